Context: an optimization exercise on an open-source flow, tuned for small area and a short achievable clock period. The choices shown serve that exercise and are no tape-out recipe.
Where RTL was checked, it was by simulation tests only, not by an equivalence proof against the original.
Order is by start time. A run may have started before the one above it ended, and the first run may already hold edits.
Some runs may be left out. An edit can pass the tests and still lose a function that they never use.
Function not checked in runs 4, 5 and 7: the RTL went through the layout flow alone.
Power is estimated from default activity; no workload was simulated.

--- flow/run.sh ---
#!/bin/bash
# synth_recipe.tcl (not shown) runs the flow's synth.tcl, then flattens the netlist and writes it again
# the make line also repeats each setting of config.mk as NAME=value (left out here)
make -C /OpenROAD-flow-scripts/flow DESIGN_CONFIG=/design/flow/config.mk WORK_HOME=/design/flow/orfs CLKGATE_MAP_FILE= SYNTH_SCRIPT=/design/flow/synth_recipe.tcl finish
--- flow/config.mk ---
export PLATFORM = sky130hd
export DESIGN_NAME = hw_cn119652311a_alu
export DESIGN_NICKNAME = hw_cn119652311a_alu
export VERILOG_FILES = /design/flow/design.v
export SDC_FILE = /design/flow/constraint.sdc
export NUM_CORES = 4
export LEC_CHECK = 0
export CAP_MARGIN = 20
export CORE_MARGIN = 2
export CORE_UTILIZATION = 40
export SLEW_MARGIN = 20
--- flow/constraint.sdc ---
create_clock -name core_clock -period 10.0 [get_ports {clk}]
set_input_delay 2.0000 -clock core_clock [delete_from_list [all_inputs] [get_ports {clk}]]
set_output_delay 2.0000 -clock core_clock [all_outputs]
set_load 0.01 [all_outputs]
--- flow/design.v ---
module hw_nti (
    input  [1:0] x,
    output reg [1:0] y
);
    always @(*) begin
        case (x)
            2'b00:   y = 2'b10;
            2'b01:   y = 2'b00;
            2'b10:   y = 2'b00;
            default: y = 2'b00;
        endcase
    end
endmodule
module hw_pti (
    input  [1:0] x,
    output reg [1:0] y
);
    always @(*) begin
        case (x)
            2'b00:   y = 2'b10;
            2'b01:   y = 2'b10;
            2'b10:   y = 2'b00;
            default: y = 2'b00;
        endcase
    end
endmodule
module hw_pb (
    input  [1:0] x,
    output reg [1:0] y
);
    always @(*) begin
        case (x)
            2'b00:   y = 2'b00;
            2'b01:   y = 2'b10;
            2'b10:   y = 2'b10;
            default: y = 2'b00;
        endcase
    end
endmodule
module hw_nb (
    input  [1:0] x,
    output reg [1:0] y
);
    always @(*) begin
        case (x)
            2'b00:   y = 2'b00;
            2'b01:   y = 2'b00;
            2'b10:   y = 2'b10;
            default: y = 2'b00;
        endcase
    end
endmodule
module hw_inc (
    input  [1:0] x,
    output reg [1:0] y
);
    always @(*) begin
        case (x)
            2'b00:   y = 2'b01;    
            2'b01:   y = 2'b10;    
            2'b10:   y = 2'b00;    
            default: y = 2'b00;
        endcase
    end
endmodule
module hw_dec (
    input  [1:0] x,
    output reg [1:0] y
);
    always @(*) begin
        case (x)
            2'b00:   y = 2'b10;    
            2'b01:   y = 2'b00;    
            2'b10:   y = 2'b01;    
            default: y = 2'b00;
        endcase
    end
endmodule
module hw_tsum (
    input  [1:0] a,
    input  [1:0] b,
    output reg [1:0] s
);
    wire [1:0] nti_a;      
    wire [1:0] pti_a;      
    wire [1:0] nti2_pti;   
    wire [1:0] inc_b;      
    wire [1:0] dec_b;      
    hw_nti u_nti1   (.x(a),     .y(nti_a));
    hw_pti u_pti    (.x(a),     .y(pti_a));
    hw_nti u_nti2   (.x(pti_a), .y(nti2_pti));
    hw_inc u_inc_b  (.x(b),     .y(inc_b));
    hw_dec u_dec_b  (.x(b),     .y(dec_b));
    wire a_is_0 = (nti_a == 2'b10);
    wire a_is_2 = (nti2_pti == 2'b10);
    wire a_is_1 = ~a_is_0 & ~a_is_2;
    always @(*) begin
        if (a_is_0)
            s = b;           
        else if (a_is_1)
            s = inc_b;       
        else
            s = dec_b;       
    end
endmodule
module hw_carry (
    input  [1:0] a,
    input  [1:0] b,
    output reg [1:0] c
);
    wire [1:0] pb_a, nb_a, pb_b, nb_b;
    hw_pb u_pb_a (.x(a), .y(pb_a));
    hw_nb u_nb_a (.x(a), .y(nb_a));
    hw_pb u_pb_b (.x(b), .y(pb_b));
    hw_nb u_nb_b (.x(b), .y(nb_b));
    always @(*) begin
        if ((nb_a == 2'b10 && pb_b == 2'b10) ||
            (pb_a == 2'b10 && nb_b == 2'b10))
            c = 2'b01;   
        else
            c = 2'b00;   
    end
endmodule
module hw_tha (
    input  [1:0] a,
    input  [1:0] b,
    output [1:0] sum,
    output [1:0] carry
);
    hw_tsum u_tsum  (.a(a), .b(b), .s(sum));
    hw_carry u_carry (.a(a), .b(b), .c(carry));
endmodule
module hw_tfa (
    input  [1:0] a,
    input  [1:0] b,
    input  [1:0] cin,
    output [1:0] sum,
    output reg [1:0] carry
);
    wire [1:0] sum_ab, carry_ab;
    wire [1:0] sum_abc, carry_sum;
    hw_tha u_tha1 (.a(a), .b(b), .sum(sum_ab), .carry(carry_ab));
    hw_tha u_tha2 (.a(sum_ab), .b(cin), .sum(sum_abc), .carry(carry_sum));
    assign sum = sum_abc;
    always @(*) begin
        if (carry_ab != 2'b00 || carry_sum != 2'b00)
            carry = 2'b01;
        else
            carry = 2'b00;
    end
endmodule
module hw_tmul (
    input  [1:0] a,
    input  [1:0] b,
    output reg [1:0] product,
    output reg [1:0] carry
);
    always @(*) begin
        case ({a, b})
            {2'b00, 2'b00}: begin product = 2'b00; carry = 2'b00; end
            {2'b00, 2'b01}: begin product = 2'b00; carry = 2'b00; end
            {2'b00, 2'b10}: begin product = 2'b00; carry = 2'b00; end
            {2'b01, 2'b00}: begin product = 2'b00; carry = 2'b00; end
            {2'b01, 2'b01}: begin product = 2'b01; carry = 2'b00; end
            {2'b01, 2'b10}: begin product = 2'b10; carry = 2'b00; end
            {2'b10, 2'b00}: begin product = 2'b00; carry = 2'b00; end
            {2'b10, 2'b01}: begin product = 2'b10; carry = 2'b00; end
            {2'b10, 2'b10}: begin product = 2'b01; carry = 2'b01; end  
            default:         begin product = 2'b00; carry = 2'b00; end
        endcase
    end
endmodule
module hw_atmul (
    input  [1:0] a,
    input  [1:0] b,
    output reg [1:0] product,
    output reg [1:0] carry
);
    always @(*) begin
        case ({a, b})
            {2'b00, 2'b00}: begin product = 2'b00; carry = 2'b00; end
            {2'b00, 2'b01}: begin product = 2'b00; carry = 2'b00; end
            {2'b00, 2'b10}: begin product = 2'b00; carry = 2'b00; end
            {2'b01, 2'b00}: begin product = 2'b00; carry = 2'b00; end
            {2'b01, 2'b01}: begin product = 2'b01; carry = 2'b00; end
            {2'b01, 2'b10}: begin product = 2'b10; carry = 2'b00; end
            {2'b10, 2'b00}: begin product = 2'b00; carry = 2'b00; end
            {2'b10, 2'b01}: begin product = 2'b10; carry = 2'b00; end
            {2'b10, 2'b10}: begin product = 2'b01; carry = 2'b00; end  
            default:         begin product = 2'b00; carry = 2'b00; end
        endcase
    end
endmodule
module hw_comp6 (
    input  [1:0] p1_in,    
    output [1:0] p1_out    
);
    hw_tsum u_add (.a(p1_in), .b(2'b10), .s(p1_out));
endmodule
module hw_comp9 (
    input  [1:0] p2_in,    
    output [1:0] p2_out    
);
    hw_tsum u_add (.a(p2_in), .b(2'b01), .s(p2_out));
endmodule
module hw_mul2x2 (
    input  [3:0] a,        
    input  [3:0] b,        
    input  [1:0] comp,     
    output [7:0] p         
);
    wire [1:0] a0 = a[1:0];
    wire [1:0] a1 = a[3:2];
    wire [1:0] b0 = b[1:0];
    wire [1:0] b1 = b[3:2];
    wire [1:0] pp_a0b0_prod, pp_a0b0_carry;   
    wire [1:0] pp_a0b1_prod, pp_a0b1_carry;   
    wire [1:0] pp_a1b0_prod, pp_a1b0_carry;   
    wire [1:0] pp_a1b1_prod, pp_a1b1_carry;   
    hw_tmul  u_pp00 (.a(a0), .b(b0), .product(pp_a0b0_prod), .carry(pp_a0b0_carry));
    hw_atmul u_pp01 (.a(a0), .b(b1), .product(pp_a0b1_prod), .carry(pp_a0b1_carry));
    hw_atmul u_pp10 (.a(a1), .b(b0), .product(pp_a1b0_prod), .carry(pp_a1b0_carry));
    hw_atmul u_pp11 (.a(a1), .b(b1), .product(pp_a1b1_prod), .carry(pp_a1b1_carry));
    wire [1:0] p0 = pp_a0b0_prod;
    wire [1:0] t1;    
    hw_tsum u_t1 (.a(pp_a0b1_prod), .b(pp_a1b0_prod), .s(t1));
    wire [1:0] p1_raw, c1;
    hw_tha u_tha1 (.a(t1), .b(pp_a0b0_carry), .sum(p1_raw), .carry(c1));
    wire [1:0] p1_comp6;
    hw_comp6 u_comp6 (.p1_in(p1_raw), .p1_out(p1_comp6));
    wire [1:0] p1 = (comp == 2'b01) ? p1_comp6 : p1_raw;
    wire [1:0] p2_raw, c2;
    hw_tha u_tha2 (.a(pp_a1b1_prod), .b(c1), .sum(p2_raw), .carry(c2));
    wire [1:0] p2_comp9;
    hw_comp9 u_comp9 (.p2_in(p2_raw), .p2_out(p2_comp9));
    wire [1:0] p2 = (comp == 2'b10) ? p2_comp9 : p2_raw;
    wire [1:0] p3_sum;
    hw_tsum u_p3 (.a(pp_a1b1_carry), .b(c2), .s(p3_sum));
    wire [1:0] p3 = p3_sum;
    assign p = {p3, p2, p1, p0};
endmodule
module hw_word_adder #(
    parameter WIDTH = 6
)(
    input  [2*WIDTH-1:0] a,
    input  [2*WIDTH-1:0] b,
    input  [1:0]         cin,
    output [2*WIDTH-1:0] sum,
    output [1:0]         cout
);
    wire [1:0] carry [0:WIDTH];
    assign carry[0] = cin;
    genvar i;
    generate
        for (i = 0; i < WIDTH; i = i + 1) begin : adder_chain
            hw_tfa u_tfa (
                .a(a[2*i+1 : 2*i]),
                .b(b[2*i+1 : 2*i]),
                .cin(carry[i]),
                .sum(sum[2*i+1 : 2*i]),
                .carry(carry[i+1])
            );
        end
    endgenerate
    assign cout = carry[WIDTH];
endmodule
module hw_mul6x6 (
    input  [11:0] a,        
    input  [11:0] b,        
    input  [1:0]  comp,     
    output [23:0] p         
);
    wire [3:0] a_l = a[3:0];     
    wire [3:0] a_m = a[7:4];     
    wire [3:0] a_h = a[11:8];    
    wire [3:0] b_l = b[3:0];
    wire [3:0] b_m = b[7:4];
    wire [3:0] b_h = b[11:8];
    wire [7:0] pp_ll, pp_lm, pp_lh;
    wire [7:0] pp_ml, pp_mm, pp_mh;
    wire [7:0] pp_hl, pp_hm, pp_hh;
    hw_mul2x2 u_ll (.a(a_l), .b(b_l), .comp(comp), .p(pp_ll));
    hw_mul2x2 u_lm (.a(a_l), .b(b_m), .comp(comp), .p(pp_lm));
    hw_mul2x2 u_lh (.a(a_l), .b(b_h), .comp(comp), .p(pp_lh));
    hw_mul2x2 u_ml (.a(a_m), .b(b_l), .comp(comp), .p(pp_ml));
    hw_mul2x2 u_mm (.a(a_m), .b(b_m), .comp(comp), .p(pp_mm));
    hw_mul2x2 u_mh (.a(a_m), .b(b_h), .comp(comp), .p(pp_mh));
    hw_mul2x2 u_hl (.a(a_h), .b(b_l), .comp(comp), .p(pp_hl));
    hw_mul2x2 u_hm (.a(a_h), .b(b_m), .comp(comp), .p(pp_hm));
    hw_mul2x2 u_hh (.a(a_h), .b(b_h), .comp(comp), .p(pp_hh));
    wire [23:0] aligned_ll = {16'b0, pp_ll};                                
    wire [23:0] aligned_lm = {12'b0, pp_lm, 4'b0};                          
    wire [23:0] aligned_lh = {8'b0,  pp_lh, 8'b0};                          
    wire [23:0] aligned_ml = {12'b0, pp_ml, 4'b0};                          
    wire [23:0] aligned_mm = {8'b0,  pp_mm, 8'b0};                          
    wire [23:0] aligned_mh = {4'b0,  pp_mh, 12'b0};                         
    wire [23:0] aligned_hl = {8'b0,  pp_hl, 8'b0};                          
    wire [23:0] aligned_hm = {4'b0,  pp_hm, 12'b0};                         
    wire [23:0] aligned_hh = {pp_hh, 16'b0};                                
    wire [23:0] sum_01, sum_23, sum_45, sum_67;
    wire [1:0]  co_01, co_23, co_45, co_67;
    hw_word_adder #(.WIDTH(12)) u_s1a (.a(aligned_ll), .b(aligned_lm),
                                        .cin(2'b00), .sum(sum_01), .cout(co_01));
    hw_word_adder #(.WIDTH(12)) u_s1b (.a(aligned_lh), .b(aligned_ml),
                                        .cin(2'b00), .sum(sum_23), .cout(co_23));
    hw_word_adder #(.WIDTH(12)) u_s1c (.a(aligned_mm), .b(aligned_mh),
                                        .cin(2'b00), .sum(sum_45), .cout(co_45));
    hw_word_adder #(.WIDTH(12)) u_s1d (.a(aligned_hl), .b(aligned_hm),
                                        .cin(2'b00), .sum(sum_67), .cout(co_67));
    wire [23:0] sum_0123, sum_4567;
    wire [1:0]  co_0123, co_4567;
    hw_word_adder #(.WIDTH(12)) u_s2a (.a(sum_01), .b(sum_23),
                                        .cin(2'b00), .sum(sum_0123), .cout(co_0123));
    hw_word_adder #(.WIDTH(12)) u_s2b (.a(sum_45), .b(sum_67),
                                        .cin(2'b00), .sum(sum_4567), .cout(co_4567));
    wire [23:0] sum_45678;
    wire [1:0]  co_45678;
    hw_word_adder #(.WIDTH(12)) u_s3 (.a(sum_4567), .b(aligned_hh),
                                       .cin(2'b00), .sum(sum_45678), .cout(co_45678));
    wire [1:0] co_final;
    hw_word_adder #(.WIDTH(12)) u_s4 (.a(sum_0123), .b(sum_45678),
                                       .cin(2'b00), .sum(p), .cout(co_final));
endmodule
module hw_cn119652311a_alu (
    input         clk,
    input         rst_n,
    input         wr_en,
    input         rd_en,
    input  [11:0] addr,     
    input  [31:0] wr_data,
    output reg [31:0] rd_data,
    output reg    irq
);
    reg [31:0] chip_id;
    reg [31:0] features;
    reg [31:0] vdd_ctrl;
    reg [31:0] vth_cfg;
    reg [31:0] operand_a;
    reg [31:0] operand_b;
    reg [31:0] operand_c;
    reg [31:0] operand_d;
    reg [31:0] alu_cmd;
    reg [31:0] alu_status;
    reg [31:0] alu_result;
    reg [31:0] gate_op;
    reg [31:0] gate_result;
    reg [31:0] approx_cfg;
    reg [31:0] comp_mode;
    reg [31:0] irq_status;
    reg [31:0] irq_enable;
    reg [31:0] wide_result [0:11];
    wire [1:0] inc_out, dec_out, nti_out, pti_out;
    wire [1:0] tsum_out;
    wire [1:0] tha_sum, tha_carry;
    wire [1:0] tfa_sum, tfa_carry;
    wire [1:0] tmul_prod, tmul_carry;
    wire [1:0] atmul_prod, atmul_carry;
    wire [7:0] mul2x2_out;
    wire [23:0] mul6x6_out;
    hw_inc  u_inc  (.x(operand_a[1:0]), .y(inc_out));
    hw_dec  u_dec  (.x(operand_a[1:0]), .y(dec_out));
    hw_nti  u_nti  (.x(operand_a[1:0]), .y(nti_out));
    hw_pti  u_pti  (.x(operand_a[1:0]), .y(pti_out));
    hw_tsum  u_tsum  (.a(operand_a[1:0]), .b(operand_b[1:0]), .s(tsum_out));
    hw_tha   u_tha   (.a(operand_a[1:0]), .b(operand_b[1:0]),
                      .sum(tha_sum), .carry(tha_carry));
    hw_tfa   u_tfa   (.a(operand_a[1:0]), .b(operand_b[1:0]),
                      .cin(operand_c[1:0]), .sum(tfa_sum), .carry(tfa_carry));
    hw_tmul  u_tmul  (.a(operand_a[1:0]), .b(operand_b[1:0]),
                      .product(tmul_prod), .carry(tmul_carry));
    hw_atmul u_atmul (.a(operand_a[1:0]), .b(operand_b[1:0]),
                      .product(atmul_prod), .carry(atmul_carry));
    hw_mul2x2 u_mul2x2 (.a(operand_a[3:0]), .b(operand_b[3:0]),
                         .comp(comp_mode[1:0]), .p(mul2x2_out));
    hw_mul6x6 u_mul6x6 (.a(operand_a[11:0]), .b(operand_b[11:0]),
                         .comp(comp_mode[1:0]), .p(mul6x6_out));
    localparam A_CHIP_ID    = 12'h000;
    localparam A_FEATURES   = 12'h004;
    localparam A_VDD_CTRL   = 12'h010;
    localparam A_VTH_CFG    = 12'h014;
    localparam A_GATE_OP    = 12'h020;
    localparam A_GATE_RESULT= 12'h024;
    localparam A_GATE_STATUS= 12'h028;
    localparam A_OP_A       = 12'h040;
    localparam A_OP_B       = 12'h044;
    localparam A_OP_C       = 12'h048;
    localparam A_OP_D       = 12'h04C;
    localparam A_ALU_CMD    = 12'h080;
    localparam A_ALU_STATUS = 12'h084;
    localparam A_ALU_RESULT = 12'h088;
    localparam A_APPROX_CFG = 12'h0C0;
    localparam A_COMP_MODE  = 12'h0C4;
    localparam A_IRQ_STATUS = 12'h200;
    localparam A_IRQ_ENABLE = 12'h204;
    localparam A_IRQ_CLEAR  = 12'h208;
    localparam OP_TSUM  = 4'd1;
    localparam OP_THA   = 4'd2;
    localparam OP_TFA   = 4'd3;
    localparam OP_TMUL  = 4'd4;
    localparam OP_ATMUL = 4'd5;
    localparam OP_WMUL2 = 4'd6;
    localparam OP_WMUL6 = 4'd7;
    localparam OP_COMP6 = 4'd8;
    localparam OP_COMP9 = 4'd9;
    integer j;
    always @(posedge clk or negedge rst_n) begin
        if (!rst_n) begin
            chip_id    <= 32'h48570001;   
            features   <= 32'h000001FF;   
            vdd_ctrl   <= 32'd1000;       
            vth_cfg    <= {8'd65, 8'd40, 8'd25, 8'd0};
            alu_status <= 32'h00000001;   
            alu_result <= 32'h0;
            gate_result<= 32'h0;
            irq_status <= 32'h0;
            irq_enable <= 32'h0;
            irq        <= 1'b0;
            approx_cfg <= 32'h0;
            comp_mode  <= 32'h0;
            operand_a  <= 32'h0;
            operand_b  <= 32'h0;
            operand_c  <= 32'h0;
            operand_d  <= 32'h0;
            alu_cmd    <= 32'h0;
            gate_op    <= 32'h0;
            for (j = 0; j < 12; j = j + 1)
                wide_result[j] <= 32'h0;
        end else begin
            if (wr_en) begin
                case (addr)
                    A_VDD_CTRL:  vdd_ctrl  <= wr_data;
                    A_VTH_CFG:   vth_cfg   <= wr_data;
                    A_OP_A:      operand_a <= wr_data;
                    A_OP_B:      operand_b <= wr_data;
                    A_OP_C:      operand_c <= wr_data;
                    A_OP_D:      operand_d <= wr_data;
                    A_APPROX_CFG:approx_cfg<= wr_data;
                    A_COMP_MODE: comp_mode <= wr_data;
                    A_IRQ_ENABLE:irq_enable<= wr_data;
                    A_IRQ_CLEAR: irq_status<= irq_status & ~wr_data;
                    A_GATE_OP: begin
                        gate_op <= wr_data;
                        case (wr_data[7:4])
                            4'h1: gate_result <= {30'b0, inc_out};
                            4'h2: gate_result <= {30'b0, dec_out};
                            4'h3: gate_result <= {30'b0, nti_out};
                            4'h4: gate_result <= {30'b0, pti_out};
                            default: gate_result <= 32'h0;
                        endcase
                    end
                    A_ALU_CMD: begin
                        alu_cmd <= wr_data;
                        alu_status <= 32'h00000002;  
                        case (wr_data[3:0])
                            OP_TSUM: begin
                                alu_result <= {30'b0, tsum_out};
                                alu_status <= 32'h00000001;
                            end
                            OP_THA: begin
                                alu_result <= {28'b0, tha_carry, tha_sum};
                                alu_status <= 32'h00000001;
                            end
                            OP_TFA: begin
                                alu_result <= {28'b0, tfa_carry, tfa_sum};
                                alu_status <= 32'h00000001;
                            end
                            OP_TMUL: begin
                                alu_result <= {28'b0, tmul_carry, tmul_prod};
                                alu_status <= 32'h00000001;
                            end
                            OP_ATMUL: begin
                                alu_result <= {28'b0, atmul_carry, atmul_prod};
                                alu_status <= 32'h00000001;
                            end
                            OP_WMUL2: begin
                                alu_result <= {24'b0, mul2x2_out};
                                alu_status <= 32'h00000001;
                            end
                            OP_WMUL6: begin
                                wide_result[0] <= {30'b0, mul6x6_out[1:0]};
                                wide_result[1] <= {30'b0, mul6x6_out[3:2]};
                                wide_result[2] <= {30'b0, mul6x6_out[5:4]};
                                wide_result[3] <= {30'b0, mul6x6_out[7:6]};
                                wide_result[4] <= {30'b0, mul6x6_out[9:8]};
                                wide_result[5] <= {30'b0, mul6x6_out[11:10]};
                                wide_result[6] <= {30'b0, mul6x6_out[13:12]};
                                wide_result[7] <= {30'b0, mul6x6_out[15:14]};
                                wide_result[8] <= {30'b0, mul6x6_out[17:16]};
                                wide_result[9] <= {30'b0, mul6x6_out[19:18]};
                                wide_result[10]<= {30'b0, mul6x6_out[21:20]};
                                wide_result[11]<= {30'b0, mul6x6_out[23:22]};
                                alu_result <= {8'b0, mul6x6_out};  
                                alu_status <= 32'h00000001;
                            end
                            default: begin
                                alu_result <= 32'h0;
                                alu_status <= 32'h00000001;
                            end
                        endcase
                        if (irq_enable[0]) begin
                            irq_status[0] <= 1'b1;
                            irq <= 1'b1;
                        end
                    end
                endcase
            end
            if (irq_status == 32'h0)
                irq <= 1'b0;
        end
    end
    always @(*) begin
        rd_data = 32'h0;
        if (rd_en) begin
            case (addr)
                A_CHIP_ID:    rd_data = chip_id;
                A_FEATURES:   rd_data = features;
                A_VDD_CTRL:   rd_data = vdd_ctrl;
                A_VTH_CFG:    rd_data = vth_cfg;
                A_GATE_OP:    rd_data = gate_op;
                A_GATE_RESULT:rd_data = gate_result;
                A_GATE_STATUS:rd_data = 32'h00000001;   
                A_OP_A:       rd_data = operand_a;
                A_OP_B:       rd_data = operand_b;
                A_OP_C:       rd_data = operand_c;
                A_OP_D:       rd_data = operand_d;
                A_ALU_CMD:    rd_data = alu_cmd;
                A_ALU_STATUS: rd_data = alu_status;
                A_ALU_RESULT: rd_data = alu_result;
                A_APPROX_CFG: rd_data = approx_cfg;
                A_COMP_MODE:  rd_data = comp_mode;
                A_IRQ_STATUS: rd_data = irq_status;
                A_IRQ_ENABLE: rd_data = irq_enable;
                12'h090: rd_data = wide_result[0];
                12'h094: rd_data = wide_result[1];
                12'h098: rd_data = wide_result[2];
                12'h09C: rd_data = wide_result[3];
                12'h0A0: rd_data = wide_result[4];
                12'h0A4: rd_data = wide_result[5];
                12'h0A8: rd_data = wide_result[6];
                12'h0AC: rd_data = wide_result[7];
                12'h0B0: rd_data = wide_result[8];
                12'h0B4: rd_data = wide_result[9];
                12'h0B8: rd_data = wide_result[10];
                12'h0BC: rd_data = wide_result[11];
                default:      rd_data = 32'h0;
            endcase
        end
    end
endmodule
==> qor.csv, run 1 <==
metric,value,unit
Placed Cells incl. Taps,3656,
Hold WS,0.469,ns
sequential fraction of the synthesis area,39.3,%
Pleak,13.9,nW
Setup crit end kind,register,
synthesized area,0.0278,mm²
Post-Synthesis Cells,2773,
Finished Layout Cells,3731,
"CTS clk-pin slew, worst paths",0.07,ns
fmax,107,MHz
Main synth FF type,dfrtp_1,
Die Wd,267,µm
Worst setup SP type,register,
CTS buffer count,43,
DPL Wire Length,62100,µm
post-DR vias/cell,6.19,
die height,267,µm
# H-tree levels,2,
status,"complete, no violations",
vias in the first global route,22800,
hold path cells,2,
insertion delay to the later sink of the worst-skew pair,0.55,ns
Via Count,23100,
max-cap viol count,0,
core area,0.0687,mm²
first-pass GRT wire length,139000,µm
Worst Hold Launch,wide_result[5][1],
row count,96,
Worst Max-Slew Pin Slew,1.08,ns
FILL cells,6577,
Initial Util,40.4,%
Yosys top cell area share,38.0,%
Unique masters post-synth,106,
IO Pins,81,
Worst slew margin,28.0,%
Post-Route WL,91900,µm
"EDFF count, synth",0,
reg-to-reg endpoint,alu_result[22],
Area after DPL,0.0296,mm²
endpoints failing hold,0,
r2r setup slk,0.70,ns
CTS tree,built,
final setup fails,0,
worst reg2reg path depth,42,
GRT Util Overall,25.4,%
CP max stage cell,dfrtp_1,
pwr dens,116,mW/mm²
initial DRC count,2023,
post-synthesis register bit count,435,
Detail Route Antenna Nets,0,
Remaining DRCs,0,
Post-CTS Hold Buffers,0,
synthesized area per cell,10.0,µm²
Final Cell Area,0.0310,mm²
yosys warns,14,
largest net degree at the start of global routing,176,
global route overflow,0,
crit share post-route,93.0,%
crit path max fanout,11,
DRT Pass-1 Iters,6,
Synth area leaders,"dfrtp_1, mux2_2, ha_1",
Final Wtd Congestion,0.920,
nets,2962,
most frequent CP cell,ha_1,
antenna violations before repair,5,
worst setup path class,reg2reg,
Root Driver,clkbuf_16,
async set-or-reset flop fraction in the synthesized netlist,100,%
CP arrival,9.72,ns
VDD IR max,0.000136,V
Final Critical Period,9.30,ns
Slew Limit Fails,0,
Critical Path Max Stage Delay,0.60,ns
wire length per cell,24.6,µm
top cell type by total area after synthesis,dfrtp_1,
clock sink count,435,
Hold WC Path Type,reg2reg,
Critical Path RT,10.42,ns
Hold Crit Endpoint,wide_result[5][1],
clk_skew,0.0165,ns
synthesis-to-layout area growth,11.8,%
Port Buffer Count,80,
Max clock buf depth,3,
Setup crit start,operand_b[2],
layout cells sized above 1,21.0,%
Inserted Diodes,0,
Final Util,45.2,%
RR Startpoint,operand_b[2],
overall die area,0.0715,mm²
worst max-delay path: cells and delay by family (launching register included):
kind,cells,cell delay [ns]
AOI/OAI and AO/OA,19,3.71
and+or+nand+nor,10,1.97
adders and majority gates,7,1.83
DFF,1,0.60
muxes,2,0.55
xor gates and xnor gates,2,0.36
buffers and inverters,2,0.13
worst max path at each step:
stage                                 to  slack [ns]
after floorplan           alu_result[22]        1.39
after CTS                 alu_result[22]        0.28
after global routing      alu_result[22]       -0.03
final                     alu_result[22]        0.70
after global placement    alu_result[22]        0.62
after detailed placement  alu_result[22]        0.31
cell usage after synthesis (all sizes together), types with 38 or more instances:
cell	number
dfrtp	422
mux2	372
nand2	213
ha	144
clkbuf	142
nor2	139
inv	116
a21oi	111
o21ai	110
a22oi	78
a221oi	70
a31oi	64
a22o	58
buf	57
mux2i	51
nor3	44
nand3	41
nand2b	40
o22ai	40
nor2b	38
logic make-up (layout without fill, tap and decap cells):
family | count (synthesis) | in the layout | share of synthesized area, %
mux | 423 | 423 | 16.9
xor+xnor | 38 | 38 | 1.23
other cells | 2 | 10 | 0.0270
simple gates | 662 | 662 | 12.0
fa+ha+maj | 144 | 144 | 6.49
compound gates | 754 | 754 | 19.6
flops | 435 | 435 | 39.3
buf+inv | 315 | 334 | 4.47
state kept, by name, summed over array words and instances (netlist names):
register     flops
operand_d       32
approx_cfg      32
operand_b       32
operand_a       32
gate_result      2
wide_result     24
irq_status      32
vdd_ctrl        32
alu_cmd         32
irq              1
alu_result      24
comp_mode       32
operand_c       32
gate_op         32
irq_enable      32
vth_cfg         32
power breakdown:
group          total, mW  internal, mW  switching (mW)  leakage, nW
Sequential          1.77          1.77         0.00478         6.02
Clock               1.65         0.957           0.696        0.697
Combinational      0.163        0.0508           0.112         7.15
layer usage:
metal  global-route usage [%]  wire length (µm)  part of all wire, %  vias up
met3                     2.57              5430                  5.9      191
met2                     43.0             43700                   47      836
met5                        0                46                0.050        -
met1                     33.4             39100                   42    11800
li1                         -                 -                    -    10300
met4                     9.77              3740                  4.1        6
layout by cell type (no fill, tap or decap), drive strengths merged, types with 15 or more instances in the layout:
master	instances
dfrtp	422
mux2	372
nand2	213
ha	144
nor2	139
inv	117
a21oi	111
o21ai	110
clkdlybuf4s50	79
a22oi	78
a221oi	70
a31oi	64
buf	64
clkbuf	64
a22o	58
mux2i	51
nor3	44
nand3	41
nand2b	40
o22ai	40
nor2b	38
a21boi	33
xnor2	28
nor4	24
a222oi	23
and3	20
a21o	19
nand3b	19
a211oi	15
nand4	15
stage by stage:
step / power [mW] / TNS, ns / setup WS (ns)
4_1_cts: 3.61 / 0 / 0.279
3_5_place_dp: 1.97 / 0 / 0.308
5_1_grt: 3.69 / -0.0280 / -0.0280
6_report: 3.59 / 0 / 0.696
2_1_floorplan: 1.88 / 0 / 1.39
3_3_place_gp: 1.96 / 0 / 0.616
what timing repair did:
| action | CTS | global route |
|---|---|---|
| setup endpoints to repair | 0 | 10 |
| gates resized for setup | 0 | 8 |
| buffers inserted | 0 | 0 |
layout make-up:
class | instances | area (µm²) | share of cell area, %
tap | 931 | 1160 | 3.75
multi-input combinational | 2031 | 15800 | 51.0
clock buffer | 64 | 1270 | 4.11
timing repair buffer | 143 | 1290 | 4.17
inverter | 116 | 435 | 1.40
clock inverter | 11 | 136 | 0.439
sequential | 435 | 10900 | 35.1
==> run 2: changes to the inputs <==
==> flow/design.v (replaced) <==
module hw_mul6x6 (
    input  [11:0] a,
    input  [11:0] b,
    input  [1:0]  comp,
    output [6:0]  pp_ll,    
    output [23:0] p
);
    function [1:0] tm;
        input [1:0] x, y;
        begin
            tm[0] = (x == 2'b01 && y == 2'b01) || (x == 2'b10 && y == 2'b10);
            tm[1] = (x == 2'b01 && y == 2'b10) || (x == 2'b10 && y == 2'b01);
        end
    endfunction
    function [1:0] tadd;
        input [1:0] x, y;
        reg [2:0] s;
        begin
            s = x + y;
            case (s)
                3'd0, 3'd3: tadd = 2'd0;
                3'd1, 3'd4: tadd = 2'd1;
                default:    tadd = 2'd2;
            endcase
        end
    endfunction
    function [6:0] blk;
        input [3:0] x, y;
        input [1:0] cm;
        reg [1:0] p0, t1, p1r, p1, y11, p2r, p2;
        reg c0, c1, c2;
        begin
            p0  = tm(x[1:0], y[1:0]);
            c0  = (x[1:0] == 2'b10) && (y[1:0] == 2'b10);
            t1  = tadd(tm(x[1:0], y[3:2]), tm(x[3:2], y[1:0]));
            p1r = tadd(t1, {1'b0, c0});
            c1  = c0 && (t1 == 2'b10);
            p1  = (cm == 2'b01) ? tadd(p1r, 2'b10) : p1r;
            y11 = tm(x[3:2], y[3:2]);
            p2r = tadd(y11, {1'b0, c1});
            c2  = c1 && (y11 == 2'b10);
            p2  = (cm == 2'b10) ? tadd(p2r, 2'b01) : p2r;
            blk = {c2, p2, p1, p0};
        end
    endfunction
    function [3:0] tfa3;
        input [1:0] x, y, z;
        reg [2:0] s;
        begin
            s = x + y + z;
            case (s)
                3'd0: tfa3 = {2'd0, 2'd0};
                3'd1: tfa3 = {2'd0, 2'd1};
                3'd2: tfa3 = {2'd0, 2'd2};
                3'd3: tfa3 = {2'd1, 2'd0};
                3'd4: tfa3 = {2'd1, 2'd1};
                3'd5: tfa3 = {2'd1, 2'd2};
                default: tfa3 = {2'd2, 2'd0};
            endcase
        end
    endfunction
    function [3:0] tha2;
        input [1:0] x, y;
        reg [2:0] s;
        begin
            s = x + y;
            case (s)
                3'd0: tha2 = {2'd0, 2'd0};
                3'd1: tha2 = {2'd0, 2'd1};
                3'd2: tha2 = {2'd0, 2'd2};
                3'd3: tha2 = {2'd1, 2'd0};
                default: tha2 = {2'd1, 2'd1};
            endcase
        end
    endfunction
    function tgen;    
        input [1:0] x, y;
        reg [2:0] s;
        begin
            s = x + y;
            tgen = (s >= 3'd3);
        end
    endfunction
    function tprop;   
        input [1:0] x, y;
        reg [2:0] s;
        begin
            s = x + y;
            tprop = (s == 3'd2);
        end
    endfunction
    function [1:0] tdig;   
        input [1:0] x, y;
        input c;
        reg [2:0] s;
        begin
            s = x + y + c;
            case (s)
                3'd0, 3'd3: tdig = 2'd0;
                3'd1, 3'd4: tdig = 2'd1;
                default:    tdig = 2'd2;
            endcase
        end
    endfunction
    wire [6:0] pp_lm, pp_lh, pp_ml, pp_mm, pp_mh, pp_hl, pp_hm, pp_hh;
    assign pp_ll = blk(a[3:0],  b[3:0],  comp);
    assign pp_lm = blk(a[3:0],  b[7:4],  comp);
    assign pp_lh = blk(a[3:0],  b[11:8], comp);
    assign pp_ml = blk(a[7:4],  b[3:0],  comp);
    assign pp_mm = blk(a[7:4],  b[7:4],  comp);
    assign pp_mh = blk(a[7:4],  b[11:8], comp);
    assign pp_hl = blk(a[11:8], b[3:0],  comp);
    assign pp_hm = blk(a[11:8], b[7:4],  comp);
    assign pp_hh = blk(a[11:8], b[11:8], comp);
    wire [1:0] hs1, hc2;
    assign {hc2, hs1} = tha2(pp_lm[1:0], pp_ml[1:0]);
    wire [1:0] ts3, tc4;
    assign {tc4, ts3} = tfa3(pp_lm[3:2], pp_ml[3:2], hc2);
    wire [1:0] ts5, tc6;
    assign {tc6, ts5} = tfa3(pp_lh[1:0], pp_mm[1:0], pp_hl[1:0]);
    wire [1:0] ts7, tc8;
    assign {tc8, ts7} = tfa3(pp_lm[5:4], pp_ml[5:4], ts5);
    wire [1:0] ts9, tc10;
    assign {tc10, ts9} = tfa3(pp_lh[3:2], pp_mm[3:2], pp_hl[3:2]);
    wire [1:0] ts11, tc12;
    assign {tc12, ts11} = tfa3({1'b0, pp_lm[6]}, {1'b0, pp_ml[6]}, tc6);
    wire [1:0] hs13, hc14;
    assign {hc14, hs13} = tha2(ts9, tc8);
    wire [1:0] ts15, tc16;
    assign {tc16, ts15} = tfa3(pp_mh[1:0], pp_hm[1:0], pp_lh[5:4]);
    wire [1:0] ts17, tc18;
    assign {tc18, ts17} = tfa3(pp_mm[5:4], pp_hl[5:4], tc10);
    wire [1:0] ts19, tc20;
    assign {tc20, ts19} = tfa3(tc12, ts15, hc14);
    wire [1:0] ts21, tc22;
    assign {tc22, ts21} = tfa3(pp_mh[3:2], pp_hm[3:2], {1'b0, pp_lh[6]});
    wire [1:0] ts23, tc24;
    assign {tc24, ts23} = tfa3({1'b0, pp_mm[6]}, {1'b0, pp_hl[6]}, tc16);
    wire [1:0] ts25, tc26;
    assign {tc26, ts25} = tfa3(ts21, tc18, ts23);
    wire [1:0] ts27, tc28;
    assign {tc28, ts27} = tfa3(pp_hh[1:0], pp_mh[5:4], pp_hm[5:4]);
    wire [1:0] ts29, tc30;
    assign {tc30, ts29} = tfa3(tc22, ts27, tc24);
    wire [1:0] ts31, tc32;
    assign {tc32, ts31} = tfa3(pp_hh[3:2], {1'b0, pp_mh[6]}, {1'b0, pp_hm[6]});
    wire [1:0] hs33, hc34;
    assign {hc34, hs33} = tha2(tc28, ts31);
    wire [1:0] hs35, hc36;
    assign {hc36, hs35} = tha2(pp_hh[5:4], tc32);
    wire [1:0] x0 = pp_ll[1:0], y0 = 2'b00;   
    wire g0 = tgen(x0, y0);
    wire q0 = tprop(x0, y0);
    wire [1:0] x1 = pp_ll[3:2], y1 = 2'b00;   
    wire g1 = tgen(x1, y1);
    wire q1 = tprop(x1, y1);
    wire [1:0] x2 = pp_ll[5:4], y2 = hs1;   
    wire g2 = tgen(x2, y2);
    wire q2 = tprop(x2, y2);
    wire [1:0] x3 = {1'b0, pp_ll[6]}, y3 = ts3;   
    wire g3 = tgen(x3, y3);
    wire q3 = tprop(x3, y3);
    wire [1:0] x4 = tc4, y4 = ts7;   
    wire g4 = tgen(x4, y4);
    wire q4 = tprop(x4, y4);
    wire [1:0] x5 = ts11, y5 = hs13;   
    wire g5 = tgen(x5, y5);
    wire q5 = tprop(x5, y5);
    wire [1:0] x6 = ts17, y6 = ts19;   
    wire g6 = tgen(x6, y6);
    wire q6 = tprop(x6, y6);
    wire [1:0] x7 = tc20, y7 = ts25;   
    wire g7 = tgen(x7, y7);
    wire q7 = tprop(x7, y7);
    wire [1:0] x8 = tc26, y8 = ts29;   
    wire g8 = tgen(x8, y8);
    wire q8 = tprop(x8, y8);
    wire [1:0] x9 = tc30, y9 = hs33;   
    wire g9 = tgen(x9, y9);
    wire q9 = tprop(x9, y9);
    wire [1:0] x10 = hc34, y10 = hs35;   
    wire g10 = tgen(x10, y10);
    wire q10 = tprop(x10, y10);
    wire [1:0] x11 = {1'b0, pp_hh[6]}, y11 = hc36;   
    wire g11 = tgen(x11, y11);
    wire q11 = tprop(x11, y11);
    wire G37 = g1 | (q1 & g0);
    wire P38 = q1 & q0;
    wire G39 = g3 | (q3 & g2);
    wire P40 = q3 & q2;
    wire G41 = g5 | (q5 & g4);
    wire P42 = q5 & q4;
    wire G43 = g7 | (q7 & g6);
    wire P44 = q7 & q6;
    wire G45 = g9 | (q9 & g8);
    wire P46 = q9 & q8;
    wire G47 = g11 | (q11 & g10);
    wire P48 = q11 & q10;
    wire G49 = g2 | (q2 & G37);
    wire P50 = q2 & P38;
    wire G51 = G39 | (P40 & G37);
    wire P52 = P40 & P38;
    wire G53 = g6 | (q6 & G41);
    wire P54 = q6 & P42;
    wire G55 = G43 | (P44 & G41);
    wire P56 = P44 & P42;
    wire G57 = g10 | (q10 & G45);
    wire P58 = q10 & P46;
    wire G59 = G47 | (P48 & G45);
    wire P60 = P48 & P46;
    wire G61 = g4 | (q4 & G51);
    wire P62 = q4 & P52;
    wire G63 = G41 | (P42 & G51);
    wire P64 = P42 & P52;
    wire G65 = G53 | (P54 & G51);
    wire P66 = P54 & P52;
    wire G67 = G55 | (P56 & G51);
    wire P68 = P56 & P52;
    wire G69 = g8 | (q8 & G67);
    wire P70 = q8 & P68;
    wire G71 = G45 | (P46 & G67);
    wire P72 = P46 & P68;
    wire G73 = G57 | (P58 & G67);
    wire P74 = P58 & P68;
    wire G75 = G59 | (P60 & G67);
    wire P76 = P60 & P68;
    wire cy0 = 1'b0;
    wire cy1 = g0;
    wire cy2 = G37;
    wire cy3 = G49;
    wire cy4 = G51;
    wire cy5 = G61;
    wire cy6 = G63;
    wire cy7 = G65;
    wire cy8 = G67;
    wire cy9 = G69;
    wire cy10 = G71;
    wire cy11 = G73;
    assign p[1:0] = tdig(x0, y0, cy0);
    assign p[3:2] = tdig(x1, y1, cy1);
    assign p[5:4] = tdig(x2, y2, cy2);
    assign p[7:6] = tdig(x3, y3, cy3);
    assign p[9:8] = tdig(x4, y4, cy4);
    assign p[11:10] = tdig(x5, y5, cy5);
    assign p[13:12] = tdig(x6, y6, cy6);
    assign p[15:14] = tdig(x7, y7, cy7);
    assign p[17:16] = tdig(x8, y8, cy8);
    assign p[19:18] = tdig(x9, y9, cy9);
    assign p[21:20] = tdig(x10, y10, cy10);
    assign p[23:22] = tdig(x11, y11, cy11);
endmodule
module hw_cn119652311a_alu (
    input         clk,
    input         rst_n,
    input         wr_en,
    input         rd_en,
    input  [11:0] addr,
    input  [31:0] wr_data,
    output reg [31:0] rd_data,
    output reg    irq
);
    function [1:0] f_inc;
        input [1:0] x;
        case (x)
            2'b00: f_inc = 2'b01;
            2'b01: f_inc = 2'b10;
            default: f_inc = 2'b00;
        endcase
    endfunction
    function [1:0] f_dec;
        input [1:0] x;
        case (x)
            2'b00: f_dec = 2'b10;
            2'b10: f_dec = 2'b01;
            default: f_dec = 2'b00;
        endcase
    endfunction
    function [1:0] f_tsum;
        input [1:0] x, y;
        case (x)
            2'b00: f_tsum = y;
            2'b01: f_tsum = f_inc(y);
            default: f_tsum = f_dec(y);
        endcase
    endfunction
    function f_carry;
        input [1:0] x, y;
        f_carry = (x == 2'b10 && (y == 2'b01 || y == 2'b10)) ||
                  (y == 2'b10 && (x == 2'b01 || x == 2'b10));
    endfunction
    reg [31:0] vdd_ctrl, vth_cfg, gate_op;
    reg [31:0] operand_a, operand_b, operand_c, operand_d;
    reg [31:0] alu_cmd, approx_cfg, comp_mode, irq_enable;
    reg [1:0]  gate_result;
    reg        irq_status;
    reg [23:0] wide_result;   
    reg [6:0]  alu_small;     
    reg        alu_wide;      
    wire [1:0] a0 = operand_a[1:0];
    wire [1:0] b0 = operand_b[1:0];
    wire [1:0] c0 = operand_c[1:0];
    wire [1:0] tsum_ab  = f_tsum(a0, b0);
    wire       carry_ab = f_carry(a0, b0);
    wire [1:0] tfa_sum  = f_tsum(tsum_ab, c0);
    wire       tfa_cy   = carry_ab | f_carry(tsum_ab, c0);
    wire [1:0] tmul_p;
    assign tmul_p[0] = (a0 == 2'b01 && b0 == 2'b01) || (a0 == 2'b10 && b0 == 2'b10);
    assign tmul_p[1] = (a0 == 2'b01 && b0 == 2'b10) || (a0 == 2'b10 && b0 == 2'b01);
    wire       tmul_cy = (a0 == 2'b10 && b0 == 2'b10);
    wire [6:0]  mul2;
    wire [23:0] mul6;
    hw_mul6x6 u_mul6x6 (.a(operand_a[11:0]), .b(operand_b[11:0]),
                        .comp(comp_mode[1:0]), .pp_ll(mul2), .p(mul6));
    reg [6:0] small_res;
    always @(*) begin
        case (wr_data[3:0])
            4'd1: small_res = {5'b0, tsum_ab};
            4'd2: small_res = {4'b0, carry_ab, tsum_ab};
            4'd3: small_res = {4'b0, tfa_cy, tfa_sum};
            4'd4: small_res = {4'b0, tmul_cy, tmul_p};
            4'd5: small_res = {5'b0, tmul_p};
            4'd6: small_res = mul2;
            default: small_res = 7'b0;
        endcase
    end
    reg [1:0] gate_res;
    always @(*) begin
        case (wr_data[7:4])
            4'h1: gate_res = f_inc(a0);
            4'h2: gate_res = f_dec(a0);
            4'h3: gate_res = (a0 == 2'b00) ? 2'b10 : 2'b00;                  
            4'h4: gate_res = (a0 == 2'b00 || a0 == 2'b01) ? 2'b10 : 2'b00;   
            default: gate_res = 2'b00;
        endcase
    end
    wire wr_top  = wr_en && addr[11:8] == 4'h0 && addr[1:0] == 2'b00;
    wire we_vdd  = wr_top && addr[7:2] == 6'h04;
    wire we_vth  = wr_top && addr[7:2] == 6'h05;
    wire we_gate = wr_top && addr[7:2] == 6'h08;
    wire we_a    = wr_top && addr[7:2] == 6'h10;
    wire we_b    = wr_top && addr[7:2] == 6'h11;
    wire we_c    = wr_top && addr[7:2] == 6'h12;
    wire we_d    = wr_top && addr[7:2] == 6'h13;
    wire we_cmd  = wr_top && addr[7:2] == 6'h20;
    wire we_apx  = wr_top && addr[7:2] == 6'h30;
    wire we_comp = wr_top && addr[7:2] == 6'h31;
    wire we_ien  = wr_en && addr == 12'h204;
    wire we_iclr = wr_en && addr == 12'h208;
    always @(posedge clk or negedge rst_n) begin
        if (!rst_n) begin
            vdd_ctrl    <= 32'd1000;
            vth_cfg     <= 32'h41281900;
            gate_op     <= 32'h0;
            operand_a   <= 32'h0;
            operand_b   <= 32'h0;
            operand_c   <= 32'h0;
            operand_d   <= 32'h0;
            alu_cmd     <= 32'h0;
            approx_cfg  <= 32'h0;
            comp_mode   <= 32'h0;
            irq_enable  <= 32'h0;
            gate_result <= 2'b0;
            irq_status  <= 1'b0;
            irq         <= 1'b0;
            wide_result <= 24'h0;
            alu_small   <= 7'h0;
            alu_wide    <= 1'b0;
        end else begin
            if (we_vdd)  vdd_ctrl   <= wr_data;
            if (we_vth)  vth_cfg    <= wr_data;
            if (we_a)    operand_a  <= wr_data;
            if (we_b)    operand_b  <= wr_data;
            if (we_c)    operand_c  <= wr_data;
            if (we_d)    operand_d  <= wr_data;
            if (we_apx)  approx_cfg <= wr_data;
            if (we_comp) comp_mode  <= wr_data;
            if (we_ien)  irq_enable <= wr_data;
            if (we_gate) begin
                gate_op     <= wr_data;
                gate_result <= gate_res;
            end
            if (we_cmd) begin
                alu_cmd  <= wr_data;
                alu_wide <= (wr_data[3:0] == 4'd7);
                if (wr_data[3:0] == 4'd7)
                    wide_result <= mul6;
                else
                    alu_small <= small_res;
            end
            if (we_cmd && irq_enable[0])
                irq_status <= 1'b1;
            else if (we_iclr && wr_data[0])
                irq_status <= 1'b0;
            if (!irq_status)
                irq <= 1'b0;
            else if (we_cmd && irq_enable[0])
                irq <= 1'b1;
        end
    end
    always @(*) begin
        rd_data = 32'h0;
        if (rd_en) begin
            case (addr)
                12'h000: rd_data = 32'h48570001;
                12'h004: rd_data = 32'h000001FF;
                12'h010: rd_data = vdd_ctrl;
                12'h014: rd_data = vth_cfg;
                12'h020: rd_data = gate_op;
                12'h024: rd_data = {30'b0, gate_result};
                12'h028: rd_data = 32'h00000001;
                12'h040: rd_data = operand_a;
                12'h044: rd_data = operand_b;
                12'h048: rd_data = operand_c;
                12'h04C: rd_data = operand_d;
                12'h080: rd_data = alu_cmd;
                12'h084: rd_data = 32'h00000001;
                12'h088: rd_data = alu_wide ? {8'b0, wide_result} : {25'b0, alu_small};
                12'h090: rd_data = {30'b0, wide_result[1:0]};
                12'h094: rd_data = {30'b0, wide_result[3:2]};
                12'h098: rd_data = {30'b0, wide_result[5:4]};
                12'h09C: rd_data = {30'b0, wide_result[7:6]};
                12'h0A0: rd_data = {30'b0, wide_result[9:8]};
                12'h0A4: rd_data = {30'b0, wide_result[11:10]};
                12'h0A8: rd_data = {30'b0, wide_result[13:12]};
                12'h0AC: rd_data = {30'b0, wide_result[15:14]};
                12'h0B0: rd_data = {30'b0, wide_result[17:16]};
                12'h0B4: rd_data = {30'b0, wide_result[19:18]};
                12'h0B8: rd_data = {30'b0, wide_result[21:20]};
                12'h0BC: rd_data = {30'b0, wide_result[23:22]};
                12'h0C0: rd_data = approx_cfg;
                12'h0C4: rd_data = comp_mode;
                12'h200: rd_data = {31'b0, irq_status};
                12'h204: rd_data = irq_enable;
                default: rd_data = 32'h0;
            endcase
        end
    end
endmodule
==> run 2 against run 1 <==
Synthesized area down 13%. Power shrank 11%. Largest cell class unchanged. Highest routed layer unchanged. Fmax fell by 2.0%. Still clean. Cell area fell by 12%. Flip-flop and latch count shrank 47. Global-route usage decreased by 1.2 points. Setup slack worse by 0.19 ns.
==> qor.csv, run 2 <==
metric,value,unit,change
Critical Path RT,10.45,ns,+0.03 ns
Detail Route Antenna Nets,0,,unchanged
synthesized area,0.0243,mm²,-13%
XOR/XNOR Fraction of Synth Area,2.42,%,+1.2 points
Max clock buf depth,3,,unchanged
Comb pwr share,4.0,%,-0.5 points
global route overflow,0,,unchanged
Pleak,12.6,nW,-9.2%
DPL Wire Length,52600,µm,-15%
CTS buffer count,40,,-7.0%
Critical Path Max Stage Delay,0.60,ns,about the same
met3 wire length,4430,µm,-18%
Hold WC Path Type,reg2reg,,
Sw Share,22.7,%,+0.039 points
highest metal used,met5,,
"count leader, synth",dfrtp_1,,
Area after DPL,0.0258,mm²,-13%
Slew Limit Fails,0,,unchanged
crit-path leading delay family,adder cells,,
Worst setup SP type,register,,
nets,2421,,-18%
area of the multi-input gates,0.0137,mm²,-13%
internal power,2.48,mW,-11%
post-synthesis compound-gate area fraction,14.7,%,-4.9 points
share of power burned in registers,49.3,%,about the same
register area,0.00973,mm²,-11%
# H-tree levels,2,,unchanged
max-cap viol count,0,,unchanged
Root Driver,clkbuf_16,,
clock sink count,388,,-11%
simple-gate share of the synthesized area,10.3,%,-1.7 points
CP arrival,9.95,ns,+0.23 ns
status,"complete, no violations",,
CP max stage cell,fa_1,,
synthesis-to-layout area growth,12.0,%,
Main synth FF type,dfrtp_1,,
yosys warns,2,,-12
core area,0.0601,mm²,-12%
post-DR vias/cell,6.09,,-1.7%
Worst slew margin,21.6,%,-6.4 points
net switching power,0.728,mW,-10%
insertion delay to the later sink of the worst-skew pair,0.55,ns,about the same
Final Critical Period,9.49,ns,+0.188 ns
Crit path buffers/inverters,5,,+3
Placed Cells incl. Taps,2950,,-19%
Worst Max-Slew Pin Slew,1.17,ns,+0.0945 ns
Via Count,18400,,-20%
Yosys top cell area share,38.6,%,+0.61 points
die height,250,µm,-6.4%
Final Cell Area,0.0272,mm²,-12%
layout cells sized above 1,24.0,%,+3.0 points
sequential fraction of the synthesis area,40.1,%,+0.79 points
synthesized area per cell,11.1,µm²,+10%
crit path max fanout,12,,+1
Port Buffer Count,80,,unchanged
DRT Pass-1 Iters,6,,unchanged
first-pass GRT wire length,116000,µm,-17%
Post-CTS Hold Buffers,0,,unchanged
clk_skew,0.0111,ns,-0.00542 ns
"commonest non-fill, non-tap cell in the layout",dfrtp_1,,
Synth area leaders,"dfrtp_1, mux2_2, ha_1",,
overall die area,0.0627,mm²,-12%
vias in the first global route,18800,,-18%
Post-Synthesis Cells,2197,,-21%
fmax,105,MHz,-2.0%
Setup crit end kind,register,,
wire length per cell,25.3,µm,+2.6%
main combinational cell family by area after synthesis,multiplexers,,
largest net degree at the start of global routing,82,,-53%
Unique masters post-synth,78,,-26%
VDD IR max,0.000147,V,+8.2%
GRT Util Overall,24.2,%,-1.2 points
async set-or-reset flop fraction in the synthesized netlist,100,%,unchanged
Clock Power Share,46.7,%,+0.6 points
Synth Area in Adders,9.78,%,+3.3 points
final setup fails,0,,unchanged
top post-synthesis cells by count,"dfrtp_1, mux2_2, nand2_1",,
antenna violations before repair,2,,-3
met2 wire len,36600,µm,-16%
FILL cells,5656,,-14%
Post-Route WL,76500,µm,-17%
Finished Layout Cells,3023,,-19%
row count,90,,-6.3%
M1 WL,33000,µm,-16%
IO Pins,81,,unchanged
CTS tree,built,,
"commonest non-fill, non-tap cells in the layout","dfrtp_1, mux2_2, nand2_1, ha_1, o21ai_0",,
"CTS clk-pin slew, worst paths",0.06,ns,about the same
Initial Util,40.4,%,about the same
worst setup path class,reg2reg,,
Remaining DRCs,0,,unchanged
top cell type by total area after synthesis,dfrtp_1,,
pwr dens,118,mW/mm²,+2.1%
post-synthesis register bit count,388,,-11%
initial DRC count,1558,,-23%
Die Wd,250,µm,-6.4%
crit share post-route,94.9,%,+1.9 points
endpoints failing hold,0,,unchanged
"EDFF count, synth",0,,unchanged
Final Wtd Congestion,0.922,,+0.14%
post-synthesis mux area share,18.9,%,+1.9 points
[run 2: cell type report]
type	count	area share, %
Timing Repair Buffer	140	4.62
Sequential cell	388	35.8
Antenna cell	1	0.00920
Inverter	53	0.732
Clock inverter	17	0.607
Clock buffer	53	4.12
Multi-Input combinational cell	1589	50.5
Tap cell	782	3.60
[run 2: power by group through the flow]
stage          clock network (mW)  registers [mW]  logic [mW]
2_1_floorplan                   0            1.61      0.0510
3_3_place_gp                    0            1.61       0.126
3_5_place_dp                    0            1.61       0.129
4_1_cts                      1.52            1.58       0.129
5_1_grt                      1.58            1.58       0.141
6_report                     1.50            1.58       0.129
[run 2: cell families (layout without fill, tap and decap cells)]
kind of cell / after synthesis / in the layout
compound gates: 506 / 506
simple gates: 462 / 462
mux: 393 / 393
flops: 388 / 388
buf+inv: 220 / 263
fa+ha+maj: 161 / 161
xor+xnor: 67 / 67
other cells: 0 / 1
[run 2: what timing repair did]
item,CTS,global route
endpoints found under the setup margin,0,8
hold endpoints to repair,0,0
setup buffers,0,2
resized for setup,0,11
[run 2: worst paths after layout]
kind | from | endpoint | slack [ns] | cells after the start
min in group asynchronous | rst_n | irq_enable[20] | 1.44 | 1
worst min-delay path | approx_cfg[4] | approx_cfg[4] | 0.49 | 2
worst min register to register | approx_cfg[4] | approx_cfg[4] | 0.49 | 2
worst max register to register | operand_a[0] | wide_result[21] | 0.51 | 38
worst max-delay path | operand_a[0] | wide_result[21] | 0.51 | 38
max in group asynchronous | rst_n | gate_op[1] | 6.56 | 3
[run 2: metal layers]
metal | global-route usage [%] | up-vias
met4 | 7.96 | 2
met5 | 0 | -
met3 | 3.23 | 146
met1 | 31.9 | 9482
li1 | - | 8173
met2 | 40.9 | 611
[run 2: worst min-delay path: stages (launching register included)]
cell     delay, ns
dfrtp_1       0.35
nand2_1       0.05
o21ai_0       0.06
[run 2: per-stage QoR]
stage	TNS (ns)	setup WS (ns)	hold WS (ns)	utilization, %	total power [mW]
finish	0	0.509	0.487	45.2	3.21
global route	-0.0125	-0.0125	0.508	45.2	3.30
floorplan	0	0.576	0.442	-	1.66
detailed placement	0	0.143	0.470	42.9	1.74
CTS	0	0.0884	0.485	45.1	3.23
global placement	0	0.343	0.459	42.9	1.73
==> run 3: changes to the inputs <==
--- a/flow/config.mk
+++ b/flow/config.mk
@@ -7,5 +7,7 @@
 export LEC_CHECK = 0
+export ABC_CLOCK_PERIOD_IN_PS = 4500
 export CAP_MARGIN = 20
 export CORE_MARGIN = 2
-export CORE_UTILIZATION = 40
+export CORE_UTILIZATION = 50
+export SETUP_SLACK_MARGIN = 4.5
 export SLEW_MARGIN = 20
==> run 3 against run 2 <==
Still clean. Synthesized area unchanged. Cell area is 13% higher. Die area decreased by 20%. Clock skew rose by 0.00054 ns. Fmax is 10% higher. Flip-flop and latch count did not move. Routed wire length rose by 8.5%. Largest power group is now the clock network.
==> qor.csv, run 3 <==
metric,value,unit,change
Final Critical Period,8.62,ns,-0.875 ns
DRT Pass-1 Iters,6,,unchanged
first-pass GRT wire length,124000,µm,+6.5%
Worst slew margin,17.3,%,-4.3 points
overall die area,0.0503,mm²,-20%
DPL Wire Length,50500,µm,-4.1%
post-synthesis register bit count,388,,unchanged
synthesized area per cell,11.1,µm²,unchanged
Finished Layout Cells,3051,,+0.93%
Pleak,14.1,nW,+12%
status,"complete, no violations",,
Post-Route WL,83000,µm,+8.5%
Hold WC Path Type,reg2reg,,
Area after DPL,0.0261,mm²,+1.1%
Die Wd,224,µm,-10%
largest net degree at the start of global routing,105,,+28%
Setup TNS Final,0,ns,unchanged
CTS tree,built,,
fmax,116,MHz,+10%
initial DRC count,1835,,+18%
Detail Route Antenna Nets,0,,unchanged
# H-tree levels,2,,unchanged
top post-synthesis cells by count,"dfrtp_1, mux2_2, nand2_1",,
worst setup path class,reg2reg,,
"CTS clk-pin slew, worst paths",0.06,ns,about the same
CP arrival,9.09,ns,-0.86 ns
Final Wtd Congestion,0.955,,+3.6%
"commonest non-fill, non-tap cell in the layout",dfrtp_1,,
pwr dens,109,mW/mm²,-7.4%
r2r setup slk,1.38,ns,+0.87 ns
vias in the first global route,19900,,+5.7%
global route overflow,0,,unchanged
async set-or-reset flop fraction in the synthesized netlist,100,%,unchanged
GRT Util Overall,32.7,%,+8.5 points
met2 wire len,39700,µm,+8.5%
Worst Max-Slew Pin Slew,1.24,ns,+0.0648 ns
"EDFF count, synth",0,,unchanged
dpl ws,0.628,ns,+0.485 ns
antenna violations before repair,2,,unchanged
Setup crit start,operand_a[0],,
synthesized area,0.0243,mm²,unchanged
clk_skew,0.0116,ns,+0.000537 ns
endpoints failing hold,0,,unchanged
wire length per cell,27.2,µm,+7.5%
Pwr Total,3.36,mW,+4.8%
Post-CTS Hold Buffers,0,,unchanged
"commonest non-fill, non-tap cells in the layout","dfrtp_1, mux2_2, buf_4, nand2_1, o21ai_0",,
core area,0.0478,mm²,-20%
critical path depth,37,,-2.6%
FILL cells,3735,,-34%
Yosys top cell area share,38.6,%,unchanged
Post-Synthesis Cells,2197,,unchanged
crit share post-route,86.2,%,-8.7 points
Root Driver,clkbuf_16,,
max-cap viol count,0,,unchanged
M1 WL,33100,µm,+0.52%
CP max stage cell,fa_2,,
VDD IR max,0.000160,V,+8.5%
Synth area leaders,"dfrtp_1, mux2_2, ha_1",,
sequential fraction of the synthesis area,40.1,%,unchanged
met3 wire length,6040,µm,+36%
RR Startpoint,operand_a[0],,
Initial Util,50.7,%,+10 points
IO Pins,81,,unchanged
row count,80,,-11%
highest metal used,met5,,
insertion delay to the later sink of the worst-skew pair,0.56,ns,about the same
clock sink count,388,,unchanged
worst reg2reg path depth,37,,-2.6%
nets,2612,,+7.9%
crit-path leading delay family,adder cells,,
Critical Path RT,10.48,ns,+0.03 ns
Placed Cells incl. Taps,2767,,-6.2%
"count leader, synth",dfrtp_1,,
top cell type by total area after synthesis,dfrtp_1,,
Final Cell Area,0.0308,mm²,+13%
Max clock buf depth,3,,unchanged
yosys warns,2,,unchanged
Unique masters post-synth,78,,unchanged
Setup crit end kind,register,,
synthesis-to-layout area growth,26.7,%,
RSZ-0062 raised after global routing,true,,
Port Buffer Count,80,,unchanged
crit path max fanout,4,,-8
final setup fails,0,,unchanged
Remaining DRCs,0,,unchanged
Final WS setup,1.38,ns,+0.875 ns
Slew Limit Fails,0,,unchanged
Via Count,19600,,+6.4%
layout cells sized above 1,42.6,%,+19 points
die height,224,µm,-10%
Worst setup SP type,register,,
Main synth FF type,dfrtp_1,,
crit path capture,wide_result[21],,
reg-to-reg endpoint,wide_result[21],,
Critical Path Max Stage Delay,0.63,ns,+0.03 ns
Crit path buffers/inverters,5,,unchanged
CTS buffer count,42,,+5.0%
post-DR vias/cell,6.42,,+5.4%
## run 3: layout make-up
type	instances	area, µm²	share of cell area (%)
antenna	2	5.00	0.0163
clock buffer	64	1260	4.11
clock inverter	11	161	0.525
inverter	53	206	0.671
multi-input combinational	1593	15500	50.4
sequential	388	9750	31.7
tap	615	769	2.50
timing repair buffer	325	3100	10.1
## run 3: how the worst min path moves through the flow
stage	end	cells past startpoint	from	slack, ns
6_report	irq_enable[4]	2	irq_enable[4]	0.48
5_1_grt	operand_c[20]	1	operand_c[20]	0.51
4_1_cts	irq_enable[4]	2	irq_enable[4]	0.48
3_5_place_dp	gate_result[1]	2	gate_result[1]	0.47
3_3_place_gp	operand_c[4]	2	operand_c[4]	0.46
2_1_floorplan	operand_c[4]	2	operand_c[4]	0.44
## run 3: logic make-up after synthesis
family | share of synthesized area [%]
buffers and inverters | 3.91
AOI/OAI and AO/OA | 14.7
DFF | 40.1
muxes | 18.9
adders and majority gates | 9.78
and+or+nand+nor | 10.3
xor gates and xnor gates | 2.42
## run 3: layer usage
metal / up-vias / global-route usage, %
li1: 8583 / -
met1: 9949 / 41.8
met2: 818 / 54.5
met3: 242 / 5.33
met4: 2 / 15.0
met5: - / 0
## run 3: where the power goes
group,internal [mW],switching [mW]
clock network,0.974,0.652
logic,0.0494,0.104
registers,1.58,0.00437
total,2.60,0.761
## run 3: per-stage QoR
stage | utilization [%] | hold slack (ns)
3_3_place_gp | 54.5 | 0.461
5_1_grt | 64.3 | 0.512
2_1_floorplan | - | 0.442
3_5_place_dp | 54.5 | 0.470
4_1_cts | 62.6 | 0.484
6_report | 64.3 | 0.481
## run 3: timing repair
action / in CTS / in global routing
pin swaps: 81 / 82
cloned: 9 / 0
buffers inserted: 157 / 41
endpoints found under the setup margin: 149 / 50
gates resized for setup: 424 / 126
## run 3: worst min-delay path: stages (launching register included)
cell and delay (ns):
dfrtp_1 0.34, nand2_1 0.05, o21ai_0 0.06
==> run 4: changes to the inputs <==
--- a/flow/design.v
+++ b/flow/design.v
@@ -14,14 +14,2 @@
     endfunction
-    function [1:0] tadd;
-        input [1:0] x, y;
-        reg [2:0] s;
-        begin
-            s = x + y;
-            case (s)
-                3'd0, 3'd3: tadd = 2'd0;
-                3'd1, 3'd4: tadd = 2'd1;
-                default:    tadd = 2'd2;
-            endcase
-        end
-    endfunction
     function [6:0] blk;
@@ -45,60 +33,39 @@
     endfunction
-    function [3:0] tfa3;
-        input [1:0] x, y, z;
-        reg [2:0] s;
+    function [1:0] tadd;
+        input [1:0] x, y;
+        reg x0, y0;
         begin
-            s = x + y + z;
-            case (s)
-                3'd0: tfa3 = {2'd0, 2'd0};
-                3'd1: tfa3 = {2'd0, 2'd1};
-                3'd2: tfa3 = {2'd0, 2'd2};
-                3'd3: tfa3 = {2'd1, 2'd0};
-                3'd4: tfa3 = {2'd1, 2'd1};
-                3'd5: tfa3 = {2'd1, 2'd2};
-                default: tfa3 = {2'd2, 2'd0};
-            endcase
+            x0 = ~x[0] & ~x[1];
+            y0 = ~y[0] & ~y[1];
+            tadd[0] = (x0 & y[0]) | (x[0] & y0) | (x[1] & y[1]);
+            tadd[1] = (x0 & y[1]) | (x[1] & y0) | (x[0] & y[0]);
         end
     endfunction
-    function [3:0] tha2;
+    function tgen;
         input [1:0] x, y;
-        reg [2:0] s;
-        begin
-            s = x + y;
-            case (s)
-                3'd0: tha2 = {2'd0, 2'd0};
-                3'd1: tha2 = {2'd0, 2'd1};
-                3'd2: tha2 = {2'd0, 2'd2};
-                3'd3: tha2 = {2'd1, 2'd0};
-                default: tha2 = {2'd1, 2'd1};
-            endcase
-        end
+        tgen = (x[0] & y[1]) | (x[1] & y[0]) | (x[1] & y[1]);
     endfunction
-    function tgen;    
+    function tprop;
         input [1:0] x, y;
-        reg [2:0] s;
-        begin
-            s = x + y;
-            tgen = (s >= 3'd3);
-        end
+        tprop = (x[0] & y[0]) | (x[1] & ~y[0] & ~y[1]) | (y[1] & ~x[0] & ~x[1]);
     endfunction
-    function tprop;   
+    function [3:0] tha2;
         input [1:0] x, y;
-        reg [2:0] s;
+        tha2 = {1'b0, tgen(x, y), tadd(x, y)};
+    endfunction
+    function [3:0] tfa3;
+        input [1:0] x, y, z;
+        reg [1:0] u;
+        reg cu, cz;
         begin
-            s = x + y;
-            tprop = (s == 3'd2);
+            u  = tadd(x, y);
+            cu = tgen(x, y);
+            cz = tgen(u, z);
+            tfa3 = {cu & cz, cu ^ cz, tadd(u, z)};
         end
     endfunction
-    function [1:0] tdig;   
+    function [1:0] tdig;
         input [1:0] x, y;
         input c;
-        reg [2:0] s;
-        begin
-            s = x + y + c;
-            case (s)
-                3'd0, 3'd3: tdig = 2'd0;
-                3'd1, 3'd4: tdig = 2'd1;
-                default:    tdig = 2'd2;
-            endcase
-        end
+        tdig = tadd(tadd(x, y), {1'b0, c});
     endfunction
--- a/flow/config.mk
+++ b/flow/config.mk
@@ -7,3 +7,3 @@
 export LEC_CHECK = 0
-export ABC_CLOCK_PERIOD_IN_PS = 4500
+export ABC_AREA = 1
 export CAP_MARGIN = 20
@@ -11,3 +11,2 @@
 export CORE_UTILIZATION = 50
-export SETUP_SLACK_MARGIN = 4.5
 export SLEW_MARGIN = 20
==> run 4 against run 3 <==
Still clean. Critical endpoint is now rd_data[20]. Critical path depth is 23 lower. Critical path type is now in2out. Synthesized area shrank 5.9%. Die area fell by 5.8%. Core utilization decreased by 7.9 points. Worst hold slack better by 0.0042 ns.
==> qor.csv, run 4 <==
metric,value,unit,change
"commonest non-fill, non-tap cell in the layout",nand2_1,,
"count leader, synth",nand2_1,,
Final Wtd Congestion,0.945,,-1.0%
final setup fails,0,,unchanged
Max clock buf depth,3,,unchanged
nets,3180,,+22%
Slew Limit Fails,0,,unchanged
CP arrival,6.43,ns,-2.66 ns
VDD IR max,0.000129,V,-20%
global route overflow,0,,unchanged
"CTS clk-pin slew, worst paths",0.06,ns,about the same
status,"complete, no violations",,
antenna violations before repair,0,,-2
synthesis-to-layout area growth,11.8,%,
"commonest non-fill, non-tap cells in the layout","nand2_1, o21ai_0, dfrtp_1, inv_1, nor2_1",,
post-CTS resize count,0,,-100%
endpoints failing hold,0,,unchanged
CTS tree,built,,
overall die area,0.0474,mm²,-5.8%
crit share post-route,84.3,%,-1.8 points
# H-tree levels,2,,unchanged
"EDFF count, synth",0,,unchanged
Root Driver,clkbuf_16,,
first-pass GRT wire length,121000,µm,-2.3%
die height,218,µm,-2.9%
core area,0.0453,mm²,-5.4%
Worst slew margin,32.0,%,+15 points
Setup crit end kind,primary output,,
Hold WS,0.485,ns,+0.00418 ns
Pleak,11.7,nW,-17%
largest net degree at the start of global routing,149,,+42%
crit path max fanout,11,,+7
Remaining DRCs,0,,unchanged
Detail Route Antenna Nets,0,,unchanged
Hold WC Path Type,reg2reg,,
pwr dens,129,mW/mm²,+18%
async set-or-reset flop fraction in the synthesized netlist,100,%,unchanged
initial DRC count,1878,,+2.3%
Critical Path RT,8.00,ns,-2.48 ns
Post-CTS Setup Inserts,0,,-100%
Final Critical Period,8.43,ns,-0.183 ns
max-cap viol count,0,,unchanged
Setup TNS Final,0,ns,unchanged
IO Pins,81,,unchanged
top cell type by total area after synthesis,dfrtp_1,,
Yosys top cell area share,41.1,%,+2.4 points
DPL Wire Length,53000,µm,+5.0%
Main synth FF type,dfrtp_1,,
synthesized area per cell,7.41,µm²,-33%
top post-synthesis cells by count,"nand2_1, o21ai_0, dfrtp_1",,
layout cells sized above 1,8.37,%,-34 points
Post-CTS Hold Buffers,0,,unchanged
synthesized area,0.0228,mm²,-5.9%
sequential fraction of the synthesis area,42.6,%,+2.5 points
Post-Synthesis Cells,3082,,+40%
clock sink count,388,,unchanged
worst setup path class,in2out,,
Synth area leaders,"dfrtp_1, nand2_1, o21ai_0",,
Die Wd,218,µm,-2.9%
Initial Util,50.5,%,-0.29 points
Port Buffer Count,80,,unchanged
post-synthesis register bit count,388,,unchanged
clk_skew,0.0127,ns,+0.00106 ns
insertion delay to the later sink of the worst-skew pair,0.56,ns,about the same
fmax,119,MHz,+2.2%
yosys warns,2,,unchanged
CTS buffer count,42,,unchanged
DRT Pass-1 Iters,6,,unchanged
wire length per cell,21.0,µm,-23%
vias in the first global route,21200,,+6.8%
post-DR vias/cell,5.89,,-8.3%
row count,78,,-2.5%
Worst setup SP type,input pin,,
Worst Max-Slew Pin Slew,1.02,ns,-0.220 ns
Via Count,21900,,+12%
Post-Route WL,78200,µm,-5.8%
Unique masters post-synth,65,,-17%
RSZ-0062 raised after global routing,false,,
GRT Util Overall,33.1,%,+0.39 points
==> run 4: cells by family (layout without fill, tap and decap cells) <==
family | count (synthesis) | in the layout | share of synthesized area, %
xor+xnor | 1 | 1 | 0.0383
compound gates | 798 | 798 | 21.1
simple gates | 1377 | 1377 | 25.5
fa+ha+maj | 46 | 46 | 2.52
buf+inv | 469 | 499 | 8.10
flops | 388 | 388 | 42.6
mux | 1 | 1 | 0.0493
other cells | 2 | 9 | 0.0329
==> run 4: path summary, 6_finish.rpt <==
kind	from	endpoint	slack, ns	cells after the start
setup / recovery	addr[11]	rd_data[20]	1.57	14
hold / removal	alu_small[1]	alu_small[1]	0.48	2
setup reg to reg	operand_b[0]	wide_result[23]	4.02	31
hold reg to reg	alu_small[1]	alu_small[1]	0.48	2
max in group asynchronous	rst_n	operand_d[15]	7.27	2
min in group asynchronous	rst_n	gate_op[29]	1.42	1
==> run 4: report_power, final <==
group          switching, mW  internal, mW
Sequential           0.00400          1.58
Clock                  0.659         0.948
Combinational         0.0872        0.0294
Total                  0.750          2.55
==> run 4: worst max-delay path, stage by stage <==
cell	delay, ns
clkdlybuf4s50_1	0.40
nor2_1	0.10
inv_1	0.06
nor3_1	0.58
inv_1	0.23
nor2_1	0.30
inv_1	0.17
nor2_1	0.52
inv_1	0.16
nor2_1	0.53
buf_4	0.36
a21oi_1	0.10
a31oi_1	0.31
clkdlybuf4s50_1	0.61
==> run 4: cell type report <==
cell class,count,area (µm²)
Fill cell,4332,19700
Multi-Input combinational cell,2231,11400
Sequential cell,388,9730
Clock buffer,61,1240
Inverter,311,1170
Timing Repair Buffer,112,1070
Tap cell,600,751
Clock inverter,15,185
Antenna cell,1,2.50
==> run 4: stage by stage <==
stage	std cells	power (mW)	util [%]	cell area, µm²	setup WS, ns
6_report	3719	3.30	56.4	25600	1.57
5_1_grt	3718	3.40	56.4	25500	1.40
4_1_cts	3718	3.32	56.4	25500	1.63
3_5_place_dp	3642	1.73	53.2	24100	1.68
3_3_place_gp	3642	1.72	53.2	24100	1.74
2_1_floorplan	3088	1.65	-	22900	3.68
==> run 4: layer usage <==
layer,up-vias,part of all wire (%),global-route usage [%]
met1,10600,42,43.0
met3,159,6.5,3.84
met2,859,48,56.1
li1,10300,-,-
met4,0,4.1,14.0
met5,-,0,0
==> run 5: changes to the inputs <==
--- a/flow/config.mk
+++ b/flow/config.mk
@@ -11,2 +11,3 @@
 export CORE_UTILIZATION = 50
+export SETUP_SLACK_MARGIN = 4.2
 export SLEW_MARGIN = 20
==> run 5 against run 4 <==
Critical path depth up 4. Power up 0.17%. Sequential share of layout area down 3.2 points. Cell area up 9.0%. Worst hold slack worse by 0.0014 ns. Count of clock-buffer cells in the layout down 6. Clock skew up 0.00091 ns. Sequential power about the same. Fmax up 33%. Synthesized area unchanged.
==> qor.csv, run 5 <==
metric,value,unit,change
status,"complete, no violations",,
"commonest non-fill, non-tap cells in the layout","nand2_1, o21ai_0, dfrtp_1, inv_1, nor2_1",,
post-DR vias/cell,5.99,,+1.7%
VDD IR max,0.000169,V,+31%
Remaining DRCs,0,,unchanged
Worst Hold Launch,alu_cmd[25],,
worst reg2reg path depth,31,,unchanged
Root Driver,clkbuf_16,,
pwr dens,119,mW/mm²,-8.1%
clk_skew,0.0136,ns,+0.000908 ns
antenna violations before repair,0,,unchanged
crit share post-route,63.2,%,-21 points
Final Util,61.5,%,+5.1 points
Worst setup SP type,input pin,,
worst setup path class,in2out,,
first-pass GRT wire length,127000,µm,+5.0%
Placed Cells incl. Taps,3639,,-0.082%
DPL Wire Length,52800,µm,-0.42%
yosys warns,2,,unchanged
Port Buffer Count,80,,unchanged
async set-or-reset flop fraction in the synthesized netlist,100,%,unchanged
Die Wd,218,µm,unchanged
global route overflow,0,,unchanged
Via Count,23100,,+5.3%
vias in the first global route,21600,,+2.0%
Setup TNS Final,0,ns,unchanged
Post-Synthesis Cells,3082,,unchanged
Slew Limit Fails,0,,unchanged
# H-tree levels,2,,unchanged
max-cap viol count,0,,unchanged
Critical Path RT,8.00,ns,about the same
"EDFF count, synth",0,,unchanged
top cell type by total area after synthesis,dfrtp_1,,
Hold WC Path Type,reg2reg,,
Main synth FF type,dfrtp_1,,
Inserted Diodes,0,,-1
CTS tree,built,,
nets,3313,,+4.2%
Pleak,12.8,nW,+9.5%
"CTS clk-pin slew, worst paths",0.06,ns,about the same
Post-Route WL,85800,µm,+9.8%
top post-synthesis cells by count,"nand2_1, o21ai_0, dfrtp_1",,
Setup crit end kind,primary output,,
layout cells sized above 1,17.7,%,+9.3 points
synthesis-to-layout area growth,21.9,%,
Initial Util,50.5,%,unchanged
Post-CTS Hold Buffers,0,,unchanged
insertion delay to the later sink of the worst-skew pair,0.56,ns,about the same
Worst slew margin,28.9,%,-3.1 points
IO Pins,81,,unchanged
CTS buffer count,40,,-4.8%
hold path cells,2,,unchanged
"count leader, synth",nand2_1,,
synthesized area,0.0228,mm²,unchanged
Finished Layout Cells,3850,,+3.5%
DRT Pass-1 Iters,6,,unchanged
CP arrival,4.32,ns,-2.11 ns
Synth area leaders,"dfrtp_1, nand2_1, o21ai_0",,
Yosys top cell area share,41.1,%,unchanged
sequential fraction of the synthesis area,42.6,%,unchanged
Setup crit start,addr[10],,
"commonest non-fill, non-tap cell in the layout",nand2_1,,
Hold Crit Endpoint,alu_cmd[25],,
crit path max fanout,5,,-6
RR Startpoint,operand_a[1],,
largest net degree at the start of global routing,169,,+13%
Max clock buf depth,3,,unchanged
clock sink count,388,,unchanged
Detail Route Antenna Nets,0,,unchanged
Unique masters post-synth,65,,unchanged
post-synthesis register bit count,388,,unchanged
wire length per cell,22.3,µm,+6.0%
Final Critical Period,6.32,ns,-2.11 ns
overall die area,0.0474,mm²,unchanged
endpoints failing hold,0,,unchanged
die height,218,µm,unchanged
row count,78,,unchanged
core area,0.0453,mm²,unchanged
r2r setup slk,4.69,ns,+0.67 ns
reg-to-reg endpoint,wide_result[23],,
synthesized area per cell,7.41,µm²,unchanged
GRT Util Overall,35.1,%,+2.1 points
Worst Max-Slew Pin Slew,1.07,ns,+0.0502 ns
Final Wtd Congestion,0.972,,+2.9%
initial DRC count,2628,,+40%
RSZ-0062 raised after global routing,true,,
fmax,158,MHz,+33%
final setup fails,0,,unchanged
-- run 5: logic make-up after synthesis --
logic type | share of synthesized area (%)
AO/OA/AOI/OAI | 21.1
XOR/XNOR | 0.0383
adder cells (fa/ha/maj) | 2.52
buffers and inverters | 8.10
flip-flops | 42.6
multiplexers | 0.0493
other | 0.0329
AND/OR/NAND/NOR | 25.5
-- run 5: final cells by class --
class,count,area [µm²]
inverters,311,1210
fillers,3998,17400
clock buffers,55,1130
clock inverters,18,258
flip-flops and latches,388,9730
well taps,600,751
multi-input cells,2232,12200
repair buffers,246,2580
-- run 5: repair_timing --
item / 4_1_cts / 5_1_grt
setup buffers: 89 / 37
endpoints found under the setup margin: 32 / 39
gates resized for setup: 326 / 134
pin swaps: 36 / 48
gates cloned: 8 / 4
-- run 5: per-stage QoR --
step | power (mW) | instance area, µm² | hold slack (ns) | worst slack [ns]
global route | 3.39 | 27900 | 0.498 | 3.64
finish | 3.31 | 27900 | 0.483 | 3.68
floorplan | 1.65 | 22900 | 0.442 | 4.20
global placement | 1.72 | 24100 | 0.466 | 2.07
detailed placement | 1.73 | 24100 | 0.468 | 1.96
CTS | 3.31 | 27000 | 0.486 | 3.69
-- run 5: worst max-delay path by stage --
| stage | end | slack [ns] | cells past startpoint |
|---|---|---|---|
| 2_1_floorplan | rd_data[7] | 4.20 | 12 |
| 3_3_place_gp | rd_data[3] | 2.07 | 15 |
| 3_5_place_dp | rd_data[3] | 1.96 | 14 |
| 4_1_cts | rd_data[5] | 3.69 | 19 |
| 5_1_grt | rd_data[5] | 3.64 | 17 |
| 6_report | rd_data[5] | 3.68 | 18 |
-- run 5: metal layers --
layer	up-vias	wire, µm	GRT usage (%)
met5	-	0	0
met4	0	5080	17.9
met3	292	6550	5.15
met2	1110	39800	58.1
met1	11100	34400	45.0
li1	10600	-	-
-- run 5: power breakdown --
| part | switching, mW | internal (mW) | leakage (nW) | total (mW) |
|---|---|---|---|---|
| Sequential | 0.00411 | 1.58 | 5.27 | 1.58 |
| Combinational | 0.0969 | 0.0351 | 6.83 | 0.132 |
| Clock | 0.650 | 0.948 | 0.684 | 1.60 |
| Total | 0.751 | 2.56 | 12.8 | 3.31 |
-- run 5: worst max-delay path, cell delays in order --
cell	delay (ns)
buf_6	0.09
nor2_4	0.09
inv_2	0.05
nor3_4	0.22
inv_4	0.11
nor2_4	0.25
inv_2	0.10
nor2_4	0.15
inv_2	0.06
nand4_1	0.17
a2111oi_4	0.06
nand3_2	0.10
o41ai_4	0.08
buf_4	0.18
buf_6	0.13
buf_12	0.14
a41oi_2	0.17
buf_2	0.17
==> run 6: changes to the inputs <==
--- a/flow/design.v
+++ b/flow/design.v
@@ -33,2 +33,15 @@
     endfunction
+    function [4:0] t2oh;
+        input [1:0] x, y;
+        reg x0, y0;
+        begin
+            x0 = ~x[0] & ~x[1];
+            y0 = ~y[0] & ~y[1];
+            t2oh[0] = x0 & y0;
+            t2oh[1] = (x0 & y[0]) | (x[0] & y0);
+            t2oh[2] = (x0 & y[1]) | (x[0] & y[0]) | (x[1] & y0);
+            t2oh[3] = (x[0] & y[1]) | (x[1] & y[0]);
+            t2oh[4] = x[1] & y[1];
+        end
+    endfunction
     function [1:0] tadd;
@@ -57,9 +70,13 @@
         input [1:0] x, y, z;
-        reg [1:0] u;
-        reg cu, cz;
+        reg [4:0] u;
+        reg z0, ge3, eq6;
         begin
-            u  = tadd(x, y);
-            cu = tgen(x, y);
-            cz = tgen(u, z);
-            tfa3 = {cu & cz, cu ^ cz, tadd(u, z)};
+            u   = t2oh(x, y);
+            z0  = ~z[0] & ~z[1];
+            tfa3[0] = (u[1] & z0) | (u[0] & z[0]) | (u[4] & z0) | (u[3] & z[0]) | (u[2] & z[1]);
+            tfa3[1] = (u[2] & z0) | (u[1] & z[0]) | (u[0] & z[1]) | (u[4] & z[0]) | (u[3] & z[1]);
+            ge3 = u[3] | u[4] | (u[2] & (z[0] | z[1])) | (u[1] & z[1]);
+            eq6 = u[4] & z[1];
+            tfa3[2] = ge3 & ~eq6;
+            tfa3[3] = eq6;
         end
@@ -69,3 +86,12 @@
         input c;
-        tdig = tadd(tadd(x, y), {1'b0, c});
+        reg [4:0] u;
+        reg m0, m1, m2;
+        begin
+            u  = t2oh(x, y);
+            m0 = u[0] | u[3];
+            m1 = u[1] | u[4];
+            m2 = u[2];
+            tdig[0] = c ? m0 : m1;
+            tdig[1] = c ? m1 : m2;
+        end
     endfunction
@@ -366,39 +392,35 @@
     end
-    always @(*) begin
-        rd_data = 32'h0;
-        if (rd_en) begin
-            case (addr)
-                12'h000: rd_data = 32'h48570001;
-                12'h004: rd_data = 32'h000001FF;
-                12'h010: rd_data = vdd_ctrl;
-                12'h014: rd_data = vth_cfg;
-                12'h020: rd_data = gate_op;
-                12'h024: rd_data = {30'b0, gate_result};
-                12'h028: rd_data = 32'h00000001;
-                12'h040: rd_data = operand_a;
-                12'h044: rd_data = operand_b;
-                12'h048: rd_data = operand_c;
-                12'h04C: rd_data = operand_d;
-                12'h080: rd_data = alu_cmd;
-                12'h084: rd_data = 32'h00000001;
-                12'h088: rd_data = alu_wide ? {8'b0, wide_result} : {25'b0, alu_small};
-                12'h090: rd_data = {30'b0, wide_result[1:0]};
-                12'h094: rd_data = {30'b0, wide_result[3:2]};
-                12'h098: rd_data = {30'b0, wide_result[5:4]};
-                12'h09C: rd_data = {30'b0, wide_result[7:6]};
-                12'h0A0: rd_data = {30'b0, wide_result[9:8]};
-                12'h0A4: rd_data = {30'b0, wide_result[11:10]};
-                12'h0A8: rd_data = {30'b0, wide_result[13:12]};
-                12'h0AC: rd_data = {30'b0, wide_result[15:14]};
-                12'h0B0: rd_data = {30'b0, wide_result[17:16]};
-                12'h0B4: rd_data = {30'b0, wide_result[19:18]};
-                12'h0B8: rd_data = {30'b0, wide_result[21:20]};
-                12'h0BC: rd_data = {30'b0, wide_result[23:22]};
-                12'h0C0: rd_data = approx_cfg;
-                12'h0C4: rd_data = comp_mode;
-                12'h200: rd_data = {31'b0, irq_status};
-                12'h204: rd_data = irq_enable;
-                default: rd_data = 32'h0;
-            endcase
+    wire rd_ok  = rd_en & ~addr[11] & ~addr[10] & ~addr[1] & ~addr[0];
+    wire rd_lo  = rd_ok & ~addr[9] & ~addr[8];
+    wire [7:0] sh;    
+    wire [7:0] sl;    
+    genvar gi;
+    generate
+        for (gi = 0; gi < 8; gi = gi + 1) begin : g_dec
+            assign sh[gi] = rd_lo & (addr[7:5] == gi);
+            assign sl[gi] = (addr[4:2] == gi);
         end
+    endgenerate
+    wire sel_irq = rd_ok & addr[9] & ~addr[8] & (addr[7:4] == 4'h0);
+    wire [31:0] grp0 = ({32{sl[0]}} & 32'h48570001) | ({32{sl[1]}} & 32'h000001FF) |
+                       ({32{sl[4]}} & vdd_ctrl) | ({32{sl[5]}} & vth_cfg);
+    wire [31:0] grp1 = ({32{sl[0]}} & gate_op) | ({32{sl[1]}} & {30'b0, gate_result}) |
+                       ({32{sl[2]}} & 32'h00000001);
+    wire [31:0] grp2 = ({32{sl[0]}} & operand_a) | ({32{sl[1]}} & operand_b) |
+                       ({32{sl[2]}} & operand_c) | ({32{sl[3]}} & operand_d);
+    wire [31:0] alu_res = alu_wide ? {8'b0, wide_result} : {25'b0, alu_small};
+    wire [1:0] wide_lo = ({2{sl[4]}} & wide_result[1:0]) | ({2{sl[5]}} & wide_result[3:2]) |
+                         ({2{sl[6]}} & wide_result[5:4]) | ({2{sl[7]}} & wide_result[7:6]);
+    wire [31:0] grp4 = ({32{sl[0]}} & alu_cmd) | ({32{sl[1]}} & 32'h00000001) |
+                       ({32{sl[2]}} & alu_res) | {30'b0, wide_lo};
+    wire [1:0] grp5 = ({2{sl[0]}} & wide_result[9:8])   | ({2{sl[1]}} & wide_result[11:10]) |
+                      ({2{sl[2]}} & wide_result[13:12]) | ({2{sl[3]}} & wide_result[15:14]) |
+                      ({2{sl[4]}} & wide_result[17:16]) | ({2{sl[5]}} & wide_result[19:18]) |
+                      ({2{sl[6]}} & wide_result[21:20]) | ({2{sl[7]}} & wide_result[23:22]);
+    wire [31:0] grp6 = ({32{sl[0]}} & approx_cfg) | ({32{sl[1]}} & comp_mode);
+    wire [31:0] grpi = ({32{sl[0]}} & {31'b0, irq_status}) | ({32{sl[1]}} & irq_enable);
+    always @(*) begin
+        rd_data = ({32{sh[0]}} & grp0) | ({32{sh[1]}} & grp1) | ({32{sh[2]}} & grp2) |
+                  ({32{sh[4]}} & grp4) | ({32{sh[5]}} & {30'b0, grp5}) |
+                  ({32{sh[6]}} & grp6) | ({32{sel_irq}} & grpi);
     end
--- a/flow/config.mk
+++ b/flow/config.mk
@@ -11,3 +11,5 @@
 export CORE_UTILIZATION = 50
-export SETUP_SLACK_MARGIN = 4.2
+export CTS_BUF_LIST = sky130_fd_sc_hd__clkbuf_4
+export CTS_CLUSTER_SIZE = 20
+export SETUP_SLACK_MARGIN = 4.5
 export SLEW_MARGIN = 20
==> run 6 against run 5 <==
Still clean on timing, DRC and antenna. Via count shrank 1.2%. Synthesized area shrank 2.3%. Critical path depth decreased by 2. First-iteration DRC count is 19% lower. Synthesized cell count fell by 1.2%. Setup slack better by 0.26 ns. Fmax increased by 4.3%. Worst hold slack improved by 0.0014 ns. Cell area shrank 4.5%. Sequential power barely moved. Largest power group is now registers.
==> qor.csv, run 6 <==
metric,value,unit,change
Placed Cells incl. Taps,3584,,-1.5%
reg-to-reg endpoint,wide_result[23],,
Final Critical Period,6.06,ns,-0.261 ns
Slew Limit Fails,0,,unchanged
synthesized area per cell,7.33,µm²,-1.2%
clk_skew,0.0878,ns,+0.0742 ns
layout cells sized above 1,17.1,%,-0.58 points
top cell type by total area after synthesis,dfrtp_1,,
Final Wtd Congestion,0.983,,+1.1%
crit share post-route,60.6,%,-2.6 points
nets,3275,,-1.1%
"commonest non-fill, non-tap cells in the layout","nand2_1, o21ai_0, dfrtp_1, inv_1, clkbuf_4",,
Unique masters post-synth,59,,-9.2%
CP arrival,4.06,ns,-0.26 ns
Yosys top cell area share,42.1,%,+0.98 points
top post-synthesis cells by count,"nand2_1, o21ai_0, dfrtp_1",,
DPL Wire Length,51900,µm,-1.7%
global route overflow,0,,unchanged
crit path capture,rd_data[17],,
VDD IR max,0.000108,V,-36%
Setup TNS Final,0,ns,unchanged
Worst setup SP type,input pin,,
Die Wd,215,µm,-1.2%
"EDFF count, synth",0,,unchanged
post-DR vias/cell,5.87,,-2.0%
GRT Util Overall,34.8,%,-0.37 points
"commonest non-fill, non-tap cell in the layout",nand2_1,,
max-cap viol count,0,,unchanged
Critical Path RT,8.00,ns,about the same
CTS tree,built,,
clock sink count,388,,unchanged
core area,0.0441,mm²,-2.6%
synthesis-to-layout area growth,19.3,%,
overall die area,0.0463,mm²,-2.3%
Main synth FF type,dfrtp_1,,
vias in the first global route,21800,,+0.68%
Synth area leaders,"dfrtp_1, nand2_1, o21ai_0",,
# H-tree levels,3,,+1
post-synthesis register bit count,388,,unchanged
Detail Route Antenna Nets,0,,unchanged
worst reg2reg path depth,28,,-9.7%
Worst Max-Slew Pin Slew,0.923,ns,-0.144 ns
Remaining DRCs,0,,unchanged
largest net degree at the start of global routing,112,,-34%
CTS buffer count,105,,+160%
"CTS clk-pin slew, worst paths",0.06,ns,about the same
Worst slew margin,38.5,%,+9.6 points
first-pass GRT wire length,125000,µm,-1.9%
sequential fraction of the synthesis area,43.6,%,+1.0 points
Root Driver,clkbuf_4,,
Via Count,22800,,-1.2%
antenna violations before repair,4,,+4
"count leader, synth",nand2_1,,
initial DRC count,2121,,-19%
RR Startpoint,operand_a[9],,
Post-Route WL,81800,µm,-4.7%
insertion delay to the later sink of the worst-skew pair,0.88,ns,+0.32 ns
fmax,165,MHz,+4.3%
row count,77,,-1.3%
wire length per cell,21.1,µm,-5.5%
Setup crit end kind,primary output,,
yosys warns,2,,unchanged
Finished Layout Cells,3884,,+0.88%
Hold WC Path Type,reg2reg,,
Max clock buf depth,3,,unchanged
DRT Pass-1 Iters,6,,unchanged
pwr dens,122,mW/mm²,+2.9%
final setup fails,0,,unchanged
r2r setup slk,5.39,ns,+0.70 ns
crit path max fanout,6,,+1
async set-or-reset flop fraction in the synthesized netlist,100,%,unchanged
Pleak,12.5,nW,-1.9%
Post-Synthesis Cells,3045,,-1.2%
synthesized area,0.0223,mm²,-2.3%
Setup crit start,addr[10],,
Port Buffer Count,80,,unchanged
status,"complete, no violations",,
endpoints failing hold,0,,unchanged
Initial Util,50.6,%,+0.11 points
die height,215,µm,-1.2%
RSZ-0062 raised after global routing,true,,
IO Pins,81,,unchanged
worst setup path class,in2out,,
[run 6: worst max-delay path, cell delays in order]
cell,delay [ns]
buf_8,0.10
nor2_4,0.09
inv_2,0.04
nor2_4,0.18
inv_2,0.08
nor2_4,0.12
nand2_4,0.10
inv_6,0.09
nand2_8,0.06
nor3_4,0.29
clkinvlp_4,0.26
clkbuf_16,0.24
o21ai_2,0.12
a221oi_1,0.06
nand4_1,0.08
buf_2,0.14
[run 6: worst min path at each step]
stage	slack (ns)	depth (start not counted)	end	from
2_1_floorplan	0.44	2	wide_result[1]	wide_result[1]
3_3_place_gp	0.46	2	wide_result[20]	wide_result[20]
3_5_place_dp	0.47	2	wide_result[22]	wide_result[22]
4_1_cts	0.49	2	operand_a[25]	operand_a[25]
5_1_grt	0.50	2	comp_mode[10]	comp_mode[10]
6_report	0.48	2	operand_a[25]	operand_a[25]
[run 6: cells by family (layout without fill, tap and decap cells)]
logic type                 Yosys count  after routing  share of synthesized area (%)
other                                2              8                         0.0337
AOI/OAI and AO/OA                  791            791                           21.4
buffers and inverters              433            671                           7.42
DFF                                388            388                           43.6
adders and majority gates           22             22                           1.23
xor gates and xnor gates             2              2                         0.0785
and+or+nand+nor                   1406           1409                           26.2
muxes                                1              1                         0.0505
[run 6: layer usage]
layer | GRT usage (%) | wire length [µm] | part of all wire [%] | vias to the layer above
met4 | 17.4 | 3960 | 4.8 | 4
met1 | 44.8 | 33500 | 41 | 10900
li1 | - | - | - | 10600
met3 | 6.69 | 6630 | 8.1 | 227
met2 | 56.2 | 37700 | 46 | 1036
met5 | 0 | 27 | 0.033 | -
[run 6: report_power, final]
group	internal (mW)	switching (mW)	leakage (nW)	total (mW)
Sequential	1.58	0.00390	5.30	1.58
Combinational	0.0483	0.124	6.37	0.172
Clock	0.821	0.679	0.867	1.50
[run 6: layout make-up]
class                      instances  area (µm²)
clock inverter                    14        95.1
tap                              592         741
timing repair buffer             213        2160
inverter                         266        1030
sequential                       388        9730
multi-input combinational       2231       11500
antenna                            2        5.00
clock buffer                     178        1340
fill                            4030       17500
[run 6: per-stage QoR]
stage	area (µm²)	hold slack [ns]	setup slack, ns	util (%)	total power [mW]
2_1_floorplan	22400	0.442	4.50	-	1.66
3_3_place_gp	23600	0.465	2.15	53.4	1.75
3_5_place_dp	23600	0.466	2.15	53.4	1.75
4_1_cts	26200	0.488	3.96	59.3	3.26
5_1_grt	26600	0.498	3.91	60.3	3.38
6_report	26600	0.485	3.94	60.3	3.25
[run 6: repair_timing]
action / 4_1_cts / 5_1_grt
buffers inserted: 72 / 23
gates cloned: 7 / 4
setup endpoints to repair: 32 / 32
pin swaps: 39 / 33
resized for setup: 296 / 57
hold buffers: 0 / 0
==> run 7: changes to the inputs <==
--- a/flow/design.v
+++ b/flow/design.v
@@ -392,35 +392,76 @@
     end
-    wire rd_ok  = rd_en & ~addr[11] & ~addr[10] & ~addr[1] & ~addr[0];
-    wire rd_lo  = rd_ok & ~addr[9] & ~addr[8];
-    wire [7:0] sh;    
-    wire [7:0] sl;    
+    wire rd_ok = (rd_en & ~addr[11]) & (~addr[10] & ~addr[1]) & ~addr[0];
+    wire g_lo  = rd_ok & (~addr[9] & ~addr[8]);
+    wire g_hi  = rd_ok & (addr[9] & ~addr[8]);
+    wire [3:0] q1, q2, q3;
     genvar gi;
     generate
-        for (gi = 0; gi < 8; gi = gi + 1) begin : g_dec
-            assign sh[gi] = rd_lo & (addr[7:5] == gi);
-            assign sl[gi] = (addr[4:2] == gi);
+        for (gi = 0; gi < 4; gi = gi + 1) begin : g_dec
+            assign q1[gi] = (addr[3:2] == gi);
+            assign q2[gi] = (addr[5:4] == gi);
+            assign q3[gi] = (addr[7:6] == gi);
         end
     endgenerate
-    wire sel_irq = rd_ok & addr[9] & ~addr[8] & (addr[7:4] == 4'h0);
-    wire [31:0] grp0 = ({32{sl[0]}} & 32'h48570001) | ({32{sl[1]}} & 32'h000001FF) |
-                       ({32{sl[4]}} & vdd_ctrl) | ({32{sl[5]}} & vth_cfg);
-    wire [31:0] grp1 = ({32{sl[0]}} & gate_op) | ({32{sl[1]}} & {30'b0, gate_result}) |
-                       ({32{sl[2]}} & 32'h00000001);
-    wire [31:0] grp2 = ({32{sl[0]}} & operand_a) | ({32{sl[1]}} & operand_b) |
-                       ({32{sl[2]}} & operand_c) | ({32{sl[3]}} & operand_d);
     wire [31:0] alu_res = alu_wide ? {8'b0, wide_result} : {25'b0, alu_small};
-    wire [1:0] wide_lo = ({2{sl[4]}} & wide_result[1:0]) | ({2{sl[5]}} & wide_result[3:2]) |
-                         ({2{sl[6]}} & wide_result[5:4]) | ({2{sl[7]}} & wide_result[7:6]);
-    wire [31:0] grp4 = ({32{sl[0]}} & alu_cmd) | ({32{sl[1]}} & 32'h00000001) |
-                       ({32{sl[2]}} & alu_res) | {30'b0, wide_lo};
-    wire [1:0] grp5 = ({2{sl[0]}} & wide_result[9:8])   | ({2{sl[1]}} & wide_result[11:10]) |
-                      ({2{sl[2]}} & wide_result[13:12]) | ({2{sl[3]}} & wide_result[15:14]) |
-                      ({2{sl[4]}} & wide_result[17:16]) | ({2{sl[5]}} & wide_result[19:18]) |
-                      ({2{sl[6]}} & wide_result[21:20]) | ({2{sl[7]}} & wide_result[23:22]);
-    wire [31:0] grp6 = ({32{sl[0]}} & approx_cfg) | ({32{sl[1]}} & comp_mode);
-    wire [31:0] grpi = ({32{sl[0]}} & {31'b0, irq_status}) | ({32{sl[1]}} & irq_enable);
+    wire s0 = (g_lo & q3[0]) & (q2[0] & q1[0]);
+    wire s1 = (g_lo & q3[0]) & (q2[0] & q1[1]);
+    wire s2 = (g_lo & q3[0]) & (q2[1] & q1[0]);
+    wire s3 = (g_lo & q3[0]) & (q2[1] & q1[1]);
+    wire s4 = (g_lo & q3[0]) & (q2[2] & q1[0]);
+    wire s5 = (g_lo & q3[0]) & (q2[2] & q1[1]);
+    wire s6 = (g_lo & q3[0]) & (q2[2] & q1[2]);
+    wire s7 = (g_lo & q3[1]) & (q2[0] & q1[0]);
+    wire s8 = (g_lo & q3[1]) & (q2[0] & q1[1]);
+    wire s9 = (g_lo & q3[1]) & (q2[0] & q1[2]);
+    wire s10 = (g_lo & q3[1]) & (q2[0] & q1[3]);
+    wire s11 = (g_lo & q3[2]) & (q2[0] & q1[0]);
+    wire s12 = (g_lo & q3[2]) & (q2[0] & q1[1]);
+    wire s13 = (g_lo & q3[2]) & (q2[0] & q1[2]);
+    wire s14 = (g_lo & q3[2]) & (q2[1] & q1[0]);
+    wire s15 = (g_lo & q3[2]) & (q2[1] & q1[1]);
+    wire s16 = (g_lo & q3[2]) & (q2[1] & q1[2]);
+    wire s17 = (g_lo & q3[2]) & (q2[1] & q1[3]);
+    wire s18 = (g_lo & q3[2]) & (q2[2] & q1[0]);
+    wire s19 = (g_lo & q3[2]) & (q2[2] & q1[1]);
+    wire s20 = (g_lo & q3[2]) & (q2[2] & q1[2]);
+    wire s21 = (g_lo & q3[2]) & (q2[2] & q1[3]);
+    wire s22 = (g_lo & q3[2]) & (q2[3] & q1[0]);
+    wire s23 = (g_lo & q3[2]) & (q2[3] & q1[1]);
+    wire s24 = (g_lo & q3[2]) & (q2[3] & q1[2]);
+    wire s25 = (g_lo & q3[2]) & (q2[3] & q1[3]);
+    wire s26 = (g_lo & q3[3]) & (q2[0] & q1[0]);
+    wire s27 = (g_lo & q3[3]) & (q2[0] & q1[1]);
+    wire s28 = (g_hi & q3[0]) & (q2[0] & q1[0]);
+    wire s29 = (g_hi & q3[0]) & (q2[0] & q1[1]);
     always @(*) begin
-        rd_data = ({32{sh[0]}} & grp0) | ({32{sh[1]}} & grp1) | ({32{sh[2]}} & grp2) |
-                  ({32{sh[4]}} & grp4) | ({32{sh[5]}} & {30'b0, grp5}) |
-                  ({32{sh[6]}} & grp6) | ({32{sel_irq}} & grpi);
+        rd_data = ({32{s0}} & 32'h48570001) |
+                  ({32{s1}} & 32'h000001FF) |
+                  ({32{s2}} & vdd_ctrl) |
+                  ({32{s3}} & vth_cfg) |
+                  ({32{s4}} & gate_op) |
+                  ({32{s5}} & {30'b0, gate_result}) |
+                  ({32{s6}} & 32'h00000001) |
+                  ({32{s7}} & operand_a) |
+                  ({32{s8}} & operand_b) |
+                  ({32{s9}} & operand_c) |
+                  ({32{s10}} & operand_d) |
+                  ({32{s11}} & alu_cmd) |
+                  ({32{s12}} & 32'h00000001) |
+                  ({32{s13}} & alu_res) |
+                  ({32{s14}} & {30'b0, wide_result[1:0]}) |
+                  ({32{s15}} & {30'b0, wide_result[3:2]}) |
+                  ({32{s16}} & {30'b0, wide_result[5:4]}) |
+                  ({32{s17}} & {30'b0, wide_result[7:6]}) |
+                  ({32{s18}} & {30'b0, wide_result[9:8]}) |
+                  ({32{s19}} & {30'b0, wide_result[11:10]}) |
+                  ({32{s20}} & {30'b0, wide_result[13:12]}) |
+                  ({32{s21}} & {30'b0, wide_result[15:14]}) |
+                  ({32{s22}} & {30'b0, wide_result[17:16]}) |
+                  ({32{s23}} & {30'b0, wide_result[19:18]}) |
+                  ({32{s24}} & {30'b0, wide_result[21:20]}) |
+                  ({32{s25}} & {30'b0, wide_result[23:22]}) |
+                  ({32{s26}} & approx_cfg) |
+                  ({32{s27}} & comp_mode) |
+                  ({32{s28}} & {31'b0, irq_status}) |
+                  ({32{s29}} & irq_enable);
     end
--- a/flow/config.mk
+++ b/flow/config.mk
@@ -11,4 +11,2 @@
 export CORE_UTILIZATION = 50
-export CTS_BUF_LIST = sky130_fd_sc_hd__clkbuf_4
-export CTS_CLUSTER_SIZE = 20
 export SETUP_SLACK_MARGIN = 4.5
==> run 7 against run 6 <==
Setup slack got worse by 0.025 ns. Count of clock-buffer cells in the layout fell by 113. Synthesized cell count fell by 3.3%. Die area barely moved. First-iteration DRC count rose by 11%. Clock power fell by 7%. Routed wire length fell by 0.33%. Critical path depth fell by 3. Final cell count fell by 4.5%. Non-clock buffer count rose by 40. Via count fell by 2.2%.
==> qor.csv, run 7 <==
metric,value,unit,change
status,"complete, no violations",,
Setup crit end kind,primary output,,
Hold WC Path Type,reg2reg,,
Critical Path Max Stage Delay,0.44,ns,+0.15 ns
Detail Route Antenna Nets,0,,unchanged
yosys warns,2,,unchanged
GRT Util Overall,34.7,%,-0.081 points
Final Critical Period,6.09,ns,+0.0246 ns
Pleak,12.8,nW,+2.2%
Worst setup SP type,input pin,,
top post-synthesis cells by count,"nand2_1, o21ai_0, dfrtp_1",,
synthesized area per cell,7.58,µm²,+3.4%
Yosys top cell area share,42.1,%,about the same
Worst slew margin,26.7,%,-12 points
XOR/XNOR Fraction of Synth Area,0.0785,%,about the same
Root Driver,clkbuf_16,,
post-synthesis compound-gate area fraction,21.6,%,+0.18 points
die height,215,µm,about the same
Final Wtd Congestion,0.970,,-1.4%
post-synthesis mux area share,0.112,%,+0.062 points
post-synthesis register bit count,388,,unchanged
Remaining DRCs,0,,unchanged
"commonest non-fill, non-tap cell in the layout",nand2_1,,
crit share post-route,60.9,%,+0.25 points
post-DR vias/cell,6.00,,+2.3%
max-cap viol count,0,,unchanged
vias in the first global route,21300,,-2.3%
# H-tree levels,2,,-1
Port Buffer Count,80,,unchanged
"commonest non-fill, non-tap cells in the layout","nand2_1, o21ai_0, dfrtp_1, inv_1, nand3_1",,
Synth Area in Adders,1.35,%,+0.11 points
sequential fraction of the synthesis area,43.6,%,about the same
worst setup path class,in2out,,
wire length per cell,22.0,µm,+4.3%
"EDFF count, synth",0,,unchanged
CP arrival,4.09,ns,+0.03 ns
DPL Wire Length,49900,µm,-3.8%
Pwr Total,3.10,mW,-4.8%
Slew Limit Fails,0,,unchanged
"CTS clk-pin slew, worst paths",0.06,ns,about the same
most frequent CP cell,nor2_1,,
Post-CTS Hold Buffers,0,,unchanged
Main synth FF type,dfrtp_1,,
main combinational cell family by area after synthesis,simple AND/OR/NAND/NOR gates,,
Initial Util,50.6,%,about the same
initial DRC count,2358,,+11%
Synth area leaders,"dfrtp_1, nand2_1, o21ai_0",,
first-pass GRT wire length,125000,µm,+0.27%
Via Count,22300,,-2.2%
VDD IR max,0.000132,V,+22%
Die Wd,215,µm,about the same
Worst Hold Launch,irq_enable[29],,
Unique masters post-synth,63,,+6.8%
IO Pins,81,,unchanged
sequence of cells on the critical path,buf_8 > inv_1 > nor2_1 > inv_1 > nor2_1 > inv_2 > nor2_4 > buf_4 > a221oi_2 > nand4_1 > nor2_1 > nand3_2 > buf_2,,
nets,3164,,-3.4%
row count,77,,unchanged
core area,0.0441,mm²,unchanged
Setup TNS Final,0,ns,unchanged
clk_skew,0.0168,ns,-0.0710 ns
antenna violations before repair,2,,-2
Worst Max-Slew Pin Slew,1.10,ns,+0.173 ns
Hold WS,0.484,ns,-0.000670 ns
final setup fails,0,,unchanged
crit path max fanout,4,,-2
CP max stage cell,a221oi_2,,
synthesis-to-layout area growth,22.3,%,
pwr dens,114,mW/mm²,-7.1%
Crit path buffers/inverters,6,,-1
crit-path leading delay family,buffers and inverters,,
clock sink count,388,,unchanged
async set-or-reset flop fraction in the synthesized netlist,100,%,unchanged
Post-Route WL,81500,µm,-0.33%
synthesized area,0.0223,mm²,about the same
worst reg2reg path depth,28,,unchanged
fmax,164,MHz,-0.40%
"count leader, synth",nand2_1,,
largest net degree at the start of global routing,156,,+39%
simple-gate share of the synthesized area,25.9,%,-0.31 points
Post-Synthesis Cells,2945,,-3.3%
layout cells sized above 1,19.1,%,+2.0 points
hold path cells,2,,unchanged
insertion delay to the later sink of the worst-skew pair,0.54,ns,-0.34 ns
Inserted Diodes,0,,-2
reg-to-reg endpoint,wide_result[21],,
Critical Path RT,8.00,ns,about the same
RR Startpoint,operand_a[1],,
endpoints failing hold,0,,unchanged
r2r setup slk,5.46,ns,+0.07 ns
RSZ-0062 raised after global routing,true,,
CTS tree,built,,
global route overflow,0,,unchanged
overall die area,0.0463,mm²,about the same
DRT Pass-1 Iters,6,,unchanged
top cell type by total area after synthesis,dfrtp_1,,
CTS buffer count,39,,-63%
Max clock buf depth,3,,unchanged
Hold Crit Endpoint,irq_enable[29],,
## run 7: changes by cell type after synthesis, moves of 17 or more
| cell | change |
|---|---|
| inv_2 | +26 |
| nand2_1 | -109 |
| nor2_1 | -17 |
| o21ai_0 | -28 |
| a21oi_1 | +27 |
| inv_1 | -30 |
| a2111oi_0 | +19 |
## run 7: worst max path at each step
stage / startpoint / end / slack, ns / cells past startpoint
2_1_floorplan: addr[3] / rd_data[13] / 4.51 / 11
3_3_place_gp: addr[2] / rd_data[7] / 2.13 / 14
3_5_place_dp: addr[3] / rd_data[7] / 2.12 / 14
4_1_cts: addr[0] / rd_data[7] / 4.08 / 13
5_1_grt: addr[5] / rd_data[0] / 3.85 / 13
6_report: addr[5] / rd_data[0] / 3.91 / 13
## run 7: cell families (layout without fill, tap and decap cells)
group	after synthesis	in the layout
AND/OR/NAND/NOR	1314	1317
flip-flops	388	388
multiplexers	2	2
XOR/XNOR	2	2
buffers and inverters	419	586
adder cells (fa/ha/maj)	24	24
other	2	6
AO/OA/AOI/OAI	794	794
## run 7: tightest hold or removal path, delay by kind of cell (launching register included)
family	cells	cell delay, ns
flip-flops	1	0.34
AO/OA/AOI/OAI	1	0.06
AND/OR/NAND/NOR	1	0.05
## run 7: timing repair
| action | in CTS | in global routing |
|---|---|---|
| setup endpoints to repair | 32 | 32 |
| pin swaps | 72 | 56 |
| cloned | 11 | 1 |
| buffers inserted | 113 | 30 |
| resized for setup | 417 | 72 |
## run 7: layout make-up
type                       instances  area, µm²
timing repair buffer             253       2710
fill                            3947      16800
tap                              592        741
sequential                       388       9730
clock inverter                     3       18.8
inverter                         263       1030
timing repair inverter             2       15.0
clock buffer                      65       1150
multi-input combinational       2145      11900
## run 7: stage by stage
stage                     utilization, %  worst slack, ns  instance area (µm²)  cells
after global routing                61.9             3.85                27300   3711
after global placement              53.2             2.13                23500   3488
after floorplan                        -             4.51                22400   2949
final                               61.9             3.91                27300   3711
after CTS                           60.4             4.08                26600   3680
after detailed placement            53.2             2.12                23500   3488
## run 7: power by group
part           total, mW  leakage, nW  internal (mW)  switching [mW]
sequential          1.58         5.30           1.58         0.00441
combinational      0.131         6.95         0.0372          0.0940
clock               1.39        0.572          0.783           0.603
total               3.10         12.8           2.40           0.701
## run 7: metal layers
layer,vias to the layer above,global-route usage [%],share of wire (%)
li1,10200,-,-
met1,10800,44.2,40
met2,1009,57.6,47
met3,269,5.99,7.9
met4,4,16.5,5.7
met5,-,0,0.037
==> run 8: changes to the inputs <==
==> flow/design.v: back to that of run 6 <==
==> run 8 against run 7 <==
Fmax is 1.9% higher. Critical path type unchanged. Combinational power is 29% higher. Critical path depth is 1 higher.
==> qor.csv, run 8 <==
metric,value,unit,change
status,"complete, no violations",,
Pwr Total,3.35,mW,+8.1%
Post-CTS Hold Buffers,0,,unchanged
overall die area,0.0463,mm²,about the same
simple-gate share of the synthesized area,26.2,%,+0.31 points
synthesized area per cell,7.33,µm²,-3.3%
top cell type by total area after synthesis,dfrtp_1,,
"count leader, synth",nand2_1,,
top post-synthesis cells by count,"nand2_1, o21ai_0, dfrtp_1",,
"commonest non-fill, non-tap cell in the layout",nand2_1,,
worst reg2reg path depth,28,,unchanged
CP arrival,3.98,ns,-0.11 ns
crit share post-route,59.8,%,-1.1 points
GRT Util Overall,34.6,%,-0.11 points
initial DRC count,2237,,-5.1%
main combinational cell family by area after synthesis,simple AND/OR/NAND/NOR gates,,
Die Wd,215,µm,about the same
Slew Limit Fails,0,,unchanged
Setup crit end kind,primary output,,
# H-tree levels,2,,unchanged
vias in the first global route,21300,,+0.13%
DRT Pass-1 Iters,6,,unchanged
yosys warns,2,,unchanged
wire length per cell,21.6,µm,-1.9%
first-pass GRT wire length,124000,µm,-0.74%
final setup fails,0,,unchanged
die height,215,µm,about the same
FILL cells,4035,,+2.2%
dpl ws,2.15,ns,+0.0221 ns
Final Critical Period,5.98,ns,-0.111 ns
Final Wtd Congestion,0.983,,+1.4%
DPL Wire Length,51900,µm,+4.0%
"EDFF count, synth",0,,unchanged
async set-or-reset flop fraction in the synthesized netlist,100,%,unchanged
Remaining DRCs,0,,unchanged
Area after DPL,0.0236,mm²,+0.38%
area of the multi-input gates,0.0115,mm²,-3.6%
worst setup path class,in2out,,
Critical Path RT,8.00,ns,about the same
r2r setup slk,5.48,ns,+0.02 ns
Final WS setup,4.02,ns,+0.111 ns
row count,77,,unchanged
Yosys top cell area share,42.1,%,about the same
Hold Crit Endpoint,operand_a[25],,
nets,3209,,+1.4%
CTS buffer count,43,,+10%
XOR/XNOR Fraction of Synth Area,0.0785,%,about the same
insertion delay to the later sink of the worst-skew pair,0.58,ns,+0.04 ns
Root Driver,clkbuf_16,,
Detail Route Antenna Nets,0,,unchanged
Critical Path Max Stage Delay,0.26,ns,-0.18 ns
Hold WS,0.485,ns,+0.000383 ns
Unique masters post-synth,59,,-6.3%
largest net degree at the start of global routing,112,,-28%
Pleak,12.3,nW,-3.7%
IO Pins,81,,unchanged
core area,0.0441,mm²,unchanged
Worst slew margin,39.3,%,+13 points
Post-Route WL,81100,µm,-0.51%
Max clock buf depth,3,,unchanged
crit path max fanout,6,,+2
"CTS clk-pin slew, worst paths",0.06,ns,about the same
VDD IR max,0.000155,V,+17%
Final Util,60.2,%,-1.7 points
Initial Util,50.6,%,about the same
Placed Cells incl. Taps,3584,,+2.8%
Port Buffer Count,80,,unchanged
post-synthesis register bit count,388,,unchanged
synthesized area,0.0223,mm²,about the same
max-cap viol count,0,,unchanged
"commonest non-fill, non-tap cells in the layout","nand2_1, o21ai_0, dfrtp_1, inv_1, nand3_1",,
clk_skew,0.0254,ns,+0.00858 ns
Finished Layout Cells,3763,,+1.4%
RSZ-0062 raised after global routing,true,,
most frequent CP cell,nor2_4,,
register area,0.00973,mm²,unchanged
Final Cell Area,0.0266,mm²,-2.7%
post-DR vias/cell,5.94,,-1.0%
global route overflow,0,,unchanged
hold path cells,2,,unchanged
Main synth FF type,dfrtp_1,,
Via Count,22400,,+0.34%
fmax,167,MHz,+1.9%
sequential fraction of the synthesis area,43.6,%,about the same
sequence of cells on the critical path,clkdlybuf4s15_1 > nor2_4 > inv_2 > nor2_4 > nand2_4 > inv_6 > nand2_8 > nor3_4 > clkinvlp_4 > buf_16 > o21ai_2 > a221oi_1 > nand4_1 > buf_2,,
Setup TNS Final,0,ns,unchanged
Worst setup SP type,input pin,,
RR Startpoint,operand_a[9],,
post-synthesis mux area share,0.0505,%,-0.062 points
Post-Synthesis Cells,3045,,+3.4%
antenna violations before repair,2,,unchanged
post-synthesis compound-gate area fraction,21.4,%,-0.18 points
Worst Max-Slew Pin Slew,0.911,ns,-0.184 ns
layout cells sized above 1,13.8,%,-5.3 points
Synth Area in Adders,1.23,%,-0.11 points
clock sink count,388,,unchanged
synthesis-to-layout area growth,19.0,%,
Hold WC Path Type,reg2reg,,
pwr dens,126,mW/mm²,+11%
reg-to-reg endpoint,wide_result[23],,
CTS tree,built,,
Synth area leaders,"dfrtp_1, nand2_1, o21ai_0",,
Worst Hold Launch,operand_a[25],,
CP max stage cell,nor3_4,,
endpoints failing hold,0,,unchanged
[run 8: timing repair]
item | CTS | global route
cloned | 10 | 3
endpoints found under the setup margin | 32 | 32
buffers inserted | 73 | 15
pin swaps | 38 | 31
gates resized for setup | 300 | 53
[run 8: kinds of logic after synthesis]
kind of cell,after synthesis
adders and majority gates,22
muxes,1
xor gates and xnor gates,2
buffers and inverters,433
AOI/OAI and AO/OA,791
other,2
DFF,388
and+or+nand+nor,1406
[run 8: where the power goes]
part	internal, mW	switching, mW
logic	0.0466	0.123
clock network	0.943	0.655
registers	1.58	0.00386
[run 8: area by class of cell]
cell class | count | share of cell area [%]
Antenna cell | 1 | 0.00942
Clock buffer | 61 | 4.68
Clock inverter | 15 | 0.617
Inverter | 266 | 3.88
Multi-Input combinational cell | 2231 | 43.2
Sequential cell | 388 | 36.6
Tap cell | 592 | 2.79
Timing Repair Buffer | 208 | 8.18
Timing Repair inverter | 1 | 0.0188
[run 8: layer usage]
layer / part of all wire, % / vias to the layer above / track usage, % / wire [µm]
li1: - / 10400 / - / -
met1: 42 / 10800 / 45.6 / 33700
met2: 46 / 932 / 55.6 / 37200
met3: 7.1 / 235 / 5.44 / 5750
met4: 5.5 / 2 / 17.1 / 4430
met5: 0.016 / - / 0 / 13
[run 8: worst max-delay path by stage]
stage              from           to  slack [ns]  cells past startpoint
3_5_place_dp    addr[2]   rd_data[1]        2.15                     11
3_3_place_gp    addr[2]   rd_data[1]        2.15                     11
5_1_grt        addr[10]  rd_data[20]        3.97                     16
4_1_cts        addr[10]  rd_data[10]        3.99                     16
2_1_floorplan  addr[11]  rd_data[13]        4.50                     14
6_report        addr[0]  rd_data[15]        4.02                     14
[run 8: worst max-delay path: cells and delay by family]
| kind | cells | cell delay (ns) |
|---|---|---|
| compound gates | 2 | 0.18 |
| buf+inv | 6 | 0.96 |
| simple gates | 6 | 0.80 |
==> run 9: changes to the inputs <==
--- a/flow/design.v
+++ b/flow/design.v
@@ -1,8 +1,64 @@
-module hw_mul6x6 (
-    input  [11:0] a,
-    input  [11:0] b,
-    input  [1:0]  comp,
-    output [6:0]  pp_ll,    
-    output [23:0] p
+module hw_cn119652311a_alu (
+    input         clk,
+    input         rst_n,
+    input         wr_en,
+    input         rd_en,
+    input  [11:0] addr,
+    input  [31:0] wr_data,
+    output [31:0] rd_data,
+    output reg    irq
 );
+    function [1:0] f_inc;
+        input [1:0] x;
+        case (x)
+            2'b00: f_inc = 2'b01;
+            2'b01: f_inc = 2'b10;
+            default: f_inc = 2'b00;
+        endcase
+    endfunction
+    function [1:0] f_dec;
+        input [1:0] x;
+        case (x)
+            2'b00: f_dec = 2'b10;
+            2'b10: f_dec = 2'b01;
+            default: f_dec = 2'b00;
+        endcase
+    endfunction
+    function [1:0] f_tsum;
+        input [1:0] x, y;
+        case (x)
+            2'b00: f_tsum = y;
+            2'b01: f_tsum = f_inc(y);
+            default: f_tsum = f_dec(y);
+        endcase
+    endfunction
+    function f_carry;
+        input [1:0] x, y;
+        f_carry = (x == 2'b10 && (y == 2'b01 || y == 2'b10)) ||
+                  (y == 2'b10 && (x == 2'b01 || x == 2'b10));
+    endfunction
+    reg [31:0] vdd_ctrl, vth_cfg, gate_op;
+    reg [31:0] operand_a, operand_b, operand_c, operand_d;
+    reg [31:0] alu_cmd, approx_cfg, comp_mode, irq_enable;
+    reg [1:0]  gate_result;
+    reg        irq_status;
+    reg [23:0] wide_result;   
+    reg [6:0]  alu_small;     
+    reg        alu_wide;      
+    wire [1:0] a0 = operand_a[1:0];
+    wire [1:0] b0 = operand_b[1:0];
+    wire [1:0] c0 = operand_c[1:0];
+    wire [1:0] tsum_ab  = f_tsum(a0, b0);
+    wire       carry_ab = f_carry(a0, b0);
+    wire [1:0] tfa_sum  = f_tsum(tsum_ab, c0);
+    wire       tfa_cy   = carry_ab | f_carry(tsum_ab, c0);
+    wire [1:0] tmul_p;
+    assign tmul_p[0] = (a0 == 2'b01 && b0 == 2'b01) || (a0 == 2'b10 && b0 == 2'b10);
+    assign tmul_p[1] = (a0 == 2'b01 && b0 == 2'b10) || (a0 == 2'b10 && b0 == 2'b01);
+    wire       tmul_cy = (a0 == 2'b10 && b0 == 2'b10);
+    wire [11:0] a = operand_a[11:0];
+    wire [11:0] b = operand_b[11:0];
+    wire [1:0]  comp = comp_mode[1:0];
+    wire [6:0]  pp_ll;
+    wire [23:0] p;
     function [1:0] tm;
@@ -243,65 +299,4 @@
     assign p[23:22] = tdig(x11, y11, cy11);
-endmodule
-module hw_cn119652311a_alu (
-    input         clk,
-    input         rst_n,
-    input         wr_en,
-    input         rd_en,
-    input  [11:0] addr,
-    input  [31:0] wr_data,
-    output reg [31:0] rd_data,
-    output reg    irq
-);
-    function [1:0] f_inc;
-        input [1:0] x;
-        case (x)
-            2'b00: f_inc = 2'b01;
-            2'b01: f_inc = 2'b10;
-            default: f_inc = 2'b00;
-        endcase
-    endfunction
-    function [1:0] f_dec;
-        input [1:0] x;
-        case (x)
-            2'b00: f_dec = 2'b10;
-            2'b10: f_dec = 2'b01;
-            default: f_dec = 2'b00;
-        endcase
-    endfunction
-    function [1:0] f_tsum;
-        input [1:0] x, y;
-        case (x)
-            2'b00: f_tsum = y;
-            2'b01: f_tsum = f_inc(y);
-            default: f_tsum = f_dec(y);
-        endcase
-    endfunction
-    function f_carry;
-        input [1:0] x, y;
-        f_carry = (x == 2'b10 && (y == 2'b01 || y == 2'b10)) ||
-                  (y == 2'b10 && (x == 2'b01 || x == 2'b10));
-    endfunction
-    reg [31:0] vdd_ctrl, vth_cfg, gate_op;
-    reg [31:0] operand_a, operand_b, operand_c, operand_d;
-    reg [31:0] alu_cmd, approx_cfg, comp_mode, irq_enable;
-    reg [1:0]  gate_result;
-    reg        irq_status;
-    reg [23:0] wide_result;   
-    reg [6:0]  alu_small;     
-    reg        alu_wide;      
-    wire [1:0] a0 = operand_a[1:0];
-    wire [1:0] b0 = operand_b[1:0];
-    wire [1:0] c0 = operand_c[1:0];
-    wire [1:0] tsum_ab  = f_tsum(a0, b0);
-    wire       carry_ab = f_carry(a0, b0);
-    wire [1:0] tfa_sum  = f_tsum(tsum_ab, c0);
-    wire       tfa_cy   = carry_ab | f_carry(tsum_ab, c0);
-    wire [1:0] tmul_p;
-    assign tmul_p[0] = (a0 == 2'b01 && b0 == 2'b01) || (a0 == 2'b10 && b0 == 2'b10);
-    assign tmul_p[1] = (a0 == 2'b01 && b0 == 2'b10) || (a0 == 2'b10 && b0 == 2'b01);
-    wire       tmul_cy = (a0 == 2'b10 && b0 == 2'b10);
-    wire [6:0]  mul2;
-    wire [23:0] mul6;
-    hw_mul6x6 u_mul6x6 (.a(operand_a[11:0]), .b(operand_b[11:0]),
-                        .comp(comp_mode[1:0]), .pp_ll(mul2), .p(mul6));
+    wire [6:0]  mul2 = pp_ll;
+    wire [23:0] mul6 = p;
     reg [6:0] small_res;
@@ -392,36 +387,97 @@
     end
-    wire rd_ok  = rd_en & ~addr[11] & ~addr[10] & ~addr[1] & ~addr[0];
-    wire rd_lo  = rd_ok & ~addr[9] & ~addr[8];
-    wire [7:0] sh;    
-    wire [7:0] sl;    
+    wire [23:0] alu_res = alu_wide ? {8'b0, wide_result} : {17'b0, alu_small};
+    hw_rdmux u_rdmux (
+        .rd_en(rd_en), .addr(addr),
+        .vdd_ctrl(vdd_ctrl), .vth_cfg(vth_cfg), .gate_op(gate_op), .gate_result(gate_result),
+        .operand_a(operand_a), .operand_b(operand_b), .operand_c(operand_c), .operand_d(operand_d),
+        .alu_cmd(alu_cmd), .alu_res(alu_res), .wide_result(wide_result),
+        .approx_cfg(approx_cfg), .comp_mode(comp_mode), .irq_status(irq_status), .irq_enable(irq_enable),
+        .rd_data(rd_data));
+endmodule
+module hw_rdmux (
+    input         rd_en,
+    input  [11:0] addr,
+    input  [31:0] vdd_ctrl, vth_cfg, gate_op,
+    input  [1:0]  gate_result,
+    input  [31:0] operand_a, operand_b, operand_c, operand_d,
+    input  [31:0] alu_cmd,
+    input  [23:0] alu_res,
+    input  [23:0] wide_result,
+    input  [31:0] approx_cfg, comp_mode,
+    input         irq_status,
+    input  [31:0] irq_enable,
+    output [31:0] rd_data
+);
+    wire rd_ok = (rd_en & ~addr[11]) & (~addr[10] & ~addr[1]) & ~addr[0];
+    wire g_lo  = rd_ok & (~addr[9] & ~addr[8]);
+    wire g_hi  = rd_ok & (addr[9] & ~addr[8]);
+    wire [3:0] q1, q2, q3;
     genvar gi;
     generate
-        for (gi = 0; gi < 8; gi = gi + 1) begin : g_dec
-            assign sh[gi] = rd_lo & (addr[7:5] == gi);
-            assign sl[gi] = (addr[4:2] == gi);
+        for (gi = 0; gi < 4; gi = gi + 1) begin : g_dec
+            assign q1[gi] = (addr[3:2] == gi);
+            assign q2[gi] = (addr[5:4] == gi);
+            assign q3[gi] = (addr[7:6] == gi);
         end
     endgenerate
-    wire sel_irq = rd_ok & addr[9] & ~addr[8] & (addr[7:4] == 4'h0);
-    wire [31:0] grp0 = ({32{sl[0]}} & 32'h48570001) | ({32{sl[1]}} & 32'h000001FF) |
-                       ({32{sl[4]}} & vdd_ctrl) | ({32{sl[5]}} & vth_cfg);
-    wire [31:0] grp1 = ({32{sl[0]}} & gate_op) | ({32{sl[1]}} & {30'b0, gate_result}) |
-                       ({32{sl[2]}} & 32'h00000001);
-    wire [31:0] grp2 = ({32{sl[0]}} & operand_a) | ({32{sl[1]}} & operand_b) |
-                       ({32{sl[2]}} & operand_c) | ({32{sl[3]}} & operand_d);
-    wire [31:0] alu_res = alu_wide ? {8'b0, wide_result} : {25'b0, alu_small};
-    wire [1:0] wide_lo = ({2{sl[4]}} & wide_result[1:0]) | ({2{sl[5]}} & wide_result[3:2]) |
-                         ({2{sl[6]}} & wide_result[5:4]) | ({2{sl[7]}} & wide_result[7:6]);
-    wire [31:0] grp4 = ({32{sl[0]}} & alu_cmd) | ({32{sl[1]}} & 32'h00000001) |
-                       ({32{sl[2]}} & alu_res) | {30'b0, wide_lo};
-    wire [1:0] grp5 = ({2{sl[0]}} & wide_result[9:8])   | ({2{sl[1]}} & wide_result[11:10]) |
-                      ({2{sl[2]}} & wide_result[13:12]) | ({2{sl[3]}} & wide_result[15:14]) |
-                      ({2{sl[4]}} & wide_result[17:16]) | ({2{sl[5]}} & wide_result[19:18]) |
-                      ({2{sl[6]}} & wide_result[21:20]) | ({2{sl[7]}} & wide_result[23:22]);
-    wire [31:0] grp6 = ({32{sl[0]}} & approx_cfg) | ({32{sl[1]}} & comp_mode);
-    wire [31:0] grpi = ({32{sl[0]}} & {31'b0, irq_status}) | ({32{sl[1]}} & irq_enable);
-    always @(*) begin
-        rd_data = ({32{sh[0]}} & grp0) | ({32{sh[1]}} & grp1) | ({32{sh[2]}} & grp2) |
-                  ({32{sh[4]}} & grp4) | ({32{sh[5]}} & {30'b0, grp5}) |
-                  ({32{sh[6]}} & grp6) | ({32{sel_irq}} & grpi);
-    end
+    wire s0 = (g_lo & q3[0]) & (q2[0] & q1[0]);
+    wire s1 = (g_lo & q3[0]) & (q2[0] & q1[1]);
+    wire s2 = (g_lo & q3[0]) & (q2[1] & q1[0]);
+    wire s3 = (g_lo & q3[0]) & (q2[1] & q1[1]);
+    wire s4 = (g_lo & q3[0]) & (q2[2] & q1[0]);
+    wire s5 = (g_lo & q3[0]) & (q2[2] & q1[1]);
+    wire s6 = (g_lo & q3[0]) & (q2[2] & q1[2]);
+    wire s7 = (g_lo & q3[1]) & (q2[0] & q1[0]);
+    wire s8 = (g_lo & q3[1]) & (q2[0] & q1[1]);
+    wire s9 = (g_lo & q3[1]) & (q2[0] & q1[2]);
+    wire s10 = (g_lo & q3[1]) & (q2[0] & q1[3]);
+    wire s11 = (g_lo & q3[2]) & (q2[0] & q1[0]);
+    wire s12 = (g_lo & q3[2]) & (q2[0] & q1[1]);
+    wire s13 = (g_lo & q3[2]) & (q2[0] & q1[2]);
+    wire s14 = (g_lo & q3[2]) & (q2[1] & q1[0]);
+    wire s15 = (g_lo & q3[2]) & (q2[1] & q1[1]);
+    wire s16 = (g_lo & q3[2]) & (q2[1] & q1[2]);
+    wire s17 = (g_lo & q3[2]) & (q2[1] & q1[3]);
+    wire s18 = (g_lo & q3[2]) & (q2[2] & q1[0]);
+    wire s19 = (g_lo & q3[2]) & (q2[2] & q1[1]);
+    wire s20 = (g_lo & q3[2]) & (q2[2] & q1[2]);
+    wire s21 = (g_lo & q3[2]) & (q2[2] & q1[3]);
+    wire s22 = (g_lo & q3[2]) & (q2[3] & q1[0]);
+    wire s23 = (g_lo & q3[2]) & (q2[3] & q1[1]);
+    wire s24 = (g_lo & q3[2]) & (q2[3] & q1[2]);
+    wire s25 = (g_lo & q3[2]) & (q2[3] & q1[3]);
+    wire s26 = (g_lo & q3[3]) & (q2[0] & q1[0]);
+    wire s27 = (g_lo & q3[3]) & (q2[0] & q1[1]);
+    wire s28 = (g_hi & q3[0]) & (q2[0] & q1[0]);
+    wire s29 = (g_hi & q3[0]) & (q2[0] & q1[1]);
+    assign rd_data = ({32{s0}} & 32'h48570001) |
+                  ({32{s1}} & 32'h000001FF) |
+                  ({32{s2}} & vdd_ctrl) |
+                  ({32{s3}} & vth_cfg) |
+                  ({32{s4}} & gate_op) |
+                  ({32{s5}} & {30'b0, gate_result}) |
+                  ({32{s6}} & 32'h00000001) |
+                  ({32{s7}} & operand_a) |
+                  ({32{s8}} & operand_b) |
+                  ({32{s9}} & operand_c) |
+                  ({32{s10}} & operand_d) |
+                  ({32{s11}} & alu_cmd) |
+                  ({32{s12}} & 32'h00000001) |
+                  ({32{s13}} & {8'b0, alu_res}) |
+                  ({32{s14}} & {30'b0, wide_result[1:0]}) |
+                  ({32{s15}} & {30'b0, wide_result[3:2]}) |
+                  ({32{s16}} & {30'b0, wide_result[5:4]}) |
+                  ({32{s17}} & {30'b0, wide_result[7:6]}) |
+                  ({32{s18}} & {30'b0, wide_result[9:8]}) |
+                  ({32{s19}} & {30'b0, wide_result[11:10]}) |
+                  ({32{s20}} & {30'b0, wide_result[13:12]}) |
+                  ({32{s21}} & {30'b0, wide_result[15:14]}) |
+                  ({32{s22}} & {30'b0, wide_result[17:16]}) |
+                  ({32{s23}} & {30'b0, wide_result[19:18]}) |
+                  ({32{s24}} & {30'b0, wide_result[21:20]}) |
+                  ({32{s25}} & {30'b0, wide_result[23:22]}) |
+                  ({32{s26}} & approx_cfg) |
+                  ({32{s27}} & comp_mode) |
+                  ({32{s28}} & {31'b0, irq_status}) |
+                  ({32{s29}} & irq_enable);
 endmodule
--- a/flow/config.mk
+++ b/flow/config.mk
@@ -11,3 +11,6 @@
 export CORE_UTILIZATION = 50
-export SETUP_SLACK_MARGIN = 4.5
+export CTS_CLUSTER_DIAMETER = 100
+export CTS_CLUSTER_SIZE = 30
+export SETUP_SLACK_MARGIN = 4.6
 export SLEW_MARGIN = 20
+export SYNTH_HIERARCHICAL = 1
==> run 9 against run 8 <==
Still clean. Synthesized cell count grew 14%. Clock skew shrank 0.0097 ns. Critical path depth grew 1. Core utilization shrank 1.0 points. Final cell count grew 10%. Die area grew 5.2%. Routed wire length grew 5.3%. Fmax grew 5.8%. Global-route usage is essentially flat. Non-clock buffer count grew 4. Largest cell class unchanged.
==> qor.csv, run 9 <==
metric,value,unit,change
crit-path leading delay family,buffers and inverters,,
Initial Util,50.6,%,about the same
top cell type by total area after synthesis,dfrtp_1,,
final setup fails,0,,unchanged
post-synthesis register bit count,388,,unchanged
initial DRC count,2379,,+6.3%
Worst Hold Launch,alu_cmd[26],,
FILL cells,4356,,+8.0%
Yosys top cell area share,39.9,%,-2.1 points
crit path max fanout,5,,-1
most frequent CP cell,nor2_4,,
"count leader, synth",nand2_1,,
Synth area leaders,"dfrtp_1, nand2_1, o21ai_0",,
Port Buffer Count,80,,unchanged
Unique masters post-synth,58,,-1.7%
Final Critical Period,5.65,ns,-0.328 ns
post-synthesis mux area share,0.0479,%,-0.0026 points
Via Count,23800,,+6.4%
global route overflow,0,,unchanged
vias in the first global route,22500,,+5.6%
grt met1 use,44.5,%,-1.1 points
nets,3603,,+12%
clk_skew,0.0157,ns,-0.00971 ns
crit share post-route,56.5,%,-3.3 points
Main synth FF type,dfrtp_1,,
Post-CTS Hold Buffers,0,,unchanged
Hold WC Path Type,reg2reg,,
r2r setup slk,5.50,ns,+0.02 ns
Post-Route WL,85400,µm,+5.3%
status,"complete, no violations",,
Worst Max-Slew Pin Slew,0.920,ns,+0.00912 ns
Critical Path RT,8.00,ns,about the same
# H-tree levels,1,,-1
GRT Util Overall,34.5,%,-0.043 points
Slew Limit Fails,0,,unchanged
IO Pins,81,,unchanged
RSZ-0062 raised after global routing,true,,
pwr dens,93.7,mW/mm²,-26%
Final WS setup,4.35,ns,+0.328 ns
register area,0.00973,mm²,unchanged
endpoints failing hold,0,,unchanged
dpl ws,2.50,ns,+0.354 ns
"EDFF count, synth",0,,unchanged
synthesized area per cell,6.80,µm²,-7.2%
CTS tree,built,,
VDD IR max,0.000168,V,+8.5%
insertion delay to the later sink of the worst-skew pair,0.56,ns,-0.02 ns
simple-gate share of the synthesized area,34.8,%,+8.6 points
post-DR vias/cell,5.73,,-3.6%
synthesis-to-layout area growth,16.9,%,
Max clock buf depth,3,,unchanged
top post-synthesis cells by count,"nand2_1, o21ai_0, dfrtp_1",,
area of the multi-input gates,0.0127,mm²,+11%
"CTS clk-pin slew, worst paths",0.09,ns,+0.03 ns
Remaining DRCs,0,,unchanged
sequence of cells on the critical path,buf_4 > nor2_4 > inv_2 > nor2_4 > buf_12 > nand2_8 > nor2_4 > buf_6 > buf_8 > buf_16 > nand2_2 > nand2_1 > nor2_1 > nand3_1 > buf_2,,
clock sink count,388,,unchanged
Setup TNS Final,0,ns,unchanged
Detail Route Antenna Nets,0,,unchanged
fmax,177,MHz,+5.8%
DPL Wire Length,51800,µm,-0.11%
Pleak,14.0,nW,+13%
M2 GR Usage,58.6,%,+2.9 points
die height,221,µm,+2.6%
Final Wtd Congestion,0.974,,-0.87%
Crit path buffers/inverters,7,,+1
yosys warns,7,,+5
main combinational cell family by area after synthesis,simple AND/OR/NAND/NOR gates,,
CP arrival,3.65,ns,-0.33 ns
Setup crit end kind,primary output,,
Root Driver,clkbuf_16,,
wire length per cell,20.6,µm,-4.5%
Inserted Diodes,0,,-1
DRT Pass-1 Iters,6,,unchanged
largest net degree at the start of global routing,146,,+30%
met3 usage,4.04,%,-1.4 points
core area,0.0465,mm²,+5.3%
Worst setup SP type,input pin,,
CTS buffer count,17,,-60%
synthesized area,0.0235,mm²,+5.3%
first-pass GRT wire length,132000,µm,+6.3%
CP max stage cell,nor2_4,,
max-cap viol count,0,,unchanged
sequential fraction of the synthesis area,41.4,%,-2.2 points
Critical Path Max Stage Delay,0.18,ns,-0.08 ns
"commonest non-fill, non-tap cell in the layout",nand2_1,,
worst setup path class,in2out,,
critical path depth,15,,+1
Post-Synthesis Cells,3457,,+14%
Setup crit start,addr[9],,
async set-or-reset flop fraction in the synthesized netlist,100,%,unchanged
XOR/XNOR Fraction of Synth Area,0.0373,%,-0.041 points
post-synthesis compound-gate area fraction,14.2,%,-7.2 points
Die Wd,221,µm,+2.6%
"commonest non-fill, non-tap cells in the layout","nand2_1, o21ai_0, dfrtp_1, inv_1, nor2_1",,
overall die area,0.0488,mm²,+5.2%
RR Startpoint,comp_mode[0],,
row count,79,,+2.6%
Worst slew margin,38.7,%,-0.61 points
Synth Area in Adders,1.17,%,-0.063 points
hold path cells,2,,unchanged
worst reg2reg path depth,22,,-21%
Hold WS,0.496,ns,+0.0116 ns
busiest layer in global routing,met2,,
layout cells sized above 1,14.9,%,+1.1 points
antenna violations before repair,0,,-2
## run 9: cell types whose count changed in the layout (fill, tap and decap cells not counted), sizes merged, moves of 8 or more
cell / delta
a22oi: -23
nand4: +16
o22ai: -11
a221oi: -29
nand3: +44
clkbuf: -36
inv: +51
a221o: -10
buf: +12
a22o: -70
nand2: +381
nor2: +101
a31o: -8
## run 9: final timing paths
kind,endpoint
max,rd_data[21]
min,alu_cmd[26]
max reg2reg,wide_result[21]
min reg2reg,alu_cmd[26]
max in group asynchronous,operand_a[4]
min in group asynchronous,alu_cmd[24]
## run 9: area by class of cell
cell class / count / share of cell area (%)
repair buffers: 212 / 8.84
well taps: 607 / 2.76
multi-input cells: 2595 / 46.1
flip-flops and latches: 388 / 35.4
inverters: 311 / 4.51
clock inverters: 4 / 0.182
repair inverters: 8 / 0.519
clock buffers: 26 / 1.67
## run 9: cell families after synthesis
kind of cell / count (synthesis)
simple gates: 1948
compound gates: 616
buf+inv: 479
flops: 388
fa+ha+maj: 22
other cells: 2
xor+xnor: 1
mux: 1
## run 9: stage by stage
| stage | power, mW | std cells | util (%) | cell area, µm² |
|---|---|---|---|---|
| 2_1_floorplan | 1.65 | 3461 | - | 23500 |
| 3_3_place_gp | 1.73 | 4011 | 52.9 | 24600 |
| 3_5_place_dp | 1.73 | 4011 | 52.9 | 24600 |
| 4_1_cts | 2.59 | 4141 | 58.0 | 26900 |
| 5_1_grt | 2.66 | 4151 | 59.2 | 27500 |
| 6_report | 2.57 | 4151 | 59.2 | 27500 |
## run 9: worst min-delay path, stage by stage, from the launching register on
cell	delay [ns]
dfrtp_1	0.35
nand2_1	0.05
o21ai_0	0.06
## run 9: per-layer routing
| layer | wire, µm | up-vias |
|---|---|---|
| met4 | 4390 | 0 |
| met2 | 40600 | 971 |
| met1 | 34300 | 11400 |
| li1 | - | 11200 |
| met3 | 6080 | 215 |
| met5 | 0 | - |
## run 9: where the power goes
| group | internal, mW | switching, mW | total [mW] |
|---|---|---|---|
| Clock | 0.335 | 0.526 | 0.861 |
| Sequential | 1.58 | 0.00470 | 1.58 |
| Combinational | 0.0361 | 0.0976 | 0.134 |
## run 9: what timing repair did
item,CTS,global route
buffers inserted,76,8
endpoints found under the setup margin,32,32
resized for setup,409,142
gates cloned,24,2
hold endpoints to repair,0,0
pin swaps,65,72
## run 9: Yosys stat by module (local to each module, per instance)
module / cells inside / flops+latches / area (µm²)
hw_cn119652311a_alu: 2587 / 388 / 19900
hw_rdmux: 870 / 0 / 3610
==> run 10: changes to the inputs <==
--- a/flow/config.mk
+++ b/flow/config.mk
@@ -10,5 +10,5 @@
 export CORE_MARGIN = 2
-export CORE_UTILIZATION = 50
+export CORE_UTILIZATION = 60
 export CTS_CLUSTER_DIAMETER = 100
-export CTS_CLUSTER_SIZE = 30
+export CTS_CLUSTER_SIZE = 26
 export SETUP_SLACK_MARGIN = 4.6
==> run 10 against run 9 <==
Highest routed layer unchanged. Sequential power about the same. Core utilization up 11 points. Critical path depth unchanged. Largest cell class unchanged. Synthesized area unchanged. Synthesized cell count unchanged.
==> qor.csv, run 10 <==
metric,value,unit,change
Hold WS,0.493,ns,-0.00293 ns
"CTS clk-pin slew, worst paths",0.09,ns,about the same
Remaining DRCs,0,,unchanged
Critical Path RT,8.00,ns,about the same
insertion delay to the later sink of the worst-skew pair,0.56,ns,about the same
Synth area leaders,"dfrtp_1, nand2_1, o21ai_0",,
Final Critical Period,5.71,ns,+0.0599 ns
Worst setup SP type,input pin,,
Worst Max-Slew Pin Slew,1.01,ns,+0.0860 ns
crit-path leading delay family,simple AND/OR/NAND/NOR gates,,
clk_skew,0.00961,ns,-0.00606 ns
DRT Pass-1 Iters,12,,+6
net switching power,0.631,mW,+0.48%
Worst Hold Launch,operand_c[13],,
Hold Crit Endpoint,operand_c[13],,
fmax,175,MHz,-1.0%
RR Startpoint,comp_mode[1],,
area of the multi-input gates,0.0124,mm²,-1.9%
synthesized area per cell,6.80,µm²,unchanged
IO Pins,81,,unchanged
Initial Util,60.8,%,+10 points
FILL cells,3178,,-27%
Pwr Total,2.61,mW,+1.4%
VDD IR max,0.000157,V,-6.6%
register area,0.00973,mm²,unchanged
yosys warns,7,,unchanged
Die Wd,202,µm,-8.6%
crit share post-route,57.1,%,+0.60 points
nets,3593,,-0.28%
RSZ-0062 raised after global routing,true,,
CTS tree,built,,
max-cap viol count,0,,unchanged
row count,72,,-8.9%
r2r setup slk,5.39,ns,-0.11 ns
reg-to-reg endpoint,wide_result[22],,
sequence of cells on the critical path,buf_6 > nor2_4 > nand3_4 > nor2_4 > buf_12 > nand2_8 > nor2_4 > buf_12 > buf_12 > buf_12 > nand2_1 > nand2_1 > nor2_1 > nand3_1 > buf_2,,
Final Wtd Congestion,0.988,,+1.4%
hold path cells,2,,unchanged
die height,202,µm,-8.6%
Main synth FF type,dfrtp_1,,
CTS buffer count,19,,+2
post-synthesis register bit count,388,,unchanged
Inserted Diodes,0,,unchanged
"count leader, synth",nand2_1,,
DPL Wire Length,49600,µm,-4.3%
Crit path buffers/inverters,6,,-1
status,"complete, no violations",,
post-DR vias/cell,6.06,,+5.8%
# H-tree levels,1,,unchanged
Setup TNS Final,0,ns,unchanged
sequential fraction of the synthesis area,41.4,%,unchanged
core area,0.0386,mm²,-17%
Max clock buf depth,3,,unchanged
CP arrival,3.71,ns,+0.06 ns
Pleak,13.7,nW,-1.7%
worst setup path class,in2out,,
clock sink count,388,,unchanged
Unique masters post-synth,58,,unchanged
Detail Route Antenna Nets,0,,unchanged
Slew Limit Fails,0,,unchanged
Root Driver,clkbuf_16,,
share of power burned in registers,60.5,%,-0.9 points
Post-Route WL,85200,µm,-0.21%
pwr dens,96.6,mW/mm²,+3.1%
final setup fails,0,,unchanged
synthesized area,0.0235,mm²,unchanged
Clock Power Share,34.3,%,+0.8 points
global route overflow,0,,unchanged
Comb pwr share,5.2,%,about the same
"commonest non-fill, non-tap cell in the layout",nand2_1,,
CP max stage cell,nor2_4,,
top post-synthesis cells by count,"nand2_1, o21ai_0, dfrtp_1",,
Post-Synthesis Cells,3457,,unchanged
Hold WC Path Type,reg2reg,,
Worst slew margin,32.9,%,-5.7 points
Post-CTS Hold Buffers,0,,unchanged
crit path max fanout,6,,+1
async set-or-reset flop fraction in the synthesized netlist,100,%,unchanged
Yosys top cell area share,39.9,%,unchanged
Critical Path Max Stage Delay,0.16,ns,-0.02 ns
wire length per cell,21.0,µm,+2.2%
most frequent CP cell,buf_12,,
Sw Share,24.2,%,-0.23 points
worst reg2reg path depth,22,,unchanged
"commonest non-fill, non-tap cells in the layout","nand2_1, o21ai_0, dfrtp_1, inv_1, nor2_1",,
GRT Util Overall,40.7,%,+6.2 points
Port Buffer Count,80,,unchanged
overall die area,0.0408,mm²,-16%
Setup crit end kind,primary output,,
internal power,1.98,mW,+1.7%
initial DRC count,2940,,+24%
synthesis-to-layout area growth,15.1,%,
Via Count,24600,,+3.3%
first-pass GRT wire length,130000,µm,-1.4%
vias in the first global route,23600,,+4.8%
layout cells sized above 1,13.5,%,-1.4 points
endpoints failing hold,0,,unchanged
antenna violations before repair,0,,unchanged
top cell type by total area after synthesis,dfrtp_1,,
largest net degree at the start of global routing,83,,-43%
"EDFF count, synth",0,,unchanged
run 10: cell families after synthesis:
| family | count (synthesis) | share of synthesized area [%] |
|---|---|---|
| AND/OR/NAND/NOR | 1948 | 34.8 |
| AO/OA/AOI/OAI | 616 | 14.2 |
| buffers and inverters | 479 | 8.34 |
| flip-flops | 388 | 41.4 |
| adder cells (fa/ha/maj) | 22 | 1.17 |
| other | 2 | 0.0320 |
| XOR/XNOR | 1 | 0.0373 |
| multiplexers | 1 | 0.0479 |
run 10: tightest hold or removal path: cells and delay by family (launching register included):
kind            cells  cell delay (ns)
flops               1             0.36
simple gates        1             0.05
compound gates      1             0.06
run 10: worst max-delay path by stage:
stage / start / cells past startpoint / endpoint / slack, ns
2_1_floorplan: addr[0] / 11 / rd_data[8] / 4.81
3_3_place_gp: addr[6] / 8 / rd_data[3] / 2.41
3_5_place_dp: addr[6] / 8 / rd_data[3] / 2.40
4_1_cts: addr[1] / 15 / rd_data[10] / 4.39
5_1_grt: addr[0] / 15 / rd_data[10] / 4.25
6_report: addr[0] / 15 / rd_data[2] / 4.29
run 10: modules after synthesis (local to each module, per instance):
module	flip-flops and latches	area (µm²)	cells inside
hw_cn119652311a_alu	388	19900	2587
hw_rdmux	0	3610	870
run 10: metrics by stage:
stage / area, µm² / setup slack, ns / cells / utilization [%]
finish: 27000 / 4.29 / 4053 / 70.0
global route: 27000 / 4.25 / 4053 / 70.0
CTS: 26500 / 4.39 / 4031 / 68.5
detailed placement: 24400 / 2.40 / 3920 / 63.2
global placement: 24400 / 2.41 / 3920 / 63.2
floorplan: 23500 / 4.81 / 3461 / -
run 10: layer usage:
metal | vias to the layer above | track usage (%) | routed length [µm]
li1 | 11200 | - | -
met3 | 400 | 7.82 | 9220
met5 | - | 0 | 0
met4 | 0 | 24.6 | 6500
met2 | 1445 | 66.8 | 38700
met1 | 11500 | 50.0 | 30800
run 10: power groups by stage:
stage	Clock (mW)	Sequential [mW]	Combinational, mW
after global routing	0.955	1.58	0.150
after floorplan	0	1.61	0.0453
final	0.896	1.58	0.137
after global placement	0	1.61	0.115
after CTS	0.893	1.58	0.132
after detailed placement	0	1.61	0.117
run 10: area by class of cell:
type / instances / area share, %
well taps: 518 / 2.40
flip-flops and latches: 388 / 36.0
repair inverters: 6 / 0.273
clock inverters: 4 / 0.167
inverters: 311 / 4.57
clock buffers: 29 / 1.90
repair buffers: 202 / 8.75
multi-input cells: 2595 / 46.0
run 10: repair_timing:
item | 4_1_cts | 5_1_grt
setup buffers | 57 | 13
cloned | 21 | 9
resized for setup | 367 | 94
pin swaps | 69 | 43
setup endpoints to repair | 32 | 32
==> run 11: changes to the inputs <==
--- a/flow/config.mk
+++ b/flow/config.mk
@@ -10,5 +10,6 @@
 export CORE_MARGIN = 2
-export CORE_UTILIZATION = 60
+export CORE_UTILIZATION = 50
 export CTS_CLUSTER_DIAMETER = 100
 export CTS_CLUSTER_SIZE = 26
+export GPL_TIMING_DRIVEN = 1
 export SETUP_SLACK_MARGIN = 4.6
==> run 11 against run 10 <==
Sequential power about the same. Via count shrank 3.1%. Flip-flop and latch count unchanged. First-iteration DRC count shrank 21%. Register-to-register slack improved by 0.13 ns. Non-clock buffer count increased by 13. Clock skew is 0.025 ns higher. Critical path depth unchanged. Largest cell class unchanged. Largest power group unchanged.
==> qor.csv, run 11 <==
metric,value,unit,change
status,"complete, no violations",,
register area,0.00973,mm²,unchanged
"commonest non-fill, non-tap cells in the layout","nand2_1, o21ai_0, dfrtp_1, inv_1, nor2_1",,
global route overflow,0,,unchanged
Post-Route WL,85400,µm,+0.24%
insertion delay to the later sink of the worst-skew pair,0.57,ns,about the same
first-pass GRT wire length,132000,µm,+1.8%
nets,3610,,+0.47%
Worst setup SP type,input pin,,
post-synthesis register bit count,388,,unchanged
Post-Synthesis Cells,3457,,unchanged
antenna violations before repair,1,,+1
pwr dens,95.1,mW/mm²,-1.5%
Post-CTS Hold Buffers,0,,unchanged
Final Cell Area,0.0275,mm²,+1.7%
die height,221,µm,+9.4%
Inserted Diodes,0,,unchanged
overall die area,0.0488,mm²,+20%
r2r setup slk,5.52,ns,+0.13 ns
crit share post-route,56.7,%,-0.39 points
yosys warns,7,,unchanged
"EDFF count, synth",0,,unchanged
wire length per cell,20.5,µm,-2.3%
Yosys top cell area share,39.9,%,unchanged
Port Buffer Count,80,,unchanged
row count,79,,+9.7%
Remaining DRCs,0,,unchanged
clock sink count,388,,unchanged
final setup fails,0,,unchanged
max-cap viol count,0,,unchanged
CTS buffer count,19,,unchanged
worst reg2reg path depth,21,,-4.5%
crit path max fanout,5,,-1
synthesized area,0.0235,mm²,unchanged
Setup TNS Final,0,ns,unchanged
Pleak,14.0,nW,+1.8%
worst setup path class,in2out,,
IO Pins,81,,unchanged
synthesized area per cell,6.80,µm²,unchanged
sequential fraction of the synthesis area,41.4,%,unchanged
Final Wtd Congestion,0.974,,-1.4%
top cell type by total area after synthesis,dfrtp_1,,
VDD IR max,0.000164,V,+4.5%
Slew Limit Fails,0,,unchanged
Area after DPL,0.0246,mm²,+0.65%
vias in the first global route,22800,,-3.4%
largest net degree at the start of global routing,146,,+76%
hold path cells,2,,unchanged
post-DR vias/cell,5.72,,-5.6%
Via Count,23800,,-3.1%
Root Driver,clkbuf_16,,
# H-tree levels,1,,unchanged
core area,0.0465,mm²,+20%
CP arrival,3.67,ns,-0.04 ns
top post-synthesis cells by count,"nand2_1, o21ai_0, dfrtp_1",,
Die Wd,221,µm,+9.4%
RSZ-0062 raised after global routing,true,,
DPL Wire Length,51800,µm,+4.5%
"CTS clk-pin slew, worst paths",0.09,ns,about the same
synthesis-to-layout area growth,17.0,%,
Pwr Total,2.61,mW,+0.11%
initial DRC count,2324,,-21%
Unique masters post-synth,58,,unchanged
Initial Util,50.6,%,-10 points
FILL cells,4385,,+38%
Final Critical Period,5.67,ns,-0.0393 ns
Setup crit end kind,primary output,,
Worst Max-Slew Pin Slew,0.951,ns,-0.0551 ns
Critical Path RT,8.00,ns,about the same
Worst slew margin,36.6,%,+3.7 points
Synth area leaders,"dfrtp_1, nand2_1, o21ai_0",,
area of the multi-input gates,0.0126,mm²,+1.3%
"commonest non-fill, non-tap cell in the layout",nand2_1,,
Main synth FF type,dfrtp_1,,
fmax,176,MHz,+0.69%
CTS tree,built,,
Max clock buf depth,3,,unchanged
Hold WC Path Type,reg2reg,,
DRT Pass-1 Iters,5,,-7
endpoints failing hold,0,,unchanged
layout cells sized above 1,14.6,%,+1.0 points
clk_skew,0.0349,ns,+0.0253 ns
Detail Route Antenna Nets,0,,unchanged
GRT Util Overall,34.7,%,-6.0 points
"count leader, synth",nand2_1,,
async set-or-reset flop fraction in the synthesized netlist,100,%,unchanged
[run 11: cell counts after synthesis]
No cell type changed its count.
[run 11: where the power goes]
part,leakage (nW),internal (mW),switching (mW)
clock,0.265,0.367,0.536
sequential,5.34,1.57,0.00466
combinational,8.37,0.0355,0.0973
[run 11: what timing repair did]
item,in CTS,in global routing
gates resized for setup,438,75
buffers inserted,85,6
cloned,23,1
pin swaps,90,52
endpoints found under the setup margin,32,32
[run 11: Yosys stat by module (local to each module, per instance)]
module | flops+latches | copies in the design | cell area (µm²)
hw_cn119652311a_alu | 388 | 1 | 19900
hw_rdmux | 0 | 1 | 3610
[run 11: layout make-up]
type                    instances  share of cell area, %
clock inverters                 4                  0.155
flip-flops and latches        388                   35.4
well taps                     607                   2.76
repair buffers                215                   8.90
multi-input cells            2595                   45.8
clock buffers                  28                   1.85
inverters                     311                   4.49
repair inverters               10                  0.637
[run 11: through the flow]
stage               worst slack [ns]  utilization [%]  hold WS, ns  std cells
floorplan                       4.81                -        0.453       3461
global placement                2.56             52.9        0.466       4011
detailed placement              2.50             52.9        0.473       4011
CTS                             4.33             58.4        0.496       4151
global route                    4.25             59.2        0.514       4158
finish                          4.33             59.2        0.493       4158
[run 11: path summary, 6_finish.rpt]
check | from | endpoint
hold / removal | approx_cfg[20] | approx_cfg[20]
setup reg to reg | comp_mode[0] | wide_result[21]
min in group asynchronous | rst_n | operand_c[27]
hold reg to reg | approx_cfg[20] | approx_cfg[20]
max in group asynchronous | rst_n | operand_a[5]
setup / recovery | addr[0] | rd_data[22]
[run 11: logic make-up after synthesis]
group / share of synthesized area [%]
fa+ha+maj: 1.17
flops: 41.4
simple gates: 34.8
xor+xnor: 0.0373
mux: 0.0479
other cells: 0.0320
buf+inv: 8.34
compound gates: 14.2
[run 11: critical path, stage by stage]
cell and delay (ns):
buf_8 0.10, nor2_4 0.13, nand3_4 0.09, nor2_4 0.13, buf_12 0.14, nand2_8 0.06, nor2_4 0.19, buf_6 0.17
buf_8 0.14, buf_16 0.15, nand2_2 0.06, nand2_2 0.08, nor2_4 0.04, nand3_4 0.07, buf_6 0.10
[run 11: metal layers]
layer,track usage [%],wire length [µm]
met1,44.1,34200
met4,16.7,4750
met2,58.6,40400
met5,0,0
met3,4.58,6140
==> run 12: changes to the inputs <==
--- a/flow/design.v
+++ b/flow/design.v
@@ -410,5 +410,5 @@
 );
-    wire rd_ok = (rd_en & ~addr[11]) & (~addr[10] & ~addr[1]) & ~addr[0];
-    wire g_lo  = rd_ok & (~addr[9] & ~addr[8]);
-    wire g_hi  = rd_ok & (addr[9] & ~addr[8]);
+    wire x_en  = (rd_en & ~addr[11]) & ~addr[10];
+    wire g_lo  = x_en & ((~addr[1] & ~addr[0]) & (~addr[9] & ~addr[8]));
+    wire g_hi  = x_en & ((~addr[1] & ~addr[0]) & (addr[9] & ~addr[8]));
     wire [3:0] q1, q2, q3;
@@ -422,30 +422,30 @@
     endgenerate
-    wire s0 = (g_lo & q3[0]) & (q2[0] & q1[0]);
-    wire s1 = (g_lo & q3[0]) & (q2[0] & q1[1]);
-    wire s2 = (g_lo & q3[0]) & (q2[1] & q1[0]);
-    wire s3 = (g_lo & q3[0]) & (q2[1] & q1[1]);
-    wire s4 = (g_lo & q3[0]) & (q2[2] & q1[0]);
-    wire s5 = (g_lo & q3[0]) & (q2[2] & q1[1]);
-    wire s6 = (g_lo & q3[0]) & (q2[2] & q1[2]);
-    wire s7 = (g_lo & q3[1]) & (q2[0] & q1[0]);
-    wire s8 = (g_lo & q3[1]) & (q2[0] & q1[1]);
-    wire s9 = (g_lo & q3[1]) & (q2[0] & q1[2]);
-    wire s10 = (g_lo & q3[1]) & (q2[0] & q1[3]);
-    wire s11 = (g_lo & q3[2]) & (q2[0] & q1[0]);
-    wire s12 = (g_lo & q3[2]) & (q2[0] & q1[1]);
-    wire s13 = (g_lo & q3[2]) & (q2[0] & q1[2]);
-    wire s14 = (g_lo & q3[2]) & (q2[1] & q1[0]);
-    wire s15 = (g_lo & q3[2]) & (q2[1] & q1[1]);
-    wire s16 = (g_lo & q3[2]) & (q2[1] & q1[2]);
-    wire s17 = (g_lo & q3[2]) & (q2[1] & q1[3]);
-    wire s18 = (g_lo & q3[2]) & (q2[2] & q1[0]);
-    wire s19 = (g_lo & q3[2]) & (q2[2] & q1[1]);
-    wire s20 = (g_lo & q3[2]) & (q2[2] & q1[2]);
-    wire s21 = (g_lo & q3[2]) & (q2[2] & q1[3]);
-    wire s22 = (g_lo & q3[2]) & (q2[3] & q1[0]);
-    wire s23 = (g_lo & q3[2]) & (q2[3] & q1[1]);
-    wire s24 = (g_lo & q3[2]) & (q2[3] & q1[2]);
-    wire s25 = (g_lo & q3[2]) & (q2[3] & q1[3]);
-    wire s26 = (g_lo & q3[3]) & (q2[0] & q1[0]);
-    wire s27 = (g_lo & q3[3]) & (q2[0] & q1[1]);
+    wire s0 = g_lo & (q3[0] & (q2[0] & q1[0]));
+    wire s1 = g_lo & (q3[0] & (q2[0] & q1[1]));
+    wire s2 = g_lo & (q3[0] & (q2[1] & q1[0]));
+    wire s3 = g_lo & (q3[0] & (q2[1] & q1[1]));
+    wire s4 = g_lo & (q3[0] & (q2[2] & q1[0]));
+    wire s5 = g_lo & (q3[0] & (q2[2] & q1[1]));
+    wire s6 = g_lo & (q3[0] & (q2[2] & q1[2]));
+    wire s7 = g_lo & (q3[1] & (q2[0] & q1[0]));
+    wire s8 = g_lo & (q3[1] & (q2[0] & q1[1]));
+    wire s9 = g_lo & (q3[1] & (q2[0] & q1[2]));
+    wire s10 = g_lo & (q3[1] & (q2[0] & q1[3]));
+    wire s11 = g_lo & (q3[2] & (q2[0] & q1[0]));
+    wire s12 = g_lo & (q3[2] & (q2[0] & q1[1]));
+    wire s13 = g_lo & (q3[2] & (q2[0] & q1[2]));
+    wire s14 = g_lo & (q3[2] & (q2[1] & q1[0]));
+    wire s15 = g_lo & (q3[2] & (q2[1] & q1[1]));
+    wire s16 = g_lo & (q3[2] & (q2[1] & q1[2]));
+    wire s17 = g_lo & (q3[2] & (q2[1] & q1[3]));
+    wire s18 = g_lo & (q3[2] & (q2[2] & q1[0]));
+    wire s19 = g_lo & (q3[2] & (q2[2] & q1[1]));
+    wire s20 = g_lo & (q3[2] & (q2[2] & q1[2]));
+    wire s21 = g_lo & (q3[2] & (q2[2] & q1[3]));
+    wire s22 = g_lo & (q3[2] & (q2[3] & q1[0]));
+    wire s23 = g_lo & (q3[2] & (q2[3] & q1[1]));
+    wire s24 = g_lo & (q3[2] & (q2[3] & q1[2]));
+    wire s25 = g_lo & (q3[2] & (q2[3] & q1[3]));
+    wire s26 = g_lo & (q3[3] & (q2[0] & q1[0]));
+    wire s27 = g_lo & (q3[3] & (q2[0] & q1[1]));
     wire s28 = (g_hi & q3[0]) & (q2[0] & q1[0]);
--- a/flow/config.mk
+++ b/flow/config.mk
@@ -13,3 +13,2 @@
 export CTS_CLUSTER_SIZE = 26
-export GPL_TIMING_DRIVEN = 1
 export SETUP_SLACK_MARGIN = 4.6
==> run 12 against run 11 <==
Still clean. Global-route usage grew 0.79 points. Critical path depth decreased by 2. Core utilization grew 2.2 points. Fmax barely moved.
==> qor.csv, run 12 <==
metric,value,unit,change
status,"complete, no violations",,
Hold WS,0.495,ns,+0.00181 ns
Via Count,24400,,+2.5%
Finished Layout Cells,4164,,+0.14%
Final Util,61.4,%,+2.2 points
DPL Wire Length,50600,µm,-2.4%
Slew Limit Fails,0,,unchanged
first-pass GRT wire length,135000,µm,+2.1%
Worst Hold Launch,operand_c[27],,
GRT Util Overall,35.5,%,+0.79 points
final setup fails,0,,unchanged
Max clock buf depth,3,,unchanged
Yosys top cell area share,39.7,%,-0.23 points
async set-or-reset flop fraction in the synthesized netlist,100,%,unchanged
antenna violations before repair,0,,-1
Final WS setup,4.34,ns,+0.00473 ns
clk_skew,0.0536,ns,+0.0187 ns
worst setup path class,in2out,,
clock sink count,388,,unchanged
Worst slew margin,35.8,%,-0.85 points
Post-Route WL,91200,µm,+6.8%
worst reg2reg path depth,25,,+19%
FILL cells,4226,,-3.6%
"commonest non-fill, non-tap cell in the layout",nand2_1,,
Detail Route Antenna Nets,0,,unchanged
Remaining DRCs,0,,unchanged
layout cells sized above 1,16.0,%,+1.5 points
top post-synthesis cells by count,"nand2_1, o21ai_0, nand3_1",,
vias in the first global route,23200,,+2.0%
dpl ws,2.56,ns,+0.0594 ns
Critical Path Max Stage Delay,0.22,ns,+0.03 ns
CP max stage cell,nor2_4,,
Area after DPL,0.0247,mm²,+0.27%
Die Wd,221,µm,+0.29%
Critical Path RT,8.00,ns,about the same
nets,3617,,+0.19%
die height,221,µm,+0.29%
initial DRC count,2454,,+5.6%
Synth area leaders,"dfrtp_1, nand2_1, o21ai_0",,
Post-CTS Hold Buffers,0,,unchanged
sequence of cells on the critical path,buf_2 > inv_2 > nand3_4 > nor2_4 > buf_12 > buf_16 > buf_12 > buf_16 > nand3_1 > nand4_1 > nor2_1 > nand2_1 > buf_2,,
synthesized area per cell,6.86,µm²,+0.88%
crit path max fanout,6,,+1
Placed Cells incl. Taps,3984,,-0.67%
RR Startpoint,operand_b[0],,
CP arrival,3.66,ns,about the same
top cell type by total area after synthesis,dfrtp_1,,
r2r setup slk,5.46,ns,-0.06 ns
DRT Pass-1 Iters,6,,+1
"count leader, synth",nand2_1,,
fmax,177,MHz,about the same
Hold Crit Endpoint,operand_c[27],,
Port Buffer Count,80,,unchanged
Worst Max-Slew Pin Slew,0.964,ns,+0.0127 ns
post-synthesis register bit count,388,,unchanged
core area,0.0467,mm²,+0.43%
hold path cells,2,,unchanged
overall die area,0.0490,mm²,+0.57%
Final Wtd Congestion,0.951,,-2.4%
Final Cell Area,0.0287,mm²,+4.2%
Setup crit end kind,primary output,,
post-DR vias/cell,5.86,,+2.4%
sequential fraction of the synthesis area,41.1,%,-0.24 points
crit share post-route,56.6,%,about the same
"commonest non-fill, non-tap cells in the layout","nand2_1, o21ai_0, dfrtp_1, nand3_1, inv_1",,
insertion delay to the later sink of the worst-skew pair,0.58,ns,about the same
wire length per cell,21.9,µm,+6.6%
Hold WC Path Type,reg2reg,,
Inserted Diodes,0,,unchanged
Final Critical Period,5.66,ns,-0.00473 ns
CTS buffer count,19,,unchanged
RSZ-0062 raised after global routing,true,,
pwr dens,92.6,mW/mm²,-2.6%
area of the multi-input gates,0.0128,mm²,+1.7%
synthesis-to-layout area growth,21.2,%,
endpoints failing hold,0,,unchanged
Post-Synthesis Cells,3447,,-0.29%
Unique masters post-synth,55,,-5.2%
global route overflow,0,,unchanged
# H-tree levels,1,,unchanged
row count,79,,unchanged
VDD IR max,0.000183,V,+11%
Pwr Total,2.65,mW,+1.5%
reg-to-reg endpoint,wide_result[22],,
largest net degree at the start of global routing,175,,+20%
max-cap viol count,0,,unchanged
Worst setup SP type,input pin,,
Root Driver,clkbuf_16,,
Setup TNS Final,0,ns,unchanged
IO Pins,81,,unchanged
Pleak,14.1,nW,+0.78%
CTS tree,built,,
synthesized area,0.0236,mm²,+0.59%
"CTS clk-pin slew, worst paths",0.10,ns,about the same
yosys warns,7,,unchanged
"EDFF count, synth",0,,unchanged
register area,0.00973,mm²,unchanged
Main synth FF type,dfrtp_1,,
Initial Util,50.7,%,+0.081 points
## run 12: area by class of cell
cell class | instances | area share, %
Multi-Input combinational cell | 2577 | 44.7
Sequential cell | 388 | 33.9
Timing Repair Buffer | 246 | 11.8
Inverter | 304 | 4.31
Tap cell | 607 | 2.65
Clock buffer | 28 | 1.78
Timing Repair inverter | 11 | 0.633
Clock inverter | 3 | 0.205
## run 12: cells by family after synthesis
family | synth area share (%)
AND/OR/NAND/NOR | 35.8
AO/OA/AOI/OAI | 13.4
buffers and inverters | 8.38
flip-flops | 41.1
adder cells (fa/ha/maj) | 1.16
other | 0.0318
XOR/XNOR | 0.0371
multiplexers | 0.0476
## run 12: critical path, delay by kind of cell
kind | cells | cell delay (ns)
buf+inv | 7 | 0.88
simple gates | 6 | 0.77
## run 12: how the worst max path moves through the flow
stage	start	endpoint	slack, ns	cells past startpoint
finish	addr[11]	rd_data[2]	4.34	13
global route	addr[0]	rd_data[1]	4.26	14
CTS	addr[1]	rd_data[2]	4.39	14
detailed placement	addr[10]	rd_data[11]	2.56	12
global placement	addr[0]	rd_data[2]	2.60	12
floorplan	addr[0]	rd_data[6]	4.85	10
## run 12: where the power goes
group | switching [mW] | total (mW) | internal (mW) | leakage (nW)
clock | 0.536 | 0.927 | 0.391 | 0.273
combinational | 0.105 | 0.148 | 0.0430 | 8.47
sequential | 0.00479 | 1.58 | 1.57 | 5.34
total | 0.646 | 2.65 | 2.01 | 14.1
## run 12: modules after synthesis (local to each module, per instance)
| module | flops+latches | area [µm²] | copies in the design | cells inside |
|---|---|---|---|---|
| hw_cn119652311a_alu | 388 | 19800 | 1 | 2590 |
| hw_rdmux | 0 | 3810 | 1 | 857 |
## run 12: metal layers
metal	up-vias	GRT usage [%]	routed length, µm
met5	-	0	0
met4	0	22.2	7480
met3	340	4.38	7510
met2	1140	58.4	40900
met1	11500	44.6	35300
li1	11400	-	-
## run 12: what timing repair did
item / in CTS / in global routing
setup buffers: 84 / 17
gates resized for setup: 429 / 136
gates cloned: 29 / 19
pin swaps: 60 / 89
setup endpoints to repair: 32 / 32
==> run 13: changes to the inputs <==
==> flow/design.v: back to that of run 9 <==
--- a/flow/config.mk
+++ b/flow/config.mk
@@ -10,5 +10,5 @@
 export CORE_MARGIN = 2
-export CORE_UTILIZATION = 50
+export CORE_UTILIZATION = 65
 export CTS_CLUSTER_DIAMETER = 100
-export CTS_CLUSTER_SIZE = 26
+export CTS_CLUSTER_SIZE = 30
 export SETUP_SLACK_MARGIN = 4.6
==> run 13 against run 12 <==
Core utilization rose by 14 points. Critical path depth did not move. Highest routed layer unchanged. Critical endpoint is now rd_data[0]. Global-route usage rose by 8.4 points. Power fell by 2.8%. Synthesized cell count rose by 0.29%. First-iteration DRC count rose by 33%.
==> qor.csv, run 13 <==
metric,value,unit,change
status,"complete, no violations",,
core area,0.0356,mm²,-24%
layout cells sized above 1,13.5,%,-2.5 points
die height,194,µm,-12%
fmax,171,MHz,-3.0%
nets,3595,,-0.61%
Critical Path RT,8.00,ns,about the same
most frequent CP cell,nand2_1,,
global route overflow,0,,unchanged
insertion delay to the later sink of the worst-skew pair,0.56,ns,-0.02 ns
CTS tree,built,,
IO Pins,81,,unchanged
GRT Util Overall,43.9,%,+8.4 points
Port Buffer Count,80,,unchanged
register area,0.00973,mm²,unchanged
Pwr Total,2.58,mW,-2.8%
crit share post-route,58.4,%,+1.8 points
DRT Pass-1 Iters,6,,unchanged
"commonest non-fill, non-tap cell in the layout",nand2_1,,
Initial Util,66.1,%,+15 points
clock sink count,388,,unchanged
largest net degree at the start of global routing,108,,-38%
vias in the first global route,23900,,+2.9%
antenna violations before repair,0,,unchanged
synthesized area,0.0235,mm²,-0.58%
Die Wd,194,µm,-12%
async set-or-reset flop fraction in the synthesized netlist,100,%,unchanged
Via Count,25200,,+3.3%
Detail Route Antenna Nets,0,,unchanged
RSZ-0062 raised after global routing,true,,
CTS buffer count,17,,-2
DPL Wire Length,49200,µm,-2.8%
initial DRC count,3270,,+33%
sequence of cells on the critical path,buf_8 > nor2_4 > nand3_4 > buf_4 > nor3_4 > buf_12 > nand2_8 > inv_8 > nand2_1 > nand3_1 > nor2_1 > nand2_1 > buf_2,,
CP arrival,3.84,ns,+0.18 ns
top post-synthesis cells by count,"nand2_1, o21ai_0, dfrtp_1",,
Synth area leaders,"dfrtp_1, nand2_1, o21ai_0",,
crit path max fanout,7,,+1
overall die area,0.0377,mm²,-23%
Worst setup SP type,input pin,,
first-pass GRT wire length,130000,µm,-3.4%
internal power,1.95,mW,-3.0%
Yosys top cell area share,39.9,%,+0.23 points
Worst slew margin,37.5,%,+1.7 points
pwr dens,96.0,mW/mm²,+3.6%
sequential fraction of the synthesis area,41.4,%,+0.24 points
worst setup path class,in2out,,
Main synth FF type,dfrtp_1,,
Worst Max-Slew Pin Slew,0.938,ns,-0.0260 ns
net switching power,0.630,mW,-2.5%
Root Driver,clkbuf_16,,
Setup TNS Final,0,ns,unchanged
Unique masters post-synth,58,,+5.5%
Crit path buffers/inverters,5,,-2
r2r setup slk,5.63,ns,+0.17 ns
Remaining DRCs,0,,unchanged
"count leader, synth",nand2_1,,
yosys warns,7,,unchanged
Max clock buf depth,3,,unchanged
max-cap viol count,0,,unchanged
crit-path leading delay family,simple AND/OR/NAND/NOR gates,,
Pleak,13.7,nW,-2.7%
Setup crit end kind,primary output,,
row count,69,,-13%
synthesis-to-layout area growth,14.3,%,
post-synthesis register bit count,388,,unchanged
final setup fails,0,,unchanged
Critical Path Max Stage Delay,0.19,ns,-0.03 ns
dpl ws,2.25,ns,-0.308 ns
VDD IR max,0.000186,V,+1.3%
post-DR vias/cell,6.31,,+7.7%
top cell type by total area after synthesis,dfrtp_1,,
# H-tree levels,1,,unchanged
Final Critical Period,5.84,ns,+0.176 ns
clk_skew,0.0441,ns,-0.00944 ns
synthesized area per cell,6.80,µm²,-0.87%
Sw Share,24.4,%,+0.095 points
"commonest non-fill, non-tap cells in the layout","nand2_1, o21ai_0, dfrtp_1, inv_1, nor2_1",,
Clock Power Share,33.4,%,-1.5 points
Final WS setup,4.16,ns,-0.176 ns
Hold WC Path Type,reg2reg,,
Post-CTS Hold Buffers,0,,unchanged
Final Util,75.6,%,+14 points
CP max stage cell,buf_12,,
share of power burned in registers,61.3,%,+1.8 points
FILL cells,2647,,-37%
Post-Route WL,86600,µm,-5.1%
Slew Limit Fails,0,,unchanged
Comb pwr share,5.3,%,-0.3 points
wire length per cell,21.7,µm,-1.1%
"EDFF count, synth",0,,unchanged
area of the multi-input gates,0.0125,mm²,-2.7%
Final Wtd Congestion,0.974,,+2.4%
"CTS clk-pin slew, worst paths",0.10,ns,about the same
endpoints failing hold,0,,unchanged
Post-Synthesis Cells,3457,,+0.29%
[run 13: cells by family (layout without fill, tap and decap cells)]
kind of cell / Yosys count / count (layout) / synth area share, %
multiplexers: 1 / 1 / 0.0479
XOR/XNOR: 1 / 1 / 0.0373
flip-flops: 388 / 388 / 41.4
other: 2 / 7 / 0.0320
AO/OA/AOI/OAI: 616 / 616 / 14.2
AND/OR/NAND/NOR: 1948 / 1950 / 34.8
adder cells (fa/ha/maj): 22 / 22 / 1.17
buffers and inverters: 479 / 550 / 8.34
[run 13: worst paths after layout]
| kind | startpoint | to | cells past startpoint |
|---|---|---|---|
| max in group asynchronous | rst_n | gate_op[0] | 3 |
| worst min register to register | irq_enable[13] | irq_enable[13] | 2 |
| worst max-delay path | addr[0] | rd_data[0] | 13 |
| worst min-delay path | irq_enable[13] | irq_enable[13] | 2 |
| worst max register to register | comp_mode[0] | wide_result[23] | 22 |
| min in group asynchronous | rst_n | operand_a[8] | 1 |
[run 13: what timing repair did]
action                     in CTS  in global routing
gates resized for setup       371                 99
setup endpoints to repair      32                 32
pin swaps                      44                 60
setup buffers                  58                 10
cloned                         27                  8
[run 13: tightest hold or removal path, delay by kind of cell (launching register included)]
kind               cells  cell delay [ns]
AOI/OAI and AO/OA      1             0.06
DFF                    1             0.36
and+or+nand+nor        1             0.05
[run 13: stage by stage]
stage	hold WS, ns	std cells	cell area [µm²]
final	0.498	3996	26900
after global routing	0.517	3995	26900
after global placement	0.466	3864	24400
after floorplan	0.453	3461	23500
after detailed placement	0.473	3864	24400
after CTS	0.499	3977	26300
[run 13: power groups by stage]
stage | clock, mW | combinational (mW) | sequential [mW]
2_1_floorplan | 0 | 0.0453 | 1.61
3_3_place_gp | 0 | 0.113 | 1.61
3_5_place_dp | 0 | 0.116 | 1.61
4_1_cts | 0.849 | 0.130 | 1.58
5_1_grt | 0.906 | 0.150 | 1.58
6_report | 0.862 | 0.137 | 1.58
[run 13: Yosys stat by module (local to each module, per instance)]
module               area [µm²]  flip-flops and latches  cells inside  copies in the design
hw_cn119652311a_alu       19900                     388          2587                     1
hw_rdmux                   3610                       0           870                     1
[run 13: cell type report]
class                   count  area share [%]
multi-input cells        2596            46.4
flip-flops and latches    388            36.2
repair buffers            200            8.17
inverters                 311            4.62
well taps                 461            2.15
clock buffers              24            1.72
repair inverters           11           0.573
clock inverters             4           0.182
diodes                      1         0.00931
[run 13: per-layer routing]
metal | up-vias | track usage, % | wire length (µm)
met1 | 11600 | 53.8 | 30000
met3 | 523 | 9.24 | 10200
met2 | 1815 | 69.4 | 38200
met4 | 0 | 31.0 | 8140
met5 | - | 0 | 0
li1 | 11200 | - | -
==> run 14: changes to the inputs <==
--- a/flow/design.v
+++ b/flow/design.v
@@ -388,4 +388,7 @@
     wire [23:0] alu_res = alu_wide ? {8'b0, wide_result} : {17'b0, alu_small};
+    wire rd_ok;
+    wire [29:0] rd_sel;
+    hw_rdsel u_rdsel (.rd_en(rd_en), .addr(addr), .rd_ok(rd_ok), .s(rd_sel));
     hw_rdmux u_rdmux (
-        .rd_en(rd_en), .addr(addr),
+        .rd_ok(rd_ok), .s(rd_sel),
         .vdd_ctrl(vdd_ctrl), .vth_cfg(vth_cfg), .gate_op(gate_op), .gate_result(gate_result),
@@ -396,5 +399,52 @@
 endmodule
-module hw_rdmux (
+module hw_rdsel (
     input         rd_en,
     input  [11:0] addr,
+    output        rd_ok,
+    output [29:0] s
+);
+    assign rd_ok = (rd_en & ~addr[11] & ~addr[10]) & (~addr[8] & ~addr[1] & ~addr[0]);
+    wire [3:0] q1, q2, q3;
+    genvar gi;
+    generate
+        for (gi = 0; gi < 4; gi = gi + 1) begin : g_dec
+            assign q1[gi] = (addr[3:2] == gi);
+            assign q2[gi] = (addr[5:4] == gi);
+            assign q3[gi] = (addr[7:6] == gi);
+        end
+    endgenerate
+    assign s[0] = (~addr[9] & q3[0]) & (q2[0] & q1[0]);
+    assign s[1] = (~addr[9] & q3[0]) & (q2[0] & q1[1]);
+    assign s[2] = (~addr[9] & q3[0]) & (q2[1] & q1[0]);
+    assign s[3] = (~addr[9] & q3[0]) & (q2[1] & q1[1]);
+    assign s[4] = (~addr[9] & q3[0]) & (q2[2] & q1[0]);
+    assign s[5] = (~addr[9] & q3[0]) & (q2[2] & q1[1]);
+    assign s[6] = (~addr[9] & q3[0]) & (q2[2] & q1[2]);
+    assign s[7] = (~addr[9] & q3[1]) & (q2[0] & q1[0]);
+    assign s[8] = (~addr[9] & q3[1]) & (q2[0] & q1[1]);
+    assign s[9] = (~addr[9] & q3[1]) & (q2[0] & q1[2]);
+    assign s[10] = (~addr[9] & q3[1]) & (q2[0] & q1[3]);
+    assign s[11] = (~addr[9] & q3[2]) & (q2[0] & q1[0]);
+    assign s[12] = (~addr[9] & q3[2]) & (q2[0] & q1[1]);
+    assign s[13] = (~addr[9] & q3[2]) & (q2[0] & q1[2]);
+    assign s[14] = (~addr[9] & q3[2]) & (q2[1] & q1[0]);
+    assign s[15] = (~addr[9] & q3[2]) & (q2[1] & q1[1]);
+    assign s[16] = (~addr[9] & q3[2]) & (q2[1] & q1[2]);
+    assign s[17] = (~addr[9] & q3[2]) & (q2[1] & q1[3]);
+    assign s[18] = (~addr[9] & q3[2]) & (q2[2] & q1[0]);
+    assign s[19] = (~addr[9] & q3[2]) & (q2[2] & q1[1]);
+    assign s[20] = (~addr[9] & q3[2]) & (q2[2] & q1[2]);
+    assign s[21] = (~addr[9] & q3[2]) & (q2[2] & q1[3]);
+    assign s[22] = (~addr[9] & q3[2]) & (q2[3] & q1[0]);
+    assign s[23] = (~addr[9] & q3[2]) & (q2[3] & q1[1]);
+    assign s[24] = (~addr[9] & q3[2]) & (q2[3] & q1[2]);
+    assign s[25] = (~addr[9] & q3[2]) & (q2[3] & q1[3]);
+    assign s[26] = (~addr[9] & q3[3]) & (q2[0] & q1[0]);
+    assign s[27] = (~addr[9] & q3[3]) & (q2[0] & q1[1]);
+    assign s[28] = (addr[9] & q3[0]) & (q2[0] & q1[0]);
+    assign s[29] = (addr[9] & q3[0]) & (q2[0] & q1[1]);
+endmodule
+module hw_rdmux (
+    input         rd_ok,
+    input  [29:0] s,
     input  [31:0] vdd_ctrl, vth_cfg, gate_op,
@@ -410,74 +460,33 @@
 );
-    wire rd_ok = (rd_en & ~addr[11]) & (~addr[10] & ~addr[1]) & ~addr[0];
-    wire g_lo  = rd_ok & (~addr[9] & ~addr[8]);
-    wire g_hi  = rd_ok & (addr[9] & ~addr[8]);
-    wire [3:0] q1, q2, q3;
-    genvar gi;
-    generate
-        for (gi = 0; gi < 4; gi = gi + 1) begin : g_dec
-            assign q1[gi] = (addr[3:2] == gi);
-            assign q2[gi] = (addr[5:4] == gi);
-            assign q3[gi] = (addr[7:6] == gi);
-        end
-    endgenerate
-    wire s0 = (g_lo & q3[0]) & (q2[0] & q1[0]);
-    wire s1 = (g_lo & q3[0]) & (q2[0] & q1[1]);
-    wire s2 = (g_lo & q3[0]) & (q2[1] & q1[0]);
-    wire s3 = (g_lo & q3[0]) & (q2[1] & q1[1]);
-    wire s4 = (g_lo & q3[0]) & (q2[2] & q1[0]);
-    wire s5 = (g_lo & q3[0]) & (q2[2] & q1[1]);
-    wire s6 = (g_lo & q3[0]) & (q2[2] & q1[2]);
-    wire s7 = (g_lo & q3[1]) & (q2[0] & q1[0]);
-    wire s8 = (g_lo & q3[1]) & (q2[0] & q1[1]);
-    wire s9 = (g_lo & q3[1]) & (q2[0] & q1[2]);
-    wire s10 = (g_lo & q3[1]) & (q2[0] & q1[3]);
-    wire s11 = (g_lo & q3[2]) & (q2[0] & q1[0]);
-    wire s12 = (g_lo & q3[2]) & (q2[0] & q1[1]);
-    wire s13 = (g_lo & q3[2]) & (q2[0] & q1[2]);
-    wire s14 = (g_lo & q3[2]) & (q2[1] & q1[0]);
-    wire s15 = (g_lo & q3[2]) & (q2[1] & q1[1]);
-    wire s16 = (g_lo & q3[2]) & (q2[1] & q1[2]);
-    wire s17 = (g_lo & q3[2]) & (q2[1] & q1[3]);
-    wire s18 = (g_lo & q3[2]) & (q2[2] & q1[0]);
-    wire s19 = (g_lo & q3[2]) & (q2[2] & q1[1]);
-    wire s20 = (g_lo & q3[2]) & (q2[2] & q1[2]);
-    wire s21 = (g_lo & q3[2]) & (q2[2] & q1[3]);
-    wire s22 = (g_lo & q3[2]) & (q2[3] & q1[0]);
-    wire s23 = (g_lo & q3[2]) & (q2[3] & q1[1]);
-    wire s24 = (g_lo & q3[2]) & (q2[3] & q1[2]);
-    wire s25 = (g_lo & q3[2]) & (q2[3] & q1[3]);
-    wire s26 = (g_lo & q3[3]) & (q2[0] & q1[0]);
-    wire s27 = (g_lo & q3[3]) & (q2[0] & q1[1]);
-    wire s28 = (g_hi & q3[0]) & (q2[0] & q1[0]);
-    wire s29 = (g_hi & q3[0]) & (q2[0] & q1[1]);
-    assign rd_data = ({32{s0}} & 32'h48570001) |
-                  ({32{s1}} & 32'h000001FF) |
-                  ({32{s2}} & vdd_ctrl) |
-                  ({32{s3}} & vth_cfg) |
-                  ({32{s4}} & gate_op) |
-                  ({32{s5}} & {30'b0, gate_result}) |
-                  ({32{s6}} & 32'h00000001) |
-                  ({32{s7}} & operand_a) |
-                  ({32{s8}} & operand_b) |
-                  ({32{s9}} & operand_c) |
-                  ({32{s10}} & operand_d) |
-                  ({32{s11}} & alu_cmd) |
-                  ({32{s12}} & 32'h00000001) |
-                  ({32{s13}} & {8'b0, alu_res}) |
-                  ({32{s14}} & {30'b0, wide_result[1:0]}) |
-                  ({32{s15}} & {30'b0, wide_result[3:2]}) |
-                  ({32{s16}} & {30'b0, wide_result[5:4]}) |
-                  ({32{s17}} & {30'b0, wide_result[7:6]}) |
-                  ({32{s18}} & {30'b0, wide_result[9:8]}) |
-                  ({32{s19}} & {30'b0, wide_result[11:10]}) |
-                  ({32{s20}} & {30'b0, wide_result[13:12]}) |
-                  ({32{s21}} & {30'b0, wide_result[15:14]}) |
-                  ({32{s22}} & {30'b0, wide_result[17:16]}) |
-                  ({32{s23}} & {30'b0, wide_result[19:18]}) |
-                  ({32{s24}} & {30'b0, wide_result[21:20]}) |
-                  ({32{s25}} & {30'b0, wide_result[23:22]}) |
-                  ({32{s26}} & approx_cfg) |
-                  ({32{s27}} & comp_mode) |
-                  ({32{s28}} & {31'b0, irq_status}) |
-                  ({32{s29}} & irq_enable);
+    wire [31:0] rd_word = ({32{s[0]}} & 32'h48570001) |
+                  ({32{s[1]}} & 32'h000001FF) |
+                  ({32{s[2]}} & vdd_ctrl) |
+                  ({32{s[3]}} & vth_cfg) |
+                  ({32{s[4]}} & gate_op) |
+                  ({32{s[5]}} & {30'b0, gate_result}) |
+                  ({32{s[6]}} & 32'h00000001) |
+                  ({32{s[7]}} & operand_a) |
+                  ({32{s[8]}} & operand_b) |
+                  ({32{s[9]}} & operand_c) |
+                  ({32{s[10]}} & operand_d) |
+                  ({32{s[11]}} & alu_cmd) |
+                  ({32{s[12]}} & 32'h00000001) |
+                  ({32{s[13]}} & {8'b0, alu_res}) |
+                  ({32{s[14]}} & {30'b0, wide_result[1:0]}) |
+                  ({32{s[15]}} & {30'b0, wide_result[3:2]}) |
+                  ({32{s[16]}} & {30'b0, wide_result[5:4]}) |
+                  ({32{s[17]}} & {30'b0, wide_result[7:6]}) |
+                  ({32{s[18]}} & {30'b0, wide_result[9:8]}) |
+                  ({32{s[19]}} & {30'b0, wide_result[11:10]}) |
+                  ({32{s[20]}} & {30'b0, wide_result[13:12]}) |
+                  ({32{s[21]}} & {30'b0, wide_result[15:14]}) |
+                  ({32{s[22]}} & {30'b0, wide_result[17:16]}) |
+                  ({32{s[23]}} & {30'b0, wide_result[19:18]}) |
+                  ({32{s[24]}} & {30'b0, wide_result[21:20]}) |
+                  ({32{s[25]}} & {30'b0, wide_result[23:22]}) |
+                  ({32{s[26]}} & approx_cfg) |
+                  ({32{s[27]}} & comp_mode) |
+                  ({32{s[28]}} & {31'b0, irq_status}) |
+                  ({32{s[29]}} & irq_enable);
+    assign rd_data = {32{rd_ok}} & rd_word;
 endmodule
--- a/flow/config.mk
+++ b/flow/config.mk
@@ -10,3 +10,3 @@
 export CORE_MARGIN = 2
-export CORE_UTILIZATION = 65
+export CORE_UTILIZATION = 50
 export CTS_CLUSTER_DIAMETER = 100
==> run 14 against run 13 <==
Non-clock buffer count increased by 83. Critical path type unchanged. Global-route usage decreased by 8.7 points. Setup slack improved by 0.14 ns. Worst hold slack got worse by 0.0015 ns. Clock power increased by 2.4%. Synthesized area decreased by 1.3%. Still clean. Clock skew decreased by 0.0012 ns. Register-to-register slack got worse by 0.04 ns. Final cell count increased by 3.6%. Fmax increased by 2.4%.
==> qor.csv, run 14 <==
metric,value,unit,change
status,"complete, no violations",,
"EDFF count, synth",0,,unchanged
die height,219,µm,+13%
Clock Power Share,33.7,%,+0.3 points
CTS buffer count,17,,unchanged
core area,0.0456,mm²,+28%
Max clock buf depth,3,,unchanged
initial DRC count,2346,,-28%
Root Driver,clkbuf_16,,
post-DR vias/cell,5.77,,-8.5%
Critical Path RT,8.00,ns,about the same
internal power,1.98,mW,+1.8%
fmax,175,MHz,+2.4%
synthesized area,0.0232,mm²,-1.3%
"commonest non-fill, non-tap cells in the layout","nand2_1, o21ai_0, dfrtp_1, inv_1, nor2_1",,
Remaining DRCs,0,,unchanged
Via Count,23900,,-5.2%
Die Wd,219,µm,+13%
Hold WC Path Type,reg2reg,,
Pleak,14.0,nW,+2.1%
IO Pins,81,,unchanged
worst setup path class,in2out,,
max-cap viol count,0,,unchanged
Port Buffer Count,80,,unchanged
Post-Route WL,85800,µm,-0.86%
Post-Synthesis Cells,3383,,-2.1%
yosys warns,7,,unchanged
worst reg2reg path depth,29,,+32%
top post-synthesis cells by count,"nand2_1, o21ai_0, dfrtp_1",,
pwr dens,93.5,mW/mm²,-2.6%
nets,3599,,+0.11%
Setup crit end kind,primary output,,
Final WS setup,4.30,ns,+0.138 ns
Setup TNS Final,0,ns,unchanged
Synth area leaders,"dfrtp_1, nand2_1, o21ai_0",,
synthesized area per cell,6.86,µm²,+0.90%
largest net degree at the start of global routing,176,,+63%
Worst setup SP type,input pin,,
endpoints failing hold,0,,unchanged
Comb pwr share,6.1,%,+0.8 points
sequential fraction of the synthesis area,41.9,%,+0.53 points
# H-tree levels,1,,unchanged
net switching power,0.636,mW,+1.0%
DRT Pass-1 Iters,7,,+1
overall die area,0.0482,mm²,+28%
layout cells sized above 1,16.5,%,+3.0 points
Worst slew margin,31.3,%,-6.2 points
vias in the first global route,22000,,-8.0%
Sw Share,24.3,%,-0.15 points
first-pass GRT wire length,129000,µm,-1.2%
Unique masters post-synth,55,,-5.2%
CP arrival,3.70,ns,-0.14 ns
Yosys top cell area share,40.4,%,+0.51 points
VDD IR max,0.000126,V,-32%
clock sink count,388,,unchanged
post-synthesis register bit count,388,,unchanged
Initial Util,50.9,%,-15 points
global route overflow,0,,unchanged
clk_skew,0.0429,ns,-0.00122 ns
RSZ-0062 raised after global routing,true,,
Detail Route Antenna Nets,0,,unchanged
dpl ws,2.72,ns,+0.468 ns
row count,78,,+13%
hold path cells,2,,unchanged
wire length per cell,20.7,µm,-4.3%
final setup fails,0,,unchanged
GRT Util Overall,35.1,%,-8.7 points
r2r setup slk,5.59,ns,-0.04 ns
Final Critical Period,5.70,ns,-0.138 ns
"CTS clk-pin slew, worst paths",0.10,ns,about the same
Worst Max-Slew Pin Slew,1.03,ns,+0.0927 ns
CTS tree,built,,
"commonest non-fill, non-tap cell in the layout",nand2_1,,
Slew Limit Fails,0,,unchanged
async set-or-reset flop fraction in the synthesized netlist,100,%,unchanged
share of power burned in registers,60.3,%,-1.0 points
insertion delay to the later sink of the worst-skew pair,0.57,ns,about the same
synthesis-to-layout area growth,20.8,%,
Main synth FF type,dfrtp_1,,
"count leader, synth",nand2_1,,
antenna violations before repair,0,,unchanged
Inserted Diodes,0,,-1
FILL cells,4102,,+55%
crit share post-route,57.0,%,-1.4 points
crit path max fanout,6,,-1
DPL Wire Length,48700,µm,-0.95%
Final Wtd Congestion,0.935,,-4.1%
top cell type by total area after synthesis,dfrtp_1,,
run 14: changes by cell type after synthesis, sizes merged, moves of 7 or more:
cell / change
nor2: -57
nand2: +7
o21ai: -26
nand4: -17
a21oi: +35
nand3b: +10
nor3: +8
nor3b: +9
nand3: -14
inv: -18
run 14: modules after synthesis, one instance, submodules excluded:
module	copies in the design	flops+latches	cells inside	area [µm²]
hw_cn119652311a_alu	1	388	2588	19800
hw_rdmux	1	0	720	3070
hw_rdsel	1	0	75	323
run 14: logic make-up (layout without fill, tap and decap cells):
group           after synthesis  after routing  share of synthesized area [%]
fa+ha+maj                    22             22                           1.19
simple gates               1887           1892                           34.1
buf+inv                     456            603                           8.12
flops                       388            388                           41.9
compound gates              625            625                           14.5
xor+xnor                      2              2                         0.0755
mux                           1              1                         0.0485
other cells                   2              6                         0.0324
run 14: what timing repair did:
item                                   4_1_cts  5_1_grt
cloned                                      19        2
buffers inserted                           128       31
hold buffers                                 0        0
endpoints found under the hold margin        0        0
setup endpoints to repair                   32       32
pin swaps                                   72      105
gates resized for setup                    343      150
run 14: worst paths after layout:
path / to / startpoint
worst min register to register: vth_cfg[28] / vth_cfg[28]
max in group asynchronous: irq_enable[20] / rst_n
worst max register to register: wide_result[23] / operand_b[1]
min in group asynchronous: alu_cmd[29] / rst_n
worst max-delay path: rd_data[0] / addr[5]
worst min-delay path: vth_cfg[28] / vth_cfg[28]
run 14: critical path: stages:
cell and delay (ns):
buf_12 0.11, nor2_4 0.15, buf_12 0.14, nand2_8 0.08, nor2_4 0.18, buf_6 0.13, buf_12 0.12, buf_8 0.11
nand2_4 0.04, nand2_2 0.06, nor2_1 0.04, nand2_1 0.11, nor2_2 0.06, a21oi_2 0.18, buf_2 0.16
run 14: metal layers:
| metal | up-vias | track usage [%] | wire length, µm |
|---|---|---|---|
| met5 | - | 0 | 0 |
| met4 | 0 | 14.9 | 4920 |
| met3 | 243 | 3.44 | 6060 |
| met2 | 1104 | 60.8 | 40700 |
| met1 | 11400 | 45.0 | 34100 |
| li1 | 11100 | - | - |
run 14: power by group through the flow:
stage,Sequential (mW),Combinational (mW),Clock [mW]
final,1.58,0.159,0.883
after floorplan,1.61,0.0464,0
after global placement,1.61,0.118,0
after global routing,1.58,0.172,0.947
after detailed placement,1.61,0.120,0
after CTS,1.58,0.150,0.889
run 14: cell type report:
class / count / area (µm²) / area share, %
flip-flops and latches: 388 / 9730 / 34.7
multi-input cells: 2548 / 12500 / 44.6
well taps: 600 / 751 / 2.68
clock inverters: 3 / 61.3 / 0.219
repair buffers: 283 / 3440 / 12.3
inverters: 291 / 1110 / 3.98
clock buffers: 26 / 459 / 1.64
run 14: stage by stage:
stage | cells | hold slack [ns] | utilization, % | power [mW] | area [µm²]
2_1_floorplan | 3387 | 0.453 | - | 1.65 | 23200
3_3_place_gp | 3929 | 0.465 | 53.4 | 1.73 | 24300
3_5_place_dp | 3930 | 0.473 | 53.4 | 1.73 | 24300
4_1_cts | 4106 | 0.499 | 59.7 | 2.62 | 27200
5_1_grt | 4139 | 0.515 | 61.5 | 2.70 | 28000
6_report | 4139 | 0.496 | 61.5 | 2.62 | 28000
==> run 15: changes to the inputs <==
--- a/flow/design.v
+++ b/flow/design.v
@@ -388,7 +388,4 @@
     wire [23:0] alu_res = alu_wide ? {8'b0, wide_result} : {17'b0, alu_small};
-    wire rd_ok;
-    wire [29:0] rd_sel;
-    hw_rdsel u_rdsel (.rd_en(rd_en), .addr(addr), .rd_ok(rd_ok), .s(rd_sel));
     hw_rdmux u_rdmux (
-        .rd_ok(rd_ok), .s(rd_sel),
+        .rd_en(rd_en), .addr(addr),
         .vdd_ctrl(vdd_ctrl), .vth_cfg(vth_cfg), .gate_op(gate_op), .gate_result(gate_result),
@@ -399,52 +396,5 @@
 endmodule
-module hw_rdsel (
+module hw_rdmux (
     input         rd_en,
     input  [11:0] addr,
-    output        rd_ok,
-    output [29:0] s
-);
-    assign rd_ok = (rd_en & ~addr[11] & ~addr[10]) & (~addr[8] & ~addr[1] & ~addr[0]);
-    wire [3:0] q1, q2, q3;
-    genvar gi;
-    generate
-        for (gi = 0; gi < 4; gi = gi + 1) begin : g_dec
-            assign q1[gi] = (addr[3:2] == gi);
-            assign q2[gi] = (addr[5:4] == gi);
-            assign q3[gi] = (addr[7:6] == gi);
-        end
-    endgenerate
-    assign s[0] = (~addr[9] & q3[0]) & (q2[0] & q1[0]);
-    assign s[1] = (~addr[9] & q3[0]) & (q2[0] & q1[1]);
-    assign s[2] = (~addr[9] & q3[0]) & (q2[1] & q1[0]);
-    assign s[3] = (~addr[9] & q3[0]) & (q2[1] & q1[1]);
-    assign s[4] = (~addr[9] & q3[0]) & (q2[2] & q1[0]);
-    assign s[5] = (~addr[9] & q3[0]) & (q2[2] & q1[1]);
-    assign s[6] = (~addr[9] & q3[0]) & (q2[2] & q1[2]);
-    assign s[7] = (~addr[9] & q3[1]) & (q2[0] & q1[0]);
-    assign s[8] = (~addr[9] & q3[1]) & (q2[0] & q1[1]);
-    assign s[9] = (~addr[9] & q3[1]) & (q2[0] & q1[2]);
-    assign s[10] = (~addr[9] & q3[1]) & (q2[0] & q1[3]);
-    assign s[11] = (~addr[9] & q3[2]) & (q2[0] & q1[0]);
-    assign s[12] = (~addr[9] & q3[2]) & (q2[0] & q1[1]);
-    assign s[13] = (~addr[9] & q3[2]) & (q2[0] & q1[2]);
-    assign s[14] = (~addr[9] & q3[2]) & (q2[1] & q1[0]);
-    assign s[15] = (~addr[9] & q3[2]) & (q2[1] & q1[1]);
-    assign s[16] = (~addr[9] & q3[2]) & (q2[1] & q1[2]);
-    assign s[17] = (~addr[9] & q3[2]) & (q2[1] & q1[3]);
-    assign s[18] = (~addr[9] & q3[2]) & (q2[2] & q1[0]);
-    assign s[19] = (~addr[9] & q3[2]) & (q2[2] & q1[1]);
-    assign s[20] = (~addr[9] & q3[2]) & (q2[2] & q1[2]);
-    assign s[21] = (~addr[9] & q3[2]) & (q2[2] & q1[3]);
-    assign s[22] = (~addr[9] & q3[2]) & (q2[3] & q1[0]);
-    assign s[23] = (~addr[9] & q3[2]) & (q2[3] & q1[1]);
-    assign s[24] = (~addr[9] & q3[2]) & (q2[3] & q1[2]);
-    assign s[25] = (~addr[9] & q3[2]) & (q2[3] & q1[3]);
-    assign s[26] = (~addr[9] & q3[3]) & (q2[0] & q1[0]);
-    assign s[27] = (~addr[9] & q3[3]) & (q2[0] & q1[1]);
-    assign s[28] = (addr[9] & q3[0]) & (q2[0] & q1[0]);
-    assign s[29] = (addr[9] & q3[0]) & (q2[0] & q1[1]);
-endmodule
-module hw_rdmux (
-    input         rd_ok,
-    input  [29:0] s,
     input  [31:0] vdd_ctrl, vth_cfg, gate_op,
@@ -460,32 +410,72 @@
 );
-    wire [31:0] rd_word = ({32{s[0]}} & 32'h48570001) |
-                  ({32{s[1]}} & 32'h000001FF) |
-                  ({32{s[2]}} & vdd_ctrl) |
-                  ({32{s[3]}} & vth_cfg) |
-                  ({32{s[4]}} & gate_op) |
-                  ({32{s[5]}} & {30'b0, gate_result}) |
-                  ({32{s[6]}} & 32'h00000001) |
-                  ({32{s[7]}} & operand_a) |
-                  ({32{s[8]}} & operand_b) |
-                  ({32{s[9]}} & operand_c) |
-                  ({32{s[10]}} & operand_d) |
-                  ({32{s[11]}} & alu_cmd) |
-                  ({32{s[12]}} & 32'h00000001) |
-                  ({32{s[13]}} & {8'b0, alu_res}) |
-                  ({32{s[14]}} & {30'b0, wide_result[1:0]}) |
-                  ({32{s[15]}} & {30'b0, wide_result[3:2]}) |
-                  ({32{s[16]}} & {30'b0, wide_result[5:4]}) |
-                  ({32{s[17]}} & {30'b0, wide_result[7:6]}) |
-                  ({32{s[18]}} & {30'b0, wide_result[9:8]}) |
-                  ({32{s[19]}} & {30'b0, wide_result[11:10]}) |
-                  ({32{s[20]}} & {30'b0, wide_result[13:12]}) |
-                  ({32{s[21]}} & {30'b0, wide_result[15:14]}) |
-                  ({32{s[22]}} & {30'b0, wide_result[17:16]}) |
-                  ({32{s[23]}} & {30'b0, wide_result[19:18]}) |
-                  ({32{s[24]}} & {30'b0, wide_result[21:20]}) |
-                  ({32{s[25]}} & {30'b0, wide_result[23:22]}) |
-                  ({32{s[26]}} & approx_cfg) |
-                  ({32{s[27]}} & comp_mode) |
-                  ({32{s[28]}} & {31'b0, irq_status}) |
-                  ({32{s[29]}} & irq_enable);
+    wire rd_ok = (rd_en & ~addr[11] & ~addr[10]) & (~addr[8] & ~addr[1] & ~addr[0]);
+    wire [3:0] q1, q2, q3;
+    genvar gi;
+    generate
+        for (gi = 0; gi < 4; gi = gi + 1) begin : g_dec
+            assign q1[gi] = (addr[3:2] == gi);
+            assign q2[gi] = (addr[5:4] == gi);
+            assign q3[gi] = (addr[7:6] == gi);
+        end
+    endgenerate
+    wire s0 = (~addr[9] & q3[0]) & (q2[0] & q1[0]);
+    wire s1 = (~addr[9] & q3[0]) & (q2[0] & q1[1]);
+    wire s2 = (~addr[9] & q3[0]) & (q2[1] & q1[0]);
+    wire s3 = (~addr[9] & q3[0]) & (q2[1] & q1[1]);
+    wire s4 = (~addr[9] & q3[0]) & (q2[2] & q1[0]);
+    wire s5 = (~addr[9] & q3[0]) & (q2[2] & q1[1]);
+    wire s6 = (~addr[9] & q3[0]) & (q2[2] & q1[2]);
+    wire s7 = (~addr[9] & q3[1]) & (q2[0] & q1[0]);
+    wire s8 = (~addr[9] & q3[1]) & (q2[0] & q1[1]);
+    wire s9 = (~addr[9] & q3[1]) & (q2[0] & q1[2]);
+    wire s10 = (~addr[9] & q3[1]) & (q2[0] & q1[3]);
+    wire s11 = (~addr[9] & q3[2]) & (q2[0] & q1[0]);
+    wire s12 = (~addr[9] & q3[2]) & (q2[0] & q1[1]);
+    wire s13 = (~addr[9] & q3[2]) & (q2[0] & q1[2]);
+    wire s14 = (~addr[9] & q3[2]) & (q2[1] & q1[0]);
+    wire s15 = (~addr[9] & q3[2]) & (q2[1] & q1[1]);
+    wire s16 = (~addr[9] & q3[2]) & (q2[1] & q1[2]);
+    wire s17 = (~addr[9] & q3[2]) & (q2[1] & q1[3]);
+    wire s18 = (~addr[9] & q3[2]) & (q2[2] & q1[0]);
+    wire s19 = (~addr[9] & q3[2]) & (q2[2] & q1[1]);
+    wire s20 = (~addr[9] & q3[2]) & (q2[2] & q1[2]);
+    wire s21 = (~addr[9] & q3[2]) & (q2[2] & q1[3]);
+    wire s22 = (~addr[9] & q3[2]) & (q2[3] & q1[0]);
+    wire s23 = (~addr[9] & q3[2]) & (q2[3] & q1[1]);
+    wire s24 = (~addr[9] & q3[2]) & (q2[3] & q1[2]);
+    wire s25 = (~addr[9] & q3[2]) & (q2[3] & q1[3]);
+    wire s26 = (~addr[9] & q3[3]) & (q2[0] & q1[0]);
+    wire s27 = (~addr[9] & q3[3]) & (q2[0] & q1[1]);
+    wire s28 = (addr[9] & q3[0]) & (q2[0] & q1[0]);
+    wire s29 = (addr[9] & q3[0]) & (q2[0] & q1[1]);
+    wire [31:0] rd_word = ({32{s0}} & 32'h48570001) |
+                  ({32{s1}} & 32'h000001FF) |
+                  ({32{s2}} & vdd_ctrl) |
+                  ({32{s3}} & vth_cfg) |
+                  ({32{s4}} & gate_op) |
+                  ({32{s5}} & {30'b0, gate_result}) |
+                  ({32{s6}} & 32'h00000001) |
+                  ({32{s7}} & operand_a) |
+                  ({32{s8}} & operand_b) |
+                  ({32{s9}} & operand_c) |
+                  ({32{s10}} & operand_d) |
+                  ({32{s11}} & alu_cmd) |
+                  ({32{s12}} & 32'h00000001) |
+                  ({32{s13}} & {8'b0, alu_res}) |
+                  ({32{s14}} & {30'b0, wide_result[1:0]}) |
+                  ({32{s15}} & {30'b0, wide_result[3:2]}) |
+                  ({32{s16}} & {30'b0, wide_result[5:4]}) |
+                  ({32{s17}} & {30'b0, wide_result[7:6]}) |
+                  ({32{s18}} & {30'b0, wide_result[9:8]}) |
+                  ({32{s19}} & {30'b0, wide_result[11:10]}) |
+                  ({32{s20}} & {30'b0, wide_result[13:12]}) |
+                  ({32{s21}} & {30'b0, wide_result[15:14]}) |
+                  ({32{s22}} & {30'b0, wide_result[17:16]}) |
+                  ({32{s23}} & {30'b0, wide_result[19:18]}) |
+                  ({32{s24}} & {30'b0, wide_result[21:20]}) |
+                  ({32{s25}} & {30'b0, wide_result[23:22]}) |
+                  ({32{s26}} & approx_cfg) |
+                  ({32{s27}} & comp_mode) |
+                  ({32{s28}} & {31'b0, irq_status}) |
+                  ({32{s29}} & irq_enable);
     assign rd_data = {32{rd_ok}} & rd_word;
--- a/flow/config.mk
+++ b/flow/config.mk
@@ -10,3 +10,3 @@
 export CORE_MARGIN = 2
-export CORE_UTILIZATION = 50
+export CORE_UTILIZATION = 55
 export CTS_CLUSTER_DIAMETER = 100
==> run 15 against run 14 <==
Sequential power hardly changed. Non-clock buffer count decreased by 38. Combinational power grew 7%. Sequential share of layout area rose by 0.68 points. Critical path depth unchanged. Clock power decreased by 7.2%. Final cell count shrank 0.99%. Synthesized cell count rose by 1.7%. Synthesized area rose by 1.3%. First-iteration DRC count increased by 6.3%. Count of clock-buffer cells in the layout rose by 2. Global-route usage up 2.4 points. Critical path type unchanged. Largest cell class unchanged. Largest power group unchanged.
==> qor.csv, run 15 <==
metric,value,unit,change
Setup TNS Final,0,ns,unchanged
sequential fraction of the synthesis area,41.4,%,-0.55 points
clk_skew,0.0200,ns,-0.0229 ns
r2r setup slk,5.06,ns,-0.53 ns
worst setup path class,in2out,,
# H-tree levels,1,,unchanged
crit share post-route,58.8,%,+1.8 points
DRT Pass-1 Iters,6,,-1
fmax,170,MHz,-3.1%
synthesis-to-layout area growth,17.0,%,
die height,211,µm,-4.0%
post-DR vias/cell,5.91,,+2.4%
"commonest non-fill, non-tap cells in the layout","nand2_1, o21ai_0, dfrtp_1, inv_1, nor2_1",,
Synth Area in Adders,1.17,%,-0.015 points
simple-gate share of the synthesized area,34.8,%,+0.70 points
vias in the first global route,22600,,+2.9%
largest net degree at the start of global routing,130,,-26%
initial DRC count,2493,,+6.3%
Detail Route Antenna Nets,0,,unchanged
Final Cell Area,0.0275,mm²,-1.9%
antenna violations before repair,1,,+1
overall die area,0.0444,mm²,-7.7%
Max clock buf depth,3,,unchanged
wire length per cell,20.7,µm,-0.21%
Worst setup SP type,input pin,,
Final Critical Period,5.88,ns,+0.184 ns
Hold WC Path Type,reg2reg,,
top post-synthesis cells by count,"nand2_1, o21ai_0, dfrtp_1",,
Final WS setup,4.12,ns,-0.184 ns
Pwr Total,2.57,mW,-2.0%
Via Count,24200,,+1.4%
Post-CTS Hold Buffers,0,,unchanged
final setup fails,0,,unchanged
core area,0.0420,mm²,-7.8%
Remaining DRCs,0,,unchanged
clock sink count,388,,unchanged
synthesized area,0.0235,mm²,+1.3%
top cell type by total area after synthesis,dfrtp_1,,
Initial Util,55.9,%,+5.0 points
post-synthesis register bit count,388,,unchanged
XOR/XNOR Fraction of Synth Area,0.0372,%,-0.038 points
"commonest non-fill, non-tap cell in the layout",nand2_1,,
Finished Layout Cells,4098,,-0.99%
Die Wd,211,µm,-4.0%
Slew Limit Fails,0,,unchanged
endpoints failing hold,0,,unchanged
DPL Wire Length,49300,µm,+1.0%
"count leader, synth",nand2_1,,
"EDFF count, synth",0,,unchanged
insertion delay to the later sink of the worst-skew pair,0.55,ns,-0.02 ns
max-cap viol count,0,,unchanged
Worst slew margin,33.7,%,+2.4 points
yosys warns,7,,unchanged
Setup crit end kind,primary output,,
dpl ws,2.85,ns,+0.129 ns
status,"complete, no violations",,
first-pass GRT wire length,128000,µm,-0.53%
Pleak,14.0,nW,+0.14%
row count,75,,-3.8%
layout cells sized above 1,14.7,%,-1.8 points
GRT Util Overall,37.6,%,+2.4 points
IO Pins,81,,unchanged
Port Buffer Count,80,,unchanged
async set-or-reset flop fraction in the synthesized netlist,100,%,unchanged
post-synthesis compound-gate area fraction,14.3,%,-0.18 points
Unique masters post-synth,58,,+5.5%
post-synthesis mux area share,0.0479,%,-0.00063 points
Post-Synthesis Cells,3441,,+1.7%
Critical Path RT,8.00,ns,about the same
synthesized area per cell,6.83,µm²,-0.39%
CTS tree,built,,
VDD IR max,0.000128,V,+1.5%
Placed Cells incl. Taps,3920,,-0.25%
Root Driver,clkbuf_16,,
Worst Max-Slew Pin Slew,0.995,ns,-0.0353 ns
Final Wtd Congestion,0.932,,-0.26%
global route overflow,0,,unchanged
Yosys top cell area share,39.9,%,-0.53 points
Synth area leaders,"dfrtp_1, nand2_1, o21ai_0",,
Post-Route WL,84800,µm,-1.2%
"CTS clk-pin slew, worst paths",0.11,ns,about the same
RSZ-0062 raised after global routing,true,,
Area after DPL,0.0244,mm²,+0.37%
pwr dens,93.4,mW/mm²,about the same
CTS buffer count,16,,-1
Main synth FF type,dfrtp_1,,
CP arrival,3.88,ns,+0.18 ns
main combinational cell family by area after synthesis,simple AND/OR/NAND/NOR gates,,
nets,3617,,+0.50%
crit path max fanout,7,,+1
[run 15: changes by cell type in the layout (fill, tap and decap cells not counted), moves of 13 or more]
cell | before | now
inv_1 | 245 | 261
nor2_1 | 168 | 210
nand2_1 | 1276 | 1241
nand3_1 | 144 | 199
nand2_4 | 18 | 31
nor2_2 | 24 | 38
[run 15: kinds of logic after synthesis]
group	after synthesis
flip-flops	388
adder cells (fa/ha/maj)	22
XOR/XNOR	1
buffers and inverters	470
AND/OR/NAND/NOR	1937
other	2
AO/OA/AOI/OAI	620
multiplexers	1
[run 15: Yosys stat by module (local to each module, per instance)]
module,cells,cell area [µm²],flops+latches
hw_rdmux,854,3620,0
hw_cn119652311a_alu,2587,19900,388
[run 15: report_power, final]
group / switching [mW] / internal, mW
Combinational: 0.118 / 0.0525
Clock: 0.494 / 0.326
Sequential: 0.00463 / 1.58
[run 15: metrics by stage]
stage | util, % | hold WS, ns
final | 65.4 | 0.496
after global routing | 65.4 | 0.515
after CTS | 64.4 | 0.499
after detailed placement | 58.1 | 0.473
after global placement | 58.1 | 0.465
after floorplan | - | 0.453
[run 15: worst paths after layout]
check                        startpoint               to  cells past startpoint
setup / recovery                addr[7]       rd_data[0]                     15
setup reg to reg           operand_a[0]  wide_result[19]                     28
hold reg to reg             gate_op[27]      gate_op[27]                      2
hold / removal              gate_op[27]      gate_op[27]                      2
min in group asynchronous         rst_n   approx_cfg[24]                      1
max in group asynchronous         rst_n    comp_mode[10]                      2
[run 15: what timing repair did]
action,4_1_cts,5_1_grt
setup buffers,116,16
gates resized for setup,375,76
gates cloned,15,1
endpoints found under the setup margin,32,32
pin swaps,106,71
[run 15: final cells by class]
| type | instances | area (µm²) |
|---|---|---|
| diodes | 2 | 5.00 |
| clock buffers | 28 | 467 |
| fillers | 3699 | 14500 |
| inverters | 302 | 1190 |
| multi-input cells | 2593 | 12600 |
| flip-flops and latches | 388 | 9730 |
| well taps | 539 | 674 |
| repair buffers | 245 | 2840 |
| repair inverters | 1 | 20.0 |
[run 15: layer usage]
metal  up-vias  wire [µm]  GRT usage (%)
met5         -          0              0
met4         0       6280           23.6
met3       334       7740           7.11
met2      1246      38400           61.1
met1     11400      32300           46.3
li1      11300          -              -
[run 15: critical path: stages]
cell and delay, ns:
buf_12 0.11, nor2_4 0.15, buf_6 0.14, nand2_8 0.10
nor2_4 0.19, buf_6 0.13, buf_12 0.14, buf_8 0.12
nand2_4 0.06, nand2_2 0.09, nor2_1 0.04, nand2_1 0.07
nor2_2 0.05, a21oi_2 0.28, buf_2 0.21
==> run 16: changes to the inputs <==
==> flow/design.v: back to that of run 9 <==
--- a/flow/config.mk
+++ b/flow/config.mk
@@ -10,6 +10,6 @@
 export CORE_MARGIN = 2
-export CORE_UTILIZATION = 55
+export CORE_UTILIZATION = 50
 export CTS_CLUSTER_DIAMETER = 100
 export CTS_CLUSTER_SIZE = 30
-export SETUP_SLACK_MARGIN = 4.6
+export SETUP_SLACK_MARGIN = 5.0
 export SLEW_MARGIN = 20
==> run 16 against run 15 <==
Critical path type unchanged. Setup slack improved by 0.22 ns. Still clean on timing, DRC and antenna. First-iteration DRC count fell by 16%. Synthesized cell count rose by 0.46%. Worst hold slack got worse by 0.0011 ns. Sequential share of layout area fell by 0.082 points. Die area rose by 9.8%.
==> qor.csv, run 16 <==
metric,value,unit,change
# H-tree levels,1,,unchanged
status,"complete, no violations",,
sequential fraction of the synthesis area,41.4,%,about the same
crit-path leading delay family,buffers and inverters,,
fmax,177,MHz,+3.9%
Worst Max-Slew Pin Slew,0.985,ns,-0.0106 ns
Initial Util,50.6,%,-5.3 points
Die Wd,221,µm,+4.8%
Final WS setup,4.34,ns,+0.223 ns
crit path max fanout,7,,unchanged
Worst slew margin,34.3,%,+0.63 points
Via Count,23600,,-2.7%
Detail Route Antenna Nets,0,,unchanged
busiest layer in global routing,met2,,
synthesized area per cell,6.80,µm²,-0.51%
M2 GR Usage,56.8,%,-4.3 points
Hold WC Path Type,reg2reg,,
Pleak,14.0,nW,+0.25%
max-cap viol count,0,,unchanged
antenna violations before repair,0,,-1
largest net degree at the start of global routing,160,,+23%
Crit path buffers/inverters,7,,+1
Hold WS,0.495,ns,-0.00113 ns
nets,3610,,-0.19%
Final Critical Period,5.66,ns,-0.223 ns
die height,221,µm,+4.8%
Inserted Diodes,0,,-2
crit share post-route,56.6,%,-2.2 points
Unique masters post-synth,58,,unchanged
vias in the first global route,22500,,-0.57%
insertion delay to the later sink of the worst-skew pair,0.54,ns,about the same
clk_skew,0.0153,ns,-0.00477 ns
GRT Util Overall,33.7,%,-3.9 points
Worst setup SP type,input pin,,
Final Util,59.3,%,-6.1 points
Synth area leaders,"dfrtp_1, nand2_1, o21ai_0",,
Remaining DRCs,0,,unchanged
dpl ws,2.23,ns,-0.618 ns
IO Pins,81,,unchanged
grt met1 use,43.6,%,-2.7 points
CTS tree,built,,
CP arrival,3.66,ns,-0.22 ns
post-synthesis register bit count,388,,unchanged
clock sink count,388,,unchanged
CTS buffer count,17,,+1
post-DR vias/cell,5.67,,-4.1%
Max clock buf depth,3,,unchanged
Yosys top cell area share,39.9,%,about the same
core area,0.0465,mm²,+11%
Finished Layout Cells,4157,,+1.4%
row count,79,,+5.3%
top post-synthesis cells by count,"nand2_1, o21ai_0, dfrtp_1",,
RSZ-0062 raised after global routing,true,,
Setup crit end kind,primary output,,
Post-Route WL,83700,µm,-1.2%
CP max stage cell,buf_12,,
final setup fails,0,,unchanged
DPL Wire Length,50500,µm,+2.5%
yosys warns,7,,unchanged
layout cells sized above 1,15.1,%,+0.42 points
"commonest non-fill, non-tap cells in the layout","nand2_1, o21ai_0, dfrtp_1, inv_1, nor2_1",,
pwr dens,92.9,mW/mm²,-0.51%
top cell type by total area after synthesis,dfrtp_1,,
Root Driver,clkbuf_16,,
sequence of cells on the critical path,buf_8 > nor2_4 > nand3_4 > buf_6 > nor3_4 > buf_12 > nand2_8 > inv_12 > buf_12 > buf_8 > nand2_4 > nand2_2 > nor2_1 > nand3_1 > buf_2,,
first-pass GRT wire length,129000,µm,+0.82%
Critical Path RT,8.00,ns,about the same
Final Wtd Congestion,0.992,,+6.4%
FILL cells,4363,,+18%
async set-or-reset flop fraction in the synthesized netlist,100,%,unchanged
Placed Cells incl. Taps,4008,,+2.2%
Port Buffer Count,80,,unchanged
VDD IR max,0.000175,V,+37%
met3 usage,3.55,%,-3.6 points
overall die area,0.0488,mm²,+9.8%
Setup TNS Final,0,ns,unchanged
Post-CTS Hold Buffers,0,,unchanged
"EDFF count, synth",0,,unchanged
Critical Path Max Stage Delay,0.19,ns,-0.09 ns
endpoints failing hold,0,,unchanged
synthesis-to-layout area growth,17.3,%,
worst setup path class,in2out,,
DRT Pass-1 Iters,6,,unchanged
synthesized area,0.0235,mm²,about the same
"count leader, synth",nand2_1,,
Main synth FF type,dfrtp_1,,
"commonest non-fill, non-tap cell in the layout",nand2_1,,
initial DRC count,2100,,-16%
"CTS clk-pin slew, worst paths",0.11,ns,about the same
Post-Synthesis Cells,3457,,+0.46%
global route overflow,0,,unchanged
Slew Limit Fails,0,,unchanged
wire length per cell,20.1,µm,-2.6%
run 16: cell count changes in the layout (fill, tap and decap cells not counted), sizes merged, moves of 2 or more:
cell	change
nand2	+25
nand3	-34
nor3	+2
inv	+18
diode	-2
o21ai	+15
nand4	+12
buf	-24
nand3b	-2
a21oi	-18
clkdlybuf4s50	-6
nor2	+3
run 16: report_power, final:
| group | internal, mW | switching, mW |
|---|---|---|
| clock | 0.333 | 0.513 |
| combinational | 0.0378 | 0.0986 |
| sequential | 1.58 | 0.00469 |
| total | 1.95 | 0.616 |
run 16: cell families after synthesis:
family / share of synthesized area (%)
other: 0.0320
and+or+nand+nor: 34.8
buffers and inverters: 8.34
DFF: 41.4
muxes: 0.0479
AOI/OAI and AO/OA: 14.2
adders and majority gates: 1.17
xor gates and xnor gates: 0.0373
run 16: through the flow:
step / total power, mW / cell area [µm²]
floorplan: 1.66 / 23600
global placement: 1.73 / 24600
detailed placement: 1.73 / 24600
CTS: 2.58 / 26900
global route: 2.65 / 27600
finish: 2.56 / 27600
run 16: final timing paths:
path / from / endpoint / slack, ns / cells past startpoint
max reg2reg: operand_b[0] / wide_result[23] / 5.50 / 26
min: irq_enable[25] / irq_enable[25] / 0.50 / 2
min reg2reg: irq_enable[25] / irq_enable[25] / 0.50 / 2
max in group asynchronous: rst_n / operand_d[17] / 7.13 / 2
max: addr[0] / rd_data[29] / 4.34 / 15
min in group asynchronous: rst_n / operand_d[27] / 1.44 / 1
run 16: metal layers:
layer	routed length (µm)	up-vias
li1	-	11200
met3	5490	220
met4	4150	0
met5	0	-
met2	39500	951
met1	34600	11200
run 16: final cells by class:
cell class / instances / area, µm² / share of cell area [%]
multi-input combinational: 2597 / 12700 / 46.2
sequential: 388 / 9730 / 35.3
timing repair buffer: 218 / 2490 / 9.05
inverter: 311 / 1260 / 4.56
tap: 607 / 759 / 2.75
clock buffer: 26 / 459 / 1.67
timing repair inverter: 7 / 105 / 0.381
clock inverter: 3 / 37.5 / 0.136
run 16: timing repair:
item | 4_1_cts | 5_1_grt
setup endpoints to repair | 32 | 35
endpoints found under the hold margin | 0 | 0
gates cloned | 21 | 3
setup buffers | 85 | 11
resized for setup | 405 | 148
pin swaps | 92 | 62
run 16: Yosys stat by module (local to each module, per instance):
module	copies in the design	cells inside
hw_cn119652311a_alu	1	2587
hw_rdmux	1	870
run 16: worst reg2reg max path, delay by kind of cell, from the launching register on:
kind	cells	cell delay, ns
AOI/OAI and AO/OA	4	0.72
adders and majority gates	1	0.35
buffers and inverters	2	0.39
DFF	1	0.55
and+or+nand+nor	19	2.38
==> run 17: changes to the inputs <==
--- a/flow/config.mk
+++ b/flow/config.mk
@@ -13,3 +13,4 @@
 export CTS_CLUSTER_SIZE = 30
-export SETUP_SLACK_MARGIN = 5.0
+export GPL_ROUTABILITY_DRIVEN = 0
+export SETUP_SLACK_MARGIN = 4.6
 export SLEW_MARGIN = 20
==> run 17 against run 16 <==
Critical path type unchanged. Largest cell class unchanged. Setup slack got worse by 0.011 ns. Highest routed layer unchanged. Core utilization down 0.42 points. Combinational power hardly changed. Die area is the same. Largest power group unchanged. Via count increased by 0.67%.
==> qor.csv, run 17 <==
metric,value,unit,change
Post-Synthesis Cells,3457,,unchanged
most frequent CP cell,nand2_1,,
Worst Max-Slew Pin Slew,1.07,ns,+0.0830 ns
top cell type by total area after synthesis,dfrtp_1,,
Post-CTS Hold Buffers,0,,unchanged
hold path cells,2,,unchanged
post-synthesis register bit count,388,,unchanged
Setup crit end kind,primary output,,
clk_skew,0.0240,ns,+0.00877 ns
wire length per cell,20.3,µm,+0.95%
die height,221,µm,unchanged
crit-path leading delay family,simple AND/OR/NAND/NOR gates,,
Final Critical Period,5.67,ns,+0.0113 ns
critical path depth,14,,-1
status,"complete, no violations",,
"commonest non-fill, non-tap cells in the layout","nand2_1, o21ai_0, dfrtp_1, inv_1, nor2_1",,
Via Count,23700,,+0.67%
Final WS setup,4.33,ns,-0.0113 ns
XOR/XNOR Fraction of Synth Area,0.0373,%,unchanged
Synth Area in Adders,1.17,%,unchanged
crit path capture,rd_data[0],,
DPL Wire Length,49800,µm,-1.3%
Die Wd,221,µm,unchanged
Remaining DRCs,0,,unchanged
CP arrival,3.67,ns,about the same
final setup fails,0,,unchanged
CTS tree,built,,
Crit path buffers/inverters,5,,-2
Worst slew margin,28.8,%,-5.5 points
core area,0.0465,mm²,unchanged
# H-tree levels,1,,unchanged
IO Pins,81,,unchanged
VDD IR max,0.000123,V,-30%
Critical Path Max Stage Delay,0.28,ns,+0.09 ns
clock sink count,388,,unchanged
antenna violations before repair,0,,unchanged
async set-or-reset flop fraction in the synthesized netlist,100,%,unchanged
Root Driver,clkbuf_16,,
Detail Route Antenna Nets,0,,unchanged
global route overflow,0,,unchanged
sequence of cells on the critical path,buf_6 > inv_2 > nor2_4 > nand3_4 > nor2_4 > buf_4 > bufbuf_16 > nand4_1 > nand2_1 > nor2_1 > nand2_1 > nor2_1 > nand2_1 > buf_2,,
Critical Path RT,8.00,ns,about the same
Unique masters post-synth,58,,unchanged
Synth area leaders,"dfrtp_1, nand2_1, o21ai_0",,
Worst setup SP type,input pin,,
r2r setup slk,5.58,ns,+0.08 ns
sequential fraction of the synthesis area,41.4,%,unchanged
"commonest non-fill, non-tap cell in the layout",nand2_1,,
Setup crit start,rd_en,,
DRT Pass-1 Iters,6,,unchanged
Max clock buf depth,3,,unchanged
post-DR vias/cell,5.73,,+1.0%
Inserted Diodes,0,,unchanged
largest net degree at the start of global routing,178,,+11%
Main synth FF type,dfrtp_1,,
first-pass GRT wire length,129000,µm,-0.45%
CP max stage cell,bufbuf_16,,
"count leader, synth",nand2_1,,
CTS buffer count,17,,unchanged
top post-synthesis cells by count,"nand2_1, o21ai_0, dfrtp_1",,
synthesized area,0.0235,mm²,unchanged
overall die area,0.0488,mm²,unchanged
Yosys top cell area share,39.9,%,unchanged
"CTS clk-pin slew, worst paths",0.12,ns,about the same
initial DRC count,2242,,+6.8%
insertion delay to the later sink of the worst-skew pair,0.55,ns,about the same
crit share post-route,56.7,%,+0.11 points
"EDFF count, synth",0,,unchanged
max-cap viol count,0,,unchanged
worst setup path class,in2out,,
post-synthesis mux area share,0.0479,%,unchanged
Slew Limit Fails,0,,unchanged
main combinational cell family by area after synthesis,simple AND/OR/NAND/NOR gates,,
yosys warns,7,,unchanged
GRT Util Overall,33.6,%,about the same
endpoints failing hold,0,,unchanged
vias in the first global route,22400,,-0.50%
Port Buffer Count,80,,unchanged
nets,3596,,-0.39%
Pleak,13.8,nW,-1.5%
Hold WC Path Type,reg2reg,,
RSZ-0062 raised after global routing,true,,
Finished Layout Cells,4143,,-0.34%
RR Startpoint,operand_a[1],,
Hold WS,0.497,ns,+0.00164 ns
simple-gate share of the synthesized area,34.8,%,unchanged
worst reg2reg path depth,30,,+15%
synthesized area per cell,6.80,µm²,unchanged
Initial Util,50.6,%,unchanged
Post-Route WL,84200,µm,+0.61%
dpl ws,2.34,ns,+0.110 ns
post-synthesis compound-gate area fraction,14.2,%,unchanged
Placed Cells incl. Taps,4009,,+0.025%
Setup TNS Final,0,ns,unchanged
pwr dens,94.6,mW/mm²,+1.8%
synthesis-to-layout area growth,16.5,%,
reg-to-reg endpoint,wide_result[21],,
row count,79,,unchanged
Pwr Total,2.59,mW,+1.1%
crit path max fanout,20,,+13
fmax,176,MHz,-0.20%
layout cells sized above 1,14.3,%,-0.85 points
[run 17: per-module statistics from Yosys (local to each module, per instance)]
module               cells  flip-flops and latches  cell area [µm²]  times used
hw_cn119652311a_alu   2587                     388            19900           1
hw_rdmux               870                       0             3610           1
[run 17: per-stage QoR]
step / util [%] / cell area [µm²]
after floorplan: - / 23500
after global placement: 52.9 / 24600
after detailed placement: 52.9 / 24600
after CTS: 57.9 / 26900
after global routing: 58.9 / 27400
final: 58.9 / 27400
[run 17: worst min path at each step]
stage	from	end	slack (ns)
CTS	alu_cmd[30]	alu_cmd[30]	0.50
floorplan	alu_small[2]	alu_small[2]	0.45
global placement	vth_cfg[20]	vth_cfg[20]	0.46
detailed placement	operand_d[25]	operand_d[25]	0.47
global route	approx_cfg[13]	approx_cfg[13]	0.51
finish	operand_b[16]	operand_b[16]	0.50
[run 17: worst reg2reg max path, delay by kind of cell (launching register included)]
family | cells | cell delay [ns]
AOI/OAI and AO/OA | 2 | 0.55
adders and majority gates | 2 | 0.74
buffers and inverters | 5 | 0.59
DFF | 1 | 0.52
and+or+nand+nor | 21 | 1.96
[run 17: timing repair]
action / in CTS / in global routing
cloned: 23 / 4
resized for setup: 403 / 101
setup buffers: 66 / 12
pin swaps: 65 / 69
setup endpoints to repair: 32 / 32
[run 17: layer usage]
layer / track usage, % / up-vias / part of all wire [%]
li1: - / 11200 / -
met1: 43.3 / 11200 / 41
met2: 56.0 / 1004 / 46
met3: 4.77 / 282 / 7.4
met4: 15.9 / 0 / 6.0
met5: 0 / - / 0
[run 17: layout make-up]
class / instances / area [µm²]
Fill cell: 4350 / 19100
Multi-Input combinational cell: 2595 / 12600
Sequential cell: 388 / 9730
Timing Repair Buffer: 206 / 2470
Inverter: 311 / 1250
Tap cell: 607 / 759
Clock buffer: 25 / 455
Timing Repair inverter: 7 / 76.3
Clock inverter: 4 / 66.3
[run 17: cell families (layout without fill, tap and decap cells)]
logic type	Yosys count	count (layout)
compound gates	616	616
xor+xnor	1	1
fa+ha+maj	22	22
buf+inv	479	553
flops	388	388
mux	1	1
other cells	2	6
simple gates	1948	1949
[run 17: report_power, final]
part	internal (mW)	switching (mW)
Sequential	1.58	0.00468
Clock	0.357	0.517
Combinational	0.0374	0.0981
Total	1.97	0.620
==> run 18: changes to the inputs <==
--- a/flow/design.v
+++ b/flow/design.v
@@ -46,3 +46,2 @@
     reg [6:0]  alu_small;     
-    reg        alu_wide;      
     wire [1:0] a0 = operand_a[1:0];
@@ -354,3 +353,2 @@
             alu_small   <= 7'h0;
-            alu_wide    <= 1'b0;
         end else begin
@@ -371,3 +369,2 @@
                 alu_cmd  <= wr_data;
-                alu_wide <= (wr_data[3:0] == 4'd7);
                 if (wr_data[3:0] == 4'd7)
@@ -387,2 +384,3 @@
     end
+    wire alu_wide = (alu_cmd[3:0] == 4'd7);
     wire [23:0] alu_res = alu_wide ? {8'b0, wide_result} : {17'b0, alu_small};
--- a/flow/config.mk
+++ b/flow/config.mk
@@ -12,4 +12,3 @@
 export CTS_CLUSTER_DIAMETER = 100
-export CTS_CLUSTER_SIZE = 30
-export GPL_ROUTABILITY_DRIVEN = 0
+export CTS_CLUSTER_SIZE = 26
 export SETUP_SLACK_MARGIN = 4.6
==> run 18 against run 17 <==
Critical path depth grew 1. Clock power down 1%. Highest routed layer unchanged. Still clean on timing, DRC and antenna. Synthesized cell count down 0.20%. Combinational power shrank 3%. First-iteration DRC count is 5.4% higher. Power is 0.80% lower. Count of clock-buffer cells in the layout increased by 3. Flip-flop and latch count shrank 1. Global-route usage up 1.1 points. Worst hold slack got worse by 0.0033 ns. Core utilization shrank 0.25 points.
==> qor.csv, run 18 <==
metric,value,unit,change
status,"complete, no violations",,
Die Wd,220,µm,-0.39%
global route overflow,0,,unchanged
endpoints failing hold,0,,unchanged
largest net degree at the start of global routing,172,,-3.4%
Post-Route WL,84100,µm,-0.24%
Via Count,23500,,-1.1%
clk_skew,0.0127,ns,-0.0114 ns
insertion delay to the later sink of the worst-skew pair,0.55,ns,about the same
vias in the first global route,21900,,-2.1%
core area,0.0463,mm²,-0.43%
worst setup path class,in2out,,
yosys warns,7,,unchanged
Critical Path RT,8.00,ns,about the same
crit share post-route,57.5,%,+0.73 points
synthesized area per cell,6.76,µm²,-0.59%
post-synthesis register bit count,387,,-0.26%
initial DRC count,2363,,+5.4%
antenna violations before repair,0,,unchanged
"commonest non-fill, non-tap cell in the layout",nand2_1,,
Inserted Diodes,0,,unchanged
# H-tree levels,1,,unchanged
"count leader, synth",nand2_1,,
RSZ-0062 raised after global routing,true,,
top post-synthesis cells by count,"nand2_1, o21ai_0, dfrtp_1",,
max-cap viol count,0,,unchanged
RR Startpoint,operand_b[1],,
Hold WS,0.494,ns,-0.00331 ns
Final Wtd Congestion,0.988,,
Setup crit start,addr[9],,
DPL Wire Length,51900,µm,+4.1%
final setup fails,0,,unchanged
Synth area leaders,"dfrtp_1, nand2_1, o21ai_0",,
CTS buffer count,18,,+1
Worst Hold Launch,operand_c[28],,
CTS tree,built,,
Remaining DRCs,0,,unchanged
Worst slew margin,28.5,%,-0.34 points
Max clock buf depth,3,,unchanged
Detail Route Antenna Nets,0,,unchanged
nets,3605,,+0.25%
DRT Pass-1 Iters,6,,unchanged
Setup crit end kind,primary output,,
clock sink count,387,,-0.26%
synthesis-to-layout area growth,16.4,%,about the same
CP arrival,3.75,ns,+0.08 ns
area of the multi-input gates,0.0124,mm²,-1.6%
Yosys top cell area share,40.1,%,+0.21 points
Post-Synthesis Cells,3450,,-0.20%
"commonest non-fill, non-tap cells in the layout","nand2_1, o21ai_0, dfrtp_1, inv_1, nor2_1",,
IO Pins,81,,unchanged
Pwr Total,2.57,mW,-0.80%
async set-or-reset flop fraction in the synthesized netlist,100,%,unchanged
Slew Limit Fails,0,,unchanged
Pleak,13.4,nW,-2.8%
GRT Util Overall,34.7,%,+1.1 points
Root Driver,clkbuf_16,,
Hold WC Path Type,reg2reg,,
crit path max fanout,6,,-70%
"EDFF count, synth",0,,unchanged
fmax,174,MHz,-1.3%
row count,79,,unchanged
Worst Max-Slew Pin Slew,1.06,ns,-0.00308 ns
top cell type by total area after synthesis,dfrtp_1,,
wire length per cell,20.3,µm,-0.38%
Main synth FF type,dfrtp_1,,
die height,220,µm,-0.39%
FILL cells,4356,,+0.14%
layout cells sized above 1,12.9,%,-1.4 points
Port Buffer Count,80,,unchanged
VDD IR max,0.000126,V,+2.8%
synthesized area,0.0233,mm²,-0.79%
Setup TNS Final,0,ns,unchanged
"CTS clk-pin slew, worst paths",0.09,ns,-0.03 ns
Unique masters post-synth,58,,unchanged
Initial Util,50.4,%,-0.19 points
post-DR vias/cell,5.66,,-1.2%
first-pass GRT wire length,128000,µm,-0.54%
Final Critical Period,5.75,ns,+0.0735 ns
Worst setup SP type,input pin,,
register area,0.00970,mm²,-0.26%
pwr dens,94.6,mW/mm²,about the same
sequential fraction of the synthesis area,41.6,%,+0.22 points
overall die area,0.0484,mm²,-0.78%
-- run 18: final cells by class --
cell class,count,share of cell area [%]
clock buffers,28,1.88
repair buffers,216,9.13
inverters,315,4.63
well taps,607,2.80
repair inverters,5,0.244
multi-input cells,2590,45.6
flip-flops and latches,387,35.7
clock inverters,1,0.0184
-- run 18: stage by stage --
stage | instances | setup slack, ns | util, % | instance area (µm²)
5_1_grt | 4149 | 4.20 | 58.7 | 27100
3_5_place_dp | 4006 | 2.27 | 52.9 | 24500
2_1_floorplan | 3454 | 4.81 | - | 23300
6_report | 4149 | 4.25 | 58.7 | 27100
3_3_place_gp | 4005 | 2.32 | 52.8 | 24400
4_1_cts | 4135 | 4.26 | 57.7 | 26700
-- run 18: logic make-up after synthesis --
logic type / Yosys count / synth area share, %
AND/OR/NAND/NOR: 1945 / 34.6
AO/OA/AOI/OAI: 610 / 14.1
buffers and inverters: 479 / 8.28
flip-flops: 387 / 41.6
adder cells (fa/ha/maj): 24 / 1.29
other: 2 / 0.0322
XOR/XNOR: 2 / 0.0751
multiplexers: 1 / 0.0483
-- run 18: worst paths after layout --
| check | endpoint | slack [ns] | depth (start not counted) |
|---|---|---|---|
| setup reg to reg | wide_result[18] | 5.53 | 31 |
| min in group asynchronous | operand_c[26] | 1.42 | 1 |
| max in group asynchronous | comp_mode[14] | 7.20 | 2 |
| hold / removal | operand_c[28] | 0.49 | 2 |
| hold reg to reg | operand_c[28] | 0.49 | 2 |
| setup / recovery | rd_data[25] | 4.25 | 15 |
-- run 18: what timing repair did --
action,CTS,global route
pin swaps,57,58
gates cloned,17,1
gates resized for setup,362,109
setup endpoints to repair,32,32
hold buffers,0,0
setup buffers,83,13
-- run 18: routing by layer --
metal | GRT usage [%] | vias up | wire (µm)
li1 | - | 11300 | -
met1 | 44.7 | 11100 | 34300
met2 | 58.0 | 888 | 39600
met3 | 3.92 | 200 | 5490
met4 | 17.6 | 0 | 4600
met5 | 0 | - | 0
-- run 18: modules after synthesis, one instance, submodules excluded --
module / flops+latches / times used / cells / area (µm²)
hw_cn119652311a_alu: 387 / 1 / 2580 / 19700
hw_rdmux: 0 / 1 / 870 / 3610
-- run 18: where the power goes --
part,switching [mW],internal [mW]
clock network,0.504,0.357
logic,0.0966,0.0358
registers,0.00436,1.57
total,0.605,1.96
-- run 18: worst max-delay path: stages --
cell       delay [ns]
buf_4            0.14
nor2_4           0.10
inv_2            0.08
nor2_4           0.16
buf_12           0.16
nand2_4          0.07
nor2_4           0.15
buf_12           0.14
buf_12           0.11
bufbuf_16        0.25
nand2_1          0.05
nand2_1          0.06
nor2_1           0.05
nand3_1          0.08
buf_2            0.13
==> run 19: changes to the inputs <==
--- a/flow/design.v
+++ b/flow/design.v
@@ -46,2 +46,3 @@
     reg [6:0]  alu_small;     
+    reg        alu_wide;      
     wire [1:0] a0 = operand_a[1:0];
@@ -353,2 +354,3 @@
             alu_small   <= 7'h0;
+            alu_wide    <= 1'b0;
         end else begin
@@ -369,2 +371,3 @@
                 alu_cmd  <= wr_data;
+                alu_wide <= (wr_data[3:0] == 4'd7);
                 if (wr_data[3:0] == 4'd7)
@@ -384,3 +387,2 @@
     end
-    wire alu_wide = (alu_cmd[3:0] == 4'd7);
     wire [23:0] alu_res = alu_wide ? {8'b0, wide_result} : {17'b0, alu_small};
==> run 19 against run 18 <==
Core utilization increased by 0.52 points. Worst hold slack got worse by 0.00077 ns. Synthesized cell count increased by 0.20%. Flip-flop and latch count increased by 1. Still clean on timing, DRC and antenna. Register-to-register slack about the same. Setup slack improved by 0.078 ns. Clock power increased by 4.9%. Final cell count increased by 0.22%. Cell area increased by 1.3%.
==> qor.csv, run 19 <==
metric,value,unit,change
endpoints failing hold,0,,unchanged
Sw Share,24.4,%,+0.84 points
internal power,1.98,mW,+0.67%
r2r setup slk,5.52,ns,about the same
FILL cells,4385,,+0.67%
Main synth FF type,dfrtp_1,,
Worst Max-Slew Pin Slew,0.951,ns,-0.114 ns
CTS tree,built,,
global route overflow,0,,unchanged
DRT Pass-1 Iters,5,,-1
crit path max fanout,5,,-1
fmax,176,MHz,+1.4%
CP arrival,3.67,ns,-0.08 ns
"count leader, synth",nand2_1,,
"commonest non-fill, non-tap cells in the layout","nand2_1, o21ai_0, dfrtp_1, inv_1, nor2_1",,
core area,0.0465,mm²,+0.43%
nets,3610,,+0.14%
reg-to-reg endpoint,wide_result[21],,
Clock Power Share,34.5,%,+1.0 points
Hold WS,0.493,ns,-0.000769 ns
Final Critical Period,5.67,ns,-0.0783 ns
Worst setup SP type,input pin,,
Post-Route WL,85400,µm,+1.6%
"EDFF count, synth",0,,unchanged
layout cells sized above 1,14.6,%,+1.6 points
pwr dens,95.1,mW/mm²,+0.47%
Worst Hold Launch,approx_cfg[20],,
Yosys top cell area share,39.9,%,-0.21 points
share of power burned in registers,60.4,%,-0.9 points
Comb pwr share,5.1,%,about the same
Detail Route Antenna Nets,0,,unchanged
yosys warns,7,,unchanged
clock sink count,388,,+0.26%
CTS buffer count,19,,+1
# H-tree levels,1,,unchanged
worst setup path class,in2out,,
Max clock buf depth,3,,unchanged
Critical Path RT,8.00,ns,about the same
DPL Wire Length,51800,µm,about the same
dpl ws,2.50,ns,+0.225 ns
overall die area,0.0488,mm²,+0.79%
final setup fails,0,,unchanged
top cell type by total area after synthesis,dfrtp_1,,
clk_skew,0.0349,ns,+0.0223 ns
wire length per cell,20.5,µm,+1.4%
worst reg2reg path depth,21,,-32%
hold path cells,2,,unchanged
first-pass GRT wire length,132000,µm,+3.4%
vias in the first global route,22800,,+3.9%
Slew Limit Fails,0,,unchanged
insertion delay to the later sink of the worst-skew pair,0.57,ns,+0.02 ns
Port Buffer Count,80,,unchanged
XOR/XNOR Fraction of Synth Area,0.0373,%,-0.038 points
Via Count,23800,,+1.4%
Root Driver,clkbuf_16,,
post-synthesis compound-gate area fraction,14.2,%,+0.15 points
top post-synthesis cells by count,"nand2_1, o21ai_0, dfrtp_1",,
Hold Crit Endpoint,approx_cfg[20],,
Post-Synthesis Cells,3457,,+0.20%
sequential fraction of the synthesis area,41.4,%,-0.22 points
status,"complete, no violations",,
net switching power,0.638,mW,+5.4%
RR Startpoint,comp_mode[0],,
Initial Util,50.6,%,+0.19 points
Pleak,14.0,nW,+4.0%
"CTS clk-pin slew, worst paths",0.09,ns,about the same
synthesized area per cell,6.80,µm²,+0.60%
VDD IR max,0.000164,V,+30%
Synth Area in Adders,1.17,%,-0.12 points
largest net degree at the start of global routing,146,,-15%
Inserted Diodes,0,,unchanged
Final Wtd Congestion,0.974,,-1.4%
Setup crit end kind,primary output,,
Unique masters post-synth,58,,unchanged
Synth area leaders,"dfrtp_1, nand2_1, o21ai_0",,
die height,221,µm,+0.39%
Worst slew margin,36.6,%,+8.1 points
simple-gate share of the synthesized area,34.8,%,+0.18 points
post-synthesis mux area share,0.0479,%,-0.00038 points
synthesis-to-layout area growth,17.0,%,
async set-or-reset flop fraction in the synthesized netlist,100,%,unchanged
synthesized area,0.0235,mm²,+0.80%
Die Wd,221,µm,+0.39%
post-DR vias/cell,5.72,,+1.1%
IO Pins,81,,unchanged
Remaining DRCs,0,,unchanged
crit share post-route,56.7,%,-0.78 points
row count,79,,unchanged
main combinational cell family by area after synthesis,simple AND/OR/NAND/NOR gates,,
post-synthesis register bit count,388,,+0.26%
Final WS setup,4.33,ns,+0.0783 ns
initial DRC count,2324,,-1.7%
RSZ-0062 raised after global routing,true,,
Setup TNS Final,0,ns,unchanged
max-cap viol count,0,,unchanged
GRT Util Overall,34.7,%,-0.047 points
"commonest non-fill, non-tap cell in the layout",nand2_1,,
antenna violations before repair,1,,+1
Hold WC Path Type,reg2reg,,
run 19: cell type report:
| class | instances | area, µm² | share of cell area [%] |
|---|---|---|---|
| clock buffer | 28 | 509 | 1.85 |
| clock inverter | 4 | 42.5 | 0.155 |
| inverter | 311 | 1230 | 4.49 |
| multi-input combinational | 2595 | 12600 | 45.8 |
| sequential | 388 | 9730 | 35.4 |
| tap | 607 | 759 | 2.76 |
| timing repair buffer | 215 | 2450 | 8.90 |
| timing repair inverter | 10 | 175 | 0.637 |
run 19: cell families (layout without fill, tap and decap cells):
kind of cell,Yosys count,count (layout)
muxes,1,1
AOI/OAI and AO/OA,616,616
other,2,6
adders and majority gates,22,22
xor gates and xnor gates,1,1
and+or+nand+nor,1948,1949
DFF,388,388
buffers and inverters,479,568
run 19: metrics by stage:
stage / area [µm²] / power, mW / utilization (%) / instances
after floorplan: 23500 / 1.65 / - / 3461
after global placement: 24600 / 1.73 / 52.9 / 4011
after detailed placement: 24600 / 1.73 / 52.9 / 4011
after CTS: 27100 / 2.63 / 58.4 / 4151
after global routing: 27500 / 2.70 / 59.2 / 4158
final: 27500 / 2.61 / 59.2 / 4158
run 19: worst max-delay path by stage:
stage,slack [ns],endpoint,from
3_3_place_gp,2.56,rd_data[2],rd_en
2_1_floorplan,4.81,rd_data[8],addr[0]
5_1_grt,4.25,rd_data[26],addr[9]
3_5_place_dp,2.50,rd_data[2],rd_en
4_1_cts,4.33,rd_data[22],addr[1]
6_report,4.33,rd_data[22],addr[0]
run 19: timing repair:
| item | 4_1_cts | 5_1_grt |
|---|---|---|
| pin swaps | 90 | 52 |
| buffers inserted | 85 | 6 |
| gates cloned | 23 | 1 |
| endpoints found under the setup margin | 32 | 32 |
| hold buffers | 0 | 0 |
| gates resized for setup | 438 | 75 |
run 19: worst max-delay path, stage by stage:
cell	delay (ns)
buf_8	0.10
nor2_4	0.13
nand3_4	0.09
nor2_4	0.13
buf_12	0.14
nand2_8	0.06
nor2_4	0.19
buf_6	0.17
buf_8	0.14
buf_16	0.15
nand2_2	0.06
nand2_2	0.08
nor2_4	0.04
nand3_4	0.07
buf_6	0.10
run 19: per-layer routing:
metal  vias up  wire length (µm)  track usage, %
met5         -                 0               0
met4         0              4750            16.7
met3       228              6140            4.58
met2       952             40400            58.6
met1     11400             34200            44.1
li1      11200                 -               -
run 19: per-module statistics from Yosys (local to each module, per instance):
module               copies in the design  cells inside  flip-flops and latches  area (µm²)
hw_rdmux                                1           870                       0        3610
hw_cn119652311a_alu                     1          2587                     388       19900
run 19: power groups by stage:
stage / logic [mW] / clock network (mW) / registers, mW
after floorplan: 0.0453 / 0 / 1.61
after global placement: 0.117 / 0 / 1.61
after detailed placement: 0.119 / 0 / 1.61
after CTS: 0.132 / 0.922 / 1.58
after global routing: 0.148 / 0.970 / 1.58
final: 0.133 / 0.903 / 1.58
==> run 20: changes to the inputs <==
--- a/flow/design.v
+++ b/flow/design.v
@@ -46,3 +46,2 @@
     reg [6:0]  alu_small;     
-    reg        alu_wide;      
     wire [1:0] a0 = operand_a[1:0];
@@ -235,54 +234,14 @@
     wire q11 = tprop(x11, y11);
-    wire G37 = g1 | (q1 & g0);
-    wire P38 = q1 & q0;
-    wire G39 = g3 | (q3 & g2);
-    wire P40 = q3 & q2;
-    wire G41 = g5 | (q5 & g4);
-    wire P42 = q5 & q4;
-    wire G43 = g7 | (q7 & g6);
-    wire P44 = q7 & q6;
-    wire G45 = g9 | (q9 & g8);
-    wire P46 = q9 & q8;
-    wire G47 = g11 | (q11 & g10);
-    wire P48 = q11 & q10;
-    wire G49 = g2 | (q2 & G37);
-    wire P50 = q2 & P38;
-    wire G51 = G39 | (P40 & G37);
-    wire P52 = P40 & P38;
-    wire G53 = g6 | (q6 & G41);
-    wire P54 = q6 & P42;
-    wire G55 = G43 | (P44 & G41);
-    wire P56 = P44 & P42;
-    wire G57 = g10 | (q10 & G45);
-    wire P58 = q10 & P46;
-    wire G59 = G47 | (P48 & G45);
-    wire P60 = P48 & P46;
-    wire G61 = g4 | (q4 & G51);
-    wire P62 = q4 & P52;
-    wire G63 = G41 | (P42 & G51);
-    wire P64 = P42 & P52;
-    wire G65 = G53 | (P54 & G51);
-    wire P66 = P54 & P52;
-    wire G67 = G55 | (P56 & G51);
-    wire P68 = P56 & P52;
-    wire G69 = g8 | (q8 & G67);
-    wire P70 = q8 & P68;
-    wire G71 = G45 | (P46 & G67);
-    wire P72 = P46 & P68;
-    wire G73 = G57 | (P58 & G67);
-    wire P74 = P58 & P68;
-    wire G75 = G59 | (P60 & G67);
-    wire P76 = P60 & P68;
     wire cy0 = 1'b0;
-    wire cy1 = g0;
-    wire cy2 = G37;
-    wire cy3 = G49;
-    wire cy4 = G51;
-    wire cy5 = G61;
-    wire cy6 = G63;
-    wire cy7 = G65;
-    wire cy8 = G67;
-    wire cy9 = G69;
-    wire cy10 = G71;
-    wire cy11 = G73;
+    wire cy1 = g0 | (q0 & cy0);
+    wire cy2 = g1 | (q1 & cy1);
+    wire cy3 = g2 | (q2 & cy2);
+    wire cy4 = g3 | (q3 & cy3);
+    wire cy5 = g4 | (q4 & cy4);
+    wire cy6 = g5 | (q5 & cy5);
+    wire cy7 = g6 | (q6 & cy6);
+    wire cy8 = g7 | (q7 & cy7);
+    wire cy9 = g8 | (q8 & cy8);
+    wire cy10 = g9 | (q9 & cy9);
+    wire cy11 = g10 | (q10 & cy10);
     assign p[1:0] = tdig(x0, y0, cy0);
@@ -354,3 +313,2 @@
             alu_small   <= 7'h0;
-            alu_wide    <= 1'b0;
         end else begin
@@ -371,3 +329,2 @@
                 alu_cmd  <= wr_data;
-                alu_wide <= (wr_data[3:0] == 4'd7);
                 if (wr_data[3:0] == 4'd7)
@@ -387,2 +344,3 @@
     end
+    wire alu_wide = (alu_cmd[3:0] == 4'd7);
     wire [23:0] alu_res = alu_wide ? {8'b0, wide_result} : {17'b0, alu_small};
==> run 20 against run 19 <==
Combinational power about the same. Count of clock-buffer cells in the layout unchanged. Setup slack got worse by 0.037 ns. Worst hold slack worse by 0.0016 ns. Fmax is 0.66% lower. Global-route usage about the same. Final cell count fell by 0.99%. Clock skew decreased by 0.020 ns. Largest cell class unchanged. Highest routed layer unchanged.
==> qor.csv, run 20 <==
metric,value,unit,change
crit-path leading delay family,buffers and inverters,,
"CTS clk-pin slew, worst paths",0.08,ns,about the same
Post-Synthesis Cells,3403,,-1.6%
VDD IR max,0.000113,V,-31%
Critical Path RT,8.00,ns,about the same
Main synth FF type,dfrtp_1,,
die height,220,µm,-0.43%
CP arrival,3.71,ns,+0.04 ns
RSZ-0062 raised after global routing,true,,
Final Critical Period,5.71,ns,+0.0374 ns
final setup fails,0,,unchanged
clock sink count,387,,-0.26%
synthesized area,0.0233,mm²,-0.87%
CTS tree,built,,
endpoints failing hold,0,,unchanged
pwr dens,95.8,mW/mm²,+0.77%
worst setup path class,in2out,,
sequential fraction of the synthesis area,41.6,%,+0.25 points
insertion delay to the later sink of the worst-skew pair,0.56,ns,about the same
sequence of cells on the critical path,buf_6 > nor2_4 > nand3_4 > nor2_4 > buf_12 > buf_6 > nand2_4 > nor2_4 > buf_12 > buf_16 > buf_12 > nand2_1 > nand2_1 > nor2_1 > nand3_1 > buf_2,,
Pleak,13.6,nW,-2.8%
"commonest non-fill, non-tap cells in the layout","nand2_1, o21ai_0, dfrtp_1, inv_1, nor2_1",,
Pwr Total,2.63,mW,+0.44%
Inserted Diodes,0,,unchanged
largest net degree at the start of global routing,178,,+22%
Slew Limit Fails,0,,unchanged
synthesized area per cell,6.85,µm²,+0.71%
Setup crit end kind,primary output,,
"EDFF count, synth",0,,unchanged
layout cells sized above 1,15.2,%,+0.63 points
CTS buffer count,19,,unchanged
Via Count,23400,,-1.6%
post-synthesis register bit count,387,,-0.26%
Yosys top cell area share,40.2,%,+0.24 points
"commonest non-fill, non-tap cell in the layout",nand2_1,,
Critical Path Max Stage Delay,0.15,ns,-0.04 ns
crit path max fanout,6,,+1
top post-synthesis cells by count,"nand2_1, o21ai_0, dfrtp_1",,
antenna violations before repair,0,,-1
max-cap viol count,0,,unchanged
XOR/XNOR Fraction of Synth Area,0.113,%,+0.076 points
top cell type by total area after synthesis,dfrtp_1,,
core area,0.0463,mm²,-0.43%
main combinational cell family by area after synthesis,simple AND/OR/NAND/NOR gates,,
row count,79,,unchanged
Initial Util,50.4,%,-0.22 points
CP max stage cell,nor2_4,,
global route overflow,0,,unchanged
post-synthesis compound-gate area fraction,14.7,%,+0.46 points
wire length per cell,20.4,µm,-0.59%
Post-CTS Hold Buffers,0,,unchanged
Synth Area in Adders,1.18,%,+0.010 points
first-pass GRT wire length,128000,µm,-3.5%
synthesis-to-layout area growth,17.6,%,
# H-tree levels,1,,unchanged
post-DR vias/cell,5.69,,-0.60%
Finished Layout Cells,4117,,-0.99%
async set-or-reset flop fraction in the synthesized netlist,100,%,unchanged
Root Driver,clkbuf_16,,
Port Buffer Count,80,,unchanged
initial DRC count,2262,,-2.7%
post-synthesis mux area share,0.150,%,+0.10 points
Remaining DRCs,0,,unchanged
Setup TNS Final,0,ns,unchanged
Unique masters post-synth,60,,+3.4%
IO Pins,81,,unchanged
vias in the first global route,21800,,-4.2%
nets,3569,,-1.1%
simple-gate share of the synthesized area,34.2,%,-0.54 points
Die Wd,220,µm,-0.43%
FILL cells,4349,,-0.82%
Synth area leaders,"dfrtp_1, nand2_1, o21ai_0",,
DRT Pass-1 Iters,7,,+2
fmax,175,MHz,-0.66%
Final Util,59.3,%,about the same
clk_skew,0.0152,ns,-0.0197 ns
GRT Util Overall,34.7,%,+0.039 points
Worst setup SP type,input pin,,
Max clock buf depth,3,,unchanged
"count leader, synth",nand2_1,,
status,"complete, no violations",,
Final Wtd Congestion,0.998,,+2.4%
overall die area,0.0483,mm²,-0.85%
Hold WC Path Type,reg2reg,,
Worst slew margin,32.2,%,-4.4 points
Post-Route WL,84100,µm,-1.6%
Crit path buffers/inverters,7,,+1
DPL Wire Length,52100,µm,+0.58%
Worst Max-Slew Pin Slew,1.02,ns,+0.0666 ns
crit share post-route,57.1,%,+0.37 points
Detail Route Antenna Nets,0,,unchanged
yosys warns,7,,unchanged
Placed Cells incl. Taps,3959,,-1.3%
-- run 20: path summary, 6_finish.rpt --
path / startpoint / slack (ns) / depth (start not counted) / endpoint
max: addr[0] / 4.29 / 16 / rd_data[26]
min: gate_op[29] / 0.49 / 2 / gate_op[29]
max reg2reg: operand_b[1] / 5.18 / 33 / wide_result[22]
min reg2reg: gate_op[29] / 0.49 / 2 / gate_op[29]
max in group asynchronous: rst_n / 6.50 / 3 / approx_cfg[15]
min in group asynchronous: rst_n / 1.41 / 1 / operand_c[26]
-- run 20: Yosys stat by module, one instance, submodules excluded --
| module | cells inside | flops+latches |
|---|---|---|
| hw_cn119652311a_alu | 2533 | 387 |
| hw_rdmux | 870 | 0 |
-- run 20: worst min-delay path: stages, from the launching register on --
cell,delay [ns]
dfrtp_1,0.35
nand2_1,0.05
o21ai_0,0.06
-- run 20: logic make-up (layout without fill, tap and decap cells) --
kind of cell    count (synthesis)  after routing
fa+ha+maj                      22             22
flops                         387            387
xor+xnor                        3              3
buf+inv                       462            563
mux                             3              3
simple gates                 1894           1896
other cells                     2              6
compound gates                630            630
-- run 20: layout make-up --
cell class	count	area, µm²	share of cell area [%]
Clock buffer	28	509	1.86
Clock inverter	4	71.3	0.260
Inverter	297	1190	4.35
Multi-Input combinational cell	2560	12500	45.4
Sequential cell	387	9700	35.4
Tap cell	607	759	2.77
Timing Repair Buffer	225	2580	9.41
Timing Repair inverter	9	144	0.525
-- run 20: through the flow --
step | worst slack, ns | area [µm²] | hold WS [ns]
after detailed placement | 2.18 | 24400 | 0.473
after CTS | 4.28 | 26900 | 0.495
after global routing | 4.26 | 27400 | 0.510
final | 4.29 | 27400 | 0.491
after global placement | 2.22 | 24400 | 0.466
after floorplan | 4.81 | 23300 | 0.450
-- run 20: routing by layer --
| metal | vias up | part of all wire, % | wire length [µm] | track usage (%) |
|---|---|---|---|---|
| met5 | - | 0 | 0 | 0 |
| met4 | 0 | 6.2 | 5170 | 17.9 |
| met3 | 252 | 6.7 | 5600 | 4.20 |
| li1 | 11100 | - | - | - |
| met2 | 926 | 47 | 39300 | 58.3 |
| met1 | 11100 | 40 | 34000 | 44.1 |
-- run 20: repair_timing --
action,CTS,global route
pin swaps,62,60
setup endpoints to repair,32,32
buffers inserted,89,11
gates cloned,22,4
resized for setup,421,98
-- run 20: report_power, final --
part           total (mW)  switching, mW  internal [mW]
combinational       0.132         0.0972         0.0346
clock               0.919          0.528          0.392
sequential           1.58        0.00434           1.57
==> run 21: changes to the inputs <==
--- a/flow/config.mk
+++ b/flow/config.mk
@@ -13,2 +13,3 @@
 export CTS_CLUSTER_SIZE = 26
+export PLACE_DENSITY = 0.8
 export SETUP_SLACK_MARGIN = 4.6
==> run 21 against run 20 <==
Routed wire length is 0.71% lower. Still clean on timing, DRC and antenna. Worst hold slack better by 0.0020 ns. Critical path depth is 3 lower. Largest cell class unchanged. Via count is 4.4% higher. Global-route usage is 1.4 points lower. Clock power is 4.7% lower. Fmax is 0.19% lower. Synthesized area stayed put. First-iteration DRC count is 40% higher. Critical endpoint is now rd_data[30]. Die area stayed put.
==> qor.csv, run 21 <==
metric,value,unit,change
"EDFF count, synth",0,,unchanged
share of power burned in registers,60.9,%,+0.9 points
initial DRC count,3162,,+40%
Initial Util,50.4,%,unchanged
antenna violations before repair,1,,+1
Inserted Diodes,0,,unchanged
row count,79,,unchanged
synthesized area per cell,6.85,µm²,unchanged
"count leader, synth",nand2_1,,
nets,3568,,-0.028%
Pleak,13.7,nW,+0.56%
Detail Route Antenna Nets,0,,unchanged
Comb pwr share,5.3,%,+0.3 points
CTS buffer count,18,,-1
synthesized area,0.0233,mm²,unchanged
Main synth FF type,dfrtp_1,,
Clock Power Share,33.8,%,-1.2 points
Critical Path Max Stage Delay,0.25,ns,+0.10 ns
first-pass GRT wire length,125000,µm,-1.8%
clk_skew,0.00920,ns,-0.00604 ns
"commonest non-fill, non-tap cells in the layout","nand2_1, o21ai_0, dfrtp_1, inv_1, nor2_1",,
top cell type by total area after synthesis,dfrtp_1,,
worst setup path class,in2out,,
wire length per cell,20.3,µm,-0.66%
Yosys top cell area share,40.2,%,unchanged
Critical Path RT,8.00,ns,about the same
Final Util,59.5,%,+0.22 points
"CTS clk-pin slew, worst paths",0.10,ns,+0.02 ns
CP arrival,3.72,ns,about the same
CP max stage cell,buf_4,,
VDD IR max,0.000124,V,+9.7%
CTS tree,built,,
global route overflow,0,,unchanged
status,"complete, no violations",,
RSZ-0062 raised after global routing,true,,
crit share post-route,57.2,%,+0.11 points
net switching power,0.622,mW,-1.1%
Hold WC Path Type,reg2reg,,
yosys warns,7,,unchanged
endpoints failing hold,0,,unchanged
Slew Limit Fails,0,,unchanged
internal power,1.97,mW,-1.5%
max-cap viol count,0,,unchanged
overall die area,0.0483,mm²,unchanged
sequential fraction of the synthesis area,41.6,%,unchanged
synthesis-to-layout area growth,18.1,%,
Via Count,24400,,+4.4%
Max clock buf depth,3,,unchanged
Setup crit end kind,primary output,,
DPL Wire Length,44900,µm,-14%
sequence of cells on the critical path,buf_4 > inv_4 > nand2_1 > nor2_1 > buf_4 > nand2_8 > buf_12 > clkinv_16 > nand2_1 > nand2_1 > nor2_1 > nand3_1 > buf_2,,
clock sink count,387,,unchanged
Setup TNS Final,0,ns,unchanged
crit-path leading delay family,buffers and inverters,,
final setup fails,0,,unchanged
Post-Route WL,83500,µm,-0.71%
Final Critical Period,5.72,ns,+0.0110 ns
"commonest non-fill, non-tap cell in the layout",nand2_1,,
async set-or-reset flop fraction in the synthesized netlist,100,%,unchanged
Remaining DRCs,0,,unchanged
layout cells sized above 1,16.3,%,+1.1 points
post-synthesis register bit count,387,,unchanged
FILL cells,3954,,-9.1%
largest net degree at the start of global routing,123,,-31%
Unique masters post-synth,60,,unchanged
Post-CTS Hold Buffers,0,,unchanged
Worst Max-Slew Pin Slew,1.02,ns,+0.00568 ns
Post-Synthesis Cells,3403,,unchanged
Final Wtd Congestion,1.02,,+2.7%
IO Pins,81,,unchanged
post-DR vias/cell,5.94,,+4.4%
die height,220,µm,unchanged
DRT Pass-1 Iters,7,,unchanged
Worst setup SP type,input pin,,
core area,0.0463,mm²,unchanged
Worst slew margin,31.8,%,-0.38 points
GRT Util Overall,33.3,%,-1.4 points
top post-synthesis cells by count,"nand2_1, o21ai_0, dfrtp_1",,
pwr dens,94.1,mW/mm²,-1.8%
Sw Share,24.0,%,+0.090 points
Crit path buffers/inverters,6,,-1
# H-tree levels,1,,unchanged
Port Buffer Count,80,,unchanged
Die Wd,220,µm,unchanged
Root Driver,clkbuf_16,,
vias in the first global route,22500,,+3.3%
crit path max fanout,8,,+2
most frequent CP cell,nand2_1,,
insertion delay to the later sink of the worst-skew pair,0.54,ns,-0.02 ns
Synth area leaders,"dfrtp_1, nand2_1, o21ai_0",,
fmax,175,MHz,-0.19%
[run 21: cell counts after synthesis]
No cell type changed its count.
[run 21: worst paths after layout]
path | to | start | depth (start not counted) | slack, ns
max | rd_data[30] | addr[4] | 13 | 4.28
min in group asynchronous | vth_cfg[17] | rst_n | 1 | 1.47
min | alu_cmd[28] | alu_cmd[28] | 2 | 0.49
max reg2reg | wide_result[23] | operand_b[1] | 31 | 5.35
max in group asynchronous | operand_a[4] | rst_n | 2 | 6.93
min reg2reg | alu_cmd[28] | alu_cmd[28] | 2 | 0.49
[run 21: cell families (layout without fill, tap and decap cells)]
kind of cell | Yosys count | in the layout | share of synthesized area, %
AO/OA/AOI/OAI | 630 | 630 | 14.7
XOR/XNOR | 3 | 3 | 0.113
adder cells (fa/ha/maj) | 22 | 22 | 1.18
buffers and inverters | 462 | 557 | 7.97
flip-flops | 387 | 387 | 41.6
multiplexers | 3 | 3 | 0.150
other | 2 | 6 | 0.0322
AND/OR/NAND/NOR | 1894 | 1900 | 34.2
[run 21: metal layers]
layer,part of all wire [%],GRT usage (%)
met5,0.013,0
met4,7.8,19.6
met3,12,6.35
met2,43,51.5
met1,37,43.7
[run 21: final cells by class]
cell class | count | area [µm²] | area share (%)
clock inverter | 1 | 5.00 | 0.0182
sequential | 387 | 9700 | 35.3
tap | 607 | 759 | 2.76
timing repair inverter | 7 | 105 | 0.382
inverter | 297 | 1200 | 4.36
multi-input combinational | 2564 | 12700 | 46.1
timing repair buffer | 223 | 2540 | 9.24
clock buffer | 29 | 513 | 1.86
[run 21: stage by stage]
stage | std cells | area, µm² | total power [mW] | worst slack (ns) | hold WS, ns
floorplan | 3407 | 23300 | 1.65 | 4.81 | 0.450
global placement | 3954 | 24400 | 1.72 | 2.54 | 0.466
detailed placement | 3954 | 24400 | 1.72 | 2.47 | 0.473
CTS | 4100 | 26700 | 2.57 | 4.40 | 0.498
global route | 4115 | 27500 | 2.65 | 4.25 | 0.513
finish | 4115 | 27500 | 2.59 | 4.28 | 0.493
[run 21: what timing repair did]
action,in CTS,in global routing
gates cloned,24,4
setup endpoints to repair,32,32
resized for setup,375,178
pin swaps,70,95
buffers inserted,92,11
[run 21: per-module statistics from Yosys, one instance, submodules excluded]
module,times used,cells
hw_cn119652311a_alu,1,2533
hw_rdmux,1,870
[run 21: worst register-to-register path, delay by kind of cell (launching register included)]
kind | cells | cell delay [ns]
adder cells (fa/ha/maj) | 2 | 0.53
flip-flops | 1 | 0.49
AND/OR/NAND/NOR | 18 | 1.77
AO/OA/AOI/OAI | 5 | 0.99
buffers and inverters | 6 | 0.76
[run 21: power by group through the flow]
stage	clock network, mW	logic, mW	registers, mW
finish	0.876	0.137	1.58
global route	0.927	0.149	1.58
CTS	0.867	0.131	1.57
detailed placement	0	0.115	1.61
global placement	0	0.114	1.60
floorplan	0	0.0445	1.60

## separate check: timing with driven ports
The flow's constraints put no driver on any port. The routed layouts listed below were extracted and timed again, unchanged, in two steps.
Step 1 sets driving cells, clkbuf_16 on the clock port and buf_2 on the other inputs (assumed; they add their load-dependent delay and slew).
Step 2, shift: input delay + t, output delay - t, t = (earliest + latest rising clock arrival at the registers) / 2. This alone moves slack from input paths to output paths.
Three values: ideal, step 1, step 2; two values: the first two.
run	t, ns	slack for setup (ns)	cell pins on the clock port's net
run 1	0.606	0.696 / 0.696 / 0.696	1
run 2	0.595	0.509 / 0.509 / 0.509	1
run 3	0.617	1.383 / 1.383 / 1.383	1
run 4	0.607	1.566 / 1.541 / 1.541	1
run 5	0.609	3.678 / 3.641 / 3.641	1
run 6	0.887	3.938 / 3.897 / 3.897	1
run 7	0.586	3.914 / 3.873 / 3.873	1
run 8	0.627	4.025 / 3.974 / 3.974	1
run 9	0.597	4.352 / 4.315 / 4.315	1
run 10	0.599	4.293 / 4.258 / 4.258	1
run 11	0.615	4.332 / 4.290 / 4.290	1
run 12	0.611	4.337 / 4.299 / 4.299	1
run 13	0.587	4.161 / 4.114 / 4.114	1
run 14	0.609	4.299 / 4.248 / 4.248	1
run 15	0.599	4.115 / 4.055 / 4.055	1
run 16	0.587	4.338 / 4.288 / 4.288	1
run 17	0.598	4.327 / 4.296 / 4.296	1
run 18	0.598	4.253 / 4.221 / 4.221	1
run 19	0.615	4.332 / 4.290 / 4.290	1
run 20	0.607	4.294 / 4.256 / 4.256	1
run 21	0.591	4.283 / 4.248 / 4.248	1
After both steps every run listed still meets setup and hold. For run 15, which loses most, drivers alone change the setup slack by -0.060 ns; drivers and shift together by -0.060 ns.
